Source: an optimization exercise on an open RTL-to-GDS flow (aim: small area). Production flows keep margins and buffers that such runs may drop. At most, simulation tests tie the RTL to the original design; equivalence was not proved. Order is by start time. A run may have started before the one above it ended, and the first run may already hold edits. Some runs may be left out. An edit can pass the tests and still lose a function that they never use. Function not checked in runs 1 to 4: the RTL went through the layout flow alone.

==> design.v <==
`default_nettype none
`timescale 1ns / 1ps
module register(
    input wire [4:0] R_Addr_A,
    input wire [4:0] R_Addr_B,
    input wire [4:0] W_Addr,
    input wire [31:0] W_Data,
    output wire [31:0] R_Data_A,
    output wire [31:0] R_Data_B,
    input wire CLK,
    input wire RST,
    input wire WE
    );
reg [31:0] r [0:31];
assign R_Data_A = r[R_Addr_A];
assign R_Data_B = r[R_Addr_B];
integer i;
always @ (posedge RST or posedge CLK)
begin
	if (RST) begin
		for (i = 0; i < 32; i = i + 1)
			r[i] <= 0;
	end else begin
		if (WE && W_Addr) r[W_Addr] <= W_Data;
	end
end
endmodule
`default_nettype none
`timescale 1ns / 1ps
module ALU(
    input wire [31:0] A,
    input wire [31:0] B,
    input wire [2:0] ALU_OP,
	input wire RST,
    output reg [31:0] F,
    output reg ZF,
    output reg OF
    );
always @* begin
	if (RST) begin
		F = 0;
		ZF = 0;
		OF = 0;
	end else begin
		case (ALU_OP)
			0: begin F = A & B; OF = 0; end
			1: begin F = A | B; OF = 0; end
			2: begin F = A ^ B; OF = 0; end
			3: begin F = ~(A | B); OF = 0; end
			4: begin {OF, F} = A + B; end
			5: begin {OF, F} = A - B; end
			6: begin F = A < B; OF = 0; end
			7: begin {OF, F} = B << A; end
			default: begin F = 0; OF = 0; end
		endcase
		ZF = F == 0 ? 1: 0;
	end
end
endmodule
`default_nettype none
`timescale 1ns / 1ps
module opt(
    input wire [5:0] OP,
    input wire [5:0] func,
    output reg WE,
    output reg [2:0] ALU_OP
    );
always @* begin
	ALU_OP = 3'b000;
	if (!OP) begin
		WE = 1;
		case (func)
			6'b100000: ALU_OP = 3'b100;
			6'b100010: ALU_OP = 3'b101;
			6'b100100: ALU_OP = 3'b000;
			6'b100101: ALU_OP = 3'b001;
			6'b100110: ALU_OP = 3'b010;
			6'b100111: ALU_OP = 3'b011;
			6'b101011: ALU_OP = 3'b110;
			6'b000100: ALU_OP = 3'b111;
		endcase
	end else begin
		WE = 0;
	end
end
endmodule
`default_nettype none
`timescale 1ns / 1ps
module CPU(
    input wire CLK,
    input wire RST,
	output wire [31:0]ALU_OUT,
	output wire ALU_OF,
	output wire ALU_ZF,
	output wire [31:0] dbg_inst,
	output wire [31:0] dbg_a,
    output wire [31:0] dbg_b,
	output wire [2:0] dbg_op,
	output wire reg_write_enable,
	output wire [31:0]alu_output,
	output wire [5:0] inst_addr,
	input wire [31:0] inst_data
    );
reg [31:0] PC;  
always @(posedge CLK or posedge RST)
begin
	if (RST) PC <= 0;
	else begin
		PC <= PC + 4;
	end
end
reg [31:0]inst_code;
always @(posedge CLK or posedge RST)
begin
	if (RST) inst_code <= 0;
	else inst_code <= inst_data;
end
assign dbg_inst = inst_code;
assign inst_addr = PC[7:2];
wire [5:0]op = inst_code[31:26];
wire [4:0]rs = inst_code[25:21];
wire [4:0]rt = inst_code[20:16];
wire [4:0]rd = inst_code[15:11];
wire [5:0]shamt = inst_code[10:6];
wire [5:0]func = inst_code[5:0];
wire [31:0]alu_input_A, alu_input_B;
register r(
	.R_Addr_A(rs),
	.R_Addr_B(rt),
	.W_Addr(rd),
	.R_Data_A(alu_input_A),
	.R_Data_B(alu_input_B),
	.W_Data(alu_output),
	.CLK(CLK),
	.RST(RST),
	.WE(reg_write_enable)
);
wire [2:0]alu_op;
wire alu_of, alu_zf;
opt o(
	.OP(op),
	.func(func),
	.ALU_OP(alu_op),
	.WE(reg_write_enable)
);
ALU a(
	.ALU_OP(alu_op),
	.A(alu_input_A),
	.B(alu_input_B),
	.F(alu_output),
	.OF(alu_of),
	.ZF(alu_zf),
	.RST(RST)
);
assign ALU_OUT = alu_output;
assign ALU_OF = alu_of;
assign ALU_ZF = alu_zf;
assign dbg_a = alu_input_A;
assign dbg_b = alu_input_B;
assign dbg_op = alu_op;
endmodule
==> run.sh <==
#!/bin/bash
# synth_recipe.tcl (not shown) runs the flow's synth.tcl, then flattens the netlist and writes it again
# the make line also repeats each setting of config.mk as NAME=value (left out here)
make -C /OpenROAD-flow-scripts/flow DESIGN_CONFIG=/design/flow/config.mk WORK_HOME=/design/flow/orfs CLKGATE_MAP_FILE= SYNTH_SCRIPT=/design/flow/synth_recipe.tcl finish
==> config.mk <==
export PLATFORM = sky130hd
export DESIGN_NAME = CPU
export DESIGN_NICKNAME = CPU
export VERILOG_FILES = /design/flow/design.v
export SDC_FILE = /design/flow/constraint.sdc
export NUM_CORES = 4
export LEC_CHECK = 0
export CAP_MARGIN = 20
export CELL_PAD_IN_SITES_DETAIL_PLACEMENT = 1
export CELL_PAD_IN_SITES_GLOBAL_PLACEMENT = 2
export CORE_MARGIN = 2
export CORE_UTILIZATION = 30
export GPL_ROUTABILITY_DRIVEN = 1
export PLACE_DENSITY = 0.45
export SETUP_SLACK_MARGIN = 0.5
export SLEW_MARGIN = 20
==> constraint.sdc <==
create_clock -name core_clock -period 12.0 [get_ports {CLK}]
set_input_delay 2.4000 -clock core_clock [delete_from_list [all_inputs] [get_ports {CLK}]]
set_output_delay 2.4000 -clock core_clock [all_outputs]
set_load 0.01 [all_outputs]
==> results of run 1 <==
==> logic make-up (layout without fill, tap and decap cells) <==
| group | after synthesis | count (layout) | synth area share (%) |
|---|---|---|---|
| xor+xnor | 19 | 19 | 0.277 |
| compound gates | 1992 | 1992 | 21.0 |
| flops | 1062 | 1062 | 44.2 |
| simple gates | 2928 | 2937 | 23.6 |
| mux | 145 | 145 | 2.69 |
| buf+inv | 877 | 972 | 6.07 |
| fa+ha+maj | 100 | 100 | 2.11 |
| other cells | 0 | 15 | 0 |
==> registers in the layout, summed over array words and instances, names as in the netlist <==
signal / cells
r.r: 1024
PC: 6
inst_code: 32
==> worst min-delay path by stage <==
stage                      end  slack, ns  depth (start not counted)
global placement     r.r[0][7]       0.38                          0
detailed placement   r.r[0][7]       0.39                          0
floorplan            r.r[0][0]       0.44                          1
CTS                 r.r[0][27]       0.40                          0
global route        r.r[0][27]       0.42                          0
finish               r.r[0][8]       0.41                          0
==> final cells by class <==
type	count	area share [%]
Timing Repair Buffer	595	7.31
Antenna cell	15	0.0525
Inverter	128	0.709
Sequential cell	1062	37.2
Multi-Input combinational cell	5193	43.4
Tap cell	2656	4.65
Clock buffer	204	5.80
Clock inverter	45	0.891
==> what timing repair did <==
action                     4_1_cts  5_1_grt
pin swaps                       12        9
setup buffers                   33       33
setup endpoints to repair       11       11
resized for setup               19       38
gates cloned                     4        5
==> cell usage after synthesis, drive strengths merged (13+ instances only) <==
cell type,n
mux2,82
mux2i,58
a22o,60
a31oi,40
and4,23
o21a,13
and3,309
o221ai,14
or3,15
nor2,221
a22oi,339
a21oi,122
buf,194
dfrtp,1062
a221oi,51
nand4,212
o31ai,17
o211ai,32
o21ai,1005
or4,17
nor3,61
nand2b,38
nor2b,22
nand3,660
and2,23
a222oi,15
a2111oi,90
nor4,70
nand3b,15
inv,124
clkbuf,555
ha,98
nand2,1183
xnor2,14
a211oi,28
a21o,18
o22ai,15
==> routing by layer <==
| layer | up-vias | global-route usage (%) | share of wire (%) |
|---|---|---|---|
| li1 | 25914 | - | - |
| met1 | 33367 | 53.2 | 41 |
| met2 | 3553 | 60.7 | 43 |
| met3 | 1060 | 9.59 | 8.6 |
| met4 | 24 | 24.2 | 7.3 |
| met5 | - | 0 | 0.041 |
==> metrics by stage <==
step	cells	setup slack, ns	util, %	instance area (µm²)	hold slack [ns]
2_1_floorplan	7123	1.04	-	60100	0.444
3_3_place_gp	9558	1.12	33.0	65800	0.384
3_5_place_dp	9559	1.04	33.0	65800	0.387
4_1_cts	9845	0.509	35.6	70900	0.405
5_1_grt	9883	0.483	35.8	71500	0.416
6_report	9898	0.667	35.8	71500	0.405
==> run_results.csv, run 1 <==
group,metric,value,unit
detailed_routing,via_count,63918,
grt,grt_pass1_vias,61509,
sta,maxSlewHeadroom,10.4,%
worst_setup_path,path_cells,"nor2_4 -> and2_2 -> buf_4 -> a222oi_1 -> nand3_1 -> o32a_1 -> inv_1 -> ha_1 -> inv_1 -> a2111oi_0 -> o31ai_2 -> nand2_1 -> o31ai_2 -> a21oi_2 -> o311a_1 -> a21oi_1 -> a221oi_1 -> nor2b_1 -> o22a_1 -> a21oi_1 -> o32ai_1 -> nand4b_1 -> nor2_2 -> clkdlybuf4s50_1",
detailed_routing,avgViaCountPerCell,6.46,
detailed_routing,drc,0,
floorplan,coreArea,199000,µm²
worst_setup_path,start_kind,"flop",
layout,area_growth,19.0,%
worst_setup_path,critPathTopFamily,"compound AO/OA/AOI/OAI gates",
floorplan,io_pins,206,
grt,grt_usage,40.6,%
yosys,synth_cell_types,103,
clock_network,clk-insertion-delay-late,0.82,ns
clock_network,cts_max_level,4,
sta,drv_slew,0,
worst_hold_path,hold_path.class,"flop to flop",
yosys,synth_edf_count,0,
layout,fin_nets,7253,
yosys,syn_nets,7257,
place,gp_congestion,0.956,
floorplan,rows,164,
worst_setup_path,worstPathMaxFanout,31,
detailed_routing,wl_per_cell,43.1,µm
yosys,ys_warn_count,5,
yosys,yosysTopAreaCell,"dfrtp_1",
worst_setup_path,crit_type,"flop to primary output",
sta,fin_crit_sh,94.4,%
worst_setup_path,cp-endpoint,"ALU_ZF",
grt,grt_pass1_wl,570,mm
grt,grt_max_degree,139,
detailed_routing,drt_iter0_markers,8139,
sta,tightest_slew,1.34,ns
worst_setup_path,critical_path.endpoint_type,"primary output",
floorplan,die-area,204000,µm²
sta,rsz0062_at_grt,"no",
worst_setup_path,worstSetupStartpoint,"inst_code[16]",
yosys,async_flop_share,100,%
floorplan,start_util,30.1,%
clock_network,cts_hold_buf,0,
run,cap_violations,0,
sta,skew,0.0359,ns
clock_network,cts_tree,"yes",
worst_setup_path,crit_buf_inv,4,
worst_setup_path,worst-path-stages,24,
clock_network,cts-buffers-inserted,139,
worst_setup_path,slowest_delay,0.69,ns
clock_network,clk_path_buf_depth,3,
layout,multi_input_area,31000,µm²
detailed_routing,wl,426,mm
floorplan,die_y,452,µm
clock_network,clkSinkCount,1062,
layout,layout_common_cells,"nand2_1 (1153), dfrtp_1 (1052), o21ai_0 (888)",
yosys,synthCells,7123,
sta,hold_viol,0,
worst_setup_path,reg2reg_depth,24,
detailed_routing,ant_nets,0,
floorplan,die-width,452,µm
grt,gr-total-overflow,0,
worst_setup_path,reg2reg_slack,3.76,ns
grt,antenna_found_initial,40,
run_status,status,"no timing/DRC/antenna violations",
yosys,synth_top_cell_area_share,44.2,%
worst_setup_path,reg2reg_to,"r.r[1][29]",
yosys,synth_area,60100,µm²
worst_setup_path,cp.required,9.60,ns
place,port-buffer-count,205,
layout,seqCellArea,26600,µm²
sta,fmax,88.2,MHz
layout,fillers,22848,
layout,drive_gt1_share,12.3,%
worst_setup_path,r2r-start,"inst_code[16]",
sta,fin_tns_setup,0,ns
place,hpwlAfterDp,278,mm
yosys,syn_area_per_cell,8.44,µm²
yosys,synth-seq-cells,1062,
sta,fin_crit,11.33,ns
clock_network,clkTransAtPathRegs,0.06,ns
detailed_routing,dr.pass1.iters,6,
worst_setup_path,cp.arrival,8.93,ns
yosys,netlist_top_cells_area,"dfrtp_1 (44%), o21ai_0 (7.4%), nand2_1 (7.4%)",
yosys,yosysSeqAreaShare,44.2,%
worst_hold_path,hold_path_startpoint,"r.r[0][8]",
layout,final_common_cell,"nand2_1",
clock_network,clockRootBuffer,"clkbuf_16",
yosys,synth_ff_type,"dfrtp_1",
worst_setup_path,cp_slowest_cell,"dfrtp_4",
sta,setup_viol,0,
Power of run 1 is not shown: the default activity estimate is doubtful for this run.
==> run 2: changes to the inputs <==
==> design.v (replaced) <==
`default_nettype none
`timescale 1ns / 1ps
module rf_nor2(
    input wire A,
    input wire B,
    output wire Y
    );
assign Y = ~(A | B);
endmodule
module rf_a21oi(
    input wire A1,
    input wire A2,
    input wire B1,
    output wire Y
    );
assign Y = ~((A1 & A2) | B1);
endmodule
module rf_rcell(
    input wire S1, D1,
    input wire S2, D2,
    input wire S3, D3,
    output wire Y
    );
assign Y = ~((S1 & D1) | (S2 & D2) | (S3 & D3));
endmodule
module rf_rcomb(
    input wire [10:0] G,
    output wire Y
    );
assign Y = ~&G;
endmodule
module rf_rbit(
    input wire [31:1] S,
    input wire [31:1] D,
    output wire Y
    );
wire [10:0] g;
genvar k;
generate
	for (k = 0; k < 10; k = k + 1) begin : grp
		rf_rcell c(.S1(S[3*k+1]), .D1(D[3*k+1]), .S2(S[3*k+2]), .D2(D[3*k+2]),
		           .S3(S[3*k+3]), .D3(D[3*k+3]), .Y(g[k]));
	end
endgenerate
assign g[10] = ~(S[31] & D[31]);
rf_rcomb m(.G(g), .Y(Y));
endmodule
`default_nettype none
`timescale 1ns / 1ps
module ALU(
    input wire [31:0] A,
    input wire [31:0] B,
    input wire [2:0] ALU_OP,
	input wire RST,
    output wire [31:0] F,
    output wire [31:0] FR,
    output wire ZF,
    output wire OF
    );
wire sub = ALU_OP[0] | ALU_OP[1];
wire [32:0] sum = {1'b0, A} + {1'b0, B ^ {32{sub}}} + {32'd0, sub};
wire borrow = ~sum[32];
wire big = |A[31:6];
wire [32:0] sh = {1'b0, B} << A[5:0];
reg [31:0] f;
reg of;
always @* begin
	of = 1'b0;
	case (ALU_OP)
		3'd0: f = A & B;
		3'd1: f = A | B;
		3'd2: f = A ^ B;
		3'd3: f = ~(A | B);
		3'd4: begin f = sum[31:0]; of = sum[32]; end
		3'd5: begin f = sum[31:0]; of = borrow; end
		3'd6: f = {31'd0, borrow};
		default: begin f = big ? 32'd0 : sh[31:0]; of = ~big & sh[32]; end
	endcase
end
assign FR = f;
assign F = RST ? 32'd0 : f;
assign OF = ~RST & of;
assign ZF = ~RST & (f == 32'd0);
endmodule
`default_nettype none
`timescale 1ns / 1ps
module opt(
    input wire [5:0] OP,
    input wire [5:0] func,
    output reg WE,
    output reg [2:0] ALU_OP
    );
always @* begin
	ALU_OP = 3'b000;
	if (!OP) begin
		WE = 1;
		case (func)
			6'b100000: ALU_OP = 3'b100;
			6'b100010: ALU_OP = 3'b101;
			6'b100100: ALU_OP = 3'b000;
			6'b100101: ALU_OP = 3'b001;
			6'b100110: ALU_OP = 3'b010;
			6'b100111: ALU_OP = 3'b011;
			6'b101011: ALU_OP = 3'b110;
			6'b000100: ALU_OP = 3'b111;
		endcase
	end else begin
		WE = 0;
	end
end
endmodule
`default_nettype none
`timescale 1ns / 1ps
module CPU(
    input wire CLK,
    input wire RST,
	output wire [31:0]ALU_OUT,
	output wire ALU_OF,
	output wire ALU_ZF,
	output wire [31:0] dbg_inst,
	output wire [31:0] dbg_a,
    output wire [31:0] dbg_b,
	output wire [2:0] dbg_op,
	output wire reg_write_enable,
	output wire [31:0]alu_output,
	output wire [5:0] inst_addr,
	input wire [31:0] inst_data
    );
reg [5:0] pc;
always @(posedge CLK or posedge RST)
	if (RST) pc <= 6'd0;
	else pc <= pc + 6'd1;
reg [31:0] inst_code;
always @(posedge CLK or posedge RST)
	if (RST) inst_code <= 32'd0;
	else inst_code <= inst_data;
assign inst_addr = pc;
assign dbg_inst = inst_code;
wire [5:0] op = inst_code[31:26];
wire [4:0] rs = inst_code[25:21];
wire [4:0] rt = inst_code[20:16];
wire [4:0] rd = inst_code[15:11];
wire [5:0] func = inst_code[5:0];
wire [2:0] alu_op;
wire we;
opt o(.OP(op), .func(func), .ALU_OP(alu_op), .WE(we));
reg [31:1] valid;
wire [31:1] wsel;
wire [31:1] sel_a;
wire [31:1] sel_b;
wire [31:0] f;       
wire [31:0] rdata [1:31];
genvar g, b;
generate
	for (g = 1; g < 32; g = g + 1) begin : row
		reg [31:0] q;
		wire [31:0] d;
		assign wsel[g] = we && (rd == g);
		assign sel_a[g] = valid[g] && (rs == g);
		assign sel_b[g] = valid[g] && (rt == g);
		assign d = ({32{wsel[g]}} & f) | ({32{~wsel[g]}} & q);
		always @(posedge CLK) q <= d;
		assign rdata[g] = q;
		always @(posedge CLK or posedge RST)
			if (RST) valid[g] <= 1'b0;
			else if (wsel[g]) valid[g] <= 1'b1;
	end
	for (b = 0; b < 32; b = b + 1) begin : rbit
		wire [31:1] col;
		for (g = 1; g < 32; g = g + 1) begin : c
			assign col[g] = rdata[g][b];
		end
		rf_rbit pa(.S(sel_a), .D(col), .Y(dbg_a[b]));
		rf_rbit pb(.S(sel_b), .D(col), .Y(dbg_b[b]));
	end
endgenerate
ALU a(
	.ALU_OP(alu_op),
	.A(dbg_a),
	.B(dbg_b),
	.RST(RST),
	.F(ALU_OUT),
	.FR(f),
	.ZF(ALU_ZF),
	.OF(ALU_OF)
);
assign alu_output = ALU_OUT;
assign dbg_op = alu_op;
assign reg_write_enable = we;
endmodule
--- a/config.mk
+++ b/config.mk
@@ -10,7 +10,8 @@
 export CELL_PAD_IN_SITES_GLOBAL_PLACEMENT = 2
 export CORE_MARGIN = 2
-export CORE_UTILIZATION = 30
+export CORE_UTILIZATION = 55
 export GPL_ROUTABILITY_DRIVEN = 1
-export PLACE_DENSITY = 0.45
-export SETUP_SLACK_MARGIN = 0.5
+export PLACE_DENSITY = 0.65
+export SETUP_SLACK_MARGIN = 0
 export SLEW_MARGIN = 20
+export SYNTH_HIERARCHICAL = 1
==> run_results.csv, run 2 <==
group,metric,value,unit
clock_network,cts_max_level,3,
detailed_routing,wl_per_cell,46.7,µm
sta,fin_crit,11.55,ns
detailed_routing,dr.pass1.iters,13,
place,preCtsSetupSlack,1.55,ns
yosys,netlist_top_cells_area,"edfxtp_1 (62%), a222oi_1 (13%), dfrtp_1 (3.6%)",
detailed_routing,drc,0,
worst_setup_path,crit_type,"flop to primary output",
worst_setup_path,critical_path.endpoint_type,"primary output",
yosys,synth-seq-cells,1061,
worst_setup_path,worstPathMaxFanout,33,
worst_setup_path,crit_top_cell,"nand4_1",
clock_network,ctsResizeCount,0,
sta,tightest_slew,1.32,ns
layout,final_core_util,64.7,%
sta,setup_viol,0,
yosys,synth_edf_count,992,
yosys,ys_warn_count,9,
sta,rsz0062_at_grt,"no",
floorplan,die-area,89700,µm²
clock_network,cts-buffers-inserted,101,
worst_setup_path,crit_buf_inv,2,
clock_network,clockRootBuffer,"clkbuf_16",
yosys,async_flop_share,6.50,%
grt,grt_pass1_wl,317,mm
yosys,yosysTopAreaCell,"edfxtp_1",
layout,drive_gt1_share,11.1,%
worst_setup_path,cp.arrival,9.15,ns
sta,fmax,86.6,MHz
worst_hold_path,hold_path.class,"flop to flop",
run_status,status,"no timing/DRC/antenna violations",
clock_network,clk-insertion-delay-late,0.72,ns
yosys,synthCells,3289,
detailed_routing,wl,229,mm
floorplan,coreArea,86600,µm²
floorplan,die_y,299,µm
grt,grt_usage,50.2,%
sta,fin_tns_setup,0,ns
worst_setup_path,start_kind,"flop",
worst_setup_path,slowest_delay,0.94,ns
worst_setup_path,critPathTopFamily,"simple AND/OR/NAND/NOR gates",
layout,fillers,7919,
clock_network,clkSinkCount,1061,
grt,gr-total-overflow,0,
worst_setup_path,cp.required,9.60,ns
layout,multi_input_area,15900,µm²
clock_network,cts_hold_buf,0,
yosys,synth.most_common_cell,"edfxtp_1",
layout,fin_nets,3782,
yosys,synth_area,48000,µm²
detailed_routing,via_count,41958,
yosys,syn_nets,3421,
yosys,synth_ff_type,"edfxtp_1",
layout,area_growth,16.7,%
layout,layout_common_cells,"edfxtp_1 (992), a222oi_1 (640), clkdlybuf4s50_1 (205)",
grt,grt_max_degree,70,
sta,maxSlewHeadroom,11.8,%
worst_setup_path,cp_slowest_cell,"o21ai_0",
layout,fin_area,56000,µm²
sta,setup_slack,0.453,ns
grt,antenna_found_initial,32,
floorplan,rows,108,
place,place_area,52500,µm²
place,port-buffer-count,205,
floorplan,io_pins,206,
layout,seqCellArea,31500,µm²
clock_network,cts_tree,"yes",
floorplan,start_util,55.4,%
clock_network,cts_setup_buffers,0,
layout,final_common_cell,"edfxtp_1",
sta,drv_slew,0,
yosys,synth_top_cell_area_share,62.0,%
yosys,yosysSeqAreaShare,65.6,%
worst_setup_path,path_cells,"and3b_1 -> and3_1 -> buf_4 -> a222oi_1 -> nand4_1 -> or3_1 -> or4_1 -> nor3_1 -> and4_1 -> nand2_1 -> o21ai_0 -> a221o_2 -> and4bb_1 -> nand4_1 -> nor4_2 -> clkdlybuf4s50_1",
detailed_routing,drt_iter0_markers,12210,
detailed_routing,avgViaCountPerCell,8.55,
clock_network,clk_path_buf_depth,3,
clock_network,clkTransAtPathRegs,0.07,ns
place,gp_congestion,1.01,
floorplan,die-width,299,µm
yosys,synth_cell_types,90,
sta,fin_crit_sh,96.2,%
yosys,synthTopCellsByCount,"edfxtp_1 (992), a222oi_1 (640), nand2_1 (162), nand4_1 (145), nor2_1 (127)",
run,cap_violations,0,
place,hpwlAfterDp,139,mm
yosys,syn_area_per_cell,14.6,µm²
grt,grt_pass1_vias,41901,
sta,skew,0.0387,ns
sta,hold_viol,0,
detailed_routing,ant_nets,0,
-- run 2: changes by cell type after synthesis, sizes merged, moves of 67 or more --
cell	previous run	this run
clkbuf	555	50
buf	194	59
a222oi	15	640
dfrtp	1062	69
nor2	221	130
a2111oi	90	2
nand2	1183	162
nand4	212	145
edfxtp	0	992
a22oi	339	2
nand3	660	89
and3	309	66
o21ai	1005	78
-- run 2: layout make-up --
type                            count  share of cell area, %
Tap cell                         1155                   2.58
Clock inverter                     53                   1.07
Multi-Input combinational cell   2014                   28.4
Clock buffer                      137                   5.01
Antenna cell                       14                 0.0625
Sequential cell                  1061                   56.3
Timing Repair Buffer              367                   5.96
Inverter                          105                  0.706
-- run 2: logic make-up after synthesis --
logic type / synth area share (%)
compound gates: 17.5
fa+ha+maj: 2.57
xor+xnor: 0.985
simple gates: 9.16
flops: 65.6
mux: 2.22
buf+inv: 1.97
-- run 2: final timing paths --
path / startpoint / end / slack, ns / depth (start not counted)
max in group asynchronous: RST / pc[4] / 8.84 / 4
max reg2reg: inst_code[16] / flop / 4.00 / 19
min: valid[10] / valid[10] / 0.49 / 1
min reg2reg: valid[10] / valid[10] / 0.49 / 1
max: inst_code[21] / ALU_ZF / 0.45 / 16
min in group asynchronous: RST / inst_code[3] / 2.56 / 4
-- run 2: stage by stage --
| step | hold WS, ns | std cells |
|---|---|---|
| after floorplan | 0.439 | 3289 |
| after global placement | 0.461 | 4697 |
| after detailed placement | 0.470 | 4700 |
| after CTS | 0.486 | 4890 |
| after global routing | 0.513 | 4898 |
| final | 0.492 | 4906 |
-- run 2: per-module statistics from Yosys (local to each module, per instance) --
module,cell area [µm²],copies in the design,flops+latches
rf_rbit,3.75,64,0
rf_rcell,10.0,640,0
opt,133,1,0
ALU,6860,1,0
CPU,32900,1,1061
rf_rcomb,23.8,64,0
-- run 2: per-layer routing --
layer  GRT usage, %  wire [µm]  vias up
met1           58.5      69600    20286
met5          0.106        133        -
li1               -          -    15361
met2           74.0      98100     5010
met3           20.5      38400     1281
met4           38.8      22700       20
Power of run 2 is not shown: the default activity estimate is doubtful for this run.
==> run 3: changes to the inputs <==
--- a/design.v
+++ b/design.v
@@ -54,32 +54,461 @@
 	input wire RST,
     output wire [31:0] F,
-    output wire [31:0] FR,
     output wire ZF,
     output wire OF
     );
-wire sub = ALU_OP[0] | ALU_OP[1];
-wire [32:0] sum = {1'b0, A} + {1'b0, B ^ {32{sub}}} + {32'd0, sub};
-wire borrow = ~sum[32];
+wire is_add = (ALU_OP == 3'd4);
+wire is_sub = (ALU_OP == 3'd5);
+wire is_slt = (ALU_OP == 3'd6);
+wire is_sll = (ALU_OP == 3'd7);
+wire inv = is_sub | is_slt;                          
+wire kg = ~RST & ~ALU_OP[2] & (ALU_OP[1:0] != 2'd2);  
+wire kx = ~RST & (~ALU_OP[2] ? (ALU_OP[1:0] != 2'd0) : (is_add | is_sub));
+wire kn = ~RST & (ALU_OP == 3'd3);
+wire kc = ~RST & (is_add | is_sub);
+wire kgn = ~kg;
+wire kxn = ~kx;
+wire knn = ~kn;
+wire kcn = ~kc;
 wire big = |A[31:6];
-wire [32:0] sh = {1'b0, B} << A[5:0];
-reg [31:0] f;
-reg of;
-always @* begin
-	of = 1'b0;
-	case (ALU_OP)
-		3'd0: f = A & B;
-		3'd1: f = A | B;
-		3'd2: f = A ^ B;
-		3'd3: f = ~(A | B);
-		3'd4: begin f = sum[31:0]; of = sum[32]; end
-		3'd5: begin f = sum[31:0]; of = borrow; end
-		3'd6: f = {31'd0, borrow};
-		default: begin f = big ? 32'd0 : sh[31:0]; of = ~big & sh[32]; end
-	endcase
-end
-assign FR = f;
-assign F = RST ? 32'd0 : f;
-assign OF = ~RST & of;
-assign ZF = ~RST & (f == 32'd0);
+wire sh_ok = ~RST & is_sll & ~big;                    
+wire enn = ~(sh_ok & ~A[5]);                          
+wire [4:0] s = A[4:0];
+wire [4:0] sn = ~A[4:0];
+wire [32:0] c;       
+wire [32:0] cn;      
+wire [31:0] y, x, xn, gn, m, mn, t, tn, fpn, fa;
+assign c[0] = inv;
+alu_xor2   u_y0(.A(A[0]), .B(B[0]), .X(y[0]));
+alu_xor2   u_x0(.A(y[0]), .B(inv), .X(x[0]));
+alu_mux2i  u_c0(.S(x[0]), .A1(c[0]), .A0(A[0]), .Y(cn[1]));
+alu_a32oi  u_m0(.A1(kg), .A2(A[0]), .A3(B[0]), .B1(kx), .B2(x[0]), .Y(mn[0]));
+alu_nand2  u_k0(.A(kc), .B(c[0]), .Y(tn[0]));
+alu_nand2  u_t0(.A(knn), .B(tn[0]), .Y(t[0]));
+alu_xor2   u_f0(.A(mn[0]), .B(t[0]), .X(fpn[0]));
+alu_xor2   u_y1(.A(A[1]), .B(B[1]), .X(y[1]));
+alu_xnor2  u_x1(.A(y[1]), .B(inv), .Y(xn[1]));
+alu_nand2  u_g1(.A(A[1]), .B(xn[1]), .Y(gn[1]));
+alu_o21ai  u_c1(.A1(xn[1]), .A2(cn[1]), .B1(gn[1]), .Y(c[2]));
+alu_o22ai  u_m1(.A1(kgn), .A2(gn[1]), .B1(kxn), .B2(xn[1]), .Y(m[1]));
+alu_o21ai  u_t1(.A1(kcn), .A2(cn[1]), .B1(knn), .Y(t[1]));
+alu_xnor2  u_f1(.A(m[1]), .B(t[1]), .Y(fpn[1]));
+alu_xor2   u_y2(.A(A[2]), .B(B[2]), .X(y[2]));
+alu_xor2   u_x2(.A(y[2]), .B(inv), .X(x[2]));
+alu_mux2i  u_c2(.S(x[2]), .A1(c[2]), .A0(A[2]), .Y(cn[3]));
+alu_a32oi  u_m2(.A1(kg), .A2(A[2]), .A3(B[2]), .B1(kx), .B2(x[2]), .Y(mn[2]));
+alu_nand2  u_k2(.A(kc), .B(c[2]), .Y(tn[2]));
+alu_nand2  u_t2(.A(knn), .B(tn[2]), .Y(t[2]));
+alu_xor2   u_f2(.A(mn[2]), .B(t[2]), .X(fpn[2]));
+alu_xor2   u_y3(.A(A[3]), .B(B[3]), .X(y[3]));
+alu_xnor2  u_x3(.A(y[3]), .B(inv), .Y(xn[3]));
+alu_nand2  u_g3(.A(A[3]), .B(xn[3]), .Y(gn[3]));
+alu_o21ai  u_c3(.A1(xn[3]), .A2(cn[3]), .B1(gn[3]), .Y(c[4]));
+alu_o22ai  u_m3(.A1(kgn), .A2(gn[3]), .B1(kxn), .B2(xn[3]), .Y(m[3]));
+alu_o21ai  u_t3(.A1(kcn), .A2(cn[3]), .B1(knn), .Y(t[3]));
+alu_xnor2  u_f3(.A(m[3]), .B(t[3]), .Y(fpn[3]));
+alu_xor2   u_y4(.A(A[4]), .B(B[4]), .X(y[4]));
+alu_xor2   u_x4(.A(y[4]), .B(inv), .X(x[4]));
+alu_mux2i  u_c4(.S(x[4]), .A1(c[4]), .A0(A[4]), .Y(cn[5]));
+alu_a32oi  u_m4(.A1(kg), .A2(A[4]), .A3(B[4]), .B1(kx), .B2(x[4]), .Y(mn[4]));
+alu_nand2  u_k4(.A(kc), .B(c[4]), .Y(tn[4]));
+alu_nand2  u_t4(.A(knn), .B(tn[4]), .Y(t[4]));
+alu_xor2   u_f4(.A(mn[4]), .B(t[4]), .X(fpn[4]));
+alu_xor2   u_y5(.A(A[5]), .B(B[5]), .X(y[5]));
+alu_xnor2  u_x5(.A(y[5]), .B(inv), .Y(xn[5]));
+alu_nand2  u_g5(.A(A[5]), .B(xn[5]), .Y(gn[5]));
+alu_o21ai  u_c5(.A1(xn[5]), .A2(cn[5]), .B1(gn[5]), .Y(c[6]));
+alu_o22ai  u_m5(.A1(kgn), .A2(gn[5]), .B1(kxn), .B2(xn[5]), .Y(m[5]));
+alu_o21ai  u_t5(.A1(kcn), .A2(cn[5]), .B1(knn), .Y(t[5]));
+alu_xnor2  u_f5(.A(m[5]), .B(t[5]), .Y(fpn[5]));
+alu_xor2   u_y6(.A(A[6]), .B(B[6]), .X(y[6]));
+alu_xor2   u_x6(.A(y[6]), .B(inv), .X(x[6]));
+alu_mux2i  u_c6(.S(x[6]), .A1(c[6]), .A0(A[6]), .Y(cn[7]));
+alu_a32oi  u_m6(.A1(kg), .A2(A[6]), .A3(B[6]), .B1(kx), .B2(x[6]), .Y(mn[6]));
+alu_nand2  u_k6(.A(kc), .B(c[6]), .Y(tn[6]));
+alu_nand2  u_t6(.A(knn), .B(tn[6]), .Y(t[6]));
+alu_xor2   u_f6(.A(mn[6]), .B(t[6]), .X(fpn[6]));
+alu_xor2   u_y7(.A(A[7]), .B(B[7]), .X(y[7]));
+alu_xnor2  u_x7(.A(y[7]), .B(inv), .Y(xn[7]));
+alu_nand2  u_g7(.A(A[7]), .B(xn[7]), .Y(gn[7]));
+alu_o21ai  u_c7(.A1(xn[7]), .A2(cn[7]), .B1(gn[7]), .Y(c[8]));
+alu_o22ai  u_m7(.A1(kgn), .A2(gn[7]), .B1(kxn), .B2(xn[7]), .Y(m[7]));
+alu_o21ai  u_t7(.A1(kcn), .A2(cn[7]), .B1(knn), .Y(t[7]));
+alu_xnor2  u_f7(.A(m[7]), .B(t[7]), .Y(fpn[7]));
+alu_xor2   u_y8(.A(A[8]), .B(B[8]), .X(y[8]));
+alu_xor2   u_x8(.A(y[8]), .B(inv), .X(x[8]));
+alu_mux2i  u_c8(.S(x[8]), .A1(c[8]), .A0(A[8]), .Y(cn[9]));
+alu_a32oi  u_m8(.A1(kg), .A2(A[8]), .A3(B[8]), .B1(kx), .B2(x[8]), .Y(mn[8]));
+alu_nand2  u_k8(.A(kc), .B(c[8]), .Y(tn[8]));
+alu_nand2  u_t8(.A(knn), .B(tn[8]), .Y(t[8]));
+alu_xor2   u_f8(.A(mn[8]), .B(t[8]), .X(fpn[8]));
+alu_xor2   u_y9(.A(A[9]), .B(B[9]), .X(y[9]));
+alu_xnor2  u_x9(.A(y[9]), .B(inv), .Y(xn[9]));
+alu_nand2  u_g9(.A(A[9]), .B(xn[9]), .Y(gn[9]));
+alu_o21ai  u_c9(.A1(xn[9]), .A2(cn[9]), .B1(gn[9]), .Y(c[10]));
+alu_o22ai  u_m9(.A1(kgn), .A2(gn[9]), .B1(kxn), .B2(xn[9]), .Y(m[9]));
+alu_o21ai  u_t9(.A1(kcn), .A2(cn[9]), .B1(knn), .Y(t[9]));
+alu_xnor2  u_f9(.A(m[9]), .B(t[9]), .Y(fpn[9]));
+alu_xor2   u_y10(.A(A[10]), .B(B[10]), .X(y[10]));
+alu_xor2   u_x10(.A(y[10]), .B(inv), .X(x[10]));
+alu_mux2i  u_c10(.S(x[10]), .A1(c[10]), .A0(A[10]), .Y(cn[11]));
+alu_a32oi  u_m10(.A1(kg), .A2(A[10]), .A3(B[10]), .B1(kx), .B2(x[10]), .Y(mn[10]));
+alu_nand2  u_k10(.A(kc), .B(c[10]), .Y(tn[10]));
+alu_nand2  u_t10(.A(knn), .B(tn[10]), .Y(t[10]));
+alu_xor2   u_f10(.A(mn[10]), .B(t[10]), .X(fpn[10]));
+alu_xor2   u_y11(.A(A[11]), .B(B[11]), .X(y[11]));
+alu_xnor2  u_x11(.A(y[11]), .B(inv), .Y(xn[11]));
+alu_nand2  u_g11(.A(A[11]), .B(xn[11]), .Y(gn[11]));
+alu_o21ai  u_c11(.A1(xn[11]), .A2(cn[11]), .B1(gn[11]), .Y(c[12]));
+alu_o22ai  u_m11(.A1(kgn), .A2(gn[11]), .B1(kxn), .B2(xn[11]), .Y(m[11]));
+alu_o21ai  u_t11(.A1(kcn), .A2(cn[11]), .B1(knn), .Y(t[11]));
+alu_xnor2  u_f11(.A(m[11]), .B(t[11]), .Y(fpn[11]));
+alu_xor2   u_y12(.A(A[12]), .B(B[12]), .X(y[12]));
+alu_xor2   u_x12(.A(y[12]), .B(inv), .X(x[12]));
+alu_mux2i  u_c12(.S(x[12]), .A1(c[12]), .A0(A[12]), .Y(cn[13]));
+alu_a32oi  u_m12(.A1(kg), .A2(A[12]), .A3(B[12]), .B1(kx), .B2(x[12]), .Y(mn[12]));
+alu_nand2  u_k12(.A(kc), .B(c[12]), .Y(tn[12]));
+alu_nand2  u_t12(.A(knn), .B(tn[12]), .Y(t[12]));
+alu_xor2   u_f12(.A(mn[12]), .B(t[12]), .X(fpn[12]));
+alu_xor2   u_y13(.A(A[13]), .B(B[13]), .X(y[13]));
+alu_xnor2  u_x13(.A(y[13]), .B(inv), .Y(xn[13]));
+alu_nand2  u_g13(.A(A[13]), .B(xn[13]), .Y(gn[13]));
+alu_o21ai  u_c13(.A1(xn[13]), .A2(cn[13]), .B1(gn[13]), .Y(c[14]));
+alu_o22ai  u_m13(.A1(kgn), .A2(gn[13]), .B1(kxn), .B2(xn[13]), .Y(m[13]));
+alu_o21ai  u_t13(.A1(kcn), .A2(cn[13]), .B1(knn), .Y(t[13]));
+alu_xnor2  u_f13(.A(m[13]), .B(t[13]), .Y(fpn[13]));
+alu_xor2   u_y14(.A(A[14]), .B(B[14]), .X(y[14]));
+alu_xor2   u_x14(.A(y[14]), .B(inv), .X(x[14]));
+alu_mux2i  u_c14(.S(x[14]), .A1(c[14]), .A0(A[14]), .Y(cn[15]));
+alu_a32oi  u_m14(.A1(kg), .A2(A[14]), .A3(B[14]), .B1(kx), .B2(x[14]), .Y(mn[14]));
+alu_nand2  u_k14(.A(kc), .B(c[14]), .Y(tn[14]));
+alu_nand2  u_t14(.A(knn), .B(tn[14]), .Y(t[14]));
+alu_xor2   u_f14(.A(mn[14]), .B(t[14]), .X(fpn[14]));
+alu_xor2   u_y15(.A(A[15]), .B(B[15]), .X(y[15]));
+alu_xnor2  u_x15(.A(y[15]), .B(inv), .Y(xn[15]));
+alu_nand2  u_g15(.A(A[15]), .B(xn[15]), .Y(gn[15]));
+alu_o21ai  u_c15(.A1(xn[15]), .A2(cn[15]), .B1(gn[15]), .Y(c[16]));
+alu_o22ai  u_m15(.A1(kgn), .A2(gn[15]), .B1(kxn), .B2(xn[15]), .Y(m[15]));
+alu_o21ai  u_t15(.A1(kcn), .A2(cn[15]), .B1(knn), .Y(t[15]));
+alu_xnor2  u_f15(.A(m[15]), .B(t[15]), .Y(fpn[15]));
+alu_xor2   u_y16(.A(A[16]), .B(B[16]), .X(y[16]));
+alu_xor2   u_x16(.A(y[16]), .B(inv), .X(x[16]));
+alu_mux2i  u_c16(.S(x[16]), .A1(c[16]), .A0(A[16]), .Y(cn[17]));
+alu_a32oi  u_m16(.A1(kg), .A2(A[16]), .A3(B[16]), .B1(kx), .B2(x[16]), .Y(mn[16]));
+alu_nand2  u_k16(.A(kc), .B(c[16]), .Y(tn[16]));
+alu_nand2  u_t16(.A(knn), .B(tn[16]), .Y(t[16]));
+alu_xor2   u_f16(.A(mn[16]), .B(t[16]), .X(fpn[16]));
+alu_xor2   u_y17(.A(A[17]), .B(B[17]), .X(y[17]));
+alu_xnor2  u_x17(.A(y[17]), .B(inv), .Y(xn[17]));
+alu_nand2  u_g17(.A(A[17]), .B(xn[17]), .Y(gn[17]));
+alu_o21ai  u_c17(.A1(xn[17]), .A2(cn[17]), .B1(gn[17]), .Y(c[18]));
+alu_o22ai  u_m17(.A1(kgn), .A2(gn[17]), .B1(kxn), .B2(xn[17]), .Y(m[17]));
+alu_o21ai  u_t17(.A1(kcn), .A2(cn[17]), .B1(knn), .Y(t[17]));
+alu_xnor2  u_f17(.A(m[17]), .B(t[17]), .Y(fpn[17]));
+alu_xor2   u_y18(.A(A[18]), .B(B[18]), .X(y[18]));
+alu_xor2   u_x18(.A(y[18]), .B(inv), .X(x[18]));
+alu_mux2i  u_c18(.S(x[18]), .A1(c[18]), .A0(A[18]), .Y(cn[19]));
+alu_a32oi  u_m18(.A1(kg), .A2(A[18]), .A3(B[18]), .B1(kx), .B2(x[18]), .Y(mn[18]));
+alu_nand2  u_k18(.A(kc), .B(c[18]), .Y(tn[18]));
+alu_nand2  u_t18(.A(knn), .B(tn[18]), .Y(t[18]));
+alu_xor2   u_f18(.A(mn[18]), .B(t[18]), .X(fpn[18]));
+alu_xor2   u_y19(.A(A[19]), .B(B[19]), .X(y[19]));
+alu_xnor2  u_x19(.A(y[19]), .B(inv), .Y(xn[19]));
+alu_nand2  u_g19(.A(A[19]), .B(xn[19]), .Y(gn[19]));
+alu_o21ai  u_c19(.A1(xn[19]), .A2(cn[19]), .B1(gn[19]), .Y(c[20]));
+alu_o22ai  u_m19(.A1(kgn), .A2(gn[19]), .B1(kxn), .B2(xn[19]), .Y(m[19]));
+alu_o21ai  u_t19(.A1(kcn), .A2(cn[19]), .B1(knn), .Y(t[19]));
+alu_xnor2  u_f19(.A(m[19]), .B(t[19]), .Y(fpn[19]));
+alu_xor2   u_y20(.A(A[20]), .B(B[20]), .X(y[20]));
+alu_xor2   u_x20(.A(y[20]), .B(inv), .X(x[20]));
+alu_mux2i  u_c20(.S(x[20]), .A1(c[20]), .A0(A[20]), .Y(cn[21]));
+alu_a32oi  u_m20(.A1(kg), .A2(A[20]), .A3(B[20]), .B1(kx), .B2(x[20]), .Y(mn[20]));
+alu_nand2  u_k20(.A(kc), .B(c[20]), .Y(tn[20]));
+alu_nand2  u_t20(.A(knn), .B(tn[20]), .Y(t[20]));
+alu_xor2   u_f20(.A(mn[20]), .B(t[20]), .X(fpn[20]));
+alu_xor2   u_y21(.A(A[21]), .B(B[21]), .X(y[21]));
+alu_xnor2  u_x21(.A(y[21]), .B(inv), .Y(xn[21]));
+alu_nand2  u_g21(.A(A[21]), .B(xn[21]), .Y(gn[21]));
+alu_o21ai  u_c21(.A1(xn[21]), .A2(cn[21]), .B1(gn[21]), .Y(c[22]));
+alu_o22ai  u_m21(.A1(kgn), .A2(gn[21]), .B1(kxn), .B2(xn[21]), .Y(m[21]));
+alu_o21ai  u_t21(.A1(kcn), .A2(cn[21]), .B1(knn), .Y(t[21]));
+alu_xnor2  u_f21(.A(m[21]), .B(t[21]), .Y(fpn[21]));
+alu_xor2   u_y22(.A(A[22]), .B(B[22]), .X(y[22]));
+alu_xor2   u_x22(.A(y[22]), .B(inv), .X(x[22]));
+alu_mux2i  u_c22(.S(x[22]), .A1(c[22]), .A0(A[22]), .Y(cn[23]));
+alu_a32oi  u_m22(.A1(kg), .A2(A[22]), .A3(B[22]), .B1(kx), .B2(x[22]), .Y(mn[22]));
+alu_nand2  u_k22(.A(kc), .B(c[22]), .Y(tn[22]));
+alu_nand2  u_t22(.A(knn), .B(tn[22]), .Y(t[22]));
+alu_xor2   u_f22(.A(mn[22]), .B(t[22]), .X(fpn[22]));
+alu_xor2   u_y23(.A(A[23]), .B(B[23]), .X(y[23]));
+alu_xnor2  u_x23(.A(y[23]), .B(inv), .Y(xn[23]));
+alu_nand2  u_g23(.A(A[23]), .B(xn[23]), .Y(gn[23]));
+alu_o21ai  u_c23(.A1(xn[23]), .A2(cn[23]), .B1(gn[23]), .Y(c[24]));
+alu_o22ai  u_m23(.A1(kgn), .A2(gn[23]), .B1(kxn), .B2(xn[23]), .Y(m[23]));
+alu_o21ai  u_t23(.A1(kcn), .A2(cn[23]), .B1(knn), .Y(t[23]));
+alu_xnor2  u_f23(.A(m[23]), .B(t[23]), .Y(fpn[23]));
+alu_xor2   u_y24(.A(A[24]), .B(B[24]), .X(y[24]));
+alu_xor2   u_x24(.A(y[24]), .B(inv), .X(x[24]));
+alu_mux2i  u_c24(.S(x[24]), .A1(c[24]), .A0(A[24]), .Y(cn[25]));
+alu_a32oi  u_m24(.A1(kg), .A2(A[24]), .A3(B[24]), .B1(kx), .B2(x[24]), .Y(mn[24]));
+alu_nand2  u_k24(.A(kc), .B(c[24]), .Y(tn[24]));
+alu_nand2  u_t24(.A(knn), .B(tn[24]), .Y(t[24]));
+alu_xor2   u_f24(.A(mn[24]), .B(t[24]), .X(fpn[24]));
+alu_xor2   u_y25(.A(A[25]), .B(B[25]), .X(y[25]));
+alu_xnor2  u_x25(.A(y[25]), .B(inv), .Y(xn[25]));
+alu_nand2  u_g25(.A(A[25]), .B(xn[25]), .Y(gn[25]));
+alu_o21ai  u_c25(.A1(xn[25]), .A2(cn[25]), .B1(gn[25]), .Y(c[26]));
+alu_o22ai  u_m25(.A1(kgn), .A2(gn[25]), .B1(kxn), .B2(xn[25]), .Y(m[25]));
+alu_o21ai  u_t25(.A1(kcn), .A2(cn[25]), .B1(knn), .Y(t[25]));
+alu_xnor2  u_f25(.A(m[25]), .B(t[25]), .Y(fpn[25]));
+alu_xor2   u_y26(.A(A[26]), .B(B[26]), .X(y[26]));
+alu_xor2   u_x26(.A(y[26]), .B(inv), .X(x[26]));
+alu_mux2i  u_c26(.S(x[26]), .A1(c[26]), .A0(A[26]), .Y(cn[27]));
+alu_a32oi  u_m26(.A1(kg), .A2(A[26]), .A3(B[26]), .B1(kx), .B2(x[26]), .Y(mn[26]));
+alu_nand2  u_k26(.A(kc), .B(c[26]), .Y(tn[26]));
+alu_nand2  u_t26(.A(knn), .B(tn[26]), .Y(t[26]));
+alu_xor2   u_f26(.A(mn[26]), .B(t[26]), .X(fpn[26]));
+alu_xor2   u_y27(.A(A[27]), .B(B[27]), .X(y[27]));
+alu_xnor2  u_x27(.A(y[27]), .B(inv), .Y(xn[27]));
+alu_nand2  u_g27(.A(A[27]), .B(xn[27]), .Y(gn[27]));
+alu_o21ai  u_c27(.A1(xn[27]), .A2(cn[27]), .B1(gn[27]), .Y(c[28]));
+alu_o22ai  u_m27(.A1(kgn), .A2(gn[27]), .B1(kxn), .B2(xn[27]), .Y(m[27]));
+alu_o21ai  u_t27(.A1(kcn), .A2(cn[27]), .B1(knn), .Y(t[27]));
+alu_xnor2  u_f27(.A(m[27]), .B(t[27]), .Y(fpn[27]));
+alu_xor2   u_y28(.A(A[28]), .B(B[28]), .X(y[28]));
+alu_xor2   u_x28(.A(y[28]), .B(inv), .X(x[28]));
+alu_mux2i  u_c28(.S(x[28]), .A1(c[28]), .A0(A[28]), .Y(cn[29]));
+alu_a32oi  u_m28(.A1(kg), .A2(A[28]), .A3(B[28]), .B1(kx), .B2(x[28]), .Y(mn[28]));
+alu_nand2  u_k28(.A(kc), .B(c[28]), .Y(tn[28]));
+alu_nand2  u_t28(.A(knn), .B(tn[28]), .Y(t[28]));
+alu_xor2   u_f28(.A(mn[28]), .B(t[28]), .X(fpn[28]));
+alu_xor2   u_y29(.A(A[29]), .B(B[29]), .X(y[29]));
+alu_xnor2  u_x29(.A(y[29]), .B(inv), .Y(xn[29]));
+alu_nand2  u_g29(.A(A[29]), .B(xn[29]), .Y(gn[29]));
+alu_o21ai  u_c29(.A1(xn[29]), .A2(cn[29]), .B1(gn[29]), .Y(c[30]));
+alu_o22ai  u_m29(.A1(kgn), .A2(gn[29]), .B1(kxn), .B2(xn[29]), .Y(m[29]));
+alu_o21ai  u_t29(.A1(kcn), .A2(cn[29]), .B1(knn), .Y(t[29]));
+alu_xnor2  u_f29(.A(m[29]), .B(t[29]), .Y(fpn[29]));
+alu_xor2   u_y30(.A(A[30]), .B(B[30]), .X(y[30]));
+alu_xor2   u_x30(.A(y[30]), .B(inv), .X(x[30]));
+alu_mux2i  u_c30(.S(x[30]), .A1(c[30]), .A0(A[30]), .Y(cn[31]));
+alu_a32oi  u_m30(.A1(kg), .A2(A[30]), .A3(B[30]), .B1(kx), .B2(x[30]), .Y(mn[30]));
+alu_nand2  u_k30(.A(kc), .B(c[30]), .Y(tn[30]));
+alu_nand2  u_t30(.A(knn), .B(tn[30]), .Y(t[30]));
+alu_xor2   u_f30(.A(mn[30]), .B(t[30]), .X(fpn[30]));
+alu_xor2   u_y31(.A(A[31]), .B(B[31]), .X(y[31]));
+alu_xnor2  u_x31(.A(y[31]), .B(inv), .Y(xn[31]));
+alu_nand2  u_g31(.A(A[31]), .B(xn[31]), .Y(gn[31]));
+alu_o21ai  u_c31(.A1(xn[31]), .A2(cn[31]), .B1(gn[31]), .Y(c[32]));
+alu_o22ai  u_m31(.A1(kgn), .A2(gn[31]), .B1(kxn), .B2(xn[31]), .Y(m[31]));
+alu_o21ai  u_t31(.A1(kcn), .A2(cn[31]), .B1(knn), .Y(t[31]));
+alu_xnor2  u_f31(.A(m[31]), .B(t[31]), .Y(fpn[31]));
+wire [32:0] v1;
+alu_nand2  u_s0_0(.A(sn[0]), .B(B[0]), .Y(v1[0]));
+alu_o22ai  u_s0_1(.A1(s[0]), .A2(B[1]), .B1(sn[0]), .B2(B[0]), .Y(v1[1]));
+alu_o22ai  u_s0_2(.A1(s[0]), .A2(B[2]), .B1(sn[0]), .B2(B[1]), .Y(v1[2]));
+alu_o22ai  u_s0_3(.A1(s[0]), .A2(B[3]), .B1(sn[0]), .B2(B[2]), .Y(v1[3]));
+alu_o22ai  u_s0_4(.A1(s[0]), .A2(B[4]), .B1(sn[0]), .B2(B[3]), .Y(v1[4]));
+alu_o22ai  u_s0_5(.A1(s[0]), .A2(B[5]), .B1(sn[0]), .B2(B[4]), .Y(v1[5]));
+alu_o22ai  u_s0_6(.A1(s[0]), .A2(B[6]), .B1(sn[0]), .B2(B[5]), .Y(v1[6]));
+alu_o22ai  u_s0_7(.A1(s[0]), .A2(B[7]), .B1(sn[0]), .B2(B[6]), .Y(v1[7]));
+alu_o22ai  u_s0_8(.A1(s[0]), .A2(B[8]), .B1(sn[0]), .B2(B[7]), .Y(v1[8]));
+alu_o22ai  u_s0_9(.A1(s[0]), .A2(B[9]), .B1(sn[0]), .B2(B[8]), .Y(v1[9]));
+alu_o22ai  u_s0_10(.A1(s[0]), .A2(B[10]), .B1(sn[0]), .B2(B[9]), .Y(v1[10]));
+alu_o22ai  u_s0_11(.A1(s[0]), .A2(B[11]), .B1(sn[0]), .B2(B[10]), .Y(v1[11]));
+alu_o22ai  u_s0_12(.A1(s[0]), .A2(B[12]), .B1(sn[0]), .B2(B[11]), .Y(v1[12]));
+alu_o22ai  u_s0_13(.A1(s[0]), .A2(B[13]), .B1(sn[0]), .B2(B[12]), .Y(v1[13]));
+alu_o22ai  u_s0_14(.A1(s[0]), .A2(B[14]), .B1(sn[0]), .B2(B[13]), .Y(v1[14]));
+alu_o22ai  u_s0_15(.A1(s[0]), .A2(B[15]), .B1(sn[0]), .B2(B[14]), .Y(v1[15]));
+alu_o22ai  u_s0_16(.A1(s[0]), .A2(B[16]), .B1(sn[0]), .B2(B[15]), .Y(v1[16]));
+alu_o22ai  u_s0_17(.A1(s[0]), .A2(B[17]), .B1(sn[0]), .B2(B[16]), .Y(v1[17]));
+alu_o22ai  u_s0_18(.A1(s[0]), .A2(B[18]), .B1(sn[0]), .B2(B[17]), .Y(v1[18]));
+alu_o22ai  u_s0_19(.A1(s[0]), .A2(B[19]), .B1(sn[0]), .B2(B[18]), .Y(v1[19]));
+alu_o22ai  u_s0_20(.A1(s[0]), .A2(B[20]), .B1(sn[0]), .B2(B[19]), .Y(v1[20]));
+alu_o22ai  u_s0_21(.A1(s[0]), .A2(B[21]), .B1(sn[0]), .B2(B[20]), .Y(v1[21]));
+alu_o22ai  u_s0_22(.A1(s[0]), .A2(B[22]), .B1(sn[0]), .B2(B[21]), .Y(v1[22]));
+alu_o22ai  u_s0_23(.A1(s[0]), .A2(B[23]), .B1(sn[0]), .B2(B[22]), .Y(v1[23]));
+alu_o22ai  u_s0_24(.A1(s[0]), .A2(B[24]), .B1(sn[0]), .B2(B[23]), .Y(v1[24]));
+alu_o22ai  u_s0_25(.A1(s[0]), .A2(B[25]), .B1(sn[0]), .B2(B[24]), .Y(v1[25]));
+alu_o22ai  u_s0_26(.A1(s[0]), .A2(B[26]), .B1(sn[0]), .B2(B[25]), .Y(v1[26]));
+alu_o22ai  u_s0_27(.A1(s[0]), .A2(B[27]), .B1(sn[0]), .B2(B[26]), .Y(v1[27]));
+alu_o22ai  u_s0_28(.A1(s[0]), .A2(B[28]), .B1(sn[0]), .B2(B[27]), .Y(v1[28]));
+alu_o22ai  u_s0_29(.A1(s[0]), .A2(B[29]), .B1(sn[0]), .B2(B[28]), .Y(v1[29]));
+alu_o22ai  u_s0_30(.A1(s[0]), .A2(B[30]), .B1(sn[0]), .B2(B[29]), .Y(v1[30]));
+alu_o22ai  u_s0_31(.A1(s[0]), .A2(B[31]), .B1(sn[0]), .B2(B[30]), .Y(v1[31]));
+alu_nand2  u_s0_32(.A(s[0]), .B(B[31]), .Y(v1[32]));
+wire [32:0] v2;
+alu_nor2   u_s1_0(.A(s[1]), .B(v1[0]), .Y(v2[0]));
+alu_nor2   u_s1_1(.A(s[1]), .B(v1[1]), .Y(v2[1]));
+alu_o22ai  u_s1_2(.A1(s[1]), .A2(v1[2]), .B1(sn[1]), .B2(v1[0]), .Y(v2[2]));
+alu_o22ai  u_s1_3(.A1(s[1]), .A2(v1[3]), .B1(sn[1]), .B2(v1[1]), .Y(v2[3]));
+alu_o22ai  u_s1_4(.A1(s[1]), .A2(v1[4]), .B1(sn[1]), .B2(v1[2]), .Y(v2[4]));
+alu_o22ai  u_s1_5(.A1(s[1]), .A2(v1[5]), .B1(sn[1]), .B2(v1[3]), .Y(v2[5]));
+alu_o22ai  u_s1_6(.A1(s[1]), .A2(v1[6]), .B1(sn[1]), .B2(v1[4]), .Y(v2[6]));
+alu_o22ai  u_s1_7(.A1(s[1]), .A2(v1[7]), .B1(sn[1]), .B2(v1[5]), .Y(v2[7]));
+alu_o22ai  u_s1_8(.A1(s[1]), .A2(v1[8]), .B1(sn[1]), .B2(v1[6]), .Y(v2[8]));
+alu_o22ai  u_s1_9(.A1(s[1]), .A2(v1[9]), .B1(sn[1]), .B2(v1[7]), .Y(v2[9]));
+alu_o22ai  u_s1_10(.A1(s[1]), .A2(v1[10]), .B1(sn[1]), .B2(v1[8]), .Y(v2[10]));
+alu_o22ai  u_s1_11(.A1(s[1]), .A2(v1[11]), .B1(sn[1]), .B2(v1[9]), .Y(v2[11]));
+alu_o22ai  u_s1_12(.A1(s[1]), .A2(v1[12]), .B1(sn[1]), .B2(v1[10]), .Y(v2[12]));
+alu_o22ai  u_s1_13(.A1(s[1]), .A2(v1[13]), .B1(sn[1]), .B2(v1[11]), .Y(v2[13]));
+alu_o22ai  u_s1_14(.A1(s[1]), .A2(v1[14]), .B1(sn[1]), .B2(v1[12]), .Y(v2[14]));
+alu_o22ai  u_s1_15(.A1(s[1]), .A2(v1[15]), .B1(sn[1]), .B2(v1[13]), .Y(v2[15]));
+alu_o22ai  u_s1_16(.A1(s[1]), .A2(v1[16]), .B1(sn[1]), .B2(v1[14]), .Y(v2[16]));
+alu_o22ai  u_s1_17(.A1(s[1]), .A2(v1[17]), .B1(sn[1]), .B2(v1[15]), .Y(v2[17]));
+alu_o22ai  u_s1_18(.A1(s[1]), .A2(v1[18]), .B1(sn[1]), .B2(v1[16]), .Y(v2[18]));
+alu_o22ai  u_s1_19(.A1(s[1]), .A2(v1[19]), .B1(sn[1]), .B2(v1[17]), .Y(v2[19]));
+alu_o22ai  u_s1_20(.A1(s[1]), .A2(v1[20]), .B1(sn[1]), .B2(v1[18]), .Y(v2[20]));
+alu_o22ai  u_s1_21(.A1(s[1]), .A2(v1[21]), .B1(sn[1]), .B2(v1[19]), .Y(v2[21]));
+alu_o22ai  u_s1_22(.A1(s[1]), .A2(v1[22]), .B1(sn[1]), .B2(v1[20]), .Y(v2[22]));
+alu_o22ai  u_s1_23(.A1(s[1]), .A2(v1[23]), .B1(sn[1]), .B2(v1[21]), .Y(v2[23]));
+alu_o22ai  u_s1_24(.A1(s[1]), .A2(v1[24]), .B1(sn[1]), .B2(v1[22]), .Y(v2[24]));
+alu_o22ai  u_s1_25(.A1(s[1]), .A2(v1[25]), .B1(sn[1]), .B2(v1[23]), .Y(v2[25]));
+alu_o22ai  u_s1_26(.A1(s[1]), .A2(v1[26]), .B1(sn[1]), .B2(v1[24]), .Y(v2[26]));
+alu_o22ai  u_s1_27(.A1(s[1]), .A2(v1[27]), .B1(sn[1]), .B2(v1[25]), .Y(v2[27]));
+alu_o22ai  u_s1_28(.A1(s[1]), .A2(v1[28]), .B1(sn[1]), .B2(v1[26]), .Y(v2[28]));
+alu_o22ai  u_s1_29(.A1(s[1]), .A2(v1[29]), .B1(sn[1]), .B2(v1[27]), .Y(v2[29]));
+alu_o22ai  u_s1_30(.A1(s[1]), .A2(v1[30]), .B1(sn[1]), .B2(v1[28]), .Y(v2[30]));
+alu_o22ai  u_s1_31(.A1(s[1]), .A2(v1[31]), .B1(sn[1]), .B2(v1[29]), .Y(v2[31]));
+alu_o22ai  u_s1_32(.A1(s[1]), .A2(v1[32]), .B1(sn[1]), .B2(v1[30]), .Y(v2[32]));
+wire [32:0] v3;
+alu_nand2  u_s2_0(.A(sn[2]), .B(v2[0]), .Y(v3[0]));
+alu_nand2  u_s2_1(.A(sn[2]), .B(v2[1]), .Y(v3[1]));
+alu_nand2  u_s2_2(.A(sn[2]), .B(v2[2]), .Y(v3[2]));
+alu_nand2  u_s2_3(.A(sn[2]), .B(v2[3]), .Y(v3[3]));
+alu_o22ai  u_s2_4(.A1(s[2]), .A2(v2[4]), .B1(sn[2]), .B2(v2[0]), .Y(v3[4]));
+alu_o22ai  u_s2_5(.A1(s[2]), .A2(v2[5]), .B1(sn[2]), .B2(v2[1]), .Y(v3[5]));
+alu_o22ai  u_s2_6(.A1(s[2]), .A2(v2[6]), .B1(sn[2]), .B2(v2[2]), .Y(v3[6]));
+alu_o22ai  u_s2_7(.A1(s[2]), .A2(v2[7]), .B1(sn[2]), .B2(v2[3]), .Y(v3[7]));
+alu_o22ai  u_s2_8(.A1(s[2]), .A2(v2[8]), .B1(sn[2]), .B2(v2[4]), .Y(v3[8]));
+alu_o22ai  u_s2_9(.A1(s[2]), .A2(v2[9]), .B1(sn[2]), .B2(v2[5]), .Y(v3[9]));
+alu_o22ai  u_s2_10(.A1(s[2]), .A2(v2[10]), .B1(sn[2]), .B2(v2[6]), .Y(v3[10]));
+alu_o22ai  u_s2_11(.A1(s[2]), .A2(v2[11]), .B1(sn[2]), .B2(v2[7]), .Y(v3[11]));
+alu_o22ai  u_s2_12(.A1(s[2]), .A2(v2[12]), .B1(sn[2]), .B2(v2[8]), .Y(v3[12]));
+alu_o22ai  u_s2_13(.A1(s[2]), .A2(v2[13]), .B1(sn[2]), .B2(v2[9]), .Y(v3[13]));
+alu_o22ai  u_s2_14(.A1(s[2]), .A2(v2[14]), .B1(sn[2]), .B2(v2[10]), .Y(v3[14]));
+alu_o22ai  u_s2_15(.A1(s[2]), .A2(v2[15]), .B1(sn[2]), .B2(v2[11]), .Y(v3[15]));
+alu_o22ai  u_s2_16(.A1(s[2]), .A2(v2[16]), .B1(sn[2]), .B2(v2[12]), .Y(v3[16]));
+alu_o22ai  u_s2_17(.A1(s[2]), .A2(v2[17]), .B1(sn[2]), .B2(v2[13]), .Y(v3[17]));
+alu_o22ai  u_s2_18(.A1(s[2]), .A2(v2[18]), .B1(sn[2]), .B2(v2[14]), .Y(v3[18]));
+alu_o22ai  u_s2_19(.A1(s[2]), .A2(v2[19]), .B1(sn[2]), .B2(v2[15]), .Y(v3[19]));
+alu_o22ai  u_s2_20(.A1(s[2]), .A2(v2[20]), .B1(sn[2]), .B2(v2[16]), .Y(v3[20]));
+alu_o22ai  u_s2_21(.A1(s[2]), .A2(v2[21]), .B1(sn[2]), .B2(v2[17]), .Y(v3[21]));
+alu_o22ai  u_s2_22(.A1(s[2]), .A2(v2[22]), .B1(sn[2]), .B2(v2[18]), .Y(v3[22]));
+alu_o22ai  u_s2_23(.A1(s[2]), .A2(v2[23]), .B1(sn[2]), .B2(v2[19]), .Y(v3[23]));
+alu_o22ai  u_s2_24(.A1(s[2]), .A2(v2[24]), .B1(sn[2]), .B2(v2[20]), .Y(v3[24]));
+alu_o22ai  u_s2_25(.A1(s[2]), .A2(v2[25]), .B1(sn[2]), .B2(v2[21]), .Y(v3[25]));
+alu_o22ai  u_s2_26(.A1(s[2]), .A2(v2[26]), .B1(sn[2]), .B2(v2[22]), .Y(v3[26]));
+alu_o22ai  u_s2_27(.A1(s[2]), .A2(v2[27]), .B1(sn[2]), .B2(v2[23]), .Y(v3[27]));
+alu_o22ai  u_s2_28(.A1(s[2]), .A2(v2[28]), .B1(sn[2]), .B2(v2[24]), .Y(v3[28]));
+alu_o22ai  u_s2_29(.A1(s[2]), .A2(v2[29]), .B1(sn[2]), .B2(v2[25]), .Y(v3[29]));
+alu_o22ai  u_s2_30(.A1(s[2]), .A2(v2[30]), .B1(sn[2]), .B2(v2[26]), .Y(v3[30]));
+alu_o22ai  u_s2_31(.A1(s[2]), .A2(v2[31]), .B1(sn[2]), .B2(v2[27]), .Y(v3[31]));
+alu_o22ai  u_s2_32(.A1(s[2]), .A2(v2[32]), .B1(sn[2]), .B2(v2[28]), .Y(v3[32]));
+wire [32:0] v4;
+alu_nor2   u_s3_0(.A(s[3]), .B(v3[0]), .Y(v4[0]));
+alu_nor2   u_s3_1(.A(s[3]), .B(v3[1]), .Y(v4[1]));
+alu_nor2   u_s3_2(.A(s[3]), .B(v3[2]), .Y(v4[2]));
+alu_nor2   u_s3_3(.A(s[3]), .B(v3[3]), .Y(v4[3]));
+alu_nor2   u_s3_4(.A(s[3]), .B(v3[4]), .Y(v4[4]));
+alu_nor2   u_s3_5(.A(s[3]), .B(v3[5]), .Y(v4[5]));
+alu_nor2   u_s3_6(.A(s[3]), .B(v3[6]), .Y(v4[6]));
+alu_nor2   u_s3_7(.A(s[3]), .B(v3[7]), .Y(v4[7]));
+alu_o22ai  u_s3_8(.A1(s[3]), .A2(v3[8]), .B1(sn[3]), .B2(v3[0]), .Y(v4[8]));
+alu_o22ai  u_s3_9(.A1(s[3]), .A2(v3[9]), .B1(sn[3]), .B2(v3[1]), .Y(v4[9]));
+alu_o22ai  u_s3_10(.A1(s[3]), .A2(v3[10]), .B1(sn[3]), .B2(v3[2]), .Y(v4[10]));
+alu_o22ai  u_s3_11(.A1(s[3]), .A2(v3[11]), .B1(sn[3]), .B2(v3[3]), .Y(v4[11]));
+alu_o22ai  u_s3_12(.A1(s[3]), .A2(v3[12]), .B1(sn[3]), .B2(v3[4]), .Y(v4[12]));
+alu_o22ai  u_s3_13(.A1(s[3]), .A2(v3[13]), .B1(sn[3]), .B2(v3[5]), .Y(v4[13]));
+alu_o22ai  u_s3_14(.A1(s[3]), .A2(v3[14]), .B1(sn[3]), .B2(v3[6]), .Y(v4[14]));
+alu_o22ai  u_s3_15(.A1(s[3]), .A2(v3[15]), .B1(sn[3]), .B2(v3[7]), .Y(v4[15]));
+alu_o22ai  u_s3_16(.A1(s[3]), .A2(v3[16]), .B1(sn[3]), .B2(v3[8]), .Y(v4[16]));
+alu_o22ai  u_s3_17(.A1(s[3]), .A2(v3[17]), .B1(sn[3]), .B2(v3[9]), .Y(v4[17]));
+alu_o22ai  u_s3_18(.A1(s[3]), .A2(v3[18]), .B1(sn[3]), .B2(v3[10]), .Y(v4[18]));
+alu_o22ai  u_s3_19(.A1(s[3]), .A2(v3[19]), .B1(sn[3]), .B2(v3[11]), .Y(v4[19]));
+alu_o22ai  u_s3_20(.A1(s[3]), .A2(v3[20]), .B1(sn[3]), .B2(v3[12]), .Y(v4[20]));
+alu_o22ai  u_s3_21(.A1(s[3]), .A2(v3[21]), .B1(sn[3]), .B2(v3[13]), .Y(v4[21]));
+alu_o22ai  u_s3_22(.A1(s[3]), .A2(v3[22]), .B1(sn[3]), .B2(v3[14]), .Y(v4[22]));
+alu_o22ai  u_s3_23(.A1(s[3]), .A2(v3[23]), .B1(sn[3]), .B2(v3[15]), .Y(v4[23]));
+alu_o22ai  u_s3_24(.A1(s[3]), .A2(v3[24]), .B1(sn[3]), .B2(v3[16]), .Y(v4[24]));
+alu_o22ai  u_s3_25(.A1(s[3]), .A2(v3[25]), .B1(sn[3]), .B2(v3[17]), .Y(v4[25]));
+alu_o22ai  u_s3_26(.A1(s[3]), .A2(v3[26]), .B1(sn[3]), .B2(v3[18]), .Y(v4[26]));
+alu_o22ai  u_s3_27(.A1(s[3]), .A2(v3[27]), .B1(sn[3]), .B2(v3[19]), .Y(v4[27]));
+alu_o22ai  u_s3_28(.A1(s[3]), .A2(v3[28]), .B1(sn[3]), .B2(v3[20]), .Y(v4[28]));
+alu_o22ai  u_s3_29(.A1(s[3]), .A2(v3[29]), .B1(sn[3]), .B2(v3[21]), .Y(v4[29]));
+alu_o22ai  u_s3_30(.A1(s[3]), .A2(v3[30]), .B1(sn[3]), .B2(v3[22]), .Y(v4[30]));
+alu_o22ai  u_s3_31(.A1(s[3]), .A2(v3[31]), .B1(sn[3]), .B2(v3[23]), .Y(v4[31]));
+alu_o22ai  u_s3_32(.A1(s[3]), .A2(v3[32]), .B1(sn[3]), .B2(v3[24]), .Y(v4[32]));
+wire [32:0] v5;
+alu_nand2  u_s4_0(.A(sn[4]), .B(v4[0]), .Y(v5[0]));
+alu_nand2  u_s4_1(.A(sn[4]), .B(v4[1]), .Y(v5[1]));
+alu_nand2  u_s4_2(.A(sn[4]), .B(v4[2]), .Y(v5[2]));
+alu_nand2  u_s4_3(.A(sn[4]), .B(v4[3]), .Y(v5[3]));
+alu_nand2  u_s4_4(.A(sn[4]), .B(v4[4]), .Y(v5[4]));
+alu_nand2  u_s4_5(.A(sn[4]), .B(v4[5]), .Y(v5[5]));
+alu_nand2  u_s4_6(.A(sn[4]), .B(v4[6]), .Y(v5[6]));
+alu_nand2  u_s4_7(.A(sn[4]), .B(v4[7]), .Y(v5[7]));
+alu_nand2  u_s4_8(.A(sn[4]), .B(v4[8]), .Y(v5[8]));
+alu_nand2  u_s4_9(.A(sn[4]), .B(v4[9]), .Y(v5[9]));
+alu_nand2  u_s4_10(.A(sn[4]), .B(v4[10]), .Y(v5[10]));
+alu_nand2  u_s4_11(.A(sn[4]), .B(v4[11]), .Y(v5[11]));
+alu_nand2  u_s4_12(.A(sn[4]), .B(v4[12]), .Y(v5[12]));
+alu_nand2  u_s4_13(.A(sn[4]), .B(v4[13]), .Y(v5[13]));
+alu_nand2  u_s4_14(.A(sn[4]), .B(v4[14]), .Y(v5[14]));
+alu_nand2  u_s4_15(.A(sn[4]), .B(v4[15]), .Y(v5[15]));
+alu_o22ai  u_s4_16(.A1(s[4]), .A2(v4[16]), .B1(sn[4]), .B2(v4[0]), .Y(v5[16]));
+alu_o22ai  u_s4_17(.A1(s[4]), .A2(v4[17]), .B1(sn[4]), .B2(v4[1]), .Y(v5[17]));
+alu_o22ai  u_s4_18(.A1(s[4]), .A2(v4[18]), .B1(sn[4]), .B2(v4[2]), .Y(v5[18]));
+alu_o22ai  u_s4_19(.A1(s[4]), .A2(v4[19]), .B1(sn[4]), .B2(v4[3]), .Y(v5[19]));
+alu_o22ai  u_s4_20(.A1(s[4]), .A2(v4[20]), .B1(sn[4]), .B2(v4[4]), .Y(v5[20]));
+alu_o22ai  u_s4_21(.A1(s[4]), .A2(v4[21]), .B1(sn[4]), .B2(v4[5]), .Y(v5[21]));
+alu_o22ai  u_s4_22(.A1(s[4]), .A2(v4[22]), .B1(sn[4]), .B2(v4[6]), .Y(v5[22]));
+alu_o22ai  u_s4_23(.A1(s[4]), .A2(v4[23]), .B1(sn[4]), .B2(v4[7]), .Y(v5[23]));
+alu_o22ai  u_s4_24(.A1(s[4]), .A2(v4[24]), .B1(sn[4]), .B2(v4[8]), .Y(v5[24]));
+alu_o22ai  u_s4_25(.A1(s[4]), .A2(v4[25]), .B1(sn[4]), .B2(v4[9]), .Y(v5[25]));
+alu_o22ai  u_s4_26(.A1(s[4]), .A2(v4[26]), .B1(sn[4]), .B2(v4[10]), .Y(v5[26]));
+alu_o22ai  u_s4_27(.A1(s[4]), .A2(v4[27]), .B1(sn[4]), .B2(v4[11]), .Y(v5[27]));
+alu_o22ai  u_s4_28(.A1(s[4]), .A2(v4[28]), .B1(sn[4]), .B2(v4[12]), .Y(v5[28]));
+alu_o22ai  u_s4_29(.A1(s[4]), .A2(v4[29]), .B1(sn[4]), .B2(v4[13]), .Y(v5[29]));
+alu_o22ai  u_s4_30(.A1(s[4]), .A2(v4[30]), .B1(sn[4]), .B2(v4[14]), .Y(v5[30]));
+alu_o22ai  u_s4_31(.A1(s[4]), .A2(v4[31]), .B1(sn[4]), .B2(v4[15]), .Y(v5[31]));
+alu_o22ai  u_s4_32(.A1(s[4]), .A2(v4[32]), .B1(sn[4]), .B2(v4[16]), .Y(v5[32]));
+wire [32:0] shn = {v5[32], v5[31], v5[30], v5[29], v5[28], v5[27], v5[26], v5[25], v5[24], v5[23], v5[22], v5[21], v5[20], v5[19], v5[18], v5[17], v5[16], v5[15], v5[14], v5[13], v5[12], v5[11], v5[10], v5[9], v5[8], v5[7], v5[6], v5[5], v5[4], v5[3], v5[2], v5[1], v5[0]};
+genvar i;
+generate
+	for (i = 1; i < 32; i = i + 1) begin : fo
+		alu_o21ai u_o(.A1(enn), .A2(shn[i]), .B1(fpn[i]), .Y(fa[i]));
+	end
+endgenerate
+wire slt_bit = ~RST & is_slt & ~c[32];
+assign fa[0] = ~fpn[0] | (~enn & ~shn[0]) | slt_bit;
+assign F = fa;
+wire a_is_32 = A[5] & (A[4:0] == 5'd0);
+assign OF = (~RST & is_add & c[32]) | (~RST & is_sub & ~c[32]) |
+            (sh_ok & (A[5] ? (a_is_32 & B[0]) : ~shn[32]));
+assign ZF = ~RST & (fa == 32'd0);
+endmodule
+module alu_xor2(input wire A, input wire B, output wire X);
+assign X = A ^ B;
+endmodule
+module alu_xnor2(input wire A, input wire B, output wire Y);
+assign Y = ~(A ^ B);
+endmodule
+module alu_nand2(input wire A, input wire B, output wire Y);
+assign Y = ~(A & B);
+endmodule
+module alu_nor2(input wire A, input wire B, output wire Y);
+assign Y = ~(A | B);
+endmodule
+module alu_mux2i(input wire S, input wire A0, input wire A1, output wire Y);
+assign Y = ~(S ? A1 : A0);
+endmodule
+module alu_o21ai(input wire A1, input wire A2, input wire B1, output wire Y);
+assign Y = ~((A1 | A2) & B1);
+endmodule
+module alu_o22ai(input wire A1, input wire A2, input wire B1, input wire B2, output wire Y);
+assign Y = ~((A1 | A2) & (B1 | B2));
+endmodule
+module alu_a32oi(input wire A1, input wire A2, input wire A3, input wire B1, input wire B2, output wire Y);
+assign Y = ~((A1 & A2 & A3) | (B1 & B2));
 endmodule
 `default_nettype none
@@ -149,5 +578,5 @@
 wire [31:1] sel_a;
 wire [31:1] sel_b;
-wire [31:0] f;       
+wire [31:0] f = ALU_OUT;    
 wire [31:0] rdata [1:31];
 genvar g, b;
@@ -181,5 +610,4 @@
 	.RST(RST),
 	.F(ALU_OUT),
-	.FR(f),
 	.ZF(ALU_ZF),
 	.OF(ALU_OF)
==> run_results.csv, run 3 <==
group,metric,value,unit
run_status,status,"aborted with a tool error",
run_status,lastStage,"5_1_grt",
run_status,error_line,"[ERROR GRT-0232] Routing congestion too high. Check the congestion heatmap in the GUI.",
clock_network,clk_path_buf_depth,3,
floorplan,start_util,55.7,%
yosys,synth_area,44200,µm²
floorplan,die_y,287,µm
floorplan,rows,103,
yosys,synth_edf_count,992,
grt,gr-total-overflow,260,
place,hpwlAfterDp,128,mm
yosys,netlist_top_cells_area,"edfxtp_1 (67%), a222oi_1 (15%), dfrtp_1 (3.9%)",
yosys,synth-seq-cells,1061,
yosys,syn_area_per_cell,16.2,µm²
yosys,ys_warn_count,8,
clock_network,clkSinkCount,1061,
yosys,synth_ff_type,"edfxtp_1",
floorplan,io_pins,206,
place,dp_cells,4266,
clock_network,cts-buffers-inserted,105,
grt,antenna_found_initial,62,
yosys,synth_top_cell_area_share,67.4,%
yosys,yosysSeqAreaShare,71.4,%
grt,grt_max_degree,70,
clock_network,cts_hold_buf,0,
yosys,async_flop_share,6.50,%
place,port-buffer-count,205,
floorplan,die-width,287,µm
sta,grt-worst-endpoint,"ALU_ZF",
sta,worstEpCategory,"primary output",
clock_network,clockRootBuffer,"clkbuf_16",
yosys,synthTopCellsByCount,"edfxtp_1 (992), a222oi_1 (640), o22ai_1 (149), nand2_1 (140), nand4_1 (133)",
yosys,synth.most_common_cell,"edfxtp_1",
yosys,syn_nets,2760,
yosys,synth_cell_types,52,
yosys,yosysTopAreaCell,"edfxtp_1",
clock_network,cts_max_level,3,
place,gp_congestion,0.970,
grt,grt_usage,83.0,%
yosys,synthCells,2725,
## run 3: cell types whose count changed after synthesis, sizes merged, moves of 51 or more
cell / previous run / this run
o22ai: 10 / 149
ha: 97 / 1
nor2: 130 / 46
a21oi: 88 / 2
mux2i: 67 / 16
inv: 103 / 10
## run 3: worst max path at each step
stage                        startpoint      to  slack [ns]  cells past startpoint
after floorplan            inst_code[2]  ALU_ZF        0.66                     44
after detailed placement  inst_code[22]  ALU_ZF       -0.70                     48
after global placement    inst_code[22]  ALU_ZF       -0.37                     48
after CTS                 inst_code[20]  ALU_ZF       -0.20                     48
## run 3: what timing repair did
action,4_1_cts
pin swaps,75
setup endpoints to repair,17
buffers inserted,238
resized for setup,115
## run 3: per-stage QoR
| step | utilization [%] | hold slack, ns | cell area [µm²] | setup WS (ns) | TNS (ns) |
|---|---|---|---|---|---|
| detailed placement | 63.2 | 0.464 | 50100 | -0.701 | -1.28 |
| floorplan | - | 0.439 | 44200 | 0.656 | 0 |
| CTS | 70.3 | 0.481 | 55700 | -0.196 | -0.351 |
| global placement | 63.2 | 0.460 | 50100 | -0.373 | -0.373 |
## run 3: cells by family after synthesis
logic type	Yosys count	synth area share (%)
simple gates	619	7.71
buf+inv	46	0.669
fa+ha+maj	1	0.0283
mux	16	0.363
compound gates	881	17.9
xor+xnor	101	2.00
flops	1061	71.4
## run 3: per-module statistics from Yosys, one instance, submodules excluded, excerpt
module	area (µm²)	flip-flops and latches	cells	times used
ALU	317	0	48	1
CPU	32900	1061	1277	1
alu_a32oi	8.76	0	1	16
alu_mux2i	10.0	0	1	16
alu_nand2	3.75	0	1	70
alu_nor2	3.75	0	1	10
alu_o22ai	6.26	0	1	149
alu_xnor2	8.76	0	1	32
rf_rcell	10.0	0	1	640
rf_rcomb	23.8	0	4	64
## run 3: metal layers
| metal | track usage [%] | overflow |
|---|---|---|
| met5 | 56.7 | 3 |
| met2 | 93.4 | 102 |
| met3 | 76.6 | 34 |
| met4 | 74.8 | 94 |
| met1 | 83.8 | 27 |
==> run 4: changes to the inputs <==
--- a/config.mk
+++ b/config.mk
@@ -10,7 +10,7 @@
 export CELL_PAD_IN_SITES_GLOBAL_PLACEMENT = 2
 export CORE_MARGIN = 2
-export CORE_UTILIZATION = 55
+export CORE_UTILIZATION = 40
 export GPL_ROUTABILITY_DRIVEN = 1
-export PLACE_DENSITY = 0.65
+export PLACE_DENSITY = 0.55
 export SETUP_SLACK_MARGIN = 0
 export SLEW_MARGIN = 20
==> run_results.csv, run 4 <==
group,metric,value,unit
clock_network,clk-insertion-delay-late,0.74,ns
yosys,syn_area_per_cell,16.2,µm²
sta,hold_viol,0,
sta,skew,0.0193,ns
sta,fmax,79.0,MHz
sta,maxSlewHeadroom,28.2,%
place,preCtsSetupSlack,-0.366,ns
floorplan,die_y,336,µm
worst_setup_path,start_kind,"flop",
detailed_routing,ant_nets,0,
worst_setup_path,r2r-start,"inst_code[22]",
worst_setup_path,slowest_delay,0.51,ns
yosys,synth_edf_count,992,
yosys,synth_top_cell_area_share,67.4,%
detailed_routing,drc,0,
layout,fillers,10421,
detailed_routing,avgViaCountPerCell,7.30,
yosys,yosysTopAreaCell,"edfxtp_1",
clock_network,clockRootBuffer,"clkbuf_16",
worst_setup_path,crit_top_cell,"buf_4",
layout,final_cell_count_no_fill,5020,
yosys,syn_nets,2760,
detailed_routing,dr.pass1.iters,11,
layout,drive_gt1_share,23.3,%
floorplan,die-area,113000,µm²
worst_setup_path,crit_type,"flop to primary output",
yosys,ys_warn_count,8,
detailed_routing,via_count,36664,
floorplan,die-width,336,µm
yosys,synthCells,2725,
yosys,yosysSeqAreaShare,71.4,%
place,hpwlAfterDp,130,mm
run_status,status,"failed layout checks",
place,gp_congestion,0.963,
grt,gr-total-overflow,0,
detailed_routing,wl_per_cell,42.2,µm
clock_network,clkSinkCount,1061,
place,port-buffer-count,205,
yosys,netlist_top_cells_area,"edfxtp_1 (67%), a222oi_1 (15%), dfrtp_1 (3.9%)",
place,dp_cells,4647,
worst_setup_path,cp_slowest_cell,"or3_4",
sta,fin_crit,12.66,ns
worst_hold_path,hold_path_startpoint,"pc[5]",
clock_network,clk_path_buf_depth,3,
yosys,synth-seq-cells,1061,
worst_setup_path,worstSetupStartpoint,"inst_code[22]",
yosys,synth_cell_types,52,
sta,tightest_slew,1.08,ns
layout,layout_common_cells,"edfxtp_1 (992), a222oi_1 (640), buf_4 (383)",
clock_network,cts_max_level,3,
grt,grt_usage,36.3,%
layout,final_common_cell,"edfxtp_1",
floorplan,coreArea,109000,µm²
worst_setup_path,worstPathMaxFanout,7,
clock_network,cts_tree,"yes",
worst_setup_path,cp.required,9.60,ns
yosys,async_flop_share,6.50,%
yosys,synth.most_common_cell,"edfxtp_1",
sta,setup_slack,-0.656,ns
worst_setup_path,critPathTopFamily,"buffers and inverters",
clock_network,cts-buffers-inserted,114,
yosys,synthTopCellsByCount,"edfxtp_1 (992), a222oi_1 (640), o22ai_1 (149), nand2_1 (140), nand4_1 (133)",
layout,fin_nets,3480,
worst_setup_path,critical_path.endpoint_type,"primary output",
yosys,synth_area,44200,µm²
sta,drv_slew,0,
worst_setup_path,crit_buf_inv,25,
floorplan,start_util,40.5,%
sta,setup_viol,7,
floorplan,rows,121,
grt,grt_pass1_wl,288,mm
run_status,check.faults,"negative setup slack",
sta,fin_crit_sh,105,%
worst_setup_path,cp.arrival,10.26,ns
sta,rsz0062_at_grt,"yes",
clock_network,clkTransAtPathRegs,0.06,ns
floorplan,io_pins,206,
worst_hold_path,hold_path.class,"flop to flop",
grt,grt_max_degree,65,
detailed_routing,wl,212,mm
detailed_routing,drt_iter0_markers,8180,
grt,antenna_found_initial,15,
layout,area_growth,27.1,%
run,cap_violations,0,
yosys,synth_ff_type,"edfxtp_1",
grt,grt_pass1_vias,36484,
-- run 4: metrics by stage --
step	setup TNS, ns	util (%)	instance area (µm²)	hold slack [ns]
6_report	-2.96	51.4	56100	0.477
5_1_grt	-9.69	51.4	56100	0.514
4_1_cts	-0.839	50.5	55100	0.481
3_5_place_dp	-0.366	46.1	50300	0.469
3_3_place_gp	-0.0857	46.1	50300	0.466
2_1_floorplan	0	-	44200	0.439
-- run 4: repair_timing --
action	4_1_cts	5_1_grt
hold buffers	0	0
resized for setup	36	179
endpoints found under the setup margin	14	26
pin swaps	32	67
setup buffers	107	46
gates cloned	0	5
-- run 4: Yosys stat by module, one instance, submodules excluded, a selection --
module     cell area (µm²)  times used  cells inside
rf_rbit               3.75          64             1
alu_xor2              8.76          64             1
alu_xnor2             8.76          32             1
rf_rcell              10.0         640             1
CPU                  32900           1          1277
alu_o21ai             5.00          63             1
alu_mux2i             10.0          16             1
alu_nand2             3.75          70             1
alu_nor2              3.75          10             1
alu_o22ai             6.26         149             1
alu_a32oi             8.76          16             1
-- run 4: logic make-up (layout without fill, tap and decap cells) --
logic type / Yosys count / in the layout / share of synthesized area (%)
flops: 1061 / 1061 / 71.4
compound gates: 881 / 881 / 17.9
simple gates: 619 / 619 / 7.71
xor+xnor: 101 / 101 / 2.00
buf+inv: 46 / 862 / 0.669
mux: 16 / 16 / 0.363
fa+ha+maj: 1 / 1 / 0.0283
other cells: 0 / 3 / 0
-- run 4: final timing paths --
check / end / slack (ns) / cells after the start
min in group asynchronous: inst_code[1] / 2.59 / 2
max in group asynchronous: inst_code[21] / 8.18 / 3
min: pc[5] / 0.48 / 1
max: ALU_ZF / -0.66 / 53
max reg2reg: flop / 2.43 / 47
min reg2reg: pc[5] / 0.48 / 1
-- run 4: layout make-up --
| cell class | count | area (µm²) | share of cell area, % |
|---|---|---|---|
| Sequential cell | 1061 | 31500 | 56.2 |
| Multi-Input combinational cell | 1618 | 13200 | 23.4 |
| Timing Repair Buffer | 640 | 5690 | 10.1 |
| Clock buffer | 136 | 3050 | 5.43 |
| Tap cell | 1476 | 1850 | 3.29 |
| Clock inverter | 76 | 822 | 1.46 |
| Inverter | 10 | 38.8 | 0.0691 |
| Antenna cell | 3 | 7.51 | 0.0134 |
-- run 4: metal layers --
metal	global-route usage (%)	up-vias	wire length (µm)	part of all wire [%]
met3	9.35	536	25200	12
met2	56.0	2861	95300	45
met4	18.4	10	12600	6.0
met5	0	-	64	0.030
met1	47.6	18976	78800	37
li1	-	14281	-	-
Power of run 4 is not shown: the default activity estimate is doubtful for this run.
==> run 5: changes to the inputs <==
--- a/design.v
+++ b/design.v
@@ -187,5 +187,4 @@
 alu_xnor2  u_x15(.A(y[15]), .B(inv), .Y(xn[15]));
 alu_nand2  u_g15(.A(A[15]), .B(xn[15]), .Y(gn[15]));
-alu_o21ai  u_c15(.A1(xn[15]), .A2(cn[15]), .B1(gn[15]), .Y(c[16]));
 alu_o22ai  u_m15(.A1(kgn), .A2(gn[15]), .B1(kxn), .B2(xn[15]), .Y(m[15]));
 alu_o21ai  u_t15(.A1(kcn), .A2(cn[15]), .B1(knn), .Y(t[15]));
@@ -243,5 +242,4 @@
 alu_xnor2  u_x23(.A(y[23]), .B(inv), .Y(xn[23]));
 alu_nand2  u_g23(.A(A[23]), .B(xn[23]), .Y(gn[23]));
-alu_o21ai  u_c23(.A1(xn[23]), .A2(cn[23]), .B1(gn[23]), .Y(c[24]));
 alu_o22ai  u_m23(.A1(kgn), .A2(gn[23]), .B1(kxn), .B2(xn[23]), .Y(m[23]));
 alu_o21ai  u_t23(.A1(kcn), .A2(cn[23]), .B1(knn), .Y(t[23]));
@@ -303,4 +301,32 @@
 alu_o21ai  u_t31(.A1(kcn), .A2(cn[31]), .B1(knn), .Y(t[31]));
 alu_xnor2  u_f31(.A(m[31]), .B(t[31]), .Y(fpn[31]));
+wire [16:9] gc1;    
+alu_nand2b u_gb1_8(.A_N(x[8]), .B(A[8]), .Y(gc1[9]));
+alu_o21ai  u_gb1_9(.A1(xn[9]), .A2(gc1[9]), .B1(gn[9]), .Y(gc1[10]));
+alu_mux2i  u_gb1_10(.S(x[10]), .A1(gc1[10]), .A0(A[10]), .Y(gc1[11]));
+alu_o21ai  u_gb1_11(.A1(xn[11]), .A2(gc1[11]), .B1(gn[11]), .Y(gc1[12]));
+alu_mux2i  u_gb1_12(.S(x[12]), .A1(gc1[12]), .A0(A[12]), .Y(gc1[13]));
+alu_o21ai  u_gb1_13(.A1(xn[13]), .A2(gc1[13]), .B1(gn[13]), .Y(gc1[14]));
+alu_mux2i  u_gb1_14(.S(x[14]), .A1(gc1[14]), .A0(A[14]), .Y(gc1[15]));
+alu_o21ai  u_gb1_15(.A1(xn[15]), .A2(gc1[15]), .B1(gn[15]), .Y(gc1[16]));
+wire pe1, po1, p1;
+alu_nand4  u_pe1(.A(x[8]), .B(x[10]), .C(x[12]), .D(x[14]), .Y(pe1));
+alu_or4    u_po1(.A(xn[9]), .B(xn[11]), .C(xn[13]), .D(xn[15]), .X(po1));
+alu_nor2   u_p1(.A(pe1), .B(po1), .Y(p1));
+alu_a21o   u_la1(.A1(p1), .A2(c[8]), .B1(gc1[16]), .X(c[16]));
+wire [24:17] gc2;    
+alu_nand2b u_gb2_16(.A_N(x[16]), .B(A[16]), .Y(gc2[17]));
+alu_o21ai  u_gb2_17(.A1(xn[17]), .A2(gc2[17]), .B1(gn[17]), .Y(gc2[18]));
+alu_mux2i  u_gb2_18(.S(x[18]), .A1(gc2[18]), .A0(A[18]), .Y(gc2[19]));
+alu_o21ai  u_gb2_19(.A1(xn[19]), .A2(gc2[19]), .B1(gn[19]), .Y(gc2[20]));
+alu_mux2i  u_gb2_20(.S(x[20]), .A1(gc2[20]), .A0(A[20]), .Y(gc2[21]));
+alu_o21ai  u_gb2_21(.A1(xn[21]), .A2(gc2[21]), .B1(gn[21]), .Y(gc2[22]));
+alu_mux2i  u_gb2_22(.S(x[22]), .A1(gc2[22]), .A0(A[22]), .Y(gc2[23]));
+alu_o21ai  u_gb2_23(.A1(xn[23]), .A2(gc2[23]), .B1(gn[23]), .Y(gc2[24]));
+wire pe2, po2, p2;
+alu_nand4  u_pe2(.A(x[16]), .B(x[18]), .C(x[20]), .D(x[22]), .Y(pe2));
+alu_or4    u_po2(.A(xn[17]), .B(xn[19]), .C(xn[21]), .D(xn[23]), .X(po2));
+alu_nor2   u_p2(.A(pe2), .B(po2), .Y(p2));
+alu_a21o   u_la2(.A1(p2), .A2(c[16]), .B1(gc2[24]), .X(c[24]));
 wire [32:0] v1;
 alu_nand2  u_s0_0(.A(sn[0]), .B(B[0]), .Y(v1[0]));
@@ -509,4 +535,19 @@
 assign Y = ~((A1 | A2) & (B1 | B2));
 endmodule
+module alu_nand2b(input wire A_N, input wire B, output wire Y);
+assign Y = ~(~A_N & B);
+endmodule
+module alu_nand4(input wire A, input wire B, input wire C, input wire D, output wire Y);
+assign Y = ~(A & B & C & D);
+endmodule
+module alu_or4(input wire A, input wire B, input wire C, input wire D, output wire X);
+assign X = A | B | C | D;
+endmodule
+module alu_or2(input wire A, input wire B, output wire X);
+assign X = A | B;
+endmodule
+module alu_a21o(input wire A1, input wire A2, input wire B1, output wire X);
+assign X = (A1 & A2) | B1;
+endmodule
 module alu_a32oi(input wire A1, input wire A2, input wire A3, input wire B1, input wire B2, output wire Y);
 assign Y = ~((A1 & A2 & A3) | (B1 & B2));
==> flow/run.sh (new file) <==
#!/bin/bash
# Own layout flow: the standard ORFS flow (standard synthesis unchanged),
# with plain buf_1 cells as the port buffers, no dummy loads in the clock
# tree, and power recovery (downsizing of cells with slack) after global
# routing. Each tool's output goes to a log of its own here.
set -euo pipefail
export BUFFER_PORTS_ARGS="-buffer_cell sky130_fd_sc_hd__buf_1"
export CTS_ARGS="-sink_clustering_enable -repair_clock_nets -dont_use_dummy_load"
export RECOVER_POWER=100
bash standard.sh synth > synth.log 2>&1
bash standard.sh \
  "BUFFER_PORTS_ARGS=$BUFFER_PORTS_ARGS" \
  "CTS_ARGS=$CTS_ARGS" \
  "RECOVER_POWER=$RECOVER_POWER" \
  finish > layout.log 2>&1
==> standard.sh (new file) <==
#!/bin/bash
# synth_recipe.tcl (not shown) runs the flow's synth.tcl, then flattens the netlist and writes it again
# the make line also repeats each setting of config.mk as NAME=value (left out here)
make -C /OpenROAD-flow-scripts/flow DESIGN_CONFIG=/design/flow/config.mk WORK_HOME=/design/flow/orfs CLKGATE_MAP_FILE= SYNTH_SCRIPT=/design/flow/synth_recipe.tcl "${@:-finish}"
removed: run.sh
==> run_results.csv, run 5 <==
group,metric,value,unit
grt,antenna_found_initial,9,
yosys,syn_nets,2782,
grt,grt_max_degree,65,
worst_setup_path,start_kind,"flop",
clock_network,clockRootBuffer,"clkbuf_16",
worst_setup_path,crit_type,"flop to primary output",
floorplan,io_pins,206,
sta,fin_crit_sh,96.7,%
floorplan,start_util,40.2,%
place,hpwlAfterDp,127,mm
worst_setup_path,critical_path.endpoint_type,"primary output",
detailed_routing,wl_per_cell,43.8,µm
floorplan,rows,122,
clock_network,cts_tree,"yes",
worst_setup_path,r2r-start,"inst_code[22]",
yosys,ys_warn_count,8,
run_status,check.faults,"max-capacitance violations, max-slew violations",
yosys,synth_ff_type,"edfxtp_1",
sta,fmax,86.2,MHz
sta,rsz0062_at_grt,"no",
grt,gr-total-overflow,0,
yosys,syn_area_per_cell,16.1,µm²
layout,area_growth,14.6,%
place,gp_congestion,0.948,
clock_network,cts-buffers-inserted,116,
yosys,synthTopCellsByCount,"edfxtp_1 (992), a222oi_1 (640), o22ai_1 (149), nand2_1 (140), nand4_1 (135)",
yosys,synth-seq-cells,1061,
yosys,synth_cell_types,54,
worst_setup_path,slowest_delay,1.01,ns
detailed_routing,ant_nets,0,
clock_network,cts_hold_buf,0,
worst_hold_path,hold_path_startpoint,"valid[10]",
yosys,synth_area,44300,µm²
worst_setup_path,worstPathMaxFanout,37,
layout,layout_common_cells,"edfxtp_1 (992), a222oi_1 (640), buf_1 (190)",
floorplan,die_y,337,µm
run_status,status,"failed layout checks",
layout,fin_nets,3211,
detailed_routing,drc,0,
layout,final_common_cell,"edfxtp_1",
worst_setup_path,crit_top_cell,"mux2i_1",
sta,hold_viol,0,
clock_network,cts_setup_buffers,0,
layout,seqCellArea,31500,µm²
yosys,synth.most_common_cell,"edfxtp_1",
clock_network,ctsResizeCount,0,
worst_setup_path,critPathTopFamily,"simple AND/OR/NAND/NOR gates",
sta,setup_viol,0,
floorplan,die-width,337,µm
clock_network,clk_path_buf_depth,3,
sta,drv_slew,1842,
detailed_routing,via_count,34828,
grt,grt_usage,35.2,%
clock_network,cts_max_level,3,
detailed_routing,wl,205,mm
yosys,synth_top_cell_area_share,67.2,%
sta,fin_crit,11.60,ns
clock_network,clkTransAtPathRegs,0.05,ns
sta,maxSlewHeadroom,-168,%
worst_setup_path,cp.required,9.60,ns
sta,tightest_slew,4.02,ns
yosys,synthCells,2747,
sta,fin_tns_setup,0,ns
floorplan,coreArea,110000,µm²
detailed_routing,dr.pass1.iters,10,
yosys,synth_edf_count,992,
sta,skew,0.0771,ns
layout,multi_input_area,12800,µm²
run,cap_violations,54,
clock_network,clk-insertion-delay-late,0.73,ns
worst_setup_path,cp.arrival,9.20,ns
yosys,netlist_top_cells_area,"edfxtp_1 (67%), a222oi_1 (14%), dfrtp_1 (3.9%)",
layout,fillers,10818,
grt,grt_pass1_vias,34687,
yosys,yosysTopAreaCell,"edfxtp_1",
detailed_routing,drt_iter0_markers,7408,
worst_setup_path,crit_buf_inv,3,
detailed_routing,avgViaCountPerCell,7.46,
worst_setup_path,worstSetupStartpoint,"inst_code[22]",
yosys,async_flop_share,6.50,%
worst_setup_path,cp_slowest_cell,"and3_1",
worst_hold_path,hold_path.class,"flop to flop",
place,port-buffer-count,205,
clock_network,clkSinkCount,1061,
grt,grt_pass1_wl,277,mm
yosys,yosysSeqAreaShare,71.1,%
layout,drive_gt1_share,9.58,%
floorplan,die-area,113000,µm²
-- run 5: cell types whose count changed after synthesis --
cell / before / now
a21o_1: 0 / 2
mux2i_1: 16 / 22
nand2b_1: 5 / 7
nand4_1: 133 / 135
nor2_1: 43 / 45
o21ai_1: 63 / 69
or4_1: 0 / 2
-- run 5: cell families after synthesis --
kind of cell / Yosys count / share of synthesized area (%)
adder cells (fa/ha/maj): 1 / 0.0282
buffers and inverters: 46 / 0.666
AND/OR/NAND/NOR: 627 / 7.79
AO/OA/AOI/OAI: 889 / 17.9
XOR/XNOR: 101 / 2.00
multiplexers: 22 / 0.497
flip-flops: 1061 / 71.1
-- run 5: final cells by class --
| type | count | share of cell area, % |
|---|---|---|
| sequential | 1061 | 62.1 |
| antenna | 9 | 0.0444 |
| inverter | 10 | 0.0764 |
| clock buffer | 116 | 5.72 |
| timing repair buffer | 347 | 3.17 |
| tap | 1488 | 3.67 |
| multi-input combinational | 1640 | 25.3 |
-- run 5: worst register-to-register path: cells and delay by family, from the launching register on --
kind | cells | cell delay (ns)
simple gates | 5 | 2.31
mux | 6 | 0.78
xor+xnor | 1 | 0.10
compound gates | 10 | 2.15
flops | 1 | 0.47
buf+inv | 3 | 2.21
-- run 5: path summary, 6_finish.rpt --
path	slack [ns]	to	cells after the start
hold reg to reg	0.47	valid[10]	1
max in group asynchronous	6.02	valid[11]	3
setup / recovery	0.40	ALU_ZF	31
setup reg to reg	3.43	flop	25
min in group asynchronous	1.89	inst_code[1]	2
hold / removal	0.47	valid[10]	1
-- run 5: per-stage QoR --
| stage | instance area, µm² | utilization [%] | hold WS [ns] | setup slack [ns] | cells |
|---|---|---|---|---|---|
| finish | 50800 | 46.1 | 0.470 | 0.402 | 4671 |
| global route | 50800 | 46.1 | 0.499 | 0.0935 | 4663 |
| CTS | 51100 | 46.4 | 0.474 | 0.792 | 4662 |
| detailed placement | 48200 | 43.8 | 0.461 | 1.59 | 4546 |
| global placement | 48200 | 43.8 | 0.466 | 1.67 | 4545 |
| floorplan | 44300 | - | 0.439 | 0.223 | 2747 |
-- run 5: per-module statistics from Yosys, one instance, submodules excluded, excerpt --
module     cells inside  copies in the design
alu_a21o              1                     2
alu_nand4             1                     2
alu_a32oi             1                    16
alu_nand2             1                    70
rf_rbit               1                    64
opt                  20                     1
-- run 5: routing by layer --
metal  GRT usage [%]  vias to the layer above  routed length (µm)
met5               0                        -                  34
met4            19.1                        6               12000
met3            7.65                      451               23100
met2            54.2                     2480               91600
met1            46.5                    18201               77700
li1                -                    13690                   -
Power of run 5 is not shown: the default activity estimate is doubtful for this run.
==> run 6: changes to the inputs <==
==> run.sh (new file) <==
#!/bin/bash
# synth_recipe.tcl (not shown) runs the flow's synth.tcl, then flattens the netlist and writes it again
# the make line also repeats each setting of config.mk as NAME=value (left out here)
make -C /OpenROAD-flow-scripts/flow DESIGN_CONFIG=/design/flow/config.mk WORK_HOME=/design/flow/orfs CLKGATE_MAP_FILE= SYNTH_SCRIPT=/design/flow/synth_recipe.tcl finish
removed: flow/run.sh
removed: standard.sh
==> run_results.csv, run 6 <==
group,metric,value,unit
sta,tightest_slew,1.06,ns
yosys,synthCells,2747,
grt,grt_usage,35.2,%
worst_setup_path,crit_type,"flop to primary output",
yosys,async_flop_share,6.50,%
sta,fin_crit,11.29,ns
detailed_routing,wl,204,mm
worst_setup_path,cp_slowest_cell,"and3_2",
floorplan,die-width,337,µm
detailed_routing,via_count,35269,
sta,skew,0.0686,ns
run_status,status,"no timing/DRC/antenna violations",
layout,layout_common_cells,"edfxtp_1 (992), a222oi_1 (640), clkdlybuf4s50_1 (204)",
yosys,netlist_top_cells_area,"edfxtp_1 (67%), a222oi_1 (14%), dfrtp_1 (3.9%)",
worst_setup_path,worstSetupStartpoint,"inst_code[16]",
detailed_routing,ant_nets,0,
sta,setup_slack,0.713,ns
clock_network,clkSinkCount,1061,
clock_network,cts-buffers-inserted,114,
floorplan,die-area,113000,µm²
place,gp_congestion,0.927,
place,preCtsSetupSlack,1.05,ns
detailed_routing,avgViaCountPerCell,7.42,
clock_network,clk-insertion-delay-late,0.74,ns
yosys,synth_area,44300,µm²
run,cap_violations,0,
yosys,synth_compound_area_share,17.9,%
yosys,yosysTopAreaCell,"edfxtp_1",
yosys,syn_nets,2782,
sta,fin_crit_sh,94.1,%
yosys,synthXorXnorAreaFrac,2.00,%
floorplan,coreArea,110000,µm²
grt,grt_pass1_wl,278,mm
clock_network,cts_max_level,3,
yosys,synth_ff_type,"edfxtp_1",
layout,seqCellArea,31500,µm²
yosys,ys_warn_count,8,
worst_setup_path,reg2reg_slack,4.05,ns
yosys,synthAdderAreaFrac,0.0282,%
floorplan,io_pins,206,
worst_setup_path,r2r-start,"inst_code[16]",
yosys,synth_top_family_by_area,"compound AO/OA/AOI/OAI gates",
worst_setup_path,start_kind,"flop",
yosys,yosysSeqAreaShare,71.1,%
grt,grt_max_degree,64,
detailed_routing,drc,0,
worst_hold_path,hold_path.class,"flop to flop",
grt,gr-total-overflow,0,
yosys,synth_edf_count,992,
detailed_routing,drt_iter0_markers,8039,
place,port-buffer-count,205,
yosys,synth-seq-cells,1061,
worst_setup_path,reg2reg_depth,29,
yosys,synthTopCellsByCount,"edfxtp_1 (992), a222oi_1 (640), o22ai_1 (149), nand2_1 (140), nand4_1 (135)",
layout,area_growth,19.8,%
sta,hold_viol,0,
clock_network,clockRootBuffer,"clkbuf_16",
worst_setup_path,cp.arrival,8.89,ns
yosys,synth.most_common_cell,"edfxtp_1",
yosys,synthMuxAreaShare,0.497,%
layout,final_common_cell,"edfxtp_1",
detailed_routing,dr.pass1.iters,9,
sta,fin_tns_setup,0,ns
sta,rsz0062_at_grt,"no",
worst_setup_path,crit_top_cell,"o21ai_1",
detailed_routing,wl_per_cell,43.0,µm
yosys,synth_top_cell_area_share,67.2,%
worst_setup_path,cp.required,9.60,ns
floorplan,rows,122,
sta,maxSlewHeadroom,29.4,%
yosys,yosys.area_share.simple,7.79,%
clock_network,clk_path_buf_depth,3,
layout,multi_input_area,13000,µm²
sta,fmax,88.6,MHz
worst_setup_path,critical_path.endpoint_type,"primary output",
grt,grt_pass1_vias,34968,
floorplan,die_y,337,µm
layout,fin_nets,3198,
worst_setup_path,cp-endpoint,"ALU_ZF",
clock_network,clkTransAtPathRegs,0.07,ns
layout,drive_gt1_share,13.3,%
place,hpwlAfterDp,127,mm
yosys,synth_cell_types,54,
sta,drv_slew,0,
yosys,syn_area_per_cell,16.1,µm²
worst_setup_path,worstPathMaxFanout,17,
sta,setup_viol,0,
grt,antenna_found_initial,10,
worst_setup_path,slowest_delay,0.73,ns
clock_network,cts_tree,"yes",
layout,fillers,10667,
floorplan,start_util,40.2,%
[run 6: kinds of logic after synthesis]
logic type / Yosys count
AOI/OAI and AO/OA: 889
xor gates and xnor gates: 101
adders and majority gates: 1
buffers and inverters: 46
DFF: 1061
muxes: 22
and+or+nand+nor: 627
[run 6: metrics by stage]
stage / area (µm²) / hold WS (ns) / util [%] / std cells
after global routing: 53100 / 0.501 / 48.2 / 4751
after global placement: 49400 / 0.467 / 44.8 / 4535
after detailed placement: 49400 / 0.468 / 44.8 / 4535
after CTS: 53000 / 0.486 / 48.1 / 4748
final: 53100 / 0.484 / 48.2 / 4756
after floorplan: 44300 / 0.439 / - / 2747
[run 6: final cells by class]
| cell class | count | area share [%] |
|---|---|---|
| tap | 1488 | 3.51 |
| clock inverter | 63 | 0.912 |
| sequential | 1061 | 59.3 |
| clock buffer | 150 | 5.96 |
| antenna | 8 | 0.0377 |
| inverter | 10 | 0.0730 |
| multi-input combinational | 1640 | 24.5 |
| timing repair buffer | 336 | 5.72 |
[run 6: worst min-delay path by stage]
stage	start	to	slack [ns]	cells after the start
after detailed placement	pc[5]	pc[5]	0.47	1
after CTS	pc[5]	pc[5]	0.49	1
after global routing	pc[5]	pc[5]	0.50	1
after floorplan	valid[10]	valid[10]	0.44	1
after global placement	pc[5]	pc[5]	0.47	1
final	pc[5]	pc[5]	0.48	1
[run 6: per-module statistics from Yosys, one instance, submodules excluded, excerpt]
module / copies in the design / flip-flops and latches
alu_a21o: 2 / 0
CPU: 1 / 1061
alu_nand2b: 2 / 0
ALU: 1 / 0
alu_o22ai: 149 / 0
rf_rbit: 64 / 0
alu_xor2: 64 / 0
alu_nor2: 12 / 0
rf_rcomb: 64 / 0
alu_o21ai: 69 / 0
alu_nand4: 2 / 0
alu_a32oi: 16 / 0
alu_or4: 2 / 0
alu_xnor2: 32 / 0
alu_mux2i: 22 / 0
[run 6: timing repair]
action / CTS / global route
gates resized for setup: 0 / 11
hold endpoints to repair: 0 / 0
hold buffers: 0 / 0
buffers inserted: 0 / 0
endpoints found under the setup margin: 0 / 1
[run 6: metal layers]
metal	vias up	GRT usage, %	wire [µm]
met2	2685	54.0	91400
met3	491	7.28	23900
met4	5	19.4	12000
met1	18316	46.8	76900
met5	-	0.511	92
li1	13772	-	-
[run 6: worst max-delay path: cells and delay by family (launching register included)]
| kind | cells | cell delay (ns) |
|---|---|---|
| compound gates | 12 | 1.63 |
| xor+xnor | 3 | 0.89 |
| buf+inv | 2 | 0.77 |
| flops | 1 | 0.43 |
| mux | 7 | 1.28 |
| simple gates | 9 | 3.12 |
Power of run 6 is not shown: the default activity estimate is doubtful for this run.
==> run 7: changes to the inputs <==
==> flow/run.sh (new file) <==
#!/bin/bash
# Own layout flow: the standard ORFS flow (standard synthesis unchanged),
# with plain buf_1 cells as the port buffers and a clock tree of smaller
# clock buffers without dummy loads. Each tool's output goes to a log of its
# own here.
set -euo pipefail
export BUFFER_PORTS_ARGS="-buffer_cell sky130_fd_sc_hd__buf_1"
export CTS_ARGS="-sink_clustering_enable -repair_clock_nets -dont_use_dummy_load -buf_list {sky130_fd_sc_hd__clkbuf_4 sky130_fd_sc_hd__clkbuf_8}"
bash standard.sh synth > synth.log 2>&1
bash standard.sh \
  "BUFFER_PORTS_ARGS=$BUFFER_PORTS_ARGS" \
  "CTS_ARGS=$CTS_ARGS" \
  finish > layout.log 2>&1
==> standard.sh (new file) <==
#!/bin/bash
# synth_recipe.tcl (not shown) runs the flow's synth.tcl, then flattens the netlist and writes it again
# the make line also repeats each setting of config.mk as NAME=value (left out here)
make -C /OpenROAD-flow-scripts/flow DESIGN_CONFIG=/design/flow/config.mk WORK_HOME=/design/flow/orfs CLKGATE_MAP_FILE= SYNTH_SCRIPT=/design/flow/synth_recipe.tcl "${@:-finish}"
removed: run.sh
==> run_results.csv, run 7 <==
group,metric,value,unit
run_status,status,"no timing/DRC/antenna violations",
yosys,synth_top_cell_area_share,67.2,%
worst_setup_path,worstPathMaxFanout,32,
layout,layout_common_cells,"edfxtp_1 (992), a222oi_1 (640), buf_1 (205)",
sta,drv_slew,0,
floorplan,start_util,40.2,%
grt,grt_max_degree,65,
grt,grt_pass1_wl,278,mm
layout,fillers,10877,
worst_setup_path,cp.required,9.60,ns
clock_network,clk_path_buf_depth,3,
detailed_routing,ant_nets,0,
floorplan,io_pins,206,
yosys,netlist_top_cells_area,"edfxtp_1 (67%), a222oi_1 (14%), dfrtp_1 (3.9%)",
sta,maxSlewHeadroom,26.8,%
yosys,yosysTopAreaCell,"edfxtp_1",
detailed_routing,wl,205,mm
place,gp_congestion,0.948,
yosys,syn_nets,2782,
layout,drive_gt1_share,14.3,%
place,port-buffer-count,205,
clock_network,cts_setup_buffers,0,
layout,seqCellArea,31500,µm²
clock_network,ctsResizeCount,0,
worst_setup_path,start_kind,"flop",
sta,tightest_slew,1.10,ns
sta,setup_viol,0,
layout,fin_nets,3276,
detailed_routing,top_layer,"met5",
sta,fmax,87.5,MHz
detailed_routing,via_count,35253,
yosys,synth.most_common_cell,"edfxtp_1",
yosys,synth-seq-cells,1061,
yosys,syn_area_per_cell,16.1,µm²
worst_setup_path,cp.arrival,9.03,ns
grt,grt_usage,35.4,%
worst_hold_path,hold_path.class,"flop to flop",
yosys,synthTopCellsByCount,"edfxtp_1 (992), a222oi_1 (640), o22ai_1 (149), nand2_1 (140), nand4_1 (135)",
detailed_routing,drc,0,
detailed_routing,dr.pass1.iters,10,
clock_network,clockRootBuffer,"clkbuf_8",
clock_network,clkTransAtPathRegs,0.05,ns
yosys,synth_cell_types,54,
clock_network,cts_tree,"yes",
worst_setup_path,crit_type,"flop to primary output",
sta,rsz0062_at_grt,"no",
yosys,synth_area,44300,µm²
clock_network,clk-insertion-delay-late,0.85,ns
layout,area_growth,14.5,%
worst_setup_path,cp_slowest_cell,"and3_2",
clock_network,clkSinkCount,1061,
yosys,ys_warn_count,8,
grt,grt_pass1_vias,35075,
worst_setup_path,critical_path.endpoint_type,"primary output",
floorplan,die-width,337,µm
clock_network,cts-buffers-inserted,181,
grt,antenna_found_initial,14,
run,cap_violations,0,
clock_network,cts_hold_buf,0,
detailed_routing,avgViaCountPerCell,7.44,
yosys,synthCells,2747,
place,hpwlAfterDp,127,mm
layout,final_common_cell,"edfxtp_1",
floorplan,die-area,113000,µm²
layout,final_cell_count_no_fill,4736,
layout,multi_input_area,13000,µm²
clock_network,cts_max_level,4,
detailed_routing,met3_length,23.2,mm
floorplan,coreArea,110000,µm²
sta,skew,0.109,ns
floorplan,rows,122,
floorplan,die_y,337,µm
sta,fin_tns_setup,0,ns
sta,fin_crit_sh,95.3,%
yosys,synth_ff_type,"edfxtp_1",
grt,gr-total-overflow,0,
detailed_routing,routed-wl-met2,92.9,mm
worst_setup_path,reg2reg_slack,4.00,ns
place,dp_cells,4546,
detailed_routing,drt_iter0_markers,7553,
detailed_routing,wl_met1,77.3,mm
worst_setup_path,slowest_delay,0.93,ns
sta,hold_viol,0,
yosys,synth_edf_count,992,
detailed_routing,wl_per_cell,43.3,µm
yosys,async_flop_share,6.50,%
yosys,yosysSeqAreaShare,71.1,%
sta,fin_crit,11.43,ns
## run 7: cell counts after synthesis
No cell type changed its count.
## run 7: area by class of cell
class / instances / area share, %
well taps: 1488 / 3.67
repair buffers: 347 / 3.61
diodes: 9 / 0.0444
flip-flops and latches: 1061 / 62.1
clock buffers: 181 / 4.91
inverters: 10 / 0.0764
multi-input cells: 1640 / 25.6
## run 7: cell families after synthesis
logic type,Yosys count,synth area share [%]
simple gates,627,7.79
flops,1061,71.1
compound gates,889,17.9
buf+inv,46,0.666
mux,22,0.497
xor+xnor,101,2.00
fa+ha+maj,1,0.0282
## run 7: per-stage QoR
| step | setup slack [ns] | hold slack [ns] | cell area [µm²] | util [%] |
|---|---|---|---|---|
| after floorplan | 0.223 | 0.439 | 44300 | - |
| after global placement | 1.67 | 0.466 | 48200 | 43.8 |
| after detailed placement | 1.59 | 0.461 | 48200 | 43.8 |
| after CTS | 0.688 | 0.474 | 50700 | 46.0 |
| after global routing | 0.0721 | 0.497 | 50700 | 46.0 |
| final | 0.567 | 0.474 | 50700 | 46.0 |
## run 7: routing by layer
layer  GRT usage (%)  vias to the layer above
li1                -                    13811
met1            46.3                    18364
met2            54.6                     2604
met3            8.37                      464
met4            19.2                       10
met5               0                        -
## run 7: critical path, delay by kind of cell (launching register included)
family          cells  cell delay [ns]
flops               1             0.44
compound gates     13             2.17
xor+xnor            3             0.77
simple gates        8             2.92
buf+inv             1             0.27
mux                 8             1.70
## run 7: worst paths after layout
check / startpoint / end / cells past startpoint
hold / removal: valid[10] / valid[10] / 1
min in group asynchronous: RST / inst_code[1] / 2
setup reg to reg: inst_code[16] / flop / 29
hold reg to reg: valid[10] / valid[10] / 1
max in group asynchronous: RST / valid[17] / 3
setup / recovery: inst_code[16] / ALU_ZF / 33
## run 7: per-module statistics from Yosys (local to each module, per instance), excerpt
module | cells inside | cell area [µm²]
alu_nor2 | 1 | 3.75
alu_nand2 | 1 | 3.75
alu_nand4 | 1 | 6.26
rf_rcell | 1 | 10.0
alu_xnor2 | 1 | 8.76
alu_o21ai | 1 | 5.00
alu_a32oi | 1 | 8.76
rf_rcomb | 4 | 23.8
CPU | 1277 | 32900
alu_nand2b | 1 | 6.26
alu_or4 | 1 | 7.51
alu_o22ai | 1 | 6.26
alu_a21o | 1 | 7.51
ALU | 48 | 317
Power of run 7 is not shown: the default activity estimate is doubtful for this run.
==> run 8: changes to the inputs <==
--- a/flow/run.sh
+++ b/flow/run.sh
@@ -6,5 +6,5 @@
 set -euo pipefail
 export BUFFER_PORTS_ARGS="-buffer_cell sky130_fd_sc_hd__buf_1"
-export CTS_ARGS="-sink_clustering_enable -repair_clock_nets -dont_use_dummy_load -buf_list {sky130_fd_sc_hd__clkbuf_4 sky130_fd_sc_hd__clkbuf_8}"
+export CTS_ARGS="-sink_clustering_enable -repair_clock_nets -dont_use_dummy_load -buf_list {sky130_fd_sc_hd__clkbuf_16} -sink_clustering_size 20 -sink_clustering_max_diameter 100"
 bash standard.sh synth > synth.log 2>&1
 bash standard.sh \
==> run_results.csv, run 8 <==
group,metric,value,unit
yosys,yosysTopAreaCell,"edfxtp_1",
detailed_routing,dr.pass1.iters,10,
grt,grt_max_degree,65,
place,gp_congestion,0.948,
layout,final_core_util,45.2,%
detailed_routing,drt_iter0_markers,7648,
run_status,status,"no timing/DRC/antenna violations",
yosys,synth_area,44300,µm²
floorplan,io_pins,206,
layout,fillers,10863,
clock_network,cts_setup_buffers,0,
detailed_routing,wl_per_cell,43.8,µm
worst_setup_path,cp.required,9.60,ns
floorplan,rows,122,
sta,maxSlewHeadroom,26.9,%
grt,antenna_found_initial,9,
layout,layout_common_cells,"edfxtp_1 (992), a222oi_1 (640), buf_1 (205)",
clock_network,cts-buffers-inserted,61,
detailed_routing,drc,0,
yosys,synth_ff_type,"edfxtp_1",
yosys,syn_nets,2782,
clock_network,clkSinkCount,1061,
detailed_routing,ant_nets,0,
grt,gr-total-overflow,0,
worst_hold_path,hold_path.class,"flop to flop",
clock_network,clkTransAtPathRegs,0.09,ns
layout,final_common_cell,"edfxtp_1",
clock_network,cts_tree,"yes",
yosys,synth-seq-cells,1061,
detailed_routing,wl,202,mm
clock_network,cts_max_level,2,
floorplan,start_util,40.2,%
worst_setup_path,crit_type,"flop to primary output",
yosys,synth_compound_area_share,17.9,%
clock_network,clockRootBuffer,"clkbuf_16",
worst_setup_path,start_kind,"flop",
grt,grt_pass1_vias,33938,
layout,area_growth,12.3,%
yosys,synthXorXnorAreaFrac,2.00,%
floorplan,die_y,337,µm
sta,rsz0062_at_grt,"no",
clock_network,clk_path_buf_depth,3,
sta,setup_viol,0,
sta,drv_slew,0,
floorplan,die-area,113000,µm²
yosys,synthMuxAreaShare,0.497,%
yosys,syn_area_per_cell,16.1,µm²
yosys,async_flop_share,6.50,%
detailed_routing,via_count,34461,
place,hpwlAfterDp,127,mm
clock_network,clk-insertion-delay-late,0.71,ns
yosys,netlist_top_cells_area,"edfxtp_1 (67%), a222oi_1 (14%), dfrtp_1 (3.9%)",
place,dp_cells,4546,
sta,holdWs,0.479,ns
layout,drive_gt1_share,11.0,%
sta,skew,0.0615,ns
grt,grt_pass1_wl,275,mm
yosys,synthAdderAreaFrac,0.0282,%
yosys,yosysSeqAreaShare,71.1,%
yosys,synth_cell_types,54,
sta,fmax,87.7,MHz
clock_network,ctsResizeCount,0,
sta,tightest_slew,1.10,ns
yosys,synth_edf_count,992,
worst_setup_path,worstPathMaxFanout,32,
yosys,synth.most_common_cell,"edfxtp_1",
sta,fin_crit,11.41,ns
grt,grt_usage,34.8,%
yosys,synth_top_cell_area_share,67.2,%
worst_setup_path,slowest_delay,0.92,ns
worst_setup_path,critical_path.endpoint_type,"primary output",
place,port-buffer-count,205,
run,cap_violations,0,
yosys,synthCells,2747,
yosys,synth_top_family_by_area,"compound AO/OA/AOI/OAI gates",
worst_setup_path,cp_slowest_cell,"and3_2",
sta,fin_tns_setup,0,ns
detailed_routing,avgViaCountPerCell,7.47,
floorplan,die-width,337,µm
floorplan,coreArea,110000,µm²
layout,fin_nets,3156,
clock_network,cts_hold_buf,0,
yosys,synthTopCellsByCount,"edfxtp_1 (992), a222oi_1 (640), o22ai_1 (149), nand2_1 (140), nand4_1 (135)",
yosys,ys_warn_count,8,
sta,fin_crit_sh,95.1,%
yosys,yosys.area_share.simple,7.79,%
sta,hold_viol,0,
layout,final_cell_count_no_fill,4615,
worst_setup_path,cp.arrival,9.01,ns
[run 8: cells by family (layout without fill, tap and decap cells)]
family,count (synthesis),in the layout
and+or+nand+nor,627,627
buffers and inverters,46,418
other,0,8
xor gates and xnor gates,101,101
muxes,22,22
DFF,1061,1061
AOI/OAI and AO/OA,889,889
adders and majority gates,1,1
[run 8: critical path: cells and delay by family (launching register included)]
family	cells	cell delay (ns)
muxes	8	1.69
and+or+nand+nor	8	2.91
DFF	1	0.46
AOI/OAI and AO/OA	13	2.16
xor gates and xnor gates	3	0.77
buffers and inverters	1	0.27
[run 8: metrics by stage]
stage	worst slack, ns	instance area, µm²
after floorplan	0.223	44300
after global placement	1.67	48200
after detailed placement	1.59	48200
after CTS	0.778	49800
after global routing	0.132	49800
final	0.591	49800
[run 8: area by class of cell]
class | instances | area, µm² | share of cell area (%)
inverter | 10 | 38.8 | 0.0779
clock buffer | 61 | 1530 | 3.07
antenna | 8 | 20.0 | 0.0402
sequential | 1061 | 31500 | 63.3
multi-input combinational | 1640 | 13000 | 26.1
timing repair buffer | 347 | 1830 | 3.68
tap | 1488 | 1860 | 3.74
[run 8: final timing paths]
path	startpoint	to	slack (ns)	cells after the start
worst min-delay path	pc[5]	pc[5]	0.48	1
worst max-delay path	inst_code[16]	ALU_ZF	0.59	33
max in group asynchronous	RST	pc[5]	9.01	3
worst max register to register	inst_code[16]	flop	3.95	29
worst min register to register	pc[5]	pc[5]	0.48	1
min in group asynchronous	RST	inst_code[1]	1.75	2
[run 8: Yosys stat by module (local to each module, per instance), a selection]
module | copies in the design | cells inside
rf_rcomb | 64 | 4
rf_rcell | 640 | 1
rf_rbit | 64 | 1
opt | 1 | 20
alu_xnor2 | 32 | 1
alu_nand2 | 70 | 1
alu_mux2i | 22 | 1
[run 8: layer usage]
layer,vias to the layer above,track usage (%),wire length [µm]
met2,2379,54.3,91100
li1,13570,-,-
met1,18077,46.3,77400
met3,425,7.06,22000
met5,-,0,56
met4,10,17.4,11600
Power of run 8 is not shown: the default activity estimate is doubtful for this run.
==> run 9: changes to the inputs <==
--- a/flow/run.sh
+++ b/flow/run.sh
@@ -6,5 +6,5 @@
 set -euo pipefail
 export BUFFER_PORTS_ARGS="-buffer_cell sky130_fd_sc_hd__buf_1"
-export CTS_ARGS="-sink_clustering_enable -repair_clock_nets -dont_use_dummy_load -buf_list {sky130_fd_sc_hd__clkbuf_16} -sink_clustering_size 20 -sink_clustering_max_diameter 100"
+export CTS_ARGS="-sink_clustering_enable -repair_clock_nets -dont_use_dummy_load -buf_list {sky130_fd_sc_hd__clkbuf_16} -sink_clustering_size 24 -sink_clustering_max_diameter 120"
 bash standard.sh synth > synth.log 2>&1
 bash standard.sh \
--- a/config.mk
+++ b/config.mk
@@ -10,7 +10,7 @@
 export CELL_PAD_IN_SITES_GLOBAL_PLACEMENT = 2
 export CORE_MARGIN = 2
-export CORE_UTILIZATION = 40
+export CORE_UTILIZATION = 48
 export GPL_ROUTABILITY_DRIVEN = 1
-export PLACE_DENSITY = 0.55
+export PLACE_DENSITY = 0.62
 export SETUP_SLACK_MARGIN = 0
 export SLEW_MARGIN = 20
==> run_results.csv, run 9 <==
group,metric,value,unit
sta,skew,0.0741,ns
floorplan,die-width,308,µm
run_status,status,"no timing/DRC/antenna violations",
sta,fin_crit,11.56,ns
grt,antenna_found_initial,19,
yosys,async_flop_share,6.50,%
yosys,synth-seq-cells,1061,
floorplan,start_util,48.4,%
floorplan,die_y,308,µm
floorplan,coreArea,91500,µm²
sta,tightest_slew,1.10,ns
clock_network,clkTransAtPathRegs,0.10,ns
place,port-buffer-count,205,
layout,drive_gt1_share,10.2,%
grt,grt_pass1_vias,34295,
detailed_routing,routed-wl-met2,83.0,mm
yosys,synth_ff_type,"edfxtp_1",
yosys,yosysTopAreaCell,"edfxtp_1",
detailed_routing,wl_met1,69.7,mm
yosys,synth_area,44300,µm²
sta,hold_viol,0,
detailed_routing,via_count,35126,
clock_network,cts_max_level,2,
clock_network,clk_path_buf_depth,3,
layout,multi_input_area,12900,µm²
yosys,synth_top_cell_area_share,67.2,%
place,hpwlAfterDp,120,mm
detailed_routing,ant_nets,0,
floorplan,rows,111,
worst_setup_path,slowest_delay,0.95,ns
sta,drv_slew,0,
grt,grt_pass1_wl,264,mm
sta,setup_viol,0,
clock_network,clk-insertion-delay-late,0.70,ns
grt,grt_max_degree,65,
worst_setup_path,worstPathMaxFanout,32,
detailed_routing,avgViaCountPerCell,8.15,
yosys,yosysSeqAreaShare,71.1,%
detailed_routing,met3_length,26.2,mm
sta,maxSlewHeadroom,26.6,%
yosys,synth_cell_types,54,
detailed_routing,dr.pass1.iters,15,
clock_network,clkSinkCount,1061,
clock_network,cts_tree,"yes",
yosys,syn_nets,2782,
yosys,syn_area_per_cell,16.1,µm²
clock_network,cts_setup_buffers,0,
yosys,synth_edf_count,992,
layout,seqCellArea,31500,µm²
worst_setup_path,cp_slowest_cell,"and3_2",
clock_network,ctsResizeCount,0,
run,cap_violations,0,
worst_setup_path,crit_type,"flop to primary output",
sta,fin_tns_setup,0,ns
layout,final_common_cell,"edfxtp_1",
sta,fmax,86.5,MHz
layout,layout_common_cells,"edfxtp_1 (992), a222oi_1 (640), buf_1 (204)",
detailed_routing,drc,0,
grt,grt_usage,39.4,%
clock_network,clockRootBuffer,"clkbuf_16",
layout,fin_nets,3152,
worst_hold_path,hold_path.class,"flop to flop",
worst_setup_path,start_kind,"flop",
worst_setup_path,cp.required,9.60,ns
clock_network,cts_hold_buf,0,
place,gp_congestion,0.941,
worst_setup_path,cp.arrival,9.16,ns
sta,rsz0062_at_grt,"no",
detailed_routing,wl,191,mm
yosys,synthTopCellsByCount,"edfxtp_1 (992), a222oi_1 (640), o22ai_1 (149), nand2_1 (140), nand4_1 (135)",
yosys,synthCells,2747,
yosys,synth.most_common_cell,"edfxtp_1",
grt,gr-total-overflow,0,
detailed_routing,top_layer,"met5",
detailed_routing,wl_per_cell,44.3,µm
yosys,ys_warn_count,8,
worst_setup_path,critical_path.endpoint_type,"primary output",
clock_network,cts-buffers-inserted,50,
floorplan,io_pins,206,
detailed_routing,drt_iter0_markers,9350,
layout,area_growth,10.9,%
yosys,netlist_top_cells_area,"edfxtp_1 (67%), a222oi_1 (14%), dfrtp_1 (3.9%)",
sta,fin_crit_sh,96.3,%
layout,fillers,8647,
floorplan,die-area,94800,µm²
==> run 9: per-stage QoR <==
| stage | setup WS (ns) | hold WS [ns] | util, % | cells | instance area, µm² |
|---|---|---|---|---|---|
| after floorplan | 0.223 | 0.439 | - | 2747 | 44300 |
| after global placement | 1.65 | 0.463 | 52.3 | 4251 | 47900 |
| after detailed placement | 1.49 | 0.465 | 52.3 | 4251 | 47900 |
| after CTS | 0.696 | 0.481 | 53.7 | 4301 | 49100 |
| after global routing | 0.140 | 0.513 | 53.7 | 4301 | 49100 |
| final | 0.444 | 0.473 | 53.7 | 4308 | 49100 |
==> run 9: logic make-up after synthesis <==
kind of cell	count (synthesis)	share of synthesized area, %
AND/OR/NAND/NOR	627	7.79
flip-flops	1061	71.1
adder cells (fa/ha/maj)	1	0.0282
XOR/XNOR	101	2.00
buffers and inverters	46	0.666
AO/OA/AOI/OAI	889	17.9
multiplexers	22	0.497
==> run 9: layout make-up <==
cell class	instances	share of cell area, %
multi-input combinational	1640	26.3
inverter	10	0.0789
tap	1186	3.02
sequential	1061	64.1
clock buffer	50	2.55
antenna	7	0.0357
timing repair buffer	354	3.85
==> run 9: worst paths after layout <==
| check | start | to | slack [ns] | cells past startpoint |
|---|---|---|---|---|
| worst max-delay path | inst_code[19] | ALU_ZF | 0.44 | 33 |
| worst min-delay path | pc[5] | pc[5] | 0.47 | 1 |
| worst max register to register | inst_code[19] | flop | 3.75 | 29 |
| worst min register to register | pc[5] | pc[5] | 0.47 | 1 |
| max in group asynchronous | RST | valid[5] | 8.97 | 3 |
| min in group asynchronous | RST | inst_code[5] | 1.81 | 2 |
==> run 9: modules after synthesis (local to each module, per instance), excerpt <==
module,flops+latches,times used,area [µm²]
alu_xnor2,0,32,8.76
CPU,1061,1,32900
alu_nor2,0,12,3.75
alu_nand2b,0,2,6.26
alu_nand4,0,2,6.26
alu_a32oi,0,16,8.76
opt,0,1,133
rf_rcell,0,640,10.0
alu_mux2i,0,22,10.0
alu_a21o,0,2,7.51
ALU,0,1,317
alu_or4,0,2,7.51
rf_rbit,0,64,3.75
alu_o22ai,0,149,6.26
alu_o21ai,0,69,5.00
alu_xor2,0,64,8.76
==> run 9: critical path: cells and delay by family, from the launching register on <==
family                    cells  cell delay (ns)
buffers and inverters         1             0.20
xor gates and xnor gates      3             0.79
and+or+nand+nor               8             2.80
AOI/OAI and AO/OA            13             2.41
muxes                         8             1.81
DFF                           1             0.45
==> run 9: routing by layer <==
layer	GRT usage [%]	vias to the layer above
met4	21.8	10
li1	-	13557
met3	9.48	514
met1	53.8	17927
met5	0	-
met2	58.2	3118
Power of run 9 is not shown: the default activity estimate is doubtful for this run.
==> run 10: changes to the inputs <==
--- a/config.mk
+++ b/config.mk
@@ -10,7 +10,7 @@
 export CELL_PAD_IN_SITES_GLOBAL_PLACEMENT = 2
 export CORE_MARGIN = 2
-export CORE_UTILIZATION = 48
+export CORE_UTILIZATION = 40
 export GPL_ROUTABILITY_DRIVEN = 1
-export PLACE_DENSITY = 0.62
+export PLACE_DENSITY = 0.55
 export SETUP_SLACK_MARGIN = 0
 export SLEW_MARGIN = 20
==> run_results.csv, run 10 <==
group,metric,value,unit
run_status,status,"no timing/DRC/antenna violations",
sta,tightest_slew,1.09,ns
layout,seqCellArea,31500,µm²
worst_setup_path,cp.arrival,9.00,ns
floorplan,io_pins,206,
clock_network,cts_tree,"yes",
grt,grt_pass1_wl,274,mm
worst_setup_path,cp.required,9.60,ns
clock_network,cts_max_level,2,
yosys,synthTopCellsByCount,"edfxtp_1 (992), a222oi_1 (640), o22ai_1 (149), nand2_1 (140), nand4_1 (135)",
sta,fin_crit_sh,95.0,%
worst_setup_path,crit_type,"flop to primary output",
layout,layout_common_cells,"edfxtp_1 (992), a222oi_1 (640), buf_1 (205)",
floorplan,die_y,337,µm
sta,skew,0.0567,ns
detailed_routing,ant_nets,0,
yosys,syn_nets,2782,
yosys,synth_cell_types,54,
worst_setup_path,worstPathMaxFanout,32,
sta,hold_viol,0,
floorplan,die-width,337,µm
clock_network,clockRootBuffer,"clkbuf_16",
grt,gr-total-overflow,0,
detailed_routing,drt_iter0_markers,7651,
clock_network,clkSinkCount,1061,
sta,rsz0062_at_grt,"no",
sta,maxSlewHeadroom,27.6,%
sta,fin_tns_setup,0,ns
yosys,synth.most_common_cell,"edfxtp_1",
sta,drv_slew,0,
yosys,netlist_top_cells_area,"edfxtp_1 (67%), a222oi_1 (14%), dfrtp_1 (3.9%)",
clock_network,cts_hold_buf,0,
grt,grt_pass1_vias,33751,
floorplan,die-area,113000,µm²
grt,grt_usage,34.8,%
yosys,yosysSeqAreaShare,71.1,%
worst_setup_path,slowest_delay,0.94,ns
clock_network,clk_path_buf_depth,3,
detailed_routing,wl_per_cell,43.9,µm
detailed_routing,drc,0,
detailed_routing,dr.pass1.iters,10,
run,cap_violations,0,
worst_setup_path,cp_slowest_cell,"and3_2",
layout,drive_gt1_share,10.6,%
yosys,async_flop_share,6.50,%
clock_network,cts-buffers-inserted,50,
sta,setup_viol,0,
layout,final_common_cell,"edfxtp_1",
yosys,synth-seq-cells,1061,
grt,antenna_found_initial,11,
yosys,synth_edf_count,992,
worst_setup_path,critical_path.endpoint_type,"primary output",
sta,fmax,87.7,MHz
floorplan,coreArea,110000,µm²
detailed_routing,via_count,34245,
yosys,yosysTopAreaCell,"edfxtp_1",
floorplan,rows,122,
layout,area_growth,11.7,%
place,hpwlAfterDp,127,mm
worst_setup_path,start_kind,"flop",
yosys,synth_ff_type,"edfxtp_1",
grt,grt_max_degree,65,
place,port-buffer-count,205,
clock_network,clk-insertion-delay-late,0.70,ns
clock_network,cts_setup_buffers,0,
layout,fin_nets,3145,
floorplan,start_util,40.2,%
place,dp_cells,4546,
yosys,synthCells,2747,
place,gp_congestion,0.948,
layout,final_cell_count_no_fill,4599,
yosys,synth_area,44300,µm²
clock_network,ctsResizeCount,0,
yosys,syn_area_per_cell,16.1,µm²
yosys,synth_top_cell_area_share,67.2,%
sta,fin_crit,11.40,ns
layout,multi_input_area,13000,µm²
layout,fillers,10870,
clock_network,clkTransAtPathRegs,0.10,ns
detailed_routing,avgViaCountPerCell,7.45,
worst_hold_path,hold_path.class,"flop to flop",
yosys,ys_warn_count,8,
detailed_routing,wl,202,mm
==> run 10: changes by cell type in the layout (fill, tap and decap cells not counted), sizes merged <==
cell and change:
diode -4, clkinv -1, buf -7, inv +1
==> run 10: modules after synthesis, one instance, submodules excluded, excerpt <==
| module | flops+latches | copies in the design | cells |
|---|---|---|---|
| rf_rcomb | 0 | 64 | 4 |
| ALU | 0 | 1 | 48 |
| alu_o22ai | 0 | 149 | 1 |
| alu_nor2 | 0 | 12 | 1 |
| alu_xor2 | 0 | 64 | 1 |
| CPU | 1061 | 1 | 1277 |
| rf_rcell | 0 | 640 | 1 |
| alu_nand2b | 0 | 2 | 1 |
| opt | 0 | 1 | 20 |
| alu_mux2i | 0 | 22 | 1 |
| alu_xnor2 | 0 | 32 | 1 |
| alu_a32oi | 0 | 16 | 1 |
==> run 10: critical path: cells and delay by family, from the launching register on <==
kind	cells	cell delay, ns
and+or+nand+nor	8	2.94
AOI/OAI and AO/OA	13	2.16
xor gates and xnor gates	3	0.77
buffers and inverters	1	0.27
muxes	8	1.67
DFF	1	0.47
==> run 10: worst paths after layout <==
check                              start            to  slack, ns  depth (start not counted)
setup / recovery           inst_code[16]        ALU_ZF       0.60                         33
hold / removal                 valid[10]     valid[10]       0.48                          1
setup reg to reg           inst_code[16]          flop       3.93                         29
hold reg to reg                valid[10]     valid[10]       0.48                          1
max in group asynchronous            RST         pc[3]       9.04                          3
min in group asynchronous            RST  inst_code[5]       1.76                          2
==> run 10: stage by stage <==
step           hold slack, ns  worst slack (ns)  cell area (µm²)  util, %
6_report                0.481             0.604            49500     44.9
4_1_cts                 0.486             0.807            49500     44.9
5_1_grt                 0.510             0.138            49500     44.9
3_5_place_dp            0.461              1.59            48200     43.8
2_1_floorplan           0.439             0.223            44300        -
3_3_place_gp            0.466              1.67            48200     43.8
==> run 10: kinds of logic after synthesis <==
family	after synthesis	synth area share, %
xor+xnor	101	2.00
fa+ha+maj	1	0.0282
simple gates	627	7.79
mux	22	0.497
buf+inv	46	0.666
compound gates	889	17.9
flops	1061	71.1
==> run 10: routing by layer <==
metal  routed length, µm  share of wire [%]  up-vias  global-route usage [%]
li1                    -                  -    13526                       -
met1               77500                 38    17985                    46.3
met2               90800                 45     2325                    54.1
met3               22200                 11      399                    7.35
met4               11400                5.6       10                    17.0
met5                  64              0.032        -                       0
==> run 10: area by class of cell <==
type                            count  share of cell area (%)
Tap cell                         1488                    3.76
Inverter                           10                  0.0784
Antenna cell                        3                  0.0152
Clock buffer                       50                    2.53
Timing Repair Buffer              347                    3.70
Multi-Input combinational cell   1640                    26.2
Sequential cell                  1061                    63.7
Power of run 10 is not shown: the default activity estimate is doubtful for this run.
==> run 11: changes to the inputs <==
--- a/flow/run.sh
+++ b/flow/run.sh
@@ -6,5 +6,5 @@
 set -euo pipefail
 export BUFFER_PORTS_ARGS="-buffer_cell sky130_fd_sc_hd__buf_1"
-export CTS_ARGS="-sink_clustering_enable -repair_clock_nets -dont_use_dummy_load -buf_list {sky130_fd_sc_hd__clkbuf_16} -sink_clustering_size 24 -sink_clustering_max_diameter 120"
+export CTS_ARGS="-sink_clustering_enable -repair_clock_nets -dont_use_dummy_load -buf_list {sky130_fd_sc_hd__clkbuf_16} -sink_clustering_size 24 -sink_clustering_max_diameter 140"
 bash standard.sh synth > synth.log 2>&1
 bash standard.sh \
==> run_results.csv, run 11 <==
group,metric,value,unit
run_status,status,"no timing/DRC/antenna violations",
layout,layout_common_cells,"edfxtp_1 (992), a222oi_1 (640), buf_1 (205)",
worst_setup_path,critPathTopFamily,"simple AND/OR/NAND/NOR gates",
run,cap_violations,0,
detailed_routing,avgViaCountPerCell,7.47,
worst_setup_path,crit_type,"flop to primary output",
grt,grt_pass1_vias,33677,
worst_setup_path,reg2reg_slack,3.96,ns
clock_network,cts_max_level,2,
sta,hold_viol,0,
layout,area_growth,11.7,%
layout,drive_gt1_share,10.6,%
yosys,yosysTopAreaCell,"edfxtp_1",
grt,grt_usage,34.8,%
sta,maxSlewHeadroom,26.0,%
layout,fillers,10867,
floorplan,coreArea,110000,µm²
floorplan,die_y,337,µm
yosys,synthCells,2747,
detailed_routing,ant_nets,0,
sta,rsz0062_at_grt,"no",
worst_setup_path,cp.required,9.60,ns
sta,skew,0.0675,ns
detailed_routing,wl,202,mm
floorplan,die-area,113000,µm²
clock_network,clk_path_buf_depth,3,
sta,fmax,87.8,MHz
detailed_routing,drt_iter0_markers,7651,
floorplan,io_pins,206,
worst_setup_path,cp.arrival,8.99,ns
clock_network,cts_tree,"yes",
grt,gr-total-overflow,0,
worst_hold_path,hold_path.class,"flop to flop",
clock_network,clk-insertion-delay-late,0.71,ns
yosys,netlist_top_cells_area,"edfxtp_1 (67%), a222oi_1 (14%), dfrtp_1 (3.9%)",
floorplan,start_util,40.2,%
yosys,async_flop_share,6.50,%
yosys,ys_warn_count,8,
detailed_routing,dr.pass1.iters,9,
worst_setup_path,crit_buf_inv,1,
sta,fin_crit,11.39,ns
worst_setup_path,worstPathMaxFanout,32,
sta,tightest_slew,1.11,ns
clock_network,cts-buffers-inserted,50,
place,hpwlAfterDp,127,mm
clock_network,cts_hold_buf,0,
layout,final_common_cell,"edfxtp_1",
detailed_routing,wl_per_cell,44.0,µm
clock_network,ctsResizeCount,0,
grt,grt_pass1_wl,274,mm
worst_hold_path,holdPathStages,1,
sta,drv_slew,0,
sta,fin_crit_sh,94.9,%
clock_network,clockRootBuffer,"clkbuf_16",
layout,fin_nets,3145,
yosys,synth-seq-cells,1061,
yosys,synth.most_common_cell,"edfxtp_1",
yosys,synth_top_cell_area_share,67.2,%
grt,antenna_found_initial,7,
sta,fin_tns_setup,0,ns
worst_setup_path,critical_path.endpoint_type,"primary output",
yosys,synth_ff_type,"edfxtp_1",
grt,grt_max_degree,65,
place,port-buffer-count,205,
floorplan,die-width,337,µm
detailed_routing,drc,0,
detailed_routing,via_count,34360,
worst_setup_path,reg2reg_depth,29,
yosys,yosysSeqAreaShare,71.1,%
yosys,synthTopCellsByCount,"edfxtp_1 (992), a222oi_1 (640), o22ai_1 (149), nand2_1 (140), nand4_1 (135)",
worst_setup_path,slowest_delay,0.92,ns
worst_setup_path,start_kind,"flop",
yosys,syn_area_per_cell,16.1,µm²
place,gp_congestion,0.948,
floorplan,rows,122,
yosys,syn_nets,2782,
sta,setup_viol,0,
clock_network,clkSinkCount,1061,
worst_setup_path,cp_slowest_cell,"and3_2",
yosys,synth_cell_types,54,
yosys,synth_area,44300,µm²
clock_network,clkTransAtPathRegs,0.10,ns
yosys,synth_edf_count,992,
worst_setup_path,worst-path-stages,33,
clock_network,cts_setup_buffers,0,
run 11: cell counts after synthesis:
No cell type changed its count.
run 11: cell families after synthesis:
group	count (synthesis)	share of synthesized area [%]
flops	1061	71.1
compound gates	889	17.9
simple gates	627	7.79
xor+xnor	101	2.00
buf+inv	46	0.666
mux	22	0.497
fa+ha+maj	1	0.0282
run 11: worst paths after layout:
path | start | end
max | inst_code[16] | ALU_ZF
min | valid[10] | valid[10]
max reg2reg | inst_code[16] | flop
min reg2reg | valid[10] | valid[10]
max in group asynchronous | RST | pc[3]
min in group asynchronous | RST | inst_code[2]
run 11: modules after synthesis (local to each module, per instance), excerpt:
module     times used  flops+latches
alu_a21o            2              0
alu_or4             2              0
alu_nand4           2              0
alu_o22ai         149              0
ALU                 1              0
alu_xnor2          32              0
alu_nand2          70              0
alu_o21ai          69              0
alu_xor2           64              0
run 11: final cells by class:
class,count,area [µm²],area share [%]
tap,1488,1860,3.76
sequential,1061,31500,63.7
clock buffer,50,1250,2.53
inverter,10,38.8,0.0784
timing repair buffer,347,1830,3.70
antenna,3,7.51,0.0152
multi-input combinational,1640,13000,26.2
run 11: routing by layer:
layer | global-route usage [%] | vias to the layer above | wire length [µm]
li1 | - | 13539 | -
met1 | 46.6 | 17985 | 77100
met2 | 54.2 | 2454 | 91100
met3 | 6.84 | 376 | 22700
met4 | 16.9 | 6 | 11100
met5 | 0 | - | 34
run 11: worst register-to-register path: cells and delay by family, from the launching register on:
| family | cells | cell delay (ns) |
|---|---|---|
| xor+xnor | 2 | 0.49 |
| simple gates | 5 | 2.24 |
| mux | 8 | 0.98 |
| flops | 1 | 0.46 |
| compound gates | 13 | 3.27 |
| buf+inv | 1 | 0.29 |
run 11: stage by stage:
stage               instances  setup WS (ns)  util, %  cell area [µm²]  hold slack, ns
floorplan                2747          0.223        -            44300           0.439
global placement         4545           1.67     43.8            48200           0.466
detailed placement       4546           1.59     43.8            48200           0.461
CTS                      4596          0.798     44.9            49500           0.486
global route             4596          0.108     44.9            49500           0.509
finish                   4599          0.611     44.9            49500           0.484
Power of run 11 is not shown: the default activity estimate is doubtful for this run.
==> run 12: changes to the inputs <==
--- a/flow/run.sh
+++ b/flow/run.sh
@@ -6,5 +6,5 @@
 set -euo pipefail
 export BUFFER_PORTS_ARGS="-buffer_cell sky130_fd_sc_hd__buf_1"
-export CTS_ARGS="-sink_clustering_enable -repair_clock_nets -dont_use_dummy_load -buf_list {sky130_fd_sc_hd__clkbuf_16} -sink_clustering_size 24 -sink_clustering_max_diameter 140"
+export CTS_ARGS="-sink_clustering_enable -repair_clock_nets -dont_use_dummy_load -buf_list {sky130_fd_sc_hd__clkbuf_16} -sink_clustering_size 27 -sink_clustering_max_diameter 130"
 bash standard.sh synth > synth.log 2>&1
 bash standard.sh \
==> run_results.csv, run 12 <==
group,metric,value,unit
run_status,status,"no timing/DRC/antenna violations",
yosys,synth_ff_type,"edfxtp_1",
detailed_routing,drc,0,
detailed_routing,drt_iter0_markers,7637,
layout,final_common_cell,"edfxtp_1",
yosys,synth_cell_types,54,
yosys,synth_edf_count,992,
worst_setup_path,r2r-start,"inst_code[16]",
grt,antenna_found_initial,10,
layout,drive_gt1_share,10.5,%
sta,skew,0.0578,ns
yosys,synth-seq-cells,1061,
sta,drv_slew,0,
floorplan,die_y,337,µm
yosys,ys_warn_count,8,
floorplan,coreArea,110000,µm²
yosys,syn_area_per_cell,16.1,µm²
clock_network,clk_path_buf_depth,3,
sta,hold_viol,0,
clock_network,cts-buffers-inserted,45,
grt,grt_usage,34.7,%
yosys,yosysTopAreaCell,"edfxtp_1",
sta,rsz0062_at_grt,"no",
clock_network,cts_setup_buffers,0,
yosys,synth.most_common_cell,"edfxtp_1",
clock_network,clkSinkCount,1061,
worst_setup_path,cp_slowest_cell,"and3_2",
place,hpwlAfterDp,127,mm
floorplan,die-width,337,µm
layout,final_core_util,44.8,%
detailed_routing,avgViaCountPerCell,7.46,
sta,tightest_slew,1.07,ns
place,port-buffer-count,205,
sta,setup_viol,0,
worst_setup_path,cp.required,9.60,ns
floorplan,die-area,113000,µm²
worst_setup_path,start_kind,"flop",
grt,grt_pass1_wl,274,mm
yosys,async_flop_share,6.50,%
worst_setup_path,cp.arrival,9.01,ns
yosys,syn_nets,2782,
sta,maxSlewHeadroom,28.6,%
layout,layout_common_cells,"edfxtp_1 (992), a222oi_1 (640), buf_1 (205)",
clock_network,clk-insertion-delay-late,0.70,ns
worst_setup_path,worstSetupStartpoint,"inst_code[16]",
floorplan,io_pins,206,
sta,fmax,87.6,MHz
layout,fin_nets,3140,
place,dp_cells,4546,
clock_network,cts_tree,"yes",
detailed_routing,wl,202,mm
sta,holdWs,0.480,ns
worst_hold_path,hold_path.class,"flop to flop",
yosys,yosysSeqAreaShare,71.1,%
grt,grt_pass1_vias,33800,
clock_network,ctsResizeCount,0,
layout,fillers,10890,
yosys,netlist_top_cells_area,"edfxtp_1 (67%), a222oi_1 (14%), dfrtp_1 (3.9%)",
sta,fin_tns_setup,0,ns
layout,area_growth,11.4,%
detailed_routing,via_count,34335,
yosys,synth_top_cell_area_share,67.2,%
floorplan,rows,122,
sta,fin_crit_sh,95.1,%
grt,grt_max_degree,65,
worst_setup_path,critical_path.endpoint_type,"primary output",
clock_network,clockRootBuffer,"clkbuf_16",
layout,final_cell_count_no_fill,4600,
worst_setup_path,slowest_delay,0.91,ns
detailed_routing,wl_per_cell,44.0,µm
worst_setup_path,worstPathMaxFanout,32,
clock_network,cts_max_level,2,
grt,gr-total-overflow,0,
floorplan,start_util,40.2,%
place,gp_congestion,0.948,
detailed_routing,ant_nets,0,
yosys,synthTopCellsByCount,"edfxtp_1 (992), a222oi_1 (640), o22ai_1 (149), nand2_1 (140), nand4_1 (135)",
clock_network,clkTransAtPathRegs,0.12,ns
detailed_routing,dr.pass1.iters,13,
run,cap_violations,0,
worst_hold_path,hold_path_startpoint,"pc[5]",
yosys,synthCells,2747,
clock_network,cts_hold_buf,0,
sta,fin_crit,11.41,ns
worst_setup_path,crit_type,"flop to primary output",
yosys,synth_area,44300,µm²
==> run 12: cell counts after synthesis <==
No cell type changed its count.
==> run 12: area by class of cell <==
class / count / area, µm² / share of cell area (%)
diodes: 9 / 22.5 / 0.0456
flip-flops and latches: 1061 / 31500 / 63.8
multi-input cells: 1640 / 13000 / 26.3
inverters: 10 / 38.8 / 0.0786
repair buffers: 347 / 1830 / 3.71
well taps: 1488 / 1860 / 3.77
clock buffers: 45 / 1130 / 2.28
==> run 12: worst max-delay path, delay by kind of cell, from the launching register on <==
kind                   cells  cell delay [ns]
flip-flops                 1             0.47
buffers and inverters      1             0.27
XOR/XNOR                   3             0.78
AO/OA/AOI/OAI             13             2.16
AND/OR/NAND/NOR            8             2.91
multiplexers               8             1.68
==> run 12: cells by family after synthesis <==
group,count (synthesis),synth area share [%]
xor gates and xnor gates,101,2.00
adders and majority gates,1,0.0282
DFF,1061,71.1
muxes,22,0.497
buffers and inverters,46,0.666
AOI/OAI and AO/OA,889,17.9
and+or+nand+nor,627,7.79
==> run 12: worst paths after layout <==
kind | to | slack, ns | cells past startpoint
worst max register to register | flop | 3.96 | 29
worst min-delay path | pc[5] | 0.48 | 1
max in group asynchronous | pc[3] | 9.02 | 3
min in group asynchronous | inst_code[5] | 1.77 | 2
worst max-delay path | ALU_ZF | 0.59 | 33
worst min register to register | pc[5] | 0.48 | 1
==> run 12: per-layer routing <==
metal	track usage (%)	share of wire, %
met1	46.1	38
met2	54.7	46
met3	7.30	11
met4	16.2	5.4
met5	0	0.042
==> run 12: per-module statistics from Yosys (local to each module, per instance), excerpt <==
module / area (µm²) / copies in the design / flops+latches
rf_rbit: 3.75 / 64 / 0
alu_xor2: 8.76 / 64 / 0
rf_rcell: 10.0 / 640 / 0
rf_rcomb: 23.8 / 64 / 0
alu_nand2b: 6.26 / 2 / 0
alu_or4: 7.51 / 2 / 0
alu_o21ai: 5.00 / 69 / 0
opt: 133 / 1 / 0
alu_xnor2: 8.76 / 32 / 0
alu_a32oi: 8.76 / 16 / 0
alu_nor2: 3.75 / 12 / 0
alu_nand2: 3.75 / 70 / 0
alu_mux2i: 10.0 / 22 / 0
alu_o22ai: 6.26 / 149 / 0
==> run 12: through the flow <==
| stage | setup slack (ns) | area, µm² |
|---|---|---|
| after floorplan | 0.223 | 44300 |
| after global placement | 1.67 | 48200 |
| after detailed placement | 1.59 | 48200 |
| after CTS | 0.766 | 49400 |
| after global routing | 0.104 | 49400 |
| final | 0.589 | 49400 |
Power of run 12 is not shown: the default activity estimate is doubtful for this run.
==> run 13: changes to the inputs <==
--- a/design.v
+++ b/design.v
@@ -1,18 +1,12 @@
 `default_nettype none
 `timescale 1ns / 1ps
-module rf_nor2(
-    input wire A,
-    input wire B,
-    output wire Y
-    );
-assign Y = ~(A | B);
-endmodule
-module rf_a21oi(
-    input wire A1,
-    input wire A2,
-    input wire B1,
-    output wire Y
+module rf_wcell(
+    input wire WE,
+    input wire WEN,
+    input wire Q,
+    input wire W,
+    output wire D
     );
-assign Y = ~((A1 & A2) | B1);
+assign D = (WE | Q) & (WEN | W);
 endmodule
 module rf_rcell(
@@ -629,5 +623,8 @@
 		assign sel_a[g] = valid[g] && (rs == g);
 		assign sel_b[g] = valid[g] && (rt == g);
-		assign d = ({32{wsel[g]}} & f) | ({32{~wsel[g]}} & q);
+		wire wseln = ~wsel[g];
+		for (b = 0; b < 32; b = b + 1) begin : wb
+			rf_wcell w(.WE(wsel[g]), .WEN(wseln), .Q(q[b]), .W(f[b]), .D(d[b]));
+		end
 		always @(posedge CLK) q <= d;
 		assign rdata[g] = q;
--- a/flow/run.sh
+++ b/flow/run.sh
@@ -6,5 +6,5 @@
 set -euo pipefail
 export BUFFER_PORTS_ARGS="-buffer_cell sky130_fd_sc_hd__buf_1"
-export CTS_ARGS="-sink_clustering_enable -repair_clock_nets -dont_use_dummy_load -buf_list {sky130_fd_sc_hd__clkbuf_16} -sink_clustering_size 27 -sink_clustering_max_diameter 130"
+export CTS_ARGS="-sink_clustering_enable -repair_clock_nets -dont_use_dummy_load -buf_list {sky130_fd_sc_hd__clkbuf_16} -sink_clustering_size 24 -sink_clustering_max_diameter 120"
 bash standard.sh synth > synth.log 2>&1
 bash standard.sh \
==> run_results.csv, run 13 <==
group,metric,value,unit
yosys,synth_top_cell_area_share,46.0,%
detailed_routing,avgViaCountPerCell,8.03,
worst_hold_path,hold_path.class,"flop to flop",
sta,skew,0.100,ns
worst_setup_path,worstPathMaxFanout,32,
layout,fin_nets,4172,
grt,grt_pass1_wl,339,mm
sta,holdWs,0.472,ns
sta,fin_tns_setup,0,ns
worst_setup_path,crit_type,"flop to primary output",
yosys,synth_edf_count,0,
grt,gr-total-overflow,0,
clock_network,clk_path_buf_depth,3,
worst_setup_path,cp_slowest_cell,"or3_1",
place,gp_congestion,0.977,
yosys,syn_nets,3801,
clock_network,clk-insertion-delay-late,0.71,ns
yosys,synthCells,3766,
sta,maxSlewHeadroom,15.8,%
place,hpwlAfterDp,163,mm
yosys,synth_cell_types,55,
yosys,synth_area,43200,µm²
run_status,status,"no timing/DRC/antenna violations",
grt,grt_pass1_vias,41997,
clock_network,cts_setup_buffers,0,
sta,rsz0062_at_grt,"no",
layout,layout_common_cells,"o22a_1 (992), dfxtp_1 (992), a222oi_1 (640)",
detailed_routing,wl,247,mm
yosys,synth_ff_type,"dfxtp_1",
layout,drive_gt1_share,7.86,%
run,cap_violations,0,
sta,fmax,86.0,MHz
yosys,netlist_top_cells_area,"dfxtp_1 (46%), o22a_1 (20%), a222oi_1 (15%)",
clock_network,cts_tree,"yes",
clock_network,cts-buffers-inserted,50,
worst_setup_path,reg2reg_depth,29,
clock_network,clkTransAtPathRegs,0.10,ns
yosys,async_flop_share,6.50,%
worst_setup_path,slowest_delay,0.68,ns
layout,largest_reg_flops,992,
grt,antenna_found_initial,18,
floorplan,die-width,333,µm
worst_setup_path,start_kind,"flop",
clock_network,clkSinkCount,1061,
sta,fin_crit_sh,96.9,%
sta,hold_viol,0,
grt,grt_max_degree,70,
yosys,yosysTopAreaCell,"dfxtp_1",
worst_hold_path,holdPathStages,1,
worst_setup_path,crit_top_cell,"o21ai_1",
clock_network,cts_max_level,2,
worst_setup_path,critical_path.endpoint_type,"primary output",
sta,setup_viol,0,
worst_setup_path,cp.required,9.60,ns
clock_network,clockRootBuffer,"clkbuf_16",
detailed_routing,wl_per_cell,44.5,µm
grt,grt_usage,42.4,%
layout,area_growth,12.0,%
yosys,synth-seq-cells,1061,
sta,drv_slew,0,
floorplan,rows,120,
detailed_routing,drt_iter0_markers,10510,
sta,tightest_slew,1.26,ns
floorplan,die_y,333,µm
detailed_routing,drc,0,
yosys,ys_warn_count,8,
floorplan,io_pins,206,
layout,final_core_util,45.2,%
detailed_routing,dr.pass1.iters,11,
floorplan,die-area,111000,µm²
sta,fin_crit,11.63,ns
clock_network,ctsResizeCount,0,
clock_network,cts_hold_buf,0,
detailed_routing,via_count,44470,
floorplan,coreArea,107000,µm²
yosys,yosysSeqAreaShare,50.0,%
layout,largest_register,"row.q",
yosys,syn_area_per_cell,11.5,µm²
place,port-buffer-count,205,
detailed_routing,ant_nets,0,
worst_setup_path,cp.arrival,9.23,ns
floorplan,start_util,40.4,%
layout,top_regs,"row.q: 992 flops, inst_code: 32 flops, valid: 31 flops",
yosys,synthTopCellsByCount,"dfxtp_1 (992), o22a_1 (992), a222oi_1 (640), nand2_1 (169), o22ai_1 (149)",
## run 13: cell types whose count changed after synthesis, sizes merged, moves of 4 or more
cell,previous run,this run
dfxtp,0,992
edfxtp,992,0
inv,10,41
nand2,140,169
nand2b,7,35
nand4b,5,1
nor2,48,25
nor3,10,3
o22a,0,992
or2,31,0
## run 13: cells by family (layout without fill, tap and decap cells)
family	after synthesis	after routing	synth area share (%)
other cells	0	2	0
flops	1061	1061	50.0
buf+inv	76	445	0.947
xor+xnor	101	101	2.05
mux	22	22	0.510
compound gates	1881	1881	38.5
fa+ha+maj	1	1	0.0290
simple gates	624	624	8.04
## run 13: cell type report
cell class	instances	area, µm²
Clock buffer	50	1250
Multi-Input combinational cell	2629	21700
Timing Repair Buffer	354	1920
Sequential cell	1061	21600
Tap cell	1403	1760
Antenna cell	2	5.00
Fill cell	11441	58700
Inverter	41	155
## run 13: path summary, 6_finish.rpt
check	from	to	slack, ns
max in group asynchronous	RST	pc[1]	9.20
min reg2reg	pc[5]	pc[5]	0.47
min in group asynchronous	RST	inst_code[11]	2.13
max reg2reg	inst_code[16]	row[18].q[0]	3.69
max	inst_code[16]	ALU_ZF	0.37
min	pc[5]	pc[5]	0.47
## run 13: routing by layer
layer	global-route usage (%)	share of wire, %	vias to the layer above
met5	0	0.040	-
met4	17.8	5.3	16
met3	12.5	14	487
met2	61.9	41	3471
met1	58.1	40	22858
li1	-	-	17638
## run 13: modules after synthesis (local to each module, per instance), excerpt
| module | cells | area, µm² | flip-flops and latches | times used |
|---|---|---|---|---|
| ALU | 48 | 317 | 0 | 1 |
| CPU | 1304 | 23100 | 1061 | 1 |
| alu_a32oi | 1 | 8.76 | 0 | 16 |
| alu_nand2 | 1 | 3.75 | 0 | 70 |
| alu_nand4 | 1 | 6.26 | 0 | 2 |
| alu_o21ai | 1 | 5.00 | 0 | 69 |
| alu_o22ai | 1 | 6.26 | 0 | 149 |
| alu_or4 | 1 | 7.51 | 0 | 2 |
| alu_xnor2 | 1 | 8.76 | 0 | 32 |
| rf_rcomb | 4 | 23.8 | 0 | 64 |
| rf_wcell | 1 | 8.76 | 0 | 992 |
## run 13: critical path, delay by kind of cell (launching register included)
kind | cells | cell delay (ns)
AO/OA/AOI/OAI | 13 | 3.21
AND/OR/NAND/NOR | 8 | 3.02
XOR/XNOR | 3 | 0.74
flip-flops | 1 | 0.45
buffers and inverters | 1 | 0.20
multiplexers | 7 | 0.87
## run 13: per-stage QoR
| step | setup slack [ns] | cell area, µm² | std cells |
|---|---|---|---|
| 3_5_place_dp | 1.51 | 47100 | 5486 |
| 2_1_floorplan | 0.0692 | 43200 | 3766 |
| 4_1_cts | 0.763 | 48300 | 5536 |
| 3_3_place_gp | 1.61 | 47100 | 5486 |
| 6_report | 0.374 | 48400 | 5540 |
| 5_1_grt | 0.0350 | 48400 | 5538 |
Power of run 13 is not shown: the default activity estimate is doubtful for this run.
==> run 14: changes to the inputs <==
--- a/config.mk
+++ b/config.mk
@@ -10,7 +10,7 @@
 export CELL_PAD_IN_SITES_GLOBAL_PLACEMENT = 2
 export CORE_MARGIN = 2
-export CORE_UTILIZATION = 40
+export CORE_UTILIZATION = 45
 export GPL_ROUTABILITY_DRIVEN = 1
-export PLACE_DENSITY = 0.55
+export PLACE_DENSITY = 0.6
 export SETUP_SLACK_MARGIN = 0
 export SLEW_MARGIN = 20
==> run_results.csv, run 14 <==
group,metric,value,unit
run_status,status,"no timing/DRC/antenna violations",
layout,fillers,10175,
grt,top_usage_layer,"met2",
sta,fin_tns_setup,0,ns
floorplan,start_util,45.4,%
yosys,yosysSeqAreaShare,50.0,%
clock_network,cts_tree,"yes",
detailed_routing,dr.pass1.iters,12,
yosys,netlist_top_cells_area,"dfxtp_1 (46%), o22a_1 (20%), a222oi_1 (15%)",
grt,grt_pass1_vias,43778,
floorplan,die-area,98500,µm²
yosys,synthTopCellsByCount,"dfxtp_1 (992), o22a_1 (992), a222oi_1 (640), nand2_1 (169), o22ai_1 (149)",
clock_network,clkSinkCount,1061,
clock_network,cts_hold_buf,0,
sta,fmax,89.9,MHz
worst_setup_path,cp.arrival,8.73,ns
grt,use_met2,67.5,%
yosys,yosysTopAreaCell,"dfxtp_1",
detailed_routing,ant_nets,0,
detailed_routing,avgViaCountPerCell,8.28,
grt,grt_pass1_wl,327,mm
worst_setup_path,start_kind,"flop",
layout,layout_common_cells,"o22a_1 (992), dfxtp_1 (992), a222oi_1 (640)",
clock_network,ctsResizeCount,0,
floorplan,die-width,314,µm
sta,setup_viol,0,
layout,final_cell_count_no_fill,5439,
worst_setup_path,slowest_delay,0.97,ns
run,cap_violations,0,
sta,tightest_slew,1.23,ns
layout,final_core_util,50.8,%
floorplan,coreArea,95200,µm²
yosys,async_flop_share,6.50,%
worst_setup_path,critical_path.endpoint_type,"primary output",
clock_network,clkTransAtPathRegs,0.09,ns
layout,largest_register,"row.q",
layout,drive_gt1_share,7.09,%
place,hpwlAfterDp,153,mm
floorplan,rows,113,
sta,fin_crit,11.13,ns
yosys,synthCells,3766,
worst_setup_path,worstSetupStartpoint,"inst_code[18]",
layout,area_growth,11.9,%
floorplan,die_y,314,µm
grt,use_met3,16.0,%
grt,use_met1,56.6,%
yosys,ys_warn_count,8,
clock_network,clk-insertion-delay-late,0.71,ns
grt,antenna_found_initial,21,
yosys,synth_ff_type,"dfxtp_1",
grt,grt_usage,45.3,%
yosys,synth-seq-cells,1061,
worst_hold_path,hold_path_startpoint,"pc[0]",
worst_hold_path,hold_end,"pc[0]",
grt,gr-total-overflow,0,
worst_setup_path,cp_slowest_cell,"and3_1",
worst_setup_path,worstPathMaxFanout,17,
layout,top_regs,"row.q: 992 flops, inst_code: 32 flops, valid: 31 flops",
sta,skew,0.103,ns
clock_network,cts_setup_buffers,0,
worst_setup_path,critPathTopFamily,"simple AND/OR/NAND/NOR gates",
clock_network,clk_path_buf_depth,3,
layout,fin_nets,4200,
detailed_routing,wl_per_cell,43.0,µm
worst_setup_path,reg2reg_to,"row[16].q[0]",
layout,largest_reg_flops,992,
sta,hold_viol,0,
place,port-buffer-count,205,
worst_hold_path,hold_path.class,"flop to flop",
sta,drv_slew,0,
place,gp_congestion,0.964,
detailed_routing,wl,234,mm
yosys,syn_area_per_cell,11.5,µm²
worst_setup_path,crit_type,"flop to primary output",
yosys,synth_top_cell_area_share,46.0,%
place,dp_cells,5376,
clock_network,cts_max_level,2,
sta,maxSlewHeadroom,17.9,%
worst_setup_path,r2r-start,"inst_code[18]",
sta,fin_crit_sh,92.7,%
worst_setup_path,reg2reg_depth,28,
clock_network,cts-buffers-inserted,50,
yosys,synth_cell_types,55,
worst_setup_path,cp.required,9.60,ns
worst_hold_path,holdPathStages,1,
sta,rsz0062_at_grt,"no",
yosys,syn_nets,3801,
worst_setup_path,crit_buf_inv,2,
clock_network,clockRootBuffer,"clkbuf_16",
yosys,synth_edf_count,0,
yosys,synth_area,43200,µm²
floorplan,io_pins,206,
worst_setup_path,reg2reg_slack,4.05,ns
detailed_routing,via_count,45016,
detailed_routing,drc,0,
grt,grt_max_degree,70,
detailed_routing,drt_iter0_markers,11096,
==> run 14: cell counts after synthesis <==
No cell type changed its count.
==> run 14: modules after synthesis, one instance, submodules excluded, a selection <==
module	copies in the design	flops+latches	cells	cell area [µm²]
alu_nor2	12	0	1	3.75
rf_rcomb	64	0	4	23.8
alu_nand2b	2	0	1	6.26
alu_xor2	64	0	1	8.76
opt	1	0	20	133
rf_rbit	64	0	1	3.75
alu_o21ai	69	0	1	5.00
alu_mux2i	22	0	1	10.0
CPU	1	1061	1304	23100
alu_a21o	2	0	1	7.51
alu_a32oi	16	0	1	8.76
alu_xnor2	32	0	1	8.76
rf_rcell	640	0	1	10.0
==> run 14: cells by family after synthesis <==
logic type      synth area share, %
compound gates                 38.5
flops                          50.0
xor+xnor                       2.05
mux                           0.510
simple gates                   8.04
buf+inv                       0.947
fa+ha+maj                    0.0290
==> run 14: worst register-to-register path: cells and delay by family, from the launching register on <==
| family | cells | cell delay, ns |
|---|---|---|
| AO/OA/AOI/OAI | 13 | 2.52 |
| AND/OR/NAND/NOR | 4 | 2.03 |
| multiplexers | 7 | 1.52 |
| buffers and inverters | 2 | 0.95 |
| XOR/XNOR | 2 | 0.49 |
| flip-flops | 1 | 0.42 |
==> run 14: worst max-delay path by stage <==
stage | to | depth (start not counted)
6_report | ALU_ZF | 31
3_5_place_dp | ALU_ZF | 31
3_3_place_gp | ALU_ZF | 33
2_1_floorplan | alu_output[0] | 27
5_1_grt | ALU_ZF | 31
4_1_cts | ALU_ZF | 31
==> run 14: metal layers <==
metal	part of all wire (%)	vias to the layer above	routed length (µm)
met5	0.053	-	123
met4	6.9	20	16100
met3	14	798	33200
met2	42	3697	98800
met1	37	22790	85600
li1	-	17711	-
==> run 14: cell type report <==
cell class / count / area (µm²) / area share (%)
Inverter: 41 / 155 / 0.321
Antenna cell: 11 / 27.5 / 0.0569
Timing Repair Buffer: 382 / 2130 / 4.40
Tap cell: 1265 / 1580 / 3.27
Multi-Input combinational cell: 2629 / 21600 / 44.7
Clock buffer: 50 / 1250 / 2.59
Sequential cell: 1061 / 21600 / 44.6
==> run 14: stage by stage <==
step                      setup slack [ns]  hold slack [ns]  area [µm²]
after floorplan                     0.0692            0.440       43200
after global placement                1.94            0.472       47000
after detailed placement              1.84            0.478       47000
after CTS                             1.07            0.504       48300
after global routing                 0.379            0.529       48300
final                                0.872            0.507       48400
Power of run 14 is not shown: the default activity estimate is doubtful for this run.
==> run 15: changes to the inputs <==
--- a/config.mk
+++ b/config.mk
@@ -10,7 +10,7 @@
 export CELL_PAD_IN_SITES_GLOBAL_PLACEMENT = 2
 export CORE_MARGIN = 2
-export CORE_UTILIZATION = 45
+export CORE_UTILIZATION = 40
 export GPL_ROUTABILITY_DRIVEN = 1
-export PLACE_DENSITY = 0.6
+export PLACE_DENSITY = 0.7
 export SETUP_SLACK_MARGIN = 0
 export SLEW_MARGIN = 20
==> run_results.csv, run 15 <==
group,metric,value,unit
worst_hold_path,hold_path.class,"flop to flop",
floorplan,die-width,333,µm
sta,rsz0062_at_grt,"no",
yosys,ys_warn_count,8,
sta,drv_slew,0,
floorplan,coreArea,107000,µm²
yosys,synthCells,3766,
worst_setup_path,start_kind,"flop",
layout,largest_reg_flops,992,
sta,setup_viol,0,
worst_setup_path,reg2reg_to,"row[3].q[0]",
grt,gr-total-overflow,0,
worst_setup_path,critical_path.endpoint_type,"primary output",
yosys,async_flop_share,6.50,%
worst_setup_path,reg2reg_slack,3.64,ns
sta,fmax,86.7,MHz
worst_setup_path,cp.required,9.60,ns
yosys,yosysSeqAreaShare,50.0,%
layout,area_growth,12.5,%
yosys,syn_area_per_cell,11.5,µm²
clock_network,cts_max_level,2,
layout,drive_gt1_share,8.36,%
detailed_routing,wl_per_cell,44.4,µm
place,port-buffer-count,205,
yosys,synth_top_cell_area_share,46.0,%
layout,layout_common_cells,"o22a_1 (992), dfxtp_1 (992), a222oi_1 (640)",
worst_setup_path,r2r-start,"inst_code[24]",
clock_network,clkTransAtPathRegs,0.10,ns
worst_setup_path,slowest_delay,0.54,ns
grt,grt_pass1_vias,43834,
detailed_routing,via_count,44992,
place,hpwlAfterDp,158,mm
worst_hold_path,holdPathStages,1,
sta,fin_crit_sh,96.1,%
yosys,synth_edf_count,0,
grt,antenna_found_initial,20,
floorplan,rows,120,
floorplan,start_util,40.4,%
layout,top_regs,"row.q: 992 flops, inst_code: 32 flops, valid: 31 flops",
detailed_routing,ant_nets,0,
clock_network,clk_path_buf_depth,3,
clock_network,clockRootBuffer,"clkbuf_16",
worst_setup_path,cp.arrival,9.13,ns
sta,tightest_slew,1.23,ns
clock_network,cts_hold_buf,0,
worst_hold_path,hold_end,"pc[5]",
yosys,netlist_top_cells_area,"dfxtp_1 (46%), o22a_1 (20%), a222oi_1 (15%)",
layout,fillers,11589,
yosys,synth_ff_type,"dfxtp_1",
grt,grt_max_degree,70,
worst_setup_path,reg2reg_depth,30,
yosys,synthTopCellsByCount,"dfxtp_1 (992), o22a_1 (992), a222oi_1 (640), nand2_1 (169), o22ai_1 (149)",
detailed_routing,avgViaCountPerCell,8.09,
clock_network,clkSinkCount,1061,
yosys,synth_area,43200,µm²
detailed_routing,drc,0,
yosys,syn_nets,3801,
yosys,synth-seq-cells,1061,
layout,fin_nets,4186,
sta,skew,0.0780,ns
clock_network,clk-insertion-delay-late,0.71,ns
yosys,yosysTopAreaCell,"dfxtp_1",
sta,maxSlewHeadroom,17.9,%
floorplan,die_y,333,µm
detailed_routing,drt_iter0_markers,9396,
worst_setup_path,crit_type,"flop to primary output",
sta,fin_tns_setup,0,ns
worst_hold_path,hold_path_startpoint,"pc[5]",
run,cap_violations,0,
clock_network,cts-buffers-inserted,50,
grt,grt_pass1_wl,340,mm
clock_network,cts_setup_buffers,0,
floorplan,io_pins,206,
floorplan,die-area,111000,µm²
yosys,synth_cell_types,55,
detailed_routing,dr.pass1.iters,13,
grt,grt_usage,42.3,%
run_status,status,"no timing/DRC/antenna violations",
clock_network,cts_tree,"yes",
sta,hold_viol,0,
layout,largest_register,"row.q",
place,gp_congestion,1.00,
worst_setup_path,worstPathMaxFanout,32,
detailed_routing,wl,247,mm
worst_setup_path,cp_slowest_cell,"and3_2",
sta,fin_crit,11.53,ns
==> run 15: cell counts after synthesis <==
No cell type changed its count.
==> run 15: worst max path at each step <==
stage,from,endpoint,cells after the start
after floorplan,inst_code[2],alu_output[0],27
after global placement,inst_code[21],ALU_ZF,34
after detailed placement,inst_code[16],ALU_ZF,32
after CTS,inst_code[16],ALU_ZF,32
after global routing,inst_code[24],ALU_ZF,33
final,inst_code[24],ALU_ZF,33
==> run 15: cells by family after synthesis <==
kind of cell | count (synthesis) | synth area share (%)
DFF | 1061 | 50.0
and+or+nand+nor | 624 | 8.04
AOI/OAI and AO/OA | 1881 | 38.5
muxes | 22 | 0.510
adders and majority gates | 1 | 0.0290
buffers and inverters | 76 | 0.947
xor gates and xnor gates | 101 | 2.05
==> run 15: final cells by class <==
class                           count  area, µm²  area share (%)
Antenna cell                       11       27.5          0.0566
Clock buffer                       50       1250            2.57
Inverter                           41        155           0.319
Multi-Input combinational cell   2629      21800            44.8
Sequential cell                  1061      21600            44.4
Tap cell                         1403       1760            3.61
Timing Repair Buffer              368       2070            4.26
==> run 15: worst max-delay path: cells and delay by family, from the launching register on <==
| family | cells | cell delay, ns |
|---|---|---|
| simple gates | 8 | 2.53 |
| compound gates | 13 | 2.26 |
| mux | 8 | 1.76 |
| xor+xnor | 3 | 1.07 |
| flops | 1 | 0.48 |
| buf+inv | 1 | 0.30 |
==> run 15: stage by stage <==
stage	setup slack, ns	cells	util, %	area (µm²)	hold slack [ns]
2_1_floorplan	0.0692	3766	-	43200	0.440
3_3_place_gp	1.36	5496	44.1	47200	0.467
3_5_place_dp	1.29	5498	44.1	47200	0.469
4_1_cts	0.478	5548	45.3	48500	0.487
5_1_grt	0.134	5553	45.4	48600	0.497
6_report	0.469	5563	45.4	48600	0.486
==> run 15: Yosys stat by module (local to each module, per instance), excerpt <==
module / flops+latches / cell area, µm² / copies in the design
opt: 0 / 133 / 1
rf_wcell: 0 / 8.76 / 992
alu_xnor2: 0 / 8.76 / 32
alu_a21o: 0 / 7.51 / 2
alu_nand2b: 0 / 6.26 / 2
rf_rbit: 0 / 3.75 / 64
alu_nor2: 0 / 3.75 / 12
==> run 15: timing repair <==
action                                  4_1_cts  5_1_grt
endpoints found under the setup margin        0        1
hold endpoints to repair                      0        0
gates resized for setup                       0        6
==> run 15: metal layers <==
metal  vias up  GRT usage, %  part of all wire (%)
li1      17694             -                     -
met1     23220          54.0                    38
met2      3395          62.9                    42
met3       669          13.6                    13
met4        14          24.1                   6.4
met5         -             0                 0.042
Power of run 15 is not shown: the default activity estimate is doubtful for this run.
==> run 16: changes to the inputs <==
--- a/flow/run.sh
+++ b/flow/run.sh
@@ -6,5 +6,5 @@
 set -euo pipefail
 export BUFFER_PORTS_ARGS="-buffer_cell sky130_fd_sc_hd__buf_1"
-export CTS_ARGS="-sink_clustering_enable -repair_clock_nets -dont_use_dummy_load -buf_list {sky130_fd_sc_hd__clkbuf_16} -sink_clustering_size 24 -sink_clustering_max_diameter 120"
+export CTS_ARGS="-sink_clustering_enable -repair_clock_nets -dont_use_dummy_load -buf_list {sky130_fd_sc_hd__clkbuf_8} -sink_clustering_size 16 -sink_clustering_max_diameter 90"
 bash standard.sh synth > synth.log 2>&1
 bash standard.sh \
--- a/config.mk
+++ b/config.mk
@@ -12,5 +12,5 @@
 export CORE_UTILIZATION = 40
 export GPL_ROUTABILITY_DRIVEN = 1
-export PLACE_DENSITY = 0.7
+export PLACE_DENSITY = 0.55
 export SETUP_SLACK_MARGIN = 0
 export SLEW_MARGIN = 20
==> run_results.csv, run 16 <==
group,metric,value,unit
clock_network,cts_setup_buffers,0,
sta,hold_viol,0,
floorplan,rows,120,
yosys,synth_top_cell_area_share,46.0,%
yosys,synth_edf_count,0,
floorplan,die-area,111000,µm²
sta,fmax,86.6,MHz
detailed_routing,via_count,44525,
grt,grt_pass1_wl,340,mm
sta,fin_tns_setup,0,ns
grt,use_met3,13.0,%
place,port-buffer-count,205,
grt,grt_pass1_vias,42104,
sta,tightest_slew,1.28,ns
yosys,synth-seq-cells,1061,
clock_network,cts_hold_buf,0,
sta,skew,0.123,ns
sta,drv_slew,0,
detailed_routing,drt_iter0_markers,10207,
detailed_routing,drc,0,
layout,area_growth,11.8,%
worst_hold_path,hold_path_startpoint,"pc[5]",
yosys,synth_area,43200,µm²
clock_network,clkTransAtPathRegs,0.12,ns
sta,setup_viol,0,
detailed_routing,avgViaCountPerCell,7.98,
worst_setup_path,slowest_delay,0.61,ns
layout,largest_register,"row.q",
clock_network,cts-buffers-inserted,77,
layout,drive_gt1_share,8.51,%
worst_setup_path,cp.arrival,9.15,ns
sta,holdWs,0.470,ns
grt,top_usage_layer,"met2",
yosys,syn_nets,3801,
yosys,synth_cell_types,55,
sta,rsz0062_at_grt,"no",
worst_setup_path,cp.required,9.60,ns
yosys,ys_warn_count,8,
detailed_routing,wl_per_cell,44.4,µm
floorplan,io_pins,206,
clock_network,cts_tree,"yes",
floorplan,start_util,40.4,%
sta,fin_crit,11.55,ns
worst_setup_path,worstSetupStartpoint,"inst_code[21]",
detailed_routing,wl,248,mm
floorplan,die-width,333,µm
clock_network,clk-insertion-delay-late,0.84,ns
run_status,status,"no timing/DRC/antenna violations",
sta,setup_slack,0.453,ns
worst_setup_path,start_kind,"flop",
place,hpwlAfterDp,163,mm
sta,fin_crit_sh,96.2,%
worst_setup_path,worstPathMaxFanout,31,
floorplan,die_y,333,µm
worst_setup_path,crit_type,"flop to primary output",
detailed_routing,ant_nets,0,
grt,use_met1,57.9,%
grt,use_met2,62.1,%
floorplan,coreArea,107000,µm²
worst_setup_path,r2r-start,"inst_code[21]",
grt,grt_usage,42.5,%
yosys,syn_area_per_cell,11.5,µm²
worst_setup_path,critical_path.endpoint_type,"primary output",
clock_network,cts_max_level,3,
clock_network,clk_path_buf_depth,3,
layout,fillers,11473,
layout,layout_common_cells,"o22a_1 (992), dfxtp_1 (992), a222oi_1 (640)",
worst_setup_path,crit_top_cell,"o21ai_1",
clock_network,clkSinkCount,1061,
worst_setup_path,cp_slowest_cell,"or3_1",
yosys,synthTopCellsByCount,"dfxtp_1 (992), o22a_1 (992), a222oi_1 (640), nand2_1 (169), o22ai_1 (149)",
yosys,netlist_top_cells_area,"dfxtp_1 (46%), o22a_1 (20%), a222oi_1 (15%)",
worst_hold_path,hold_path.class,"flop to flop",
detailed_routing,dr.pass1.iters,12,
layout,fin_nets,4199,
place,gp_congestion,0.977,
clock_network,ctsResizeCount,0,
yosys,yosysSeqAreaShare,50.0,%
place,preCtsSetupSlack,1.51,ns
yosys,synthCells,3766,
yosys,yosysTopAreaCell,"dfxtp_1",
grt,antenna_found_initial,25,
clock_network,clockRootBuffer,"clkbuf_8",
grt,gr-total-overflow,0,
yosys,async_flop_share,6.50,%
grt,grt_max_degree,70,
run,cap_violations,0,
yosys,synth_ff_type,"dfxtp_1",
layout,top_regs,"row.q: 992 flops, inst_code: 32 flops, valid: 31 flops",
layout,largest_reg_flops,992,
sta,maxSlewHeadroom,14.5,%
[run 16: cell counts after synthesis]
Identical to the previous run, type by type.
[run 16: per-layer routing]
metal	routed length [µm]	vias up	part of all wire, %
li1	-	17699	-
met1	98800	22903	40
met2	103000	3354	41
met3	32900	549	13
met4	13200	20	5.3
met5	116	-	0.047
[run 16: final timing paths]
path | slack [ns] | endpoint | depth (start not counted)
setup / recovery | 0.45 | ALU_ZF | 34
hold / removal | 0.47 | pc[5] | 1
setup reg to reg | 3.80 | row[16].q[0] | 31
hold reg to reg | 0.47 | pc[5] | 1
max in group asynchronous | 9.29 | pc[0] | 4
min in group asynchronous | 2.05 | inst_code[12] | 3
[run 16: per-stage QoR]
stage / util [%] / instances / instance area, µm²
after floorplan: - / 3766 / 43200
after global placement: 44.0 / 5486 / 47100
after detailed placement: 44.0 / 5486 / 47100
after CTS: 45.0 / 5563 / 48100
after global routing: 45.1 / 5570 / 48300
final: 45.1 / 5579 / 48300
[run 16: worst max-delay path: cells and delay by family, from the launching register on]
| family | cells | cell delay, ns |
|---|---|---|
| AOI/OAI and AO/OA | 13 | 3.22 |
| and+or+nand+nor | 9 | 2.59 |
| muxes | 7 | 0.87 |
| xor gates and xnor gates | 3 | 0.67 |
| buffers and inverters | 2 | 0.50 |
| DFF | 1 | 0.49 |
[run 16: cell type report]
type | count | area [µm²] | area share [%]
diodes | 14 | 35.0 | 0.0725
clock buffers | 77 | 1060 | 2.19
inverters | 41 | 155 | 0.321
multi-input cells | 2629 | 21800 | 45.1
flip-flops and latches | 1061 | 21600 | 44.7
well taps | 1403 | 1760 | 3.64
repair buffers | 354 | 1920 | 3.97
[run 16: modules after synthesis, one instance, submodules excluded, excerpt]
module,area [µm²],cells inside,times used
alu_xnor2,8.76,1,32
alu_nor2,3.75,1,12
rf_rcomb,23.8,4,64
alu_or4,7.51,1,2
alu_o21ai,5.00,1,69
alu_a21o,7.51,1,2
alu_o22ai,6.26,1,149
ALU,317,48,1
alu_nand2,3.75,1,70
alu_a32oi,8.76,1,16
alu_mux2i,10.0,1,22
alu_nand4,6.26,1,2
[run 16: logic make-up (layout without fill, tap and decap cells)]
group                      Yosys count  after routing  share of synthesized area [%]
and+or+nand+nor                    624            624                           8.04
buffers and inverters               76            472                          0.947
muxes                               22             22                          0.510
xor gates and xnor gates           101            101                           2.05
other                                0             14                              0
adders and majority gates            1              1                         0.0290
AOI/OAI and AO/OA                 1881           1881                           38.5
DFF                               1061           1061                           50.0
Power of run 16 is not shown: the default activity estimate is doubtful for this run.
==> run 17: changes to the inputs <==
--- a/flow/run.sh
+++ b/flow/run.sh
@@ -6,5 +6,5 @@
 set -euo pipefail
 export BUFFER_PORTS_ARGS="-buffer_cell sky130_fd_sc_hd__buf_1"
-export CTS_ARGS="-sink_clustering_enable -repair_clock_nets -dont_use_dummy_load -buf_list {sky130_fd_sc_hd__clkbuf_8} -sink_clustering_size 16 -sink_clustering_max_diameter 90"
+export CTS_ARGS="-sink_clustering_enable -repair_clock_nets -dont_use_dummy_load -buf_list {sky130_fd_sc_hd__clkbuf_16} -sink_clustering_size 27 -sink_clustering_max_diameter 130"
 bash standard.sh synth > synth.log 2>&1
 bash standard.sh \
==> run_results.csv, run 17 <==
group,metric,value,unit
worst_hold_path,hold_path.class,"flop to flop",
layout,layout_common_cells,"o22a_1 (992), dfxtp_1 (992), a222oi_1 (640)",
floorplan,start_util,40.4,%
worst_setup_path,slowest_delay,0.89,ns
clock_network,clk_path_buf_depth,3,
worst_setup_path,cp_slowest_cell,"a222oi_1",
worst_hold_path,hold_path_startpoint,"pc[5]",
run_status,status,"no timing/DRC/antenna violations",
yosys,synthTopCellsByCount,"dfxtp_1 (992), o22a_1 (992), a222oi_1 (640), nand2_1 (169), o22ai_1 (149)",
yosys,yosysTopAreaCell,"dfxtp_1",
worst_setup_path,crit_type,"flop to primary output",
yosys,synth-seq-cells,1061,
detailed_routing,avgViaCountPerCell,8.05,
sta,fmax,86.4,MHz
clock_network,cts_hold_buf,0,
clock_network,clk-insertion-delay-late,0.69,ns
sta,fin_crit_sh,96.5,%
layout,largest_reg_flops,992,
sta,tightest_slew,1.33,ns
worst_setup_path,worstSetupStartpoint,"inst_code[23]",
floorplan,coreArea,107000,µm²
sta,fin_tns_setup,0,ns
place,gp_congestion,0.977,
yosys,synth_edf_count,0,
layout,area_growth,11.7,%
worst_setup_path,cp.arrival,9.18,ns
grt,grt_usage,42.3,%
layout,drive_gt1_share,7.75,%
sta,maxSlewHeadroom,11.5,%
floorplan,die-area,111000,µm²
grt,grt_pass1_wl,339,mm
detailed_routing,drt_iter0_markers,10403,
place,hpwlAfterDp,163,mm
yosys,netlist_top_cells_area,"dfxtp_1 (46%), o22a_1 (20%), a222oi_1 (15%)",
layout,largest_register,"row.q",
yosys,async_flop_share,6.50,%
floorplan,rows,120,
detailed_routing,via_count,44602,
layout,fillers,11432,
clock_network,cts_tree,"yes",
clock_network,clkSinkCount,1061,
clock_network,cts_max_level,2,
yosys,syn_nets,3801,
clock_network,ctsResizeCount,0,
grt,grt_max_degree,70,
yosys,yosysSeqAreaShare,50.0,%
sta,setup_viol,0,
floorplan,die_y,333,µm
worst_setup_path,cp.required,9.60,ns
detailed_routing,dr.pass1.iters,14,
clock_network,clockRootBuffer,"clkbuf_16",
yosys,synthCells,3766,
grt,grt_pass1_vias,41944,
yosys,synth_area,43200,µm²
grt,antenna_found_initial,23,
sta,hold_viol,0,
detailed_routing,drc,0,
floorplan,die-width,333,µm
layout,top_regs,"row.q: 992 flops, inst_code: 32 flops, valid: 31 flops",
clock_network,clkTransAtPathRegs,0.11,ns
sta,rsz0062_at_grt,"no",
detailed_routing,ant_nets,0,
sta,skew,0.0930,ns
yosys,synth_ff_type,"dfxtp_1",
detailed_routing,wl_per_cell,44.5,µm
worst_setup_path,reg2reg_slack,3.74,ns
clock_network,cts_setup_buffers,0,
worst_setup_path,r2r-start,"inst_code[18]",
sta,drv_slew,0,
worst_setup_path,worstPathMaxFanout,32,
yosys,synth_cell_types,55,
yosys,syn_area_per_cell,11.5,µm²
floorplan,io_pins,206,
worst_setup_path,critical_path.endpoint_type,"primary output",
yosys,ys_warn_count,8,
worst_setup_path,start_kind,"flop",
place,port-buffer-count,205,
sta,fin_crit,11.58,ns
clock_network,cts-buffers-inserted,45,
grt,gr-total-overflow,0,
run,cap_violations,0,
yosys,synth_top_cell_area_share,46.0,%
layout,fin_nets,4167,
detailed_routing,wl,247,mm
-- run 17: cell types whose count changed in the layout (fill, tap and decap cells not counted), sizes merged --
cell / before / now
diode: 14 / 7
clkbuf: 77 / 45
-- run 17: cells by family (layout without fill, tap and decap cells) --
| kind of cell | after synthesis | in the layout | synth area share (%) |
|---|---|---|---|
| mux | 22 | 22 | 0.510 |
| compound gates | 1881 | 1881 | 38.5 |
| flops | 1061 | 1061 | 50.0 |
| xor+xnor | 101 | 101 | 2.05 |
| fa+ha+maj | 1 | 1 | 0.0290 |
| buf+inv | 76 | 440 | 0.947 |
| simple gates | 624 | 624 | 8.04 |
| other cells | 0 | 7 | 0 |
-- run 17: worst paths after layout --
kind / to / cells past startpoint
max: ALU_ZF / 30
min: pc[5] / 1
max reg2reg: row[16].q[0] / 29
min reg2reg: pc[5] / 1
max in group asynchronous: pc[1] / 4
min in group asynchronous: inst_code[5] / 3
-- run 17: through the flow --
stage	area [µm²]	setup WS [ns]	util (%)	hold WS, ns	cells
6_report	48300	0.421	45.1	0.473	5540
5_1_grt	48300	0.0264	45.1	0.491	5534
4_1_cts	48200	0.721	45.0	0.482	5531
3_5_place_dp	47100	1.51	44.0	0.466	5486
3_3_place_gp	47100	1.61	44.0	0.460	5486
2_1_floorplan	43200	0.0692	-	0.440	3766
-- run 17: critical path, delay by kind of cell, from the launching register on --
kind            cells  cell delay (ns)
compound gates     11             2.69
xor+xnor            3             0.83
buf+inv             2             0.43
flops               1             0.48
mux                 6             1.34
simple gates        8             2.64
-- run 17: layout make-up --
class	count	area, µm²	area share (%)
inverter	41	155	0.321
antenna	7	17.5	0.0363
tap	1403	1760	3.64
multi-input combinational	2629	21700	45.0
timing repair buffer	354	1920	3.97
sequential	1061	21600	44.7
clock buffer	45	1130	2.33
-- run 17: layer usage --
| metal | routed length, µm | vias to the layer above | GRT usage (%) |
|---|---|---|---|
| met5 | 109 | - | 0 |
| met4 | 13100 | 18 | 18.7 |
| met3 | 32400 | 494 | 11.9 |
| met2 | 102000 | 3512 | 61.6 |
| met1 | 98600 | 22933 | 58.2 |
| li1 | - | 17645 | - |
-- run 17: Yosys stat by module, one instance, submodules excluded, a selection --
module	cells inside	area (µm²)
opt	20	133
rf_rcell	1	10.0
alu_nand2b	1	6.26
alu_or4	1	7.51
alu_nand2	1	3.75
CPU	1304	23100
alu_o22ai	1	6.26
alu_xnor2	1	8.76
alu_o21ai	1	5.00
ALU	48	317
alu_a32oi	1	8.76
Power of run 17 is not shown: the default activity estimate is doubtful for this run.
==> run 18: changes to the inputs <==
--- a/config.mk
+++ b/config.mk
@@ -12,4 +12,5 @@
 export CORE_UTILIZATION = 40
 export GPL_ROUTABILITY_DRIVEN = 1
+export GPL_TIMING_DRIVEN = 0
 export PLACE_DENSITY = 0.55
 export SETUP_SLACK_MARGIN = 0
==> run_results.csv, run 18 <==
group,metric,value,unit
run_status,status,"no timing/DRC/antenna violations",
place,preCtsSetupSlack,0.624,ns
worst_setup_path,critical_path.endpoint_type,"primary output",
layout,largest_reg_flops,992,
worst_setup_path,cp.required,9.60,ns
clock_network,cts-buffers-inserted,45,
detailed_routing,ant_nets,0,
yosys,synthCells,3766,
floorplan,start_util,40.4,%
place,hpwlAfterDp,156,mm
yosys,syn_nets,3801,
yosys,yosysSeqAreaShare,50.0,%
layout,fin_area,51200,µm²
yosys,synth_area,43200,µm²
detailed_routing,drt_iter0_markers,8880,
floorplan,die_y,333,µm
sta,skew,0.0611,ns
sta,tightest_slew,1.13,ns
yosys,synth_cell_types,55,
detailed_routing,via_count,44537,
layout,fin_nets,4213,
floorplan,die-width,333,µm
layout,layout_common_cells,"o22a_1 (992), dfxtp_1 (992), a222oi_1 (640)",
yosys,synth_top_cell_area_share,46.0,%
sta,setup_slack,0.247,ns
detailed_routing,avgViaCountPerCell,7.98,
worst_setup_path,start_kind,"flop",
layout,top_regs,"row.q: 992 flops, inst_code: 32 flops, valid: 31 flops",
layout,largest_register,"row.q",
run,cap_violations,0,
yosys,ys_warn_count,8,
grt,grt_pass1_wl,322,mm
sta,fin_crit_sh,97.9,%
layout,area_growth,18.6,%
sta,hold_viol,0,
clock_network,clk-insertion-delay-late,0.71,ns
grt,gr-total-overflow,0,
floorplan,rows,120,
worst_setup_path,crit_type,"flop to primary output",
worst_setup_path,cp.arrival,9.35,ns
grt,top_usage_layer,"met2",
grt,use_met1,51.9,%
grt,grt_usage,39.6,%
place,port-buffer-count,205,
clock_network,clkSinkCount,1061,
yosys,netlist_top_cells_area,"dfxtp_1 (46%), o22a_1 (20%), a222oi_1 (15%)",
layout,num_antenna_cells,0,
grt,grt_pass1_vias,44813,
clock_network,cts_max_level,2,
sta,drv_slew,0,
layout,drive_gt1_share,10.3,%
clock_network,clockRootBuffer,"clkbuf_16",
sta,maxSlewHeadroom,24.4,%
detailed_routing,wl_per_cell,41.4,µm
place,gp_congestion,0.952,
floorplan,coreArea,107000,µm²
detailed_routing,drc,0,
grt,use_met3,9.10,%
grt,antenna_found_initial,4,
yosys,async_flop_share,6.50,%
worst_setup_path,worstPathMaxFanout,17,
floorplan,die-area,111000,µm²
worst_hold_path,hold_path.class,"flop to flop",
yosys,synth_edf_count,0,
sta,fin_tns_setup,0,ns
yosys,synth_ff_type,"dfxtp_1",
grt,grt_max_degree,51,
sta,fmax,85.1,MHz
grt,use_met2,59.4,%
detailed_routing,dr.pass1.iters,14,
worst_setup_path,cp_slowest_cell,"and3_2",
detailed_routing,wl,231,mm
yosys,syn_area_per_cell,11.5,µm²
yosys,synth-seq-cells,1061,
yosys,synthTopCellsByCount,"dfxtp_1 (992), o22a_1 (992), a222oi_1 (640), nand2_1 (169), o22ai_1 (149)",
clock_network,cts_tree,"yes",
sta,holdWs,0.470,ns
sta,setup_viol,0,
floorplan,io_pins,206,
clock_network,clk_path_buf_depth,3,
yosys,yosysTopAreaCell,"dfxtp_1",
worst_setup_path,slowest_delay,0.79,ns
clock_network,clkTransAtPathRegs,0.11,ns
sta,fin_crit,11.75,ns
place,place_area,49900,µm²
worst_setup_path,crit_top_cell,"mux2i_1",
[run 18: cell counts after synthesis]
No cell type changed its count.
[run 18: stage by stage]
step | cells | util (%)
after floorplan | 3766 | -
after global placement | 5374 | 42.7
after detailed placement | 5531 | 46.6
after CTS | 5576 | 47.7
after global routing | 5579 | 47.9
final | 5579 | 47.9
[run 18: cell families (layout without fill, tap and decap cells)]
kind of cell / Yosys count / after routing / share of synthesized area, %
AOI/OAI and AO/OA: 1881 / 1881 / 38.5
DFF: 1061 / 1061 / 50.0
and+or+nand+nor: 624 / 624 / 8.04
buffers and inverters: 76 / 486 / 0.947
muxes: 22 / 22 / 0.510
adders and majority gates: 1 / 1 / 0.0290
xor gates and xnor gates: 101 / 101 / 2.05
[run 18: path summary, 6_finish.rpt]
kind,startpoint,to,slack [ns],depth (start not counted)
setup reg to reg,inst_code[18],row[22].q[0],3.61,29
max in group asynchronous,RST,pc[0],9.35,3
hold reg to reg,pc[5],pc[5],0.47,1
setup / recovery,inst_code[18],ALU_ZF,0.25,32
min in group asynchronous,RST,valid[21],2.04,2
hold / removal,pc[5],pc[5],0.47,1
[run 18: final cells by class]
class	instances	area, µm²
buffer	35	255
clock buffer	45	1130
fill	11254	55800
inverter	41	156
multi-input combinational	2629	21900
sequential	1061	21600
tap	1403	1760
timing repair buffer	365	4430
[run 18: critical path: cells and delay by family, from the launching register on]
kind | cells | cell delay [ns]
buffers and inverters | 1 | 0.19
xor gates and xnor gates | 3 | 0.79
AOI/OAI and AO/OA | 13 | 2.25
DFF | 1 | 0.42
and+or+nand+nor | 7 | 3.10
muxes | 8 | 1.87
[run 18: timing repair]
item | 4_1_cts | 5_1_grt
hold buffers | 0 | 0
setup buffers | 0 | 3
pin swaps | 0 | 7
endpoints found under the setup margin | 1 | 4
resized for setup | 8 | 26
[run 18: per-module statistics from Yosys, one instance, submodules excluded, a selection]
| module | copies in the design | area [µm²] | flip-flops and latches | cells inside |
|---|---|---|---|---|
| alu_nor2 | 12 | 3.75 | 0 | 1 |
| alu_nand4 | 2 | 6.26 | 0 | 1 |
| rf_rcomb | 64 | 23.8 | 0 | 4 |
| alu_o22ai | 149 | 6.26 | 0 | 1 |
| alu_or4 | 2 | 7.51 | 0 | 1 |
| rf_rcell | 640 | 10.0 | 0 | 1 |
| alu_nand2 | 70 | 3.75 | 0 | 1 |
| alu_mux2i | 22 | 10.0 | 0 | 1 |
| alu_a21o | 2 | 7.51 | 0 | 1 |
| opt | 1 | 133 | 0 | 20 |
| alu_xor2 | 64 | 8.76 | 0 | 1 |
| alu_nand2b | 2 | 6.26 | 0 | 1 |
| alu_a32oi | 16 | 8.76 | 0 | 1 |
| rf_rbit | 64 | 3.75 | 0 | 1 |
| alu_o21ai | 69 | 5.00 | 0 | 1 |
[run 18: per-layer routing]
metal | share of wire, % | vias up | wire [µm]
li1 | - | 17722 | -
met1 | 39 | 22864 | 90400
met2 | 43 | 3317 | 98900
met3 | 12 | 634 | 26900
met4 | 6.4 | 0 | 14700
met5 | 0 | - | 0
Power of run 18 is not shown: the default activity estimate is doubtful for this run.

-- what the ideal ports hide --
The flow's constraints put no driver on any port. The routed layouts listed below were extracted and timed again, unchanged, in two steps. Step 1, drivers: a clkbuf_16 drives CLK and a buf_2 each remaining input, both assumed. Step 2 times the ports against the registers' clock, not the clock port: input delays grow and output delays shrink by t, the midpoint of the rising clock arrivals with the driver on. a / b / c = no drivers / after step 1 / after step 2; a / b = the first two.
| run | t (ns) | setup slack, ns | hold slack, ns | worst register clock-pin slew, ns | cell pins on the clock port's net |
|---|---|---|---|---|---|
| run 1 | 0.903 | 0.667 / 0.567 / 1.470 | 0.405 / 0.405 / 0.405 | 0.07 / 0.07 | 1 |
| run 2 | 0.776 | 0.453 / 0.377 / 1.153 | 0.492 / 0.492 / 0.492 | 0.07 / 0.07 | 1 |
| run 4 | 0.802 | -0.656 / -0.729 / 0.074 | 0.477 / 0.477 / 0.477 | 0.07 / 0.07 | 1 |
| run 5 | 0.768 | 0.402 / 0.323 / 1.092 | 0.470 / 0.470 / 0.470 | 0.07 / 0.07 | 1 |
| run 6 | 0.782 | 0.713 / 0.636 / 1.418 | 0.484 / 0.484 / 0.484 | 0.07 / 0.07 | 1 |
| run 7 | 0.870 | 0.567 / 0.494 / 1.364 | 0.474 / 0.474 / 0.474 | 0.06 / 0.06 | 1 |
| run 8 | 0.758 | 0.591 / 0.510 / 1.268 | 0.479 / 0.479 / 0.479 | 0.09 / 0.09 | 1 |
| run 9 | 0.738 | 0.444 / 0.370 / 1.108 | 0.473 / 0.473 / 0.473 | 0.11 / 0.11 | 1 |
| run 10 | 0.752 | 0.604 / 0.524 / 1.275 | 0.481 / 0.481 / 0.481 | 0.10 / 0.10 | 1 |
| run 11 | 0.748 | 0.611 / 0.538 / 1.287 | 0.484 / 0.484 / 0.484 | 0.10 / 0.10 | 1 |
| run 12 | 0.752 | 0.589 / 0.510 / 1.263 | 0.480 / 0.480 / 0.480 | 0.12 / 0.12 | 1 |
| run 13 | 0.746 | 0.374 / 0.293 / 1.038 | 0.472 / 0.472 / 0.472 | 0.11 / 0.11 | 1 |
| run 14 | 0.735 | 0.872 / 0.795 / 1.529 | 0.507 / 0.507 / 0.507 | 0.10 / 0.10 | 1 |
| run 15 | 0.750 | 0.469 / 0.390 / 1.140 | 0.486 / 0.486 / 0.486 | 0.11 / 0.11 | 1 |
| run 16 | 0.859 | 0.453 / 0.377 / 1.236 | 0.470 / 0.470 / 0.470 | 0.12 / 0.12 | 1 |
| run 17 | 0.725 | 0.421 / 0.339 / 1.063 | 0.473 / 0.473 / 0.473 | 0.12 / 0.12 | 1 |
| run 18 | 0.754 | 0.247 / 0.169 / 0.923 | 0.470 / 0.470 / 0.470 | 0.12 / 0.12 | 1 |
